Source: an optimization exercise on an open RTL-to-GDS flow (aim: small area). Production flows keep margins and buffers that such runs may drop. Where RTL was checked, it was by simulation tests only, not by an equivalence proof against the original. Order is by start time. A run may have started before the one above it ended, and the first run may already hold edits. Not every run is shown, and edits may drop behaviour that the tests do not exercise. Only the layout flow was run in runs 2, 3, 13 and 16; the RTL was not checked for function there. No activity file was given, so power comes from the tool's default toggle rates.

[design/flow/run.sh]
#!/bin/bash
# synth_recipe.tcl (not shown) runs the flow's synth.tcl, then flattens the netlist and writes it again
# the make line also repeats each setting of config.mk as NAME=value (left out here)
make -C /OpenROAD-flow-scripts/flow DESIGN_CONFIG=/design/flow/config.mk WORK_HOME=/design/flow/orfs CLKGATE_MAP_FILE= SYNTH_SCRIPT=/design/flow/synth_recipe.tcl finish
[design/flow/config.mk]
export PLATFORM = sky130hd
export DESIGN_NAME = float_multiply
export DESIGN_NICKNAME = float_multiply
export VERILOG_FILES = /design/flow/design.v
export SDC_FILE = /design/flow/constraint.sdc
export NUM_CORES = 4
export LEC_CHECK = 0
export ABC_AREA = 1
export CAP_MARGIN = 20
export CORE_MARGIN = 2
export CORE_UTILIZATION = 50
export SLEW_MARGIN = 20
[design/flow/constraint.sdc]
create_clock -name core_clock -period 10.0 [get_ports {clk}]
set_input_delay 2.0000 -clock core_clock [delete_from_list [all_inputs] [get_ports {clk}]]
set_output_delay 2.0000 -clock core_clock [all_outputs]
set_load 0.01 [all_outputs]
[design/flow/design.v]
module float_multiply (clk, reset, IN1, IN2, OUT);
input clk, reset;
input [31:0] IN1, IN2;
output [31:0] OUT;
reg [31:0] X1;
reg [31:0] X2;
reg [2:0]  stage;
reg [25:0] acc;      
wire changed = (IN1 != X1) || (IN2 != X2);
wire st0 = (stage == 3'd0);
wire st7 = (stage == 3'd7);
reg [3:0] digit;
always @(*) begin
    case (stage)
        3'd1: digit = X2[3:0];
        3'd2: digit = X2[7:4];
        3'd3: digit = X2[11:8];
        3'd4: digit = X2[15:12];
        3'd5: digit = X2[19:16];
        default: digit = {1'b1, X2[22:20]};
    endcase
end
wire [23:0] ma = {1'b1, X1[22:0]};
wire [27:0] sum = acc[25:2] + ma * digit;
always @(posedge clk) begin
    if (reset || (st7 && changed))
        stage <= 3'd0;
    else if (!st7)
        stage <= stage + 3'd1;
    if (st0) begin
        X1 <= IN1;
        X2 <= IN2;
    end
    if (st0)
        acc <= 26'd0;
    else if (!st7)
        acc <= sum[27:2];
end
wire p47 = acc[25];
wire [22:0] v = p47 ? acc[24:2] : acc[23:1];
wire rb = p47 ? acc[1] : acc[0];
wire [22:0] frac = v + rb;
wire [7:0] expo = X1[30:23] + X2[30:23] + 8'd129 + p47;
wire zero = (X1[30:0] == 31'd0) || (X2[30:0] == 31'd0);
assign OUT = (st7 && !zero) ? {X1[31] ^ X2[31], expo, frac} : 32'd0;
endmodule
==> results.yml, run 1 <==
route:
  drcViolationCount: 0
  post_drt_wl_per_cell_um: 14.98
  drt-pass1-iter-count: 5
  vias: 7966
  via_per_inst: 5.067
  routed_wl_um: 23550
  first_iter_violations: 523
  antenna_left: 0
cells_and_area:
  areaGrowthSynthToFinish_pct: 16.00
  nets: 1524
  insertedDiodeCount: 0
  fillers: 1794
  layout-drive-gt1-share_pct: 5.232
synthesis:
  synth_top_area_share_pct: 20.15
  synth_cells: 1243
  ys_top_cells_by_area: "edfxtp_1 20%, fa_1 14%, inv_1 9.9%"
  synth_edf_count: 64
  synth_flop_cell: "edfxtp_1"
  yosysTopAreaCell: "edfxtp_1"
  yosysSeqAreaShare_pct: 26.23
  async_flop_share_pct: 0
  yosysUniqueCellTypes: 49
  synth_area_um2: 9539
  avgSynthCellArea_um2: 7.674
  syn_nets: 1433
  synth-seq-cells: 93
  ys_warn_count: 1
cts:
  h-tree-depth: 3
  cts_hold_buf: 0
  cts_buffers: 9
  cts.clk_slew.worst_paths_ns: 0.07
  post-cts-setup-buffers: 0
  post_cts_resized: 0
  clock_path_buffers: 2
  clockRootBuffer: "clkbuf_16"
  cts_tree: "built"
  clock-sinks: 93
  insertion_delay_ns: 0.36
worst_setup_path:
  path_cells: "inv_1 -> ha_1 -> inv_1 -> ha_1 -> fa_1 -> nand2_1 -> nand2_1 -> a21oi_1 -> inv_1 -> nand2_1 -> inv_1 -> nor2_1 -> nor2_1 -> nor2_1 -> nor2_1 -> nor3_1 -> clkdlybuf4s50_1"
  start_kind: "flip-flop"
  r2r_cells: 26
  end_kind: "output pin"
  cpMaxStageDelayCell: "dfxtp_2"
  worstPathRequired_ns: 8.00
  critical_path_class: "flip-flop to output pin"
  crit_arrival_ns: 3.98
  max_stage_delay_ns: 0.90
  critPathMaxFanout: 47
global_route:
  grt_pass1_vias: 7755
  grt_pass1_wl_um: 38840
  overflow: 0
  antenna_found_initial: 0
  track_usage_pct: 24.44
  grt_max_degree: 48
placement:
  place_congestion: 0.9001
  hpwl_um: 19590
  placement.io_buffers: 97
floorplanning:
  rows: 50
  die_area_um2: 20200
  die_w_um: 142.1
  core_area_um2: 18710
  start_util_pct: 51.00
  pin_count: 98
  chipHeight_um: 142.1
worst_hold_path:
  min_path_cells: 2
  min_path_type: "flip-flop to flip-flop"
timing:
  worst_pin_slew_ns: 0.9246
  rsz0062_at_grt: "no"
  clock_skew_ns: 0.01309
  finalCritPeriodShare_pct: 59.85
  tns_ns: 0
  period_minus_slack_ns: 5.985
  finalHoldViolCount: 0
  relSlewSlack_pct: 38.36
  fmax_mhz: 167.1
  setup_viol: 0
  slew_viol_final: 0
flow_run:
  drv_cap: 0
status:
  status: "timing/DRC/antenna clean"
==> synthesized netlist by cell type (15+ instances only) <==
cell	count
nor2_1	191
nand2_1	179
nor4_1	15
a21oi_1	40
clkbuf_1	15
fa_1	68
xor2_1	35
xnor2_1	47
nand3_1	49
nor3_1	27
inv_1	251
o21ai_0	43
dfxtp_1	29
nand4_1	26
ha_1	56
edfxtp_1	64
==> cells by family after synthesis <==
family / after synthesis / synth area share [%]
simple gates: 518 / 23.94
buf+inv: 286 / 11.73
compound gates: 140 / 8.959
fa+ha+maj: 124 / 21.62
flops: 93 / 26.23
xor+xnor: 82 / 7.529
==> flip-flops by register name (all words and copies together) (netlist names) <==
name,cells
X1,32
X2,32
acc,26
stage,3
==> layout make-up <==
type                    instances  area (um^2)  share of cell area (%)
inverters                     262        983.4                   8.887
clock inverters                 6        96.34                  0.8706
repair buffers                104         1041                   9.408
flip-flops and latches         93         2504                   22.63
clock buffers                   9        225.2                   2.035
well taps                     234        292.8                   2.646
multi-input cells             864         5923                   53.53
==> metrics by stage <==
step	util [%]	setup WS [ns]	hold WS (ns)	instances	cell area, um^2
final	59.16	4.015	0.4894	1572	11070
after global routing	59.16	3.686	0.5186	1572	11070
after CTS	59.02	4.009	0.4910	1571	11040
after detailed placement	57.30	4.412	0.4770	1556	10720
after global placement	57.30	4.476	0.4713	1556	10720
after floorplan	-	5.008	0.4454	1243	9539
==> critical path, delay by kind of cell, from the launching register on <==
family	cells	cell delay (ns)
AO/OA/AOI/OAI	1	0.13
adder cells (fa/ha/maj)	3	0.94
buffers and inverters	5	1.00
flip-flops	1	0.90
AND/OR/NAND/NOR	8	0.66
==> worst paths after layout <==
path                                from      end  slack [ns]
worst max-delay path             acc[25]  OUT[29]        4.02
worst min-delay path              acc[0]   acc[0]        0.49
worst max register to register  stage[2]  acc[23]        4.44
worst min register to register    acc[0]   acc[0]        0.49
==> routing by layer <==
layer | GRT usage, % | up-vias | share of wire, %
met5 | 0 | - | 0
met4 | 7.526 | 0 | 2.0
met3 | 2.153 | 21 | 3.7
met2 | 37.86 | 179 | 43
met1 | 36.40 | 3646 | 51
li1 | - | 4120 | -
==> placed cells by master (no fill, tap or decap), drive strengths merged, types with 32 or more instances in the layout <==
master	n
inv	263
nor2	199
nand2	183
clkdlybuf4s50	97
fa	68
edfxtp	64
o21ai	60
ha	56
nand3	50
xnor2	47
a21oi	40
xor2	35
nor3	32
Power of run 1 is not shown: the default activity estimate is doubtful for this run.
==> run 2, diff against run 1 <==
==> design/flow/design.v (replaced) <==
module fa (a, b, c, s, co);
input a, b, c;
output s, co;
assign s = a ^ b ^ c;
assign co = (a & b) | (a & c) | (b & c);
endmodule
module ha (a, b, s, co);
input a, b;
output s, co;
assign s = a ^ b;
assign co = a & b;
endmodule
module float_multiply (clk, reset, IN1, IN2, OUT);
input clk, reset;
input [31:0] IN1, IN2;
output [31:0] OUT;
reg [31:0] X1;
reg [31:0] X2;
reg [2:0]  stage;
reg [25:0] acc;    
reg        cf;     
wire changed = (IN1 != X1) || (IN2 != X2);
wire st0 = (stage == 3'd0);
wire st7 = (stage == 3'd7);
reg [3:0] digit;
always @(*) begin
    case (stage)
        3'd1: digit = X2[3:0];
        3'd2: digit = X2[7:4];
        3'd3: digit = X2[11:8];
        3'd4: digit = X2[15:12];
        3'd5: digit = X2[19:16];
        default: digit = {1'b1, X2[22:20]};
    endcase
end
wire [23:0] ma = {1'b1, X1[22:0]};
wire [23:0] pp0 = ma & {24{digit[0]}};
wire [23:0] pp1 = ma & {24{digit[1]}};
wire [23:0] pp2 = ma & {24{digit[2]}};
wire [23:0] pp3 = ma & {24{digit[3]}};
wire fs0;
wire fc0;
wire fs1;
wire fc1;
wire fs2;
wire fc2;
wire hs0;
wire hc0;
wire fs3;
wire fc3;
wire hs1;
wire hc1;
wire fs4;
wire fc4;
wire hs2;
wire hc2;
wire fs5;
wire fc5;
wire hs3;
wire hc3;
wire fs6;
wire fc6;
wire hs4;
wire hc4;
wire fs7;
wire fc7;
wire hs5;
wire hc5;
wire fs8;
wire fc8;
wire hs6;
wire hc6;
wire fs9;
wire fc9;
wire fs10;
wire fc10;
wire fs11;
wire fc11;
wire hs7;
wire hc7;
wire fs12;
wire fc12;
wire hs8;
wire hc8;
wire fs13;
wire fc13;
wire hs9;
wire hc9;
wire fs14;
wire fc14;
wire hs10;
wire hc10;
wire fs15;
wire fc15;
wire hs11;
wire hc11;
wire fs16;
wire fc16;
wire hs12;
wire hc12;
wire fs17;
wire fc17;
wire hs13;
wire hc13;
wire fs18;
wire fc18;
wire hs14;
wire hc14;
wire fs19;
wire fc19;
wire hs15;
wire hc15;
wire fs20;
wire fc20;
wire hs16;
wire hc16;
wire fs21;
wire fc21;
wire hs17;
wire hc17;
wire fs22;
wire fc22;
wire hs18;
wire hc18;
wire fs23;
wire fc23;
wire hs19;
wire hc19;
wire fs24;
wire fc24;
wire fs25;
wire fc25;
wire fs26;
wire fc26;
wire fs27;
wire fc27;
wire fs28;
wire fc28;
wire fs29;
wire fc29;
wire fs30;
wire fc30;
wire fs31;
wire fc31;
wire fs32;
wire fc32;
wire fs33;
wire fc33;
wire fs34;
wire fc34;
wire fs35;
wire fc35;
wire fs36;
wire fc36;
wire fs37;
wire fc37;
wire fs38;
wire fc38;
wire fs39;
wire fc39;
wire fs40;
wire fc40;
wire fs41;
wire fc41;
wire fs42;
wire fc42;
wire fs43;
wire fc43;
wire fs44;
wire fc44;
wire fs45;
wire fc45;
wire fs46;
wire fc46;
wire fs47;
wire fc47;
wire fs48;
wire fc48;
wire fs49;
wire fc49;
wire fs50;
wire fc50;
wire fs51;
wire fc51;
wire fs52;
wire fc52;
wire fs53;
wire fc53;
wire fs54;
wire fc54;
wire fs55;
wire fc55;
wire fs56;
wire fc56;
wire fs57;
wire fc57;
wire fs58;
wire fc58;
wire fs59;
wire fc59;
wire fs60;
wire fc60;
wire fs61;
wire fc61;
wire fs62;
wire fc62;
wire fs63;
wire fc63;
wire fs64;
wire fc64;
wire fs65;
wire fc65;
wire fs66;
wire fc66;
wire fs67;
wire fc67;
wire fs68;
wire fc68;
wire fs69;
wire fc69;
wire fs70;
wire fc70;
wire fs71;
wire fc71;
wire hs20;
wire hc20;
wire hs21;
wire hc21;
wire hs22;
wire hc22;
wire fs72;
wire fc72;
wire hs23;
wire hc23;
wire fs73;
wire fc73;
wire fs74;
wire fc74;
wire fs75;
wire fc75;
wire fs76;
wire fc76;
wire fs77;
wire fc77;
wire fs78;
wire fc78;
wire fs79;
wire fc79;
wire fs80;
wire fc80;
wire fs81;
wire fc81;
wire hs24;
wire hc24;
wire fs82;
wire fc82;
wire fs83;
wire fc83;
wire fs84;
wire fc84;
wire fs85;
wire fc85;
wire fs86;
wire fc86;
wire fs87;
wire fc87;
wire fs88;
wire fc88;
wire fs89;
wire fc89;
wire fs90;
wire fc90;
wire hs25;
wire hc25;
wire hs26;
wire hc26;
wire hs27;
wire hc27;
wire hs28;
wire hc28;
fa u_fa0 (.a(acc[3]), .b(pp0[1]), .c(pp1[0]), .s(fs0), .co(fc0));
fa u_fa1 (.a(acc[4]), .b(pp0[2]), .c(pp1[1]), .s(fs1), .co(fc1));
fa u_fa2 (.a(acc[5]), .b(pp0[3]), .c(pp1[2]), .s(fs2), .co(fc2));
ha u_ha0 (.a(pp2[1]), .b(pp3[0]), .s(hs0), .co(hc0));
fa u_fa3 (.a(acc[6]), .b(pp0[4]), .c(pp1[3]), .s(fs3), .co(fc3));
ha u_ha1 (.a(pp2[2]), .b(pp3[1]), .s(hs1), .co(hc1));
fa u_fa4 (.a(acc[7]), .b(pp0[5]), .c(pp1[4]), .s(fs4), .co(fc4));
ha u_ha2 (.a(pp2[3]), .b(pp3[2]), .s(hs2), .co(hc2));
fa u_fa5 (.a(acc[8]), .b(pp0[6]), .c(pp1[5]), .s(fs5), .co(fc5));
ha u_ha3 (.a(pp2[4]), .b(pp3[3]), .s(hs3), .co(hc3));
fa u_fa6 (.a(acc[9]), .b(pp0[7]), .c(pp1[6]), .s(fs6), .co(fc6));
ha u_ha4 (.a(pp2[5]), .b(pp3[4]), .s(hs4), .co(hc4));
fa u_fa7 (.a(acc[10]), .b(pp0[8]), .c(pp1[7]), .s(fs7), .co(fc7));
ha u_ha5 (.a(pp2[6]), .b(pp3[5]), .s(hs5), .co(hc5));
fa u_fa8 (.a(acc[11]), .b(pp0[9]), .c(pp1[8]), .s(fs8), .co(fc8));
ha u_ha6 (.a(pp2[7]), .b(pp3[6]), .s(hs6), .co(hc6));
fa u_fa9 (.a(acc[12]), .b(pp0[10]), .c(pp1[9]), .s(fs9), .co(fc9));
fa u_fa10 (.a(pp2[8]), .b(pp3[7]), .c(cf), .s(fs10), .co(fc10));
fa u_fa11 (.a(acc[13]), .b(pp0[11]), .c(pp1[10]), .s(fs11), .co(fc11));
ha u_ha7 (.a(pp2[9]), .b(pp3[8]), .s(hs7), .co(hc7));
fa u_fa12 (.a(acc[14]), .b(pp0[12]), .c(pp1[11]), .s(fs12), .co(fc12));
ha u_ha8 (.a(pp2[10]), .b(pp3[9]), .s(hs8), .co(hc8));
fa u_fa13 (.a(acc[15]), .b(pp0[13]), .c(pp1[12]), .s(fs13), .co(fc13));
ha u_ha9 (.a(pp2[11]), .b(pp3[10]), .s(hs9), .co(hc9));
fa u_fa14 (.a(acc[16]), .b(pp0[14]), .c(pp1[13]), .s(fs14), .co(fc14));
ha u_ha10 (.a(pp2[12]), .b(pp3[11]), .s(hs10), .co(hc10));
fa u_fa15 (.a(acc[17]), .b(pp0[15]), .c(pp1[14]), .s(fs15), .co(fc15));
ha u_ha11 (.a(pp2[13]), .b(pp3[12]), .s(hs11), .co(hc11));
fa u_fa16 (.a(acc[18]), .b(pp0[16]), .c(pp1[15]), .s(fs16), .co(fc16));
ha u_ha12 (.a(pp2[14]), .b(pp3[13]), .s(hs12), .co(hc12));
fa u_fa17 (.a(acc[19]), .b(pp0[17]), .c(pp1[16]), .s(fs17), .co(fc17));
ha u_ha13 (.a(pp2[15]), .b(pp3[14]), .s(hs13), .co(hc13));
fa u_fa18 (.a(acc[20]), .b(pp0[18]), .c(pp1[17]), .s(fs18), .co(fc18));
ha u_ha14 (.a(pp2[16]), .b(pp3[15]), .s(hs14), .co(hc14));
fa u_fa19 (.a(acc[21]), .b(pp0[19]), .c(pp1[18]), .s(fs19), .co(fc19));
ha u_ha15 (.a(pp2[17]), .b(pp3[16]), .s(hs15), .co(hc15));
fa u_fa20 (.a(acc[22]), .b(pp0[20]), .c(pp1[19]), .s(fs20), .co(fc20));
ha u_ha16 (.a(pp2[18]), .b(pp3[17]), .s(hs16), .co(hc16));
fa u_fa21 (.a(acc[23]), .b(pp0[21]), .c(pp1[20]), .s(fs21), .co(fc21));
ha u_ha17 (.a(pp2[19]), .b(pp3[18]), .s(hs17), .co(hc17));
fa u_fa22 (.a(acc[24]), .b(pp0[22]), .c(pp1[21]), .s(fs22), .co(fc22));
ha u_ha18 (.a(pp2[20]), .b(pp3[19]), .s(hs18), .co(hc18));
fa u_fa23 (.a(acc[25]), .b(pp0[23]), .c(pp1[22]), .s(fs23), .co(fc23));
ha u_ha19 (.a(pp2[21]), .b(pp3[20]), .s(hs19), .co(hc19));
fa u_fa24 (.a(pp1[23]), .b(pp2[22]), .c(pp3[21]), .s(fs24), .co(fc24));
fa u_fa25 (.a(fc0), .b(fs1), .c(pp2[0]), .s(fs25), .co(fc25));
fa u_fa26 (.a(fc1), .b(fs2), .c(hs0), .s(fs26), .co(fc26));
fa u_fa27 (.a(fc2), .b(hc0), .c(fs3), .s(fs27), .co(fc27));
fa u_fa28 (.a(fc3), .b(hc1), .c(fs4), .s(fs28), .co(fc28));
fa u_fa29 (.a(fc4), .b(hc2), .c(fs5), .s(fs29), .co(fc29));
fa u_fa30 (.a(fc5), .b(hc3), .c(fs6), .s(fs30), .co(fc30));
fa u_fa31 (.a(fc6), .b(hc4), .c(fs7), .s(fs31), .co(fc31));
fa u_fa32 (.a(fc7), .b(hc5), .c(fs8), .s(fs32), .co(fc32));
fa u_fa33 (.a(fc8), .b(hc6), .c(fs9), .s(fs33), .co(fc33));
fa u_fa34 (.a(fc9), .b(fc10), .c(fs11), .s(fs34), .co(fc34));
fa u_fa35 (.a(fc11), .b(hc7), .c(fs12), .s(fs35), .co(fc35));
fa u_fa36 (.a(fc12), .b(hc8), .c(fs13), .s(fs36), .co(fc36));
fa u_fa37 (.a(fc13), .b(hc9), .c(fs14), .s(fs37), .co(fc37));
fa u_fa38 (.a(fc14), .b(hc10), .c(fs15), .s(fs38), .co(fc38));
fa u_fa39 (.a(fc15), .b(hc11), .c(fs16), .s(fs39), .co(fc39));
fa u_fa40 (.a(fc16), .b(hc12), .c(fs17), .s(fs40), .co(fc40));
fa u_fa41 (.a(fc17), .b(hc13), .c(fs18), .s(fs41), .co(fc41));
fa u_fa42 (.a(fc18), .b(hc14), .c(fs19), .s(fs42), .co(fc42));
fa u_fa43 (.a(fc19), .b(hc15), .c(fs20), .s(fs43), .co(fc43));
fa u_fa44 (.a(fc20), .b(hc16), .c(fs21), .s(fs44), .co(fc44));
fa u_fa45 (.a(fc21), .b(hc17), .c(fs22), .s(fs45), .co(fc45));
fa u_fa46 (.a(fc22), .b(hc18), .c(fs23), .s(fs46), .co(fc46));
fa u_fa47 (.a(fc23), .b(hc19), .c(fs24), .s(fs47), .co(fc47));
fa u_fa48 (.a(fc24), .b(pp2[23]), .c(pp3[22]), .s(fs48), .co(fc48));
fa u_fa49 (.a(fc26), .b(fs27), .c(hs1), .s(fs49), .co(fc49));
fa u_fa50 (.a(fc27), .b(fs28), .c(hs2), .s(fs50), .co(fc50));
fa u_fa51 (.a(fc28), .b(fs29), .c(hs3), .s(fs51), .co(fc51));
fa u_fa52 (.a(fc29), .b(fs30), .c(hs4), .s(fs52), .co(fc52));
fa u_fa53 (.a(fc30), .b(fs31), .c(hs5), .s(fs53), .co(fc53));
fa u_fa54 (.a(fc31), .b(fs32), .c(hs6), .s(fs54), .co(fc54));
fa u_fa55 (.a(fc32), .b(fs33), .c(fs10), .s(fs55), .co(fc55));
fa u_fa56 (.a(fc33), .b(fs34), .c(hs7), .s(fs56), .co(fc56));
fa u_fa57 (.a(fc34), .b(fs35), .c(hs8), .s(fs57), .co(fc57));
fa u_fa58 (.a(fc35), .b(fs36), .c(hs9), .s(fs58), .co(fc58));
fa u_fa59 (.a(fc36), .b(fs37), .c(hs10), .s(fs59), .co(fc59));
fa u_fa60 (.a(fc37), .b(fs38), .c(hs11), .s(fs60), .co(fc60));
fa u_fa61 (.a(fc38), .b(fs39), .c(hs12), .s(fs61), .co(fc61));
fa u_fa62 (.a(fc39), .b(fs40), .c(hs13), .s(fs62), .co(fc62));
fa u_fa63 (.a(fc40), .b(fs41), .c(hs14), .s(fs63), .co(fc63));
fa u_fa64 (.a(fc41), .b(fs42), .c(hs15), .s(fs64), .co(fc64));
fa u_fa65 (.a(fc42), .b(fs43), .c(hs16), .s(fs65), .co(fc65));
fa u_fa66 (.a(fc43), .b(fs44), .c(hs17), .s(fs66), .co(fc66));
fa u_fa67 (.a(fc44), .b(fs45), .c(hs18), .s(fs67), .co(fc67));
fa u_fa68 (.a(fc45), .b(fs46), .c(hs19), .s(fs68), .co(fc68));
fa u_fa69 (.a(fc68), .b(fc46), .c(fs47), .s(fs69), .co(fc69));
fa u_fa70 (.a(fc69), .b(fc47), .c(fs48), .s(fs70), .co(fc70));
fa u_fa71 (.a(fc70), .b(fc48), .c(pp3[23]), .s(fs71), .co(fc71));
ha u_ha20 (.a(acc[2]), .b(pp0[0]), .s(hs20), .co(hc20));
ha u_ha21 (.a(fs0), .b(hc20), .s(hs21), .co(hc21));
ha u_ha22 (.a(fs25), .b(hc21), .s(hs22), .co(hc22));
fa u_fa72 (.a(fc25), .b(fs26), .c(hc22), .s(fs72), .co(fc72));
ha u_ha23 (.a(fs49), .b(fc72), .s(hs23), .co(hc23));
fa u_fa73 (.a(fc49), .b(fs50), .c(hc23), .s(fs73), .co(fc73));
fa u_fa74 (.a(fc50), .b(fs51), .c(fc73), .s(fs74), .co(fc74));
fa u_fa75 (.a(fc51), .b(fs52), .c(fc74), .s(fs75), .co(fc75));
fa u_fa76 (.a(fc52), .b(fs53), .c(fc75), .s(fs76), .co(fc76));
fa u_fa77 (.a(fc53), .b(fs54), .c(fc76), .s(fs77), .co(fc77));
fa u_fa78 (.a(fc54), .b(fs55), .c(fc77), .s(fs78), .co(fc78));
fa u_fa79 (.a(fc55), .b(fs56), .c(fc78), .s(fs79), .co(fc79));
fa u_fa80 (.a(fc56), .b(fs57), .c(fc79), .s(fs80), .co(fc80));
fa u_fa81 (.a(fc57), .b(fs58), .c(fc80), .s(fs81), .co(fc81));
ha u_ha24 (.a(fc58), .b(fs59), .s(hs24), .co(hc24));
fa u_fa82 (.a(fc59), .b(fs60), .c(hc24), .s(fs82), .co(fc82));
fa u_fa83 (.a(fc60), .b(fs61), .c(fc82), .s(fs83), .co(fc83));
fa u_fa84 (.a(fc61), .b(fs62), .c(fc83), .s(fs84), .co(fc84));
fa u_fa85 (.a(fc62), .b(fs63), .c(fc84), .s(fs85), .co(fc85));
fa u_fa86 (.a(fc63), .b(fs64), .c(fc85), .s(fs86), .co(fc86));
fa u_fa87 (.a(fc64), .b(fs65), .c(fc86), .s(fs87), .co(fc87));
fa u_fa88 (.a(fc65), .b(fs66), .c(fc87), .s(fs88), .co(fc88));
fa u_fa89 (.a(fc66), .b(fs67), .c(fc88), .s(fs89), .co(fc89));
fa u_fa90 (.a(fc67), .b(fs68), .c(fc89), .s(fs90), .co(fc90));
ha u_ha25 (.a(fs69), .b(fc90), .s(hs25), .co(hc25));
ha u_ha26 (.a(fs70), .b(hc25), .s(hs26), .co(hc26));
ha u_ha27 (.a(fs71), .b(hc26), .s(hs27), .co(hc27));
ha u_ha28 (.a(fc71), .b(hc27), .s(hs28), .co(hc28));
wire [27:0] sum = {hs28, hs27, hs26, hs25, fs90, fs89, fs88, fs87, fs86, fs85, fs84, fs83, fs82, hs24, fs81, fs80, fs79, fs78, fs77, fs76, fs75, fs74, fs73, hs23, fs72, hs22, hs21, hs20};
wire cf_n = fc81;
always @(posedge clk) begin
    if (reset || (st7 && changed))
        stage <= 3'd0;
    else if (!st7)
        stage <= stage + 3'd1;
    if (st0) begin
        X1 <= IN1;
        X2 <= IN2;
    end
    if (st0) begin
        acc <= 26'd0;
        cf <= 1'b0;
    end else if (!st7) begin
        acc <= sum[27:2];
        cf <= cf_n;
    end
end
wire [25:0] t = acc + {cf, 12'd0};
wire p47 = t[25];
wire [22:0] v = p47 ? t[24:2] : t[23:1];
wire rb = p47 ? t[1] : t[0];
wire [22:0] frac = v + rb;
wire [7:0] expo = X1[30:23] + X2[30:23] + 8'd129 + p47;
wire zero = (X1[30:0] == 31'd0) || (X2[30:0] == 31'd0);
assign OUT = (st7 && !zero) ? {X1[31] ^ X2[31], expo, frac} : 32'd0;
endmodule
--- a/design/flow/config.mk
+++ b/design/flow/config.mk
@@ -5,8 +5,9 @@
 export SDC_FILE = /design/flow/constraint.sdc
 export NUM_CORES = 4
 export LEC_CHECK = 0
-export ABC_AREA = 1
 export CAP_MARGIN = 20
 export CORE_MARGIN = 2
 export CORE_UTILIZATION = 50
+export CTS_BUF_LIST = sky130_fd_sc_hd__clkbuf_8
 export SLEW_MARGIN = 20
+export SYNTH_HIERARCHICAL = 1
==> run 2 against run 1 <==
  * Critical endpoint is now acc[25]
  * Count of clock-buffer cells in the layout did not move
  * Via count decreased by 14%
  * Non-clock buffer count increased by 1
  * Maximum frequency fell by 33%
  * Final cell count down 26%
  * Sequential share of layout area rose by 2.0 points
  * Core utilization about the same
  * Highest routed layer unchanged
==> results.yml, run 2 <==
worst_setup_path:
  critical_path_class: "flip-flop to flip-flop"
  end_kind: "flip-flop"
  crit_arrival_ns: 9.19
  max_stage_delay_ns: 0.69
  worstReg2RegStart: "stage[2]"
  worstPathRequired_ns: 10.25
  critPathMaxFanout: 24
  cp_common_cell: "fa_1"
  start_kind: "flip-flop"
  cp-startpoint: "stage[2]"
  r2r_setup_slack_ns: 1.07
  cpMaxStageDelayCell: "dfxtp_1"
cts:
  cts_buffers: 9
  clock-sinks: 94
  cts_tree: "built"
  clockRootBuffer: "clkbuf_8"
  h-tree-depth: 3
  cts.clk_slew.worst_paths_ns: 0.11
  clock_path_buffers: 2
  insertion_delay_ns: 0.40
  post-cts-setup-buffers: 0
  post_cts_resized: 0
  cts_hold_buf: 0
synthesis:
  yosysTopAreaCell: "edfxtp_1"
  ys_top_cells_by_count: "92 x fa_1, 75 x nor2_1, 71 x and2_1, 64 x edfxtp_1, 52 x ha_1"
  synth_top_area_share_pct: 21.52
  synth_cells: 856
  ys_warn_count: 7
  synth_edf_count: 64
  yosysSeqAreaShare_pct: 28.24
  avgSynthCellArea_um2: 10.43
  syn_nets: 1066
  synth_area_um2: 8932
  yosysUniqueCellTypes: 69
  yosysMostFrequentCell: "fa_1"
  synth-seq-cells: 94
  synth_flop_cell: "edfxtp_1"
  ys_top_cells_by_area: "edfxtp_1 22%, fa_1 21%, ha_1 7.3%"
  async_flop_share_pct: 0
cells_and_area:
  areaGrowthSynthToFinish_pct: 14.86
  layout-drive-gt1-share_pct: 4.497
  nets: 1139
  final_common_cell: "clkdlybuf4s50_1"
  layout_common_cells: "97 x clkdlybuf4s50_1, 92 x fa_1, 75 x nor2_1, 71 x and2_1, 64 x edfxtp_1"
  insertedDiodeCount: 0
  reg.largest.list: "X1 x32, X2 x32, acc x26"
  final_area_um2: 10260
  fin_util_pct: 59.11
route:
  via_per_inst: 5.911
  drt-pass1-iter-count: 5
  first_iter_violations: 454
  post_drt_wl_per_cell_um: 20.14
  antenna_left: 0
  drcViolationCount: 0
  routed_wl_um: 23350
  vias: 6851
timing:
  finalCritPeriodShare_pct: 89.34
  clock_skew_ns: 0.01524
  period_minus_slack_ns: 8.934
  slew_viol_final: 0
  fmax_mhz: 111.9
  setup_ws_ns: 1.066
  worst_pin_slew_ns: 0.9480
  whs_ns: 0.5193
  tns_ns: 0
  setup_viol: 0
  finalHoldViolCount: 0
  rsz0062_at_grt: "no"
  relSlewSlack_pct: 36.80
floorplanning:
  die_w_um: 137.7
  core_area_um2: 17360
  die_area_um2: 18950
  pin_count: 98
  chipHeight_um: 137.7
  start_util_pct: 51.46
  rows: 48
worst_hold_path:
  min_from: "acc[0]"
  min_path_type: "flip-flop to flip-flop"
global_route:
  grt_max_degree: 78
  overflow: 0
  track_usage_pct: 26.06
  grt_pass1_vias: 6916
  antenna_found_initial: 0
  grt_pass1_wl_um: 37130
pwr:
  p_leak_nw: 3.833
  powerDensity_nw_per_um2: 257.1
  vdd_drop_max_mv: 0.1607
status:
  status: "timing/DRC/antenna clean"
placement:
  placement.io_buffers: 97
  place_congestion: 0.8931
  pre_cts_ws_ns: 1.156
  placed_area_um2: 10080
  hpwl_um: 18250
flow_run:
  drv_cap: 0
[run 2: layout make-up]
class / instances / area, um^2
Fill cell: 1493 / 7097
Inverter: 16 / 60.06
Tap cell: 225 / 281.5
Clock buffer: 9 / 123.9
Sequential cell: 94 / 2522
Multi-Input combinational cell: 703 / 6183
Clock inverter: 7 / 57.56
Timing Repair Buffer: 105 / 1031
[run 2: path summary, 6_finish.rpt]
| path | to | cells after the start |
|---|---|---|
| max reg2reg | acc[25] | 26 |
| min reg2reg | acc[0] | 2 |
| min | acc[0] | 2 |
| max | acc[25] | 26 |
[run 2: cells by family (layout without fill, tap and decap cells)]
family	count (synthesis)	count (layout)	share of synthesized area, %
multiplexers	31	31	3.474
adder cells (fa/ha/maj)	144	144	27.90
AND/OR/NAND/NOR	333	333	20.37
XOR/XNOR	89	89	8.895
buffers and inverters	59	137	2.731
AO/OA/AOI/OAI	106	106	8.391
flip-flops	94	94	28.24
[run 2: through the flow]
step / total power, mW / instances
after floorplan: 2.011 / 856
after global placement: 2.354 / 1143
after detailed placement: 2.424 / 1143
after CTS: 2.677 / 1159
after global routing: 2.977 / 1159
final: 2.638 / 1159
[run 2: modules after synthesis, one instance, submodules excluded]
module,cells inside,flip-flops and latches
float_multiply,736,94
ha,1,0
fa,1,0
[run 2: metal layers]
metal | vias to the layer above | GRT usage [%] | wire [um]
met5 | - | 0 | 0
met4 | 0 | 6.987 | 384
met3 | 26 | 3.422 | 1101
met2 | 244 | 42.92 | 11260
met1 | 3403 | 36.39 | 10600
li1 | 3178 | - | -
[run 2: power breakdown]
group | internal, mW | switching (mW)
combinational | 0.824 | 0.880
sequential | 0.518 | 0.165
clock | 0.0935 | 0.158
[run 2: worst max-delay path: cells and delay by family, from the launching register on]
kind | cells | cell delay (ns)
adders and majority gates | 18 | 6.18
AOI/OAI and AO/OA | 4 | 1.34
DFF | 1 | 0.69
and+or+nand+nor | 2 | 0.31
buffers and inverters | 1 | 0.13
muxes | 1 | 0.12
==> run 3, diff against run 2 <==
==> design/flow/flow/run.sh (new file) <==
#!/bin/bash
# Standard layout, with the port buffers made from the smallest buffer cell.
set -euo pipefail
bash standard.sh BUFFER_PORTS_ARGS="-buffer_cell sky130_fd_sc_hd__buf_1" finish > flow.log 2>&1
==> design/flow/standard.sh (new file) <==
#!/bin/bash
# synth_recipe.tcl (not shown) runs the flow's synth.tcl, then flattens the netlist and writes it again
# the make line also repeats each setting of config.mk as NAME=value (left out here)
make -C /OpenROAD-flow-scripts/flow DESIGN_CONFIG=/design/flow/config.mk WORK_HOME=/design/flow/orfs CLKGATE_MAP_FILE= SYNTH_SCRIPT=/design/flow/synth_recipe.tcl "${@:-finish}"
removed: design/flow/run.sh
==> run 3 against run 2 <==
  * Flip-flop and latch count unchanged
  * Non-clock buffer count unchanged
  * Global-route usage is 0.31 points lower
  * Still clean on timing, DRC and antenna
  * Register-to-register slack about the same
  * Power up 1.8%
  * Wire length increased by 0.29%
  * Worst hold slack better by 0.0066 ns
  * Critical path depth is the same
  * Area after synthesis is the same
  * Sequential share of layout area is 1.4 points higher
  * Clock power rose by about 20%
==> results.yml, run 3 <==
route:
  post_drt_wl_per_cell_um: 20.20
  wl_met2_um: 11200
  wl_met3_um: 1296
  first_iter_violations: 441
  drcViolationCount: 0
  wl_met1_um: 10510
  via_per_inst: 5.807
  routed_wl_um: 23410
  vias: 6730
  antenna_left: 0
  drt-pass1-iter-count: 5
  top_layer_used: "met4"
cts:
  cts_buffers: 9
  post_cts_resized: 0
  clock_path_buffers: 2
  clockRootBuffer: "clkbuf_8"
  cts.clk_slew.worst_paths_ns: 0.11
  insertion_delay_ns: 0.39
  post-cts-setup-buffers: 0
  cts_tree: "built"
  clock-sinks: 94
  cts_hold_buf: 0
  h-tree-depth: 3
worst_hold_path:
  min_path_type: "flip-flop to flip-flop"
placement:
  dp_cells: 1143
  hpwl_um: 18230
  placement.io_buffers: 97
  place_congestion: 0.8571
global_route:
  overflow: 0
  track_usage_pct: 25.76
  grt_max_degree: 47
  antenna_found_initial: 0
  grt_pass1_wl_um: 36570
  grt_pass1_vias: 6707
cells_and_area:
  reg.largest.list: "X1 x32, X2 x32, acc x26"
  regArea_um2: 2522
  layoutNonFillerInstCount: 1159
  layout_common_cells: "97 x buf_1, 92 x fa_1, 75 x nor2_1, 71 x and2_1, 64 x edfxtp_1"
  fillers: 1548
  nets: 1139
  final_common_cell: "buf_1"
  layout-drive-gt1-share_pct: 4.604
  areaGrowthSynthToFinish_pct: 8.587
  fin_util_pct: 55.88
  multi_input_area_um2: 6183
  insertedDiodeCount: 0
timing:
  period_minus_slack_ns: 8.941
  setup_viol: 0
  worst_pin_slew_ns: 1.017
  slew_viol_final: 0
  finalHoldViolCount: 0
  tns_ns: 0
  rsz0062_at_grt: "no"
  relSlewSlack_pct: 31.97
  fmax_mhz: 111.8
  clock_skew_ns: 0.01466
  finalCritPeriodShare_pct: 89.41
synthesis:
  avgSynthCellArea_um2: 10.43
  synth_flop_cell: "edfxtp_1"
  synth_cells: 856
  synth_area_um2: 8932
  async_flop_share_pct: 0
  ys_top_cells_by_area: "edfxtp_1 22%, fa_1 21%, ha_1 7.3%"
  yosysUniqueCellTypes: 69
  yosysSeqAreaShare_pct: 28.24
  ys_top_cells_by_count: "92 x fa_1, 75 x nor2_1, 71 x and2_1, 64 x edfxtp_1, 52 x ha_1"
  yosysTopAreaCell: "edfxtp_1"
  synth_edf_count: 64
  yosysMostFrequentCell: "fa_1"
  synth_top_area_share_pct: 21.52
  ys_warn_count: 7
  syn_nets: 1066
  synth-seq-cells: 94
worst_setup_path:
  end_kind: "flip-flop"
  crit_arrival_ns: 9.20
  critical_path_class: "flip-flop to flip-flop"
  start_kind: "flip-flop"
  worstPathRequired_ns: 10.26
  critPathMaxFanout: 24
floorplanning:
  die_area_um2: 18950
  pin_count: 98
  start_util_pct: 51.46
  chipHeight_um: 137.7
  core_area_um2: 17360
  rows: 48
  die_w_um: 137.7
pwr:
  p_leak_nw: 3.610
  powerDensity_nw_per_um2: 276.8
  vdd_drop_max_mv: 0.2112
  p_total_mw: 2.685
status:
  status: "timing/DRC/antenna clean"
flow_run:
  drv_cap: 0
[run 3: path summary, 6_finish.rpt]
path	to	depth (start not counted)	slack, ns	start
max	acc[25]	26	1.06	stage[2]
min	acc[0]	2	0.53	acc[0]
max reg2reg	acc[25]	26	1.06	stage[2]
min reg2reg	acc[0]	2	0.53	acc[0]
[run 3: layout make-up]
class                   count  area share [%]
multi-input cells         703           63.75
flip-flops and latches     94           26.01
clock inverters             7           1.071
clock buffers               9           1.277
inverters                  16          0.6192
repair buffers            105           4.373
well taps                 225           2.902
[run 3: critical path: stages (launching register included)]
cell and delay (ns):
dfxtp_1 0.70, inv_1 0.12, ha_1 0.29, a211oi_1 0.22
o21ai_0 0.25, o2111ai_1 0.16, o21a_1 0.73, and2_1 0.25
fa_1 0.44, fa_1 0.52, fa_1 0.42, ha_1 0.21
fa_1 0.38, fa_1 0.39, fa_1 0.39, fa_1 0.39
fa_1 0.39, fa_1 0.38, fa_1 0.39, fa_1 0.38
fa_1 0.37, ha_1 0.20, ha_1 0.18, ha_1 0.18
ha_1 0.27, mux2i_1 0.13, nor2_1 0.05
[run 3: Yosys stat by module, one instance, submodules excluded]
module	cell area (um^2)	cells inside
float_multiply	6748	736
ha	12.51	1
fa	20.02	1
[run 3: kinds of logic (layout without fill, tap and decap cells)]
family | count (synthesis) | after routing | share of synthesized area, %
DFF | 94 | 94 | 28.24
muxes | 31 | 31 | 3.474
xor gates and xnor gates | 89 | 89 | 8.895
AOI/OAI and AO/OA | 106 | 106 | 8.391
adders and majority gates | 144 | 144 | 27.90
buffers and inverters | 59 | 137 | 2.731
and+or+nand+nor | 333 | 333 | 20.37
[run 3: metal layers]
metal | global-route usage, % | vias up
met5 | 0 | -
met4 | 6.701 | 0
met3 | 3.385 | 27
met2 | 42.34 | 221
met1 | 36.10 | 3303
li1 | - | 3179
[run 3: metrics by stage]
step | hold slack, ns | area (um^2) | setup WS (ns)
finish | 0.5258 | 9699 | 1.059
global route | 0.5813 | 9699 | 0.6596
CTS | 0.5304 | 9697 | 1.078
detailed placement | 0.5047 | 9469 | 1.140
global placement | 0.4803 | 9469 | 1.358
floorplan | 0.4632 | 8932 | 2.097
[run 3: power breakdown]
part           switching [mW]  internal (mW)
combinational           0.889          0.810
clock                   0.158          0.144
sequential              0.167          0.517
==> run 4, diff against run 3 <==
--- a/design/flow/design.v
+++ b/design/flow/design.v
@@ -417,12 +417,62 @@
         cf <= cf_n;
     end
 end
-wire [25:0] t = acc + {cf, 12'd0};
-wire p47 = t[25];
-wire [22:0] v = p47 ? t[24:2] : t[23:1];
-wire rb = p47 ? t[1] : t[0];
-wire [22:0] frac = v + rb;
-wire [7:0] expo = X1[30:23] + X2[30:23] + 8'd129 + p47;
+wire p47 = acc[25] ^ (cf & (&acc[24:12]));
+wire [25:0] u;
+wire [26:0] uc;
+wire np47 = ~p47;
+ha u_t0 (.a(acc[0]), .b(np47), .s(u[0]), .co(uc[1]));
+fa u_t1 (.a(acc[1]), .b(p47), .c(uc[1]), .s(u[1]), .co(uc[2]));
+ha u_t2 (.a(acc[2]), .b(uc[2]), .s(u[2]), .co(uc[3]));
+ha u_t3 (.a(acc[3]), .b(uc[3]), .s(u[3]), .co(uc[4]));
+ha u_t4 (.a(acc[4]), .b(uc[4]), .s(u[4]), .co(uc[5]));
+ha u_t5 (.a(acc[5]), .b(uc[5]), .s(u[5]), .co(uc[6]));
+ha u_t6 (.a(acc[6]), .b(uc[6]), .s(u[6]), .co(uc[7]));
+ha u_t7 (.a(acc[7]), .b(uc[7]), .s(u[7]), .co(uc[8]));
+ha u_t8 (.a(acc[8]), .b(uc[8]), .s(u[8]), .co(uc[9]));
+ha u_t9 (.a(acc[9]), .b(uc[9]), .s(u[9]), .co(uc[10]));
+ha u_t10 (.a(acc[10]), .b(uc[10]), .s(u[10]), .co(uc[11]));
+ha u_t11 (.a(acc[11]), .b(uc[11]), .s(u[11]), .co(uc[12]));
+fa u_t12 (.a(acc[12]), .b(cf), .c(uc[12]), .s(u[12]), .co(uc[13]));
+ha u_t13 (.a(acc[13]), .b(uc[13]), .s(u[13]), .co(uc[14]));
+ha u_t14 (.a(acc[14]), .b(uc[14]), .s(u[14]), .co(uc[15]));
+ha u_t15 (.a(acc[15]), .b(uc[15]), .s(u[15]), .co(uc[16]));
+ha u_t16 (.a(acc[16]), .b(uc[16]), .s(u[16]), .co(uc[17]));
+ha u_t17 (.a(acc[17]), .b(uc[17]), .s(u[17]), .co(uc[18]));
+ha u_t18 (.a(acc[18]), .b(uc[18]), .s(u[18]), .co(uc[19]));
+ha u_t19 (.a(acc[19]), .b(uc[19]), .s(u[19]), .co(uc[20]));
+ha u_t20 (.a(acc[20]), .b(uc[20]), .s(u[20]), .co(uc[21]));
+ha u_t21 (.a(acc[21]), .b(uc[21]), .s(u[21]), .co(uc[22]));
+ha u_t22 (.a(acc[22]), .b(uc[22]), .s(u[22]), .co(uc[23]));
+ha u_t23 (.a(acc[23]), .b(uc[23]), .s(u[23]), .co(uc[24]));
+ha u_t24 (.a(acc[24]), .b(uc[24]), .s(u[24]), .co(uc[25]));
+ha u_t25 (.a(acc[25]), .b(uc[25]), .s(u[25]), .co(uc[26]));
+wire [22:0] frac = p47 ? u[24:2] : u[23:1];
+wire [7:0] ex = X1[30:23];
+wire [7:0] ey = X2[30:23];
+wire [7:0] es;
+wire [8:0] ec;
+assign ec[0] = p47;
+fa u_e0 (.a(ex[0]), .b(ey[0]), .c(ec[0]), .s(es[0]), .co(ec[1]));
+fa u_e1 (.a(ex[1]), .b(ey[1]), .c(ec[1]), .s(es[1]), .co(ec[2]));
+fa u_e2 (.a(ex[2]), .b(ey[2]), .c(ec[2]), .s(es[2]), .co(ec[3]));
+fa u_e3 (.a(ex[3]), .b(ey[3]), .c(ec[3]), .s(es[3]), .co(ec[4]));
+fa u_e4 (.a(ex[4]), .b(ey[4]), .c(ec[4]), .s(es[4]), .co(ec[5]));
+fa u_e5 (.a(ex[5]), .b(ey[5]), .c(ec[5]), .s(es[5]), .co(ec[6]));
+fa u_e6 (.a(ex[6]), .b(ey[6]), .c(ec[6]), .s(es[6]), .co(ec[7]));
+fa u_e7 (.a(ex[7]), .b(ey[7]), .c(ec[7]), .s(es[7]), .co(ec[8]));
+wire [7:0] ei;
+wire [8:0] eic;
+assign eic[0] = 1'b1;
+ha u_ei0 (.a(es[0]), .b(eic[0]), .s(ei[0]), .co(eic[1]));
+ha u_ei1 (.a(es[1]), .b(eic[1]), .s(ei[1]), .co(eic[2]));
+ha u_ei2 (.a(es[2]), .b(eic[2]), .s(ei[2]), .co(eic[3]));
+ha u_ei3 (.a(es[3]), .b(eic[3]), .s(ei[3]), .co(eic[4]));
+ha u_ei4 (.a(es[4]), .b(eic[4]), .s(ei[4]), .co(eic[5]));
+ha u_ei5 (.a(es[5]), .b(eic[5]), .s(ei[5]), .co(eic[6]));
+ha u_ei6 (.a(es[6]), .b(eic[6]), .s(ei[6]), .co(eic[7]));
+ha u_ei7 (.a(es[7]), .b(eic[7]), .s(ei[7]), .co(eic[8]));
+wire [7:0] expo = {~ei[7], ei[6:0]};
 wire zero = (X1[30:0] == 31'd0) || (X2[30:0] == 31'd0);
 assign OUT = (st7 && !zero) ? {X1[31] ^ X2[31], expo, frac} : 32'd0;
 endmodule
==> run 4 against run 3 <==
  * Via count is 22% lower
  * Setup slack worse by 0.28 ns
  * Flip-flop and latch count stayed put
  * Power is 4.5% lower
  * Die area is 9.6% lower
  * Largest cell class unchanged
==> results.yml, run 4 <==
cts:
  cts.clk_slew.worst_paths_ns: 0.11
  insertion_delay_ns: 0.40
  clock-sinks: 94
  clock_path_buffers: 2
  post-cts-setup-buffers: 0
  cts_tree: "built"
  cts_hold_buf: 0
  post_cts_resized: 0
  h-tree-depth: 3
  cts_buffers: 9
  clockRootBuffer: "clkbuf_8"
pwr:
  vdd_drop_max_mv: 0.1282
  switchingPower_mw: 1.097
  p_comb_share_pct: 63.8
  seqPwrFrac_pct: 24.6
  netSwitchingFraction_pct: 42.81
  p_int_mw: 1.466
  p_leak_nw: 3.542
  powerDensity_nw_per_um2: 289.8
  p_clk_share_pct: 11.6
  p_total_mw: 2.563
route:
  first_iter_violations: 339
  routed_wl_um: 19390
  antenna_left: 0
  vias: 5256
  post_drt_wl_per_cell_um: 20.06
  via_per_inst: 5.435
  drcViolationCount: 0
  drt-pass1-iter-count: 4
synthesis:
  synth-seq-cells: 94
  avgSynthCellArea_um2: 12.32
  ys_warn_count: 7
  async_flop_share_pct: 0
  ys_top_cells_by_area: "fa_1 25%, edfxtp_1 24%, ha_1 10%"
  synth_edf_count: 64
  synth_cells: 653
  yosysSeqAreaShare_pct: 31.35
  yosysUniqueCellTypes: 45
  synth_top_area_share_pct: 25.13
  ys_top_cells_by_count: "101 x fa_1, 69 x and2_1, 66 x ha_1, 65 x xnor2_1, 64 x edfxtp_1"
  syn_nets: 886
  synth_area_um2: 8045
  yosysMostFrequentCell: "fa_1"
  yosysTopAreaCell: "fa_1"
  synth_flop_cell: "edfxtp_1"
global_route:
  antenna_found_initial: 0
  grt_pass1_vias: 5590
  grt_pass1_wl_um: 30710
  overflow: 0
  grt_max_degree: 55
  track_usage_pct: 24.38
worst_setup_path:
  end_kind: "output pin"
  cp_common_cell: "ha_1"
  cpMaxStageDelayCell: "nor4_2"
  crit_family: "adder cells"
  cp_num_buf_inv: 2
  critPathMaxFanout: 4
  critical_path_class: "flip-flop to output pin"
  worstPathRequired_ns: 8.00
  start_kind: "flip-flop"
  max_stage_delay_ns: 0.52
  crit_arrival_ns: 7.22
cells_and_area:
  reg.largest.list: "X1 x32, X2 x32, acc x26"
  fin_util_pct: 55.87
  layout-drive-gt1-share_pct: 4.527
  insertedDiodeCount: 0
  nets: 979
  areaGrowthSynthToFinish_pct: 9.907
  final_common_cell: "fa_1"
  layout_common_cells: "101 x fa_1, 97 x buf_1, 69 x and2_1, 65 x xnor2_1, 65 x ha_1"
floorplanning:
  die_w_um: 130.9
  die_area_um2: 17120
  chipHeight_um: 130.9
  rows: 46
  start_util_pct: 50.83
  pin_count: 98
  core_area_um2: 15830
timing:
  setup_viol: 0
  slew_viol_final: 0
  setup_ws_ns: 0.7795
  rsz0062_at_grt: "no"
  clock_skew_ns: 0.01930
  finalHoldViolCount: 0
  tns_ns: 0
  finalCritPeriodShare_pct: 92.21
  worst_pin_slew_ns: 1.033
  relSlewSlack_pct: 31.01
  fmax_mhz: 108.5
  period_minus_slack_ns: 9.221
placement:
  place_congestion: 0.9238
  placement.io_buffers: 97
  hpwl_um: 15540
  pre_cts_ws_ns: 1.187
flow_run:
  drv_cap: 0
worst_hold_path:
  min_path_type: "flip-flop to flip-flop"
status:
  status: "timing/DRC/antenna clean"
## run 4: Yosys stat by module, one instance, submodules excluded
module / area [um^2] / times used / cells / flip-flops and latches
float_multiply: 5273 / 1 / 492 / 94
fa: 20.02 / 101 / 1 / 0
ha: 12.51 / 60 / 1 / 0
## run 4: area by class of cell
class / count / area [um^2]
repair buffers: 105 / 424.2
flip-flops and latches: 94 / 2522
multi-input cells: 523 / 5351
fillers: 1401 / 6985
inverters: 13 / 48.80
clock inverters: 7 / 101.3
well taps: 216 / 270.3
clock buffers: 9 / 123.9
## run 4: kinds of logic (layout without fill, tap and decap cells)
group	count (synthesis)	count (layout)	synth area share [%]
fa+ha+maj	167	167	35.40
xor+xnor	66	66	7.278
compound gates	25	25	2.644
flops	94	94	31.35
other cells	1	1	0.04661
buf+inv	36	134	2.442
mux	50	50	6.221
simple gates	214	214	14.62
## run 4: stage by stage
stage	hold WS (ns)	cells	area [um^2]
after global placement	0.4905	951	8617
final	0.5334	967	8842
after floorplan	0.4702	653	8045
after CTS	0.5344	967	8842
after global routing	0.5653	967	8842
after detailed placement	0.5055	951	8617
## run 4: power groups by stage
| stage | logic [mW] | registers, mW | clock network (mW) |
|---|---|---|---|
| after floorplan | 1.30 | 0.599 | 0 |
| after global placement | 1.63 | 0.641 | 0 |
| after detailed placement | 1.67 | 0.642 | 0 |
| after CTS | 1.68 | 0.633 | 0.305 |
| after global routing | 1.92 | 0.647 | 0.320 |
| final | 1.63 | 0.631 | 0.297 |
## run 4: worst register-to-register path: cells and delay by family, from the launching register on
| kind | cells | cell delay (ns) |
|---|---|---|
| buf+inv | 1 | 0.18 |
| flops | 1 | 0.51 |
| fa+ha+maj | 18 | 6.27 |
| simple gates | 2 | 0.38 |
| compound gates | 4 | 1.05 |
| mux | 1 | 0.12 |
## run 4: worst paths after layout
check	from	endpoint	slack, ns	depth (start not counted)
setup / recovery	acc[24]	OUT[22]	0.78	31
hold / removal	acc[0]	acc[0]	0.53	2
setup reg to reg	stage[1]	acc[25]	1.35	26
hold reg to reg	acc[0]	acc[0]	0.53	2
## run 4: per-layer routing
metal	share of wire (%)	GRT usage, %
met1	46	34.26
met2	47	38.51
met3	3.9	3.176
met4	3.4	10.26
met5	0	0
==> run 5, diff against run 4 <==
==> design/flow/design.v (replaced) <==
module fa (a, b, c, s, co);
input a, b, c;
output s, co;
assign s = a ^ b ^ c;
assign co = (a & b) | (a & c) | (b & c);
endmodule
module ha (a, b, s, co);
input a, b;
output s, co;
assign s = a ^ b;
assign co = a & b;
endmodule
module float_multiply (clk, reset, IN1, IN2, OUT);
input clk, reset;
input [31:0] IN1, IN2;
output [31:0] OUT;
reg [31:0] X1;
reg [31:0] X2;
reg [2:0]  stage;
reg [25:0] acc;    
reg        cf;     
wire changed = (IN1 != X1) || (IN2 != X2);
wire st0 = (stage == 3'd0);
wire st7 = (stage == 3'd7);
reg [3:0] digit;
always @(*) begin
    case (stage)
        3'd1: digit = X2[3:0];
        3'd2: digit = X2[7:4];
        3'd3: digit = X2[11:8];
        3'd4: digit = X2[15:12];
        3'd5: digit = X2[19:16];
        default: digit = {1'b1, X2[22:20]};
    endcase
end
wire [23:0] ma = {1'b1, X1[22:0]};
wire [23:0] pp0 = ma & {24{digit[0]}};
wire [23:0] pp1 = ma & {24{digit[1]}};
wire [23:0] pp2 = ma & {24{digit[2]}};
wire [23:0] pp3 = ma & {24{digit[3]}};
wire hs0;
wire hc0;
wire fs0;
wire fc0;
wire fs1;
wire fc1;
wire fs2;
wire fc2;
wire fs3;
wire fc3;
wire fs4;
wire fc4;
wire fs5;
wire fc5;
wire fs6;
wire fc6;
wire hs1;
wire hc1;
wire fs7;
wire fc7;
wire hs2;
wire hc2;
wire fs8;
wire fc8;
wire hs3;
wire hc3;
wire fs9;
wire fc9;
wire hs4;
wire hc4;
wire fs10;
wire fc10;
wire hs5;
wire hc5;
wire fs11;
wire fc11;
wire hs6;
wire hc6;
wire fs12;
wire fc12;
wire hs7;
wire hc7;
wire fs13;
wire fc13;
wire hs8;
wire hc8;
wire fs14;
wire fc14;
wire hs9;
wire hc9;
wire fs15;
wire fc15;
wire hs10;
wire hc10;
wire fs16;
wire fc16;
wire hs11;
wire hc11;
wire fs17;
wire fc17;
wire hs12;
wire hc12;
wire fs18;
wire fc18;
wire hs13;
wire hc13;
wire fs19;
wire fc19;
wire hs14;
wire hc14;
wire hs15;
wire hc15;
wire hs16;
wire hc16;
wire fs20;
wire fc20;
wire fs21;
wire fc21;
wire fs22;
wire fc22;
wire fs23;
wire fc23;
wire fs24;
wire fc24;
wire fs25;
wire fc25;
wire fs26;
wire fc26;
wire fs27;
wire fc27;
wire fs28;
wire fc28;
wire fs29;
wire fc29;
wire fs30;
wire fc30;
wire fs31;
wire fc31;
wire fs32;
wire fc32;
wire fs33;
wire fc33;
wire fs34;
wire fc34;
wire fs35;
wire fc35;
wire fs36;
wire fc36;
wire fs37;
wire fc37;
wire fs38;
wire fc38;
wire fs39;
wire fc39;
wire fs40;
wire fc40;
wire fs41;
wire fc41;
wire hs17;
wire hc17;
wire hs18;
wire hc18;
wire fs42;
wire fc42;
wire fs43;
wire fc43;
wire fs44;
wire fc44;
wire fs45;
wire fc45;
wire fs46;
wire fc46;
wire fs47;
wire fc47;
wire fs48;
wire fc48;
wire fs49;
wire fc49;
wire fs50;
wire fc50;
wire fs51;
wire fc51;
wire fs52;
wire fc52;
wire fs53;
wire fc53;
wire fs54;
wire fc54;
wire fs55;
wire fc55;
wire fs56;
wire fc56;
wire fs57;
wire fc57;
wire fs58;
wire fc58;
wire fs59;
wire fc59;
wire fs60;
wire fc60;
wire fs61;
wire fc61;
wire fs62;
wire fc62;
wire fs63;
wire fc63;
wire fs64;
wire fc64;
wire fs65;
wire fc65;
wire hs19;
wire hc19;
wire hs20;
wire hc20;
wire fs66;
wire fc66;
wire fs67;
wire fc67;
wire fs68;
wire fc68;
wire fs69;
wire fc69;
wire fs70;
wire fc70;
wire fs71;
wire fc71;
wire fs72;
wire fc72;
wire fs73;
wire fc73;
wire fs74;
wire fc74;
wire fs75;
wire fc75;
wire fs76;
wire fc76;
wire fs77;
wire fc77;
wire fs78;
wire fc78;
wire hs21;
wire hc21;
wire fs79;
wire fc79;
wire fs80;
wire fc80;
wire fs81;
wire fc81;
wire fs82;
wire fc82;
wire fs83;
wire fc83;
wire fs84;
wire fc84;
wire fs85;
wire fc85;
wire fs86;
wire fc86;
wire fs87;
wire fc87;
wire fs88;
wire fc88;
wire fs89;
wire fc89;
wire fs90;
wire fc90;
wire hs22;
wire hc22;
ha u_ha0 (.a(acc[5]), .b(pp0[3]), .s(hs0), .co(hc0));
fa u_fa0 (.a(acc[6]), .b(pp0[4]), .c(pp1[3]), .s(fs0), .co(fc0));
fa u_fa1 (.a(acc[7]), .b(pp0[5]), .c(pp1[4]), .s(fs1), .co(fc1));
fa u_fa2 (.a(acc[8]), .b(pp0[6]), .c(pp1[5]), .s(fs2), .co(fc2));
fa u_fa3 (.a(acc[9]), .b(pp0[7]), .c(pp1[6]), .s(fs3), .co(fc3));
fa u_fa4 (.a(acc[10]), .b(pp0[8]), .c(pp1[7]), .s(fs4), .co(fc4));
fa u_fa5 (.a(acc[11]), .b(pp0[9]), .c(pp1[8]), .s(fs5), .co(fc5));
fa u_fa6 (.a(acc[12]), .b(pp0[10]), .c(pp1[9]), .s(fs6), .co(fc6));
ha u_ha1 (.a(pp2[8]), .b(pp3[7]), .s(hs1), .co(hc1));
fa u_fa7 (.a(acc[13]), .b(pp0[11]), .c(pp1[10]), .s(fs7), .co(fc7));
ha u_ha2 (.a(pp2[9]), .b(pp3[8]), .s(hs2), .co(hc2));
fa u_fa8 (.a(acc[14]), .b(pp0[12]), .c(pp1[11]), .s(fs8), .co(fc8));
ha u_ha3 (.a(pp2[10]), .b(pp3[9]), .s(hs3), .co(hc3));
fa u_fa9 (.a(acc[15]), .b(pp0[13]), .c(pp1[12]), .s(fs9), .co(fc9));
ha u_ha4 (.a(pp2[11]), .b(pp3[10]), .s(hs4), .co(hc4));
fa u_fa10 (.a(acc[16]), .b(pp0[14]), .c(pp1[13]), .s(fs10), .co(fc10));
ha u_ha5 (.a(pp2[12]), .b(pp3[11]), .s(hs5), .co(hc5));
fa u_fa11 (.a(acc[17]), .b(pp0[15]), .c(pp1[14]), .s(fs11), .co(fc11));
ha u_ha6 (.a(pp2[13]), .b(pp3[12]), .s(hs6), .co(hc6));
fa u_fa12 (.a(acc[18]), .b(pp0[16]), .c(pp1[15]), .s(fs12), .co(fc12));
ha u_ha7 (.a(pp2[14]), .b(pp3[13]), .s(hs7), .co(hc7));
fa u_fa13 (.a(acc[19]), .b(pp0[17]), .c(pp1[16]), .s(fs13), .co(fc13));
ha u_ha8 (.a(pp2[15]), .b(pp3[14]), .s(hs8), .co(hc8));
fa u_fa14 (.a(acc[20]), .b(pp0[18]), .c(pp1[17]), .s(fs14), .co(fc14));
ha u_ha9 (.a(pp2[16]), .b(pp3[15]), .s(hs9), .co(hc9));
fa u_fa15 (.a(acc[21]), .b(pp0[19]), .c(pp1[18]), .s(fs15), .co(fc15));
ha u_ha10 (.a(pp2[17]), .b(pp3[16]), .s(hs10), .co(hc10));
fa u_fa16 (.a(acc[22]), .b(pp0[20]), .c(pp1[19]), .s(fs16), .co(fc16));
ha u_ha11 (.a(pp2[18]), .b(pp3[17]), .s(hs11), .co(hc11));
fa u_fa17 (.a(acc[23]), .b(pp0[21]), .c(pp1[20]), .s(fs17), .co(fc17));
ha u_ha12 (.a(pp2[19]), .b(pp3[18]), .s(hs12), .co(hc12));
fa u_fa18 (.a(acc[24]), .b(pp0[22]), .c(pp1[21]), .s(fs18), .co(fc18));
ha u_ha13 (.a(pp2[20]), .b(pp3[19]), .s(hs13), .co(hc13));
fa u_fa19 (.a(acc[25]), .b(pp0[23]), .c(pp1[22]), .s(fs19), .co(fc19));
ha u_ha14 (.a(pp2[21]), .b(pp3[20]), .s(hs14), .co(hc14));
ha u_ha15 (.a(pp1[23]), .b(pp2[22]), .s(hs15), .co(hc15));
ha u_ha16 (.a(acc[4]), .b(pp0[2]), .s(hs16), .co(hc16));
fa u_fa20 (.a(pp1[2]), .b(pp2[1]), .c(pp3[0]), .s(fs20), .co(fc20));
fa u_fa21 (.a(pp2[2]), .b(pp3[1]), .c(fs0), .s(fs21), .co(fc21));
fa u_fa22 (.a(pp2[3]), .b(pp3[2]), .c(fs1), .s(fs22), .co(fc22));
fa u_fa23 (.a(pp2[4]), .b(pp3[3]), .c(fs2), .s(fs23), .co(fc23));
fa u_fa24 (.a(pp2[5]), .b(pp3[4]), .c(fs3), .s(fs24), .co(fc24));
fa u_fa25 (.a(pp2[6]), .b(pp3[5]), .c(fs4), .s(fs25), .co(fc25));
fa u_fa26 (.a(pp2[7]), .b(pp3[6]), .c(fs5), .s(fs26), .co(fc26));
fa u_fa27 (.a(cf), .b(fs6), .c(hs1), .s(fs27), .co(fc27));
fa u_fa28 (.a(fs7), .b(hs2), .c(fc6), .s(fs28), .co(fc28));
fa u_fa29 (.a(fs8), .b(hs3), .c(fc7), .s(fs29), .co(fc29));
fa u_fa30 (.a(fs9), .b(hs4), .c(fc8), .s(fs30), .co(fc30));
fa u_fa31 (.a(fs10), .b(hs5), .c(fc9), .s(fs31), .co(fc31));
fa u_fa32 (.a(fs11), .b(hs6), .c(fc10), .s(fs32), .co(fc32));
fa u_fa33 (.a(fs12), .b(hs7), .c(fc11), .s(fs33), .co(fc33));
fa u_fa34 (.a(fs13), .b(hs8), .c(fc12), .s(fs34), .co(fc34));
fa u_fa35 (.a(fs14), .b(hs9), .c(fc13), .s(fs35), .co(fc35));
fa u_fa36 (.a(fs15), .b(hs10), .c(fc14), .s(fs36), .co(fc36));
fa u_fa37 (.a(fs16), .b(hs11), .c(fc15), .s(fs37), .co(fc37));
fa u_fa38 (.a(fs17), .b(hs12), .c(fc16), .s(fs38), .co(fc38));
fa u_fa39 (.a(fs18), .b(hs13), .c(fc17), .s(fs39), .co(fc39));
fa u_fa40 (.a(fs19), .b(hs14), .c(fc18), .s(fs40), .co(fc40));
fa u_fa41 (.a(pp3[21]), .b(hs15), .c(fc19), .s(fs41), .co(fc41));
ha u_ha17 (.a(pp2[23]), .b(pp3[22]), .s(hs17), .co(hc17));
ha u_ha18 (.a(acc[3]), .b(pp0[1]), .s(hs18), .co(hc18));
fa u_fa42 (.a(pp1[1]), .b(pp2[0]), .c(hs16), .s(fs42), .co(fc42));
fa u_fa43 (.a(hs0), .b(fs20), .c(hc16), .s(fs43), .co(fc43));
fa u_fa44 (.a(hc0), .b(fs21), .c(fc20), .s(fs44), .co(fc44));
fa u_fa45 (.a(fc0), .b(fs22), .c(fc21), .s(fs45), .co(fc45));
fa u_fa46 (.a(fc1), .b(fs23), .c(fc22), .s(fs46), .co(fc46));
fa u_fa47 (.a(fc2), .b(fs24), .c(fc23), .s(fs47), .co(fc47));
fa u_fa48 (.a(fc3), .b(fs25), .c(fc24), .s(fs48), .co(fc48));
fa u_fa49 (.a(fc4), .b(fs26), .c(fc25), .s(fs49), .co(fc49));
fa u_fa50 (.a(fc5), .b(fs27), .c(fc26), .s(fs50), .co(fc50));
fa u_fa51 (.a(hc1), .b(fs28), .c(fc27), .s(fs51), .co(fc51));
fa u_fa52 (.a(hc2), .b(fs29), .c(fc28), .s(fs52), .co(fc52));
fa u_fa53 (.a(hc3), .b(fs30), .c(fc29), .s(fs53), .co(fc53));
fa u_fa54 (.a(hc4), .b(fs31), .c(fc30), .s(fs54), .co(fc54));
fa u_fa55 (.a(hc5), .b(fs32), .c(fc31), .s(fs55), .co(fc55));
fa u_fa56 (.a(hc6), .b(fs33), .c(fc32), .s(fs56), .co(fc56));
fa u_fa57 (.a(hc7), .b(fs34), .c(fc33), .s(fs57), .co(fc57));
fa u_fa58 (.a(hc8), .b(fs35), .c(fc34), .s(fs58), .co(fc58));
fa u_fa59 (.a(hc9), .b(fs36), .c(fc35), .s(fs59), .co(fc59));
fa u_fa60 (.a(hc10), .b(fs37), .c(fc36), .s(fs60), .co(fc60));
fa u_fa61 (.a(hc11), .b(fs38), .c(fc37), .s(fs61), .co(fc61));
fa u_fa62 (.a(hc12), .b(fs39), .c(fc38), .s(fs62), .co(fc62));
fa u_fa63 (.a(hc13), .b(fs40), .c(fc39), .s(fs63), .co(fc63));
fa u_fa64 (.a(hc14), .b(fs41), .c(fc40), .s(fs64), .co(fc64));
fa u_fa65 (.a(hc15), .b(hs17), .c(fc41), .s(fs65), .co(fc65));
ha u_ha19 (.a(pp3[23]), .b(hc17), .s(hs19), .co(hc19));
ha u_ha20 (.a(acc[2]), .b(pp0[0]), .s(hs20), .co(hc20));
fa u_fa66 (.a(pp1[0]), .b(hs18), .c(hc20), .s(fs66), .co(fc66));
fa u_fa67 (.a(fs42), .b(hc18), .c(fc66), .s(fs67), .co(fc67));
fa u_fa68 (.a(fs43), .b(fc42), .c(fc67), .s(fs68), .co(fc68));
fa u_fa69 (.a(fs44), .b(fc43), .c(fc68), .s(fs69), .co(fc69));
fa u_fa70 (.a(fs45), .b(fc44), .c(fc69), .s(fs70), .co(fc70));
fa u_fa71 (.a(fs46), .b(fc45), .c(fc70), .s(fs71), .co(fc71));
fa u_fa72 (.a(fs47), .b(fc46), .c(fc71), .s(fs72), .co(fc72));
fa u_fa73 (.a(fs48), .b(fc47), .c(fc72), .s(fs73), .co(fc73));
fa u_fa74 (.a(fs49), .b(fc48), .c(fc73), .s(fs74), .co(fc74));
fa u_fa75 (.a(fs50), .b(fc49), .c(fc74), .s(fs75), .co(fc75));
fa u_fa76 (.a(fs51), .b(fc50), .c(fc75), .s(fs76), .co(fc76));
fa u_fa77 (.a(fs52), .b(fc51), .c(fc76), .s(fs77), .co(fc77));
fa u_fa78 (.a(fs53), .b(fc52), .c(fc77), .s(fs78), .co(fc78));
ha u_ha21 (.a(fs54), .b(fc53), .s(hs21), .co(hc21));
fa u_fa79 (.a(fs55), .b(fc54), .c(hc21), .s(fs79), .co(fc79));
fa u_fa80 (.a(fs56), .b(fc55), .c(fc79), .s(fs80), .co(fc80));
fa u_fa81 (.a(fs57), .b(fc56), .c(fc80), .s(fs81), .co(fc81));
fa u_fa82 (.a(fs58), .b(fc57), .c(fc81), .s(fs82), .co(fc82));
fa u_fa83 (.a(fs59), .b(fc58), .c(fc82), .s(fs83), .co(fc83));
fa u_fa84 (.a(fs60), .b(fc59), .c(fc83), .s(fs84), .co(fc84));
fa u_fa85 (.a(fs61), .b(fc60), .c(fc84), .s(fs85), .co(fc85));
fa u_fa86 (.a(fs62), .b(fc61), .c(fc85), .s(fs86), .co(fc86));
fa u_fa87 (.a(fs63), .b(fc62), .c(fc86), .s(fs87), .co(fc87));
fa u_fa88 (.a(fs64), .b(fc63), .c(fc87), .s(fs88), .co(fc88));
fa u_fa89 (.a(fs65), .b(fc64), .c(fc88), .s(fs89), .co(fc89));
fa u_fa90 (.a(hs19), .b(fc65), .c(fc89), .s(fs90), .co(fc90));
ha u_ha22 (.a(hc19), .b(fc90), .s(hs22), .co(hc22));
wire [27:0] sum = {hs22, fs90, fs89, fs88, fs87, fs86, fs85, fs84, fs83, fs82, fs81, fs80, fs79, hs21, fs78, fs77, fs76, fs75, fs74, fs73, fs72, fs71, fs70, fs69, fs68, fs67, fs66, hs20};
wire cf_n = fc78;
always @(posedge clk) begin
    if (reset || (st7 && changed))
        stage <= 3'd0;
    else if (!st7)
        stage <= stage + 3'd1;
    if (st0) begin
        X1 <= IN1;
        X2 <= IN2;
    end
    if (st0) begin
        acc <= 26'd0;
        cf <= 1'b0;
    end else if (!st7) begin
        acc <= sum[27:2];
        cf <= cf_n;
    end
end
wire p47 = acc[25] ^ (cf & (&acc[24:12]));
wire [25:0] u;
wire [26:0] uc;
wire np47 = ~p47;
ha u_t0 (.a(acc[0]), .b(np47), .s(u[0]), .co(uc[1]));
fa u_t1 (.a(acc[1]), .b(p47), .c(uc[1]), .s(u[1]), .co(uc[2]));
ha u_t2 (.a(acc[2]), .b(uc[2]), .s(u[2]), .co(uc[3]));
ha u_t3 (.a(acc[3]), .b(uc[3]), .s(u[3]), .co(uc[4]));
ha u_t4 (.a(acc[4]), .b(uc[4]), .s(u[4]), .co(uc[5]));
ha u_t5 (.a(acc[5]), .b(uc[5]), .s(u[5]), .co(uc[6]));
ha u_t6 (.a(acc[6]), .b(uc[6]), .s(u[6]), .co(uc[7]));
ha u_t7 (.a(acc[7]), .b(uc[7]), .s(u[7]), .co(uc[8]));
ha u_t8 (.a(acc[8]), .b(uc[8]), .s(u[8]), .co(uc[9]));
ha u_t9 (.a(acc[9]), .b(uc[9]), .s(u[9]), .co(uc[10]));
ha u_t10 (.a(acc[10]), .b(uc[10]), .s(u[10]), .co(uc[11]));
ha u_t11 (.a(acc[11]), .b(uc[11]), .s(u[11]), .co(uc[12]));
fa u_t12 (.a(acc[12]), .b(cf), .c(uc[12]), .s(u[12]), .co(uc[13]));
ha u_t13 (.a(acc[13]), .b(uc[13]), .s(u[13]), .co(uc[14]));
ha u_t14 (.a(acc[14]), .b(uc[14]), .s(u[14]), .co(uc[15]));
ha u_t15 (.a(acc[15]), .b(uc[15]), .s(u[15]), .co(uc[16]));
ha u_t16 (.a(acc[16]), .b(uc[16]), .s(u[16]), .co(uc[17]));
ha u_t17 (.a(acc[17]), .b(uc[17]), .s(u[17]), .co(uc[18]));
ha u_t18 (.a(acc[18]), .b(uc[18]), .s(u[18]), .co(uc[19]));
ha u_t19 (.a(acc[19]), .b(uc[19]), .s(u[19]), .co(uc[20]));
ha u_t20 (.a(acc[20]), .b(uc[20]), .s(u[20]), .co(uc[21]));
ha u_t21 (.a(acc[21]), .b(uc[21]), .s(u[21]), .co(uc[22]));
ha u_t22 (.a(acc[22]), .b(uc[22]), .s(u[22]), .co(uc[23]));
ha u_t23 (.a(acc[23]), .b(uc[23]), .s(u[23]), .co(uc[24]));
ha u_t24 (.a(acc[24]), .b(uc[24]), .s(u[24]), .co(uc[25]));
ha u_t25 (.a(acc[25]), .b(uc[25]), .s(u[25]), .co(uc[26]));
wire [22:0] frac = p47 ? u[24:2] : u[23:1];
wire [7:0] ex = X1[30:23];
wire [7:0] ey = X2[30:23];
wire [7:0] es;
wire [8:0] ec;
assign ec[0] = p47;
fa u_e0 (.a(ex[0]), .b(ey[0]), .c(ec[0]), .s(es[0]), .co(ec[1]));
fa u_e1 (.a(ex[1]), .b(ey[1]), .c(ec[1]), .s(es[1]), .co(ec[2]));
fa u_e2 (.a(ex[2]), .b(ey[2]), .c(ec[2]), .s(es[2]), .co(ec[3]));
fa u_e3 (.a(ex[3]), .b(ey[3]), .c(ec[3]), .s(es[3]), .co(ec[4]));
fa u_e4 (.a(ex[4]), .b(ey[4]), .c(ec[4]), .s(es[4]), .co(ec[5]));
fa u_e5 (.a(ex[5]), .b(ey[5]), .c(ec[5]), .s(es[5]), .co(ec[6]));
fa u_e6 (.a(ex[6]), .b(ey[6]), .c(ec[6]), .s(es[6]), .co(ec[7]));
fa u_e7 (.a(ex[7]), .b(ey[7]), .c(ec[7]), .s(es[7]), .co(ec[8]));
wire [7:0] ei;
wire [8:0] eic;
assign eic[0] = 1'b1;
ha u_ei0 (.a(es[0]), .b(eic[0]), .s(ei[0]), .co(eic[1]));
ha u_ei1 (.a(es[1]), .b(eic[1]), .s(ei[1]), .co(eic[2]));
ha u_ei2 (.a(es[2]), .b(eic[2]), .s(ei[2]), .co(eic[3]));
ha u_ei3 (.a(es[3]), .b(eic[3]), .s(ei[3]), .co(eic[4]));
ha u_ei4 (.a(es[4]), .b(eic[4]), .s(ei[4]), .co(eic[5]));
ha u_ei5 (.a(es[5]), .b(eic[5]), .s(ei[5]), .co(eic[6]));
ha u_ei6 (.a(es[6]), .b(eic[6]), .s(ei[6]), .co(eic[7]));
ha u_ei7 (.a(es[7]), .b(eic[7]), .s(ei[7]), .co(eic[8]));
wire [7:0] expo = {~ei[7], ei[6:0]};
wire zero = (X1[30:0] == 31'd0) || (X2[30:0] == 31'd0);
assign OUT = (st7 && !zero) ? {X1[31] ^ X2[31], expo, frac} : 32'd0;
endmodule
==> run 5 against run 4 <==
  * Global-route usage fell by 1.1 points
  * Flip-flop and latch count did not move
  * Cell area fell by 1.5%
  * Non-clock buffer count fell by 2
  * Die area fell by 0.91%
  * Combinational power barely moved
  * Wire length fell by 4.1%
  * Clock power fell by 15%
  * First-iteration DRC count fell by 2.7%
  * Sequential power barely moved
  * Largest cell class unchanged
==> results.yml, run 5 <==
pwr:
  switchingPower_mw: 1.097
  p_leak_nw: 3.463
  p_comb_share_pct: 65.0
  powerDensity_nw_per_um2: 289.4
  seqPwrFrac_pct: 25.0
  p_clk_share_pct: 10.0
  vdd_drop_max_mv: 0.1560
  p_int_mw: 1.423
  netSwitchingFraction_pct: 43.54
synthesis:
  synth-seq-cells: 94
  synth_area_um2: 7970
  async_flop_share_pct: 0
  avgSynthCellArea_um2: 12.32
  synth_flop_cell: "edfxtp_1"
  ys_top_cells_by_area: "fa_1 25%, edfxtp_1 24%, ha_1 9.4%"
  yosysTopAreaCell: "fa_1"
  syn_nets: 874
  yosysUniqueCellTypes: 45
  synth_cells: 647
  synth_top_area_share_pct: 25.37
  yosysMostFrequentCell: "fa_1"
  yosysSeqAreaShare_pct: 31.65
  synth_edf_count: 64
  ys_warn_count: 7
  ys_top_cells_by_count: "101 x fa_1, 69 x and2_1, 65 x xnor2_1, 64 x edfxtp_1"
cells_and_area:
  areaGrowthSynthToFinish_pct: 9.262
  insertedDiodeCount: 0
  fillers: 1385
  reg.largest.list: "X1 x32, X2 x32, acc x26"
  nets: 965
  layout-drive-gt1-share_pct: 4.172
  final_common_cell: "fa_1"
  layout_common_cells: "101 x fa_1, 97 x buf_1, 69 x and2_1, 65 x xnor2_1, 64 x edfxtp_1"
global_route:
  antenna_found_initial: 0
  grt_max_degree: 59
  grt_pass1_wl_um: 29510
  grt_pass1_vias: 5439
  track_usage_pct: 23.32
  overflow: 0
worst_setup_path:
  rr_endpoint: "acc[25]"
  crit_arrival_ns: 9.77
  start_kind: "flip-flop"
  crit_family: "adder cells"
  cp_common_cell: "fa_1"
  max_stage_delay_ns: 0.69
  r2r_setup_slack_ns: 0.48
  cp_num_buf_inv: 1
  critPathMaxFanout: 24
  worstPathRequired_ns: 10.25
  end_kind: "flip-flop"
  r2r_cells: 26
  critical_path_class: "flip-flop to flip-flop"
  cpMaxStageDelayCell: "a21oi_2"
  worstReg2RegStart: "stage[1]"
cts:
  cts_tree: "built"
  cts_buffers: 9
  cts.clk_slew.worst_paths_ns: 0.11
  cts_hold_buf: 0
  clock-sinks: 94
  insertion_delay_ns: 0.39
  clockRootBuffer: "clkbuf_8"
  post_cts_resized: 0
  post-cts-setup-buffers: 0
  clock_path_buffers: 2
  h-tree-depth: 3
timing:
  setup_viol: 0
  fmax_mhz: 105.1
  relSlewSlack_pct: 37.75
  whs_ns: 0.5304
  setup_ws_ns: 0.4825
  rsz0062_at_grt: "no"
  finalCritPeriodShare_pct: 95.18
  tns_ns: 0
  worst_pin_slew_ns: 0.9337
  clock_skew_ns: 0.01621
  slew_viol_final: 0
  finalHoldViolCount: 0
  period_minus_slack_ns: 9.518
route:
  via_per_inst: 5.377
  first_iter_violations: 330
  vias: 5157
  drt-pass1-iter-count: 5
  drcViolationCount: 0
  post_drt_wl_per_cell_um: 19.40
  routed_wl_um: 18600
  antenna_left: 0
placement:
  hpwl_um: 14790
  place_congestion: 0.8812
  pre_cts_ws_ns: 0.4217
  placement.io_buffers: 97
floorplanning:
  rows: 46
  start_util_pct: 50.72
  pin_count: 98
  chipHeight_um: 130.3
  die_area_um2: 16970
  die_w_um: 130.3
  core_area_um2: 15710
worst_hold_path:
  min_path_cells: 2
  holdPathEnd: "acc[0]"
  min_from: "acc[0]"
  min_path_type: "flip-flop to flip-flop"
status:
  status: "timing/DRC/antenna clean"
flow_run:
  drv_cap: 0
-- run 5: modules after synthesis, one instance, submodules excluded --
module | flip-flops and latches | times used | cells inside | cell area, um^2
fa | 0 | 101 | 1 | 20.02
ha | 0 | 54 | 1 | 12.51
float_multiply | 94 | 1 | 492 | 5273
-- run 5: worst register-to-register path, stage by stage, from the launching register on --
cell and delay (ns):
dfxtp_1 0.51, inv_1 0.19, ha_1 0.34, or2_1 0.30, o21ai_1 0.23, a211oi_1 0.10
a21oi_2 0.69, and2_1 0.26, fa_1 0.45, fa_1 0.59, fa_1 0.43, ha_1 0.22
fa_1 0.38, fa_1 0.38, fa_1 0.38, fa_1 0.38, fa_1 0.38, fa_1 0.39
fa_1 0.39, fa_1 0.40, fa_1 0.40, fa_1 0.38, fa_1 0.38, fa_1 0.37
ha_1 0.28, mux2i_1 0.13, nor2_1 0.05
-- run 5: worst max-delay path by stage --
stage | endpoint | start | slack (ns) | cells past startpoint
floorplan | acc[25] | stage[1] | 1.33 | 28
global placement | acc[25] | stage[1] | 0.75 | 26
detailed placement | acc[25] | stage[1] | 0.42 | 26
CTS | acc[25] | stage[1] | 0.41 | 26
global route | acc[25] | stage[1] | 0.03 | 26
finish | acc[25] | stage[1] | 0.48 | 26
-- run 5: cells by family after synthesis --
group           share of synthesized area (%)
compound gates                          2.669
xor+xnor                                7.347
fa+ha+maj                               34.79
buf+inv                                 2.465
flops                                   31.65
mux                                     6.279
other cells                           0.04705
simple gates                            14.76
-- run 5: power groups by stage --
stage	logic (mW)	registers, mW	clock network, mW
6_report	1.64	0.630	0.251
5_1_grt	1.92	0.647	0.266
4_1_cts	1.68	0.631	0.254
3_5_place_dp	1.68	0.640	0
3_3_place_gp	1.62	0.640	0
2_1_floorplan	1.33	0.597	0
-- run 5: cell type report --
class	instances	area [um^2]	share of cell area [%]
sequential	94	2522	28.97
timing repair buffer	103	409.1	4.698
inverter	13	48.80	0.5603
clock buffer	10	137.6	1.580
multi-input combinational	517	5276	60.59
clock inverter	6	43.79	0.5029
tap	216	270.3	3.103
-- run 5: through the flow --
step,cells,utilization [%],cell area [um^2],power [mW]
2_1_floorplan,647,-,7970,1.930
3_3_place_gp,943,54.27,8527,2.257
3_5_place_dp,943,54.27,8527,2.316
4_1_cts,959,55.42,8708,2.567
5_1_grt,959,55.42,8708,2.828
6_report,959,55.42,8708,2.520
-- run 5: per-layer routing --
layer,global-route usage (%),wire length (um),share of wire (%)
met2,38.59,8954,48
met1,32.37,8463,45
met5,0,0,0
met3,3.813,905,4.9
met4,5.882,282,1.5
==> run 6, diff against run 5 <==
==> design/flow/design.v (replaced) <==
module fa (a, b, c, s, co);
input a, b, c;
output s, co;
assign s = a ^ b ^ c;
assign co = (a & b) | (a & c) | (b & c);
endmodule
module ha (a, b, s, co);
input a, b;
output s, co;
assign s = a ^ b;
assign co = a & b;
endmodule
module float_multiply (clk, reset, IN1, IN2, OUT);
input clk, reset;
input [31:0] IN1, IN2;
output [31:0] OUT;
reg [31:0] X1;
reg [31:0] X2;
reg [2:0]  stage;
reg [28:0] acc;     
reg [1:0]  cf;      
wire changed = (IN1 != X1) || (IN2 != X2);
wire st0 = (stage == 3'd0);
wire st7 = (stage == 3'd7);
wire [22:0] fa_m = (IN1[22:0] & {23{st0}}) | (X1[22:0] & {23{~st0}});
reg [4:0] win;
always @(*) begin
    case (stage)
        3'd0: win = {IN2[1:0], 3'b000};
        3'd1: win = X2[5:1];
        3'd2: win = X2[9:5];
        3'd3: win = X2[13:9];
        3'd4: win = X2[17:13];
        3'd5: win = X2[21:17];
        default: win = {3'b001, X2[22:21]};
    endcase
end
wire one0 = win[0] ^ win[1];
wire two0 = (win[2] & ~win[1] & ~win[0]) | (~win[2] & win[1] & win[0]);
wire neg0 = win[2] & ~(win[1] & win[0]);
wire one1 = win[2] ^ win[3];
wire two1 = (win[4] & ~win[3] & ~win[2]) | (~win[4] & win[3] & win[2]);
wire neg1 = win[4] & ~(win[3] & win[2]);
wire [23:0] m0 = {1'b1, X1[22:0]};
wire [23:0] m1 = {1'b1, fa_m};
wire [25:0] e0 = {neg0, {m0 ^ {24{neg0}}}, neg0};    
wire [25:0] e1 = {neg1, {m1 ^ {24{neg1}}}, neg1};
wire [24:0] pp0 = ({25{one0}} & e0[25:1]) | ({25{two0}} & e0[24:0]);
wire [24:0] pp1 = ({25{one1}} & e1[25:1]) | ({25{two1}} & e1[24:0]);
wire [24:0] A = acc[28:4] & {25{~st0}};
wire [1:0] cfg = cf & {2{~st0}};
wire nA24 = ~A[24];
wire nneg0 = ~neg0;
wire nneg1 = ~neg1;
wire npp1_24 = ~pp1[24];
wire fs0;
wire fc0;
wire fs1;
wire fc1;
wire fs2;
wire fc2;
wire fs3;
wire fc3;
wire fs4;
wire fc4;
wire fs5;
wire fc5;
wire fs6;
wire fc6;
wire fs7;
wire fc7;
wire fs8;
wire fc8;
wire fs9;
wire fc9;
wire fs10;
wire fc10;
wire fs11;
wire fc11;
wire fs12;
wire fc12;
wire fs13;
wire fc13;
wire fs14;
wire fc14;
wire fs15;
wire fc15;
wire hs0;
wire hc0;
wire fs16;
wire fc16;
wire fs17;
wire fc17;
wire hs1;
wire hc1;
wire fs18;
wire fc18;
wire fs19;
wire fc19;
wire hs2;
wire hc2;
wire fs20;
wire fc20;
wire fs21;
wire fc21;
wire hs3;
wire hc3;
wire fs22;
wire fc22;
wire fs23;
wire fc23;
wire fs24;
wire fc24;
wire fs25;
wire fc25;
wire fs26;
wire fc26;
wire fs27;
wire fc27;
wire fs28;
wire fc28;
wire fs29;
wire fc29;
wire fs30;
wire fc30;
wire fs31;
wire fc31;
wire fs32;
wire fc32;
wire fs33;
wire fc33;
wire hs4;
wire hc4;
wire fs34;
wire fc34;
wire fs35;
wire fc35;
wire hs5;
wire hc5;
wire fs36;
wire fc36;
wire fs37;
wire fc37;
wire hs6;
wire hc6;
wire fs38;
wire fc38;
wire fs39;
wire fc39;
wire hs7;
wire hc7;
wire fs40;
wire fc40;
wire fs41;
wire fc41;
wire fs42;
wire fc42;
wire fs43;
wire fc43;
wire fs44;
wire fc44;
wire fs45;
wire fc45;
wire fs46;
wire fc46;
wire fs47;
wire fc47;
wire fs48;
wire fc48;
wire fs49;
wire fc49;
wire fs50;
wire fc50;
wire fs51;
wire fc51;
fa u_fa0 (.a(A[0]), .b(neg0), .c(pp0[0]), .s(fs0), .co(fc0));
fa u_fa1 (.a(A[1]), .b(pp0[1]), .c(fc0), .s(fs1), .co(fc1));
fa u_fa2 (.a(A[2]), .b(neg1), .c(pp0[2]), .s(fs2), .co(fc2));
fa u_fa3 (.a(pp1[0]), .b(fs2), .c(fc1), .s(fs3), .co(fc3));
fa u_fa4 (.a(A[3]), .b(pp0[3]), .c(pp1[1]), .s(fs4), .co(fc4));
fa u_fa5 (.a(fc2), .b(fs4), .c(fc3), .s(fs5), .co(fc5));
fa u_fa6 (.a(A[4]), .b(pp0[4]), .c(pp1[2]), .s(fs6), .co(fc6));
fa u_fa7 (.a(fc4), .b(fs6), .c(fc5), .s(fs7), .co(fc7));
fa u_fa8 (.a(A[5]), .b(pp0[5]), .c(pp1[3]), .s(fs8), .co(fc8));
fa u_fa9 (.a(fc6), .b(fs8), .c(fc7), .s(fs9), .co(fc9));
fa u_fa10 (.a(A[6]), .b(pp0[6]), .c(pp1[4]), .s(fs10), .co(fc10));
fa u_fa11 (.a(fc8), .b(fs10), .c(fc9), .s(fs11), .co(fc11));
fa u_fa12 (.a(A[7]), .b(pp0[7]), .c(pp1[5]), .s(fs12), .co(fc12));
fa u_fa13 (.a(fc10), .b(fs12), .c(fc11), .s(fs13), .co(fc13));
fa u_fa14 (.a(A[8]), .b(cfg[0]), .c(pp0[8]), .s(fs14), .co(fc14));
fa u_fa15 (.a(pp1[6]), .b(fc12), .c(fs14), .s(fs15), .co(fc15));
ha u_ha0 (.a(fs15), .b(fc13), .s(hs0), .co(hc0));
fa u_fa16 (.a(A[9]), .b(pp0[9]), .c(pp1[7]), .s(fs16), .co(fc16));
fa u_fa17 (.a(fc14), .b(fs16), .c(fc15), .s(fs17), .co(fc17));
ha u_ha1 (.a(fs17), .b(hc0), .s(hs1), .co(hc1));
fa u_fa18 (.a(A[10]), .b(pp0[10]), .c(pp1[8]), .s(fs18), .co(fc18));
fa u_fa19 (.a(fc16), .b(fs18), .c(fc17), .s(fs19), .co(fc19));
ha u_ha2 (.a(fs19), .b(hc1), .s(hs2), .co(hc2));
fa u_fa20 (.a(A[11]), .b(pp0[11]), .c(pp1[9]), .s(fs20), .co(fc20));
fa u_fa21 (.a(fc18), .b(fs20), .c(fc19), .s(fs21), .co(fc21));
ha u_ha3 (.a(fs21), .b(hc2), .s(hs3), .co(hc3));
fa u_fa22 (.a(A[12]), .b(pp0[12]), .c(pp1[10]), .s(fs22), .co(fc22));
fa u_fa23 (.a(fc20), .b(fs22), .c(fc21), .s(fs23), .co(fc23));
fa u_fa24 (.a(A[13]), .b(pp0[13]), .c(pp1[11]), .s(fs24), .co(fc24));
fa u_fa25 (.a(fc22), .b(fs24), .c(fc23), .s(fs25), .co(fc25));
fa u_fa26 (.a(A[14]), .b(pp0[14]), .c(pp1[12]), .s(fs26), .co(fc26));
fa u_fa27 (.a(fc24), .b(fs26), .c(fc25), .s(fs27), .co(fc27));
fa u_fa28 (.a(A[15]), .b(pp0[15]), .c(pp1[13]), .s(fs28), .co(fc28));
fa u_fa29 (.a(fc26), .b(fs28), .c(fc27), .s(fs29), .co(fc29));
fa u_fa30 (.a(A[16]), .b(pp0[16]), .c(pp1[14]), .s(fs30), .co(fc30));
fa u_fa31 (.a(fc28), .b(fs30), .c(fc29), .s(fs31), .co(fc31));
fa u_fa32 (.a(A[17]), .b(cfg[1]), .c(pp0[17]), .s(fs32), .co(fc32));
fa u_fa33 (.a(pp1[15]), .b(fc30), .c(fs32), .s(fs33), .co(fc33));
ha u_ha4 (.a(fs33), .b(fc31), .s(hs4), .co(hc4));
fa u_fa34 (.a(A[18]), .b(pp0[18]), .c(pp1[16]), .s(fs34), .co(fc34));
fa u_fa35 (.a(fc32), .b(fs34), .c(fc33), .s(fs35), .co(fc35));
ha u_ha5 (.a(fs35), .b(hc4), .s(hs5), .co(hc5));
fa u_fa36 (.a(A[19]), .b(pp0[19]), .c(pp1[17]), .s(fs36), .co(fc36));
fa u_fa37 (.a(fc34), .b(fs36), .c(fc35), .s(fs37), .co(fc37));
ha u_ha6 (.a(fs37), .b(hc5), .s(hs6), .co(hc6));
fa u_fa38 (.a(A[20]), .b(pp0[20]), .c(pp1[18]), .s(fs38), .co(fc38));
fa u_fa39 (.a(fc36), .b(fs38), .c(fc37), .s(fs39), .co(fc39));
ha u_ha7 (.a(fs39), .b(hc6), .s(hs7), .co(hc7));
fa u_fa40 (.a(A[21]), .b(pp0[21]), .c(pp1[19]), .s(fs40), .co(fc40));
fa u_fa41 (.a(fc38), .b(fs40), .c(fc39), .s(fs41), .co(fc41));
fa u_fa42 (.a(A[22]), .b(pp0[22]), .c(pp1[20]), .s(fs42), .co(fc42));
fa u_fa43 (.a(fc40), .b(fs42), .c(fc41), .s(fs43), .co(fc43));
fa u_fa44 (.a(A[23]), .b(pp0[23]), .c(pp1[21]), .s(fs44), .co(fc44));
fa u_fa45 (.a(fc42), .b(fs44), .c(fc43), .s(fs45), .co(fc45));
fa u_fa46 (.a(A[24]), .b(pp0[24]), .c(pp1[22]), .s(fs46), .co(fc46));
fa u_fa47 (.a(fc44), .b(fs46), .c(fc45), .s(fs47), .co(fc47));
fa u_fa48 (.a(nA24), .b(nneg0), .c(pp1[23]), .s(fs48), .co(fc48));
fa u_fa49 (.a(fc46), .b(fs48), .c(fc47), .s(fs49), .co(fc49));
fa u_fa50 (.a(npp1_24), .b(fc48), .c(fc49), .s(fs50), .co(fc50));
fa u_fa51 (.a(nneg1), .b(pp1[24]), .c(fc50), .s(fs51), .co(fc51));
wire [28:0] sum = {
    ~(fc51),
    fs51,
    fs50,
    fs49,
    fs47,
    fs45,
    fs43,
    fs41,
    hs7,
    hs6,
    hs5,
    hs4,
    fs31,
    fs29,
    fs27,
    fs25,
    fs23,
    hs3,
    hs2,
    hs1,
    hs0,
    fs13,
    fs11,
    fs9,
    fs7,
    fs5,
    fs3,
    fs1,
    fs0};
wire [1:0] cf_n = {hc7, hc3};
always @(posedge clk) begin
    if (reset || (st7 && changed))
        stage <= 3'd0;
    else if (!st7)
        stage <= stage + 3'd1;
    X1 <= {X1[31:23], fa_m};
    if (st0) begin
        X1[31:23] <= IN1[31:23];
        X2 <= IN2;
    end
    if (!st7) begin
        acc <= sum;
        cf <= cf_n;
    end
end
wire tc_in12 = 1'b0;
wire tc_out12 = (acc[12] & cf[0]) | ((acc[12] | cf[0]) & tc_in12);
wire tc_in21 = tc_out12 & (&acc[20:13]);
wire tc_out21 = (acc[21] & cf[1]) | ((acc[21] | cf[1]) & tc_in21);
wire p47 = acc[25] ^ (tc_out21 & (&acc[24:22]));
wire np47 = ~p47;
wire [25:0] u;
wire [26:0] uc;
ha u_t0 (.a(acc[0]), .b(np47), .s(u[0]), .co(uc[1]));
fa u_t1 (.a(acc[1]), .b(p47), .c(uc[1]), .s(u[1]), .co(uc[2]));
ha u_t2 (.a(acc[2]), .b(uc[2]), .s(u[2]), .co(uc[3]));
ha u_t3 (.a(acc[3]), .b(uc[3]), .s(u[3]), .co(uc[4]));
ha u_t4 (.a(acc[4]), .b(uc[4]), .s(u[4]), .co(uc[5]));
ha u_t5 (.a(acc[5]), .b(uc[5]), .s(u[5]), .co(uc[6]));
ha u_t6 (.a(acc[6]), .b(uc[6]), .s(u[6]), .co(uc[7]));
ha u_t7 (.a(acc[7]), .b(uc[7]), .s(u[7]), .co(uc[8]));
ha u_t8 (.a(acc[8]), .b(uc[8]), .s(u[8]), .co(uc[9]));
ha u_t9 (.a(acc[9]), .b(uc[9]), .s(u[9]), .co(uc[10]));
ha u_t10 (.a(acc[10]), .b(uc[10]), .s(u[10]), .co(uc[11]));
ha u_t11 (.a(acc[11]), .b(uc[11]), .s(u[11]), .co(uc[12]));
fa u_t12 (.a(acc[12]), .b(cf[0]), .c(uc[12]), .s(u[12]), .co(uc[13]));
ha u_t13 (.a(acc[13]), .b(uc[13]), .s(u[13]), .co(uc[14]));
ha u_t14 (.a(acc[14]), .b(uc[14]), .s(u[14]), .co(uc[15]));
ha u_t15 (.a(acc[15]), .b(uc[15]), .s(u[15]), .co(uc[16]));
ha u_t16 (.a(acc[16]), .b(uc[16]), .s(u[16]), .co(uc[17]));
ha u_t17 (.a(acc[17]), .b(uc[17]), .s(u[17]), .co(uc[18]));
ha u_t18 (.a(acc[18]), .b(uc[18]), .s(u[18]), .co(uc[19]));
ha u_t19 (.a(acc[19]), .b(uc[19]), .s(u[19]), .co(uc[20]));
ha u_t20 (.a(acc[20]), .b(uc[20]), .s(u[20]), .co(uc[21]));
fa u_t21 (.a(acc[21]), .b(cf[1]), .c(uc[21]), .s(u[21]), .co(uc[22]));
ha u_t22 (.a(acc[22]), .b(uc[22]), .s(u[22]), .co(uc[23]));
ha u_t23 (.a(acc[23]), .b(uc[23]), .s(u[23]), .co(uc[24]));
ha u_t24 (.a(acc[24]), .b(uc[24]), .s(u[24]), .co(uc[25]));
ha u_t25 (.a(acc[25]), .b(uc[25]), .s(u[25]), .co(uc[26]));
wire [22:0] frac = p47 ? u[24:2] : u[23:1];
wire [7:0] ex = X1[30:23];
wire [7:0] ey = X2[30:23];
wire [7:0] es;
wire [8:0] ec;
assign ec[0] = p47;
fa u_e0 (.a(ex[0]), .b(ey[0]), .c(ec[0]), .s(es[0]), .co(ec[1]));
fa u_e1 (.a(ex[1]), .b(ey[1]), .c(ec[1]), .s(es[1]), .co(ec[2]));
fa u_e2 (.a(ex[2]), .b(ey[2]), .c(ec[2]), .s(es[2]), .co(ec[3]));
fa u_e3 (.a(ex[3]), .b(ey[3]), .c(ec[3]), .s(es[3]), .co(ec[4]));
fa u_e4 (.a(ex[4]), .b(ey[4]), .c(ec[4]), .s(es[4]), .co(ec[5]));
fa u_e5 (.a(ex[5]), .b(ey[5]), .c(ec[5]), .s(es[5]), .co(ec[6]));
fa u_e6 (.a(ex[6]), .b(ey[6]), .c(ec[6]), .s(es[6]), .co(ec[7]));
fa u_e7 (.a(ex[7]), .b(ey[7]), .c(ec[7]), .s(es[7]), .co(ec[8]));
wire [7:0] ei;
wire [8:0] eic;
assign eic[0] = 1'b1;
ha u_ei0 (.a(es[0]), .b(eic[0]), .s(ei[0]), .co(eic[1]));
ha u_ei1 (.a(es[1]), .b(eic[1]), .s(ei[1]), .co(eic[2]));
ha u_ei2 (.a(es[2]), .b(eic[2]), .s(ei[2]), .co(eic[3]));
ha u_ei3 (.a(es[3]), .b(eic[3]), .s(ei[3]), .co(eic[4]));
ha u_ei4 (.a(es[4]), .b(eic[4]), .s(ei[4]), .co(eic[5]));
ha u_ei5 (.a(es[5]), .b(eic[5]), .s(ei[5]), .co(eic[6]));
ha u_ei6 (.a(es[6]), .b(eic[6]), .s(ei[6]), .co(eic[7]));
ha u_ei7 (.a(es[7]), .b(eic[7]), .s(ei[7]), .co(eic[8]));
wire [7:0] expo = {~ei[7], ei[6:0]};
wire zero = (X1[30:0] == 31'd0) || (X2[30:0] == 31'd0);
assign OUT = (st7 && !zero) ? {X1[31] ^ X2[31], expo, frac} : 32'd0;
endmodule
==> run 6 against run 5 <==
  * Combinational power down 9%
  * Sequential power up 25%
  * Die area down 3.8%
  * Critical path depth up 6
  * Clock power up 14%
  * Maximum frequency up 2.5%
  * Wire length up 1.5%
  * Area after synthesis down 4.0%
  * Critical endpoint is now OUT[22]
  * Power up 2.3%
  * Count of clock-buffer cells in the layout down 1
  * Synthesized cell count down 3.2%
  * Cell area down 4.2%
==> results.yml, run 6 <==
pwr:
  vdd_drop_max_mv: 0.1049
  p_total_mw: 2.579
  p_leak_nw: 3.337
  powerDensity_nw_per_um2: 309.0
route:
  drcViolationCount: 0
  post_drt_wl_per_cell_um: 20.85
  routed_wl_um: 18890
  via_per_inst: 5.732
  vias: 5193
  first_iter_violations: 266
  antenna_left: 0
  drt-pass1-iter-count: 4
global_route:
  track_usage_pct: 24.31
  grt_pass1_wl_um: 29840
  grt_max_degree: 60
  overflow: 0
  antenna_found_initial: 0
  grt_pass1_vias: 5378
worst_setup_path:
  cp_common_cell: "ha_1"
  worstPathRequired_ns: 8.00
  end_kind: "output pin"
  critical_path_class: "flip-flop to output pin"
  critPathMaxFanout: 3
  max_stage_delay_ns: 0.47
  start_kind: "flip-flop"
  cpMaxStageDelayCell: "edfxtp_1"
  crit_arrival_ns: 7.28
floorplanning:
  pin_count: 98
  die_w_um: 127.7
  die_area_um2: 16320
  chipHeight_um: 127.7
  core_area_um2: 15090
  start_util_pct: 50.73
  rows: 45
synthesis:
  ys_warn_count: 7
  synth_cells: 626
  synth_top_area_share_pct: 28.24
  syn_nets: 801
  ys_top_cells_by_count: "86 x xor2_1, 72 x edfxtp_1, 63 x fa_1, 46 x ha_1, 36 x nor2_1"
  ys_top_cells_by_area: "edfxtp_1 28%, fa_1 16%, xor2_1 9.8%"
  synth-seq-cells: 98
  yosysSeqAreaShare_pct: 35.04
  yosysUniqueCellTypes: 52
  synth_flop_cell: "edfxtp_1"
  synth_edf_count: 72
  yosysTopAreaCell: "edfxtp_1"
  async_flop_share_pct: 0
  yosysMostFrequentCell: "xor2_1"
  synth_area_um2: 7655
  avgSynthCellArea_um2: 12.23
cts:
  cts_tree: "built"
  clock_path_buffers: 2
  insertion_delay_ns: 0.40
  clockRootBuffer: "clkbuf_8"
  cts_buffers: 9
  h-tree-depth: 3
  cts_hold_buf: 0
  post-cts-setup-buffers: 0
  cts.clk_slew.worst_paths_ns: 0.09
  post_cts_resized: 0
  clock-sinks: 98
cells_and_area:
  final_area_um2: 8346
  insertedDiodeCount: 0
  layout_common_cells: "97 x buf_1, 85 x xor2_1, 72 x edfxtp_1, 63 x fa_1, 46 x ha_1"
  reg.largest.list: "X1 x32, X2 x32, acc x29"
  nets: 888
  layout-drive-gt1-share_pct: 10.45
  final_common_cell: "buf_1"
  areaGrowthSynthToFinish_pct: 9.022
  fin_util_pct: 55.31
timing:
  fmax_mhz: 107.7
  setup_viol: 0
  rsz0062_at_grt: "no"
  period_minus_slack_ns: 9.284
  relSlewSlack_pct: 35.09
  clock_skew_ns: 0.01540
  slew_viol_final: 0
  finalHoldViolCount: 0
  tns_ns: 0
  worst_pin_slew_ns: 0.9713
  finalCritPeriodShare_pct: 92.84
status:
  status: "timing/DRC/antenna clean"
worst_hold_path:
  min_path_type: "flip-flop to flip-flop"
flow_run:
  drv_cap: 0
placement:
  place_congestion: 0.9031
  placed_area_um2: 8135
  hpwl_um: 15350
  placement.io_buffers: 97
## run 6: cell count changes after synthesis, sizes merged, moves of 23 or more
cell | previous run | this run
and2 | 69 | 0
xnor2 | 66 | 26
mux2i | 50 | 27
fa | 101 | 63
mux2 | 0 | 26
xor2 | 0 | 86
## run 6: cell type report
| type | count | area (um^2) |
|---|---|---|
| Clock buffer | 9 | 123.9 |
| Multi-Input combinational cell | 486 | 4751 |
| Tap cell | 188 | 235.2 |
| Timing Repair Buffer | 103 | 409.1 |
| Fill cell | 1364 | 6744 |
| Inverter | 15 | 57.56 |
| Sequential cell | 98 | 2683 |
| Clock inverter | 7 | 86.33 |
## run 6: final timing paths
kind	slack (ns)	start	cells after the start	endpoint
min reg2reg	0.54	stage[1]	2	stage[1]
max	0.72	acc[18]	32	OUT[22]
max reg2reg	1.34	stage[2]	24	acc[20]
min	0.54	stage[1]	2	stage[1]
## run 6: logic make-up after synthesis
kind of cell / after synthesis / synth area share [%]
AND/OR/NAND/NOR: 141 / 10.22
XOR/XNOR: 112 / 12.81
adder cells (fa/ha/maj): 109 / 23.99
flip-flops: 98 / 35.04
AO/OA/AOI/OAI: 70 / 7.454
multiplexers: 53 / 7.404
buffers and inverters: 42 / 3.024
other: 1 / 0.04899
## run 6: worst max-delay path: cells and delay by family, from the launching register on
family / cells / cell delay, ns
multiplexers: 1 / 0.13
buffers and inverters: 2 / 0.34
flip-flops: 1 / 0.47
adder cells (fa/ha/maj): 24 / 5.13
XOR/XNOR: 1 / 0.21
AND/OR/NAND/NOR: 4 / 0.60
## run 6: power by group
group | internal (mW) | switching, mW | total [mW]
registers | 0.680 | 0.109 | 0.789
logic | 0.694 | 0.809 | 1.50
clock network | 0.138 | 0.149 | 0.287
total | 1.51 | 1.07 | 2.58
## run 6: modules after synthesis, one instance, submodules excluded
module | area, um^2 | cells inside | flops+latches
float_multiply | 5918 | 525 | 98
fa | 20.02 | 1 | 0
ha | 12.51 | 1 | 0
## run 6: through the flow
| stage | setup slack, ns | hold WS (ns) | instances |
|---|---|---|---|
| floorplan | 1.251 | 0.4901 | 626 |
| global placement | 0.8499 | 0.5125 | 890 |
| detailed placement | 0.6872 | 0.5250 | 890 |
| CTS | 0.6530 | 0.5368 | 906 |
| global route | 0.2744 | 0.5811 | 906 |
| finish | 0.7158 | 0.5384 | 906 |
## run 6: layer usage
layer / up-vias / track usage [%] / wire [um]
li1: 2456 / - / -
met1: 2590 / 31.58 / 8231
met4: 0 / 7.111 / 406
met5: - / 0 / 0
met2: 126 / 42.50 / 9542
met3: 21 / 3.548 / 710
==> run 7, diff against run 6 <==
--- a/design/flow/config.mk
+++ b/design/flow/config.mk
@@ -8,6 +8,7 @@
 export CAP_MARGIN = 20
 export CORE_MARGIN = 2
 export CORE_UTILIZATION = 50
-export CTS_BUF_LIST = sky130_fd_sc_hd__clkbuf_8
+export CTS_BUF_LIST = sky130_fd_sc_hd__clkbuf_16
+export CTS_CLUSTER_SIZE = 50
 export SLEW_MARGIN = 20
 export SYNTH_HIERARCHICAL = 1
==> run 7 against run 6 <==
  * Critical endpoint unchanged
  * Sequential share of layout area decreased by 0.39 points
  * Still clean
  * Count of clock-buffer cells in the layout unchanged
  * Die area unchanged
  * Flip-flop and latch count unchanged
  * Sequential power about the same
  * Clock power increased by 31%
==> results.yml, run 7 <==
status:
  status: "timing/DRC/antenna clean"
timing:
  relSlewSlack_pct: 35.08
  rsz0062_at_grt: "no"
  slew_viol_final: 0
  worst_pin_slew_ns: 0.9714
  clock_skew_ns: 0.01020
  finalCritPeriodShare_pct: 92.39
  tns_ns: 0
  fmax_mhz: 108.2
  period_minus_slack_ns: 9.239
  whs_ns: 0.5352
  finalHoldViolCount: 0
  setup_viol: 0
cells_and_area:
  regArea_um2: 2683
  layout-drive-gt1-share_pct: 10.45
  nets: 888
  insertedDiodeCount: 0
  final_common_cell: "buf_1"
  multi_input_area_um2: 4751
  fillers: 1349
  layout_common_cells: "97 x buf_1, 85 x xor2_1, 72 x edfxtp_1, 63 x fa_1, 46 x ha_1"
  reg.largest.list: "X1 x32, X2 x32, acc x29"
  areaGrowthSynthToFinish_pct: 10.35
cts:
  cts_hold_buf: 0
  cts_buffers: 9
  post_cts_resized: 0
  clock_path_buffers: 2
  h-tree-depth: 3
  insertion_delay_ns: 0.36
  cts_tree: "built"
  clock-sinks: 98
  clockRootBuffer: "clkbuf_16"
  post-cts-setup-buffers: 0
  cts.clk_slew.worst_paths_ns: 0.07
floorplanning:
  core_area_um2: 15090
  die_w_um: 127.7
  rows: 45
  chipHeight_um: 127.7
  start_util_pct: 50.73
  die_area_um2: 16320
  pin_count: 98
synthesis:
  ys_top_cells_by_area: "edfxtp_1 28%, fa_1 16%, xor2_1 9.8%"
  ys_warn_count: 7
  synth-xor-area-share_pct: 12.81
  yosysUniqueCellTypes: 52
  avgSynthCellArea_um2: 12.23
  yosysSeqAreaShare_pct: 35.04
  synth_flop_cell: "edfxtp_1"
  synth_edf_count: 72
  synth-compound-area-share_pct: 7.453
  synth_area_um2: 7655
  synth_cells: 626
  yosysMostFrequentCell: "xor2_1"
  synth-seq-cells: 98
  muxShareOfSynthArea_pct: 7.404
  ys_top_cells_by_count: "86 x xor2_1, 72 x edfxtp_1, 63 x fa_1, 46 x ha_1, 36 x nor2_1"
  async_flop_share_pct: 0
  synth_top_family_by_area: "adder cells"
  syn_nets: 801
  synth_top_area_share_pct: 28.24
  yosysTopAreaCell: "edfxtp_1"
  yosys.area_share.simple_pct: 10.22
  synthAdderAreaFrac_pct: 23.99
route:
  post_drt_wl_per_cell_um: 20.90
  first_iter_violations: 269
  wl_met2_um: 9467
  top_layer_used: "met4"
  routed_wl_um: 18930
  wl_met1_um: 8365
  vias: 5209
  drcViolationCount: 0
  wl_met3_um: 610
  via_per_inst: 5.749
  antenna_left: 0
  drt-pass1-iter-count: 4
worst_setup_path:
  start_kind: "flip-flop"
  cp_num_buf_inv: 2
  end_kind: "output pin"
  crit_family: "adder cells"
  worstPathRequired_ns: 8.00
  max_stage_delay_ns: 0.45
  critPathMaxFanout: 3
  cpMaxStageDelayCell: "edfxtp_1"
  cp_common_cell: "ha_1"
  crit_arrival_ns: 7.24
  critical_path_class: "flip-flop to output pin"
worst_hold_path:
  min_path_type: "flip-flop to flip-flop"
global_route:
  track_usage_pct: 24.29
  grt_pass1_wl_um: 29810
  grt_pass1_vias: 5414
  antenna_found_initial: 0
  grt_max_degree: 60
  overflow: 0
placement:
  hpwl_um: 15350
  placement.io_buffers: 97
  place_congestion: 0.9031
pwr:
  netSwitchingFraction_pct: 40.42
  p_total_mw: 2.673
  switchingPower_mw: 1.080
  p_leak_nw: 3.383
  powerDensity_nw_per_um2: 316.4
  seqPwrFrac_pct: 29.5
  p_int_mw: 1.592
  vdd_drop_max_mv: 0.1060
  p_clk_share_pct: 14.1
  p_comb_share_pct: 56.4
flow_run:
  drv_cap: 0
## run 7: cell count changes in the layout (fill, tap and decap cells not counted)
| cell | previous run | this run |
|---|---|---|
| clkbuf_8 | 9 | 0 |
| clkbuf_16 | 0 | 9 |
## run 7: worst paths after layout
kind | from | endpoint | slack (ns) | cells past startpoint
worst max-delay path | acc[18] | OUT[22] | 0.76 | 32
worst min-delay path | stage[1] | stage[1] | 0.54 | 2
worst max register to register | stage[2] | acc[20] | 1.34 | 24
worst min register to register | stage[1] | stage[1] | 0.54 | 2
## run 7: logic make-up (layout without fill, tap and decap cells)
group           count (synthesis)  after routing
flops                          98             98
compound gates                 70             70
fa+ha+maj                     109            109
buf+inv                        42            134
other cells                     1              1
xor+xnor                      112            112
simple gates                  141            141
mux                            53             53
## run 7: area by class of cell
type / count / area share [%]
clock buffers: 9 / 2.666
clock inverters: 7 / 1.022
inverters: 15 / 0.6814
multi-input cells: 486 / 56.24
flip-flops and latches: 98 / 31.76
well taps: 188 / 2.785
repair buffers: 103 / 4.844
## run 7: power groups by stage
stage	combinational, mW	clock, mW	sequential [mW]
after global routing	1.73	0.394	0.807
after floorplan	1.14	0	0.757
after CTS	1.53	0.380	0.791
after global placement	1.48	0	0.797
after detailed placement	1.52	0	0.798
final	1.51	0.377	0.790
## run 7: Yosys stat by module (local to each module, per instance)
| module | times used | cells |
|---|---|---|
| fa | 63 | 1 |
| float_multiply | 1 | 525 |
| ha | 38 | 1 |
## run 7: worst register-to-register path: cells and delay by family (launching register included)
kind	cells	cell delay, ns
flip-flops	1	0.70
XOR/XNOR	1	0.42
AND/OR/NAND/NOR	4	1.13
adder cells (fa/ha/maj)	16	5.40
AO/OA/AOI/OAI	1	0.19
buffers and inverters	2	0.58
## run 7: layer usage
metal / vias to the layer above / track usage [%]
met3: 25 / 2.671
met1: 2598 / 31.53
met5: - / 0
li1: 2454 / -
met4: 0 / 8.985
met2: 132 / 42.25
## run 7: stage by stage
step                      std cells  instance area [um^2]  utilization, %  worst slack (ns)
after CTS                       906                  8447           55.98            0.7020
after global placement          890                  8135           53.91            0.8499
after global routing            906                  8447           55.98            0.3315
after floorplan                 626                  7655               -             1.251
after detailed placement        890                  8135           53.91            0.6872
final                           906                  8447           55.98            0.7615
==> run 8, diff against run 7 <==
--- a/design/flow/config.mk
+++ b/design/flow/config.mk
@@ -8,7 +8,7 @@
 export CAP_MARGIN = 20
 export CORE_MARGIN = 2
 export CORE_UTILIZATION = 50
-export CTS_BUF_LIST = sky130_fd_sc_hd__clkbuf_16
-export CTS_CLUSTER_SIZE = 50
+export CTS_BUF_LIST = sky130_fd_sc_hd__clkbuf_8
+export CTS_CLUSTER_SIZE = 30
 export SLEW_MARGIN = 20
 export SYNTH_HIERARCHICAL = 1
==> run 8 against run 7 <==
  * Core utilization decreased by 0.67 points
  * Die area unchanged
  * Maximum frequency decreased by 0.49%
  * Synthesized cell count unchanged
  * Critical path type unchanged
  * Combinational power about the same
  * Wire length decreased by 0.22%
  * Cell area decreased by 1.2%
  * Area after synthesis unchanged
  * Non-clock buffer count unchanged
==> results.yml, run 8 <==
timing:
  fmax_mhz: 107.7
  clock_skew_ns: 0.01540
  finalCritPeriodShare_pct: 92.84
  tns_ns: 0
  setup_viol: 0
  period_minus_slack_ns: 9.284
  finalHoldViolCount: 0
  slew_viol_final: 0
  relSlewSlack_pct: 35.09
  rsz0062_at_grt: "no"
  worst_pin_slew_ns: 0.9713
cts:
  post_cts_resized: 0
  clock_path_buffers: 2
  clock-sinks: 98
  cts.clk_slew.worst_paths_ns: 0.09
  cts_tree: "built"
  post-cts-setup-buffers: 0
  h-tree-depth: 3
  cts_hold_buf: 0
  insertion_delay_ns: 0.40
  cts_buffers: 9
  clockRootBuffer: "clkbuf_8"
floorplanning:
  core_area_um2: 15090
  rows: 45
  chipHeight_um: 127.7
  die_w_um: 127.7
  die_area_um2: 16320
  pin_count: 98
  start_util_pct: 50.73
worst_setup_path:
  crit_arrival_ns: 7.28
  r2r_setup_slack_ns: 1.34
  worstPathRequired_ns: 8.00
  cp_num_buf_inv: 2
  max_stage_delay_ns: 0.47
  r2r_cells: 24
  crit_cells: 32
  worstReg2RegStart: "stage[2]"
  rr_endpoint: "acc[20]"
  cp_common_cell: "ha_1"
  end_kind: "output pin"
  start_kind: "flip-flop"
  critPathMaxFanout: 3
  critical_path_class: "flip-flop to output pin"
  cpMaxStageDelayCell: "edfxtp_1"
  crit_family: "adder cells"
flow_run:
  drv_cap: 0
cells_and_area:
  reg.largest.list: "X1 x32, X2 x32, acc x29"
  nets: 888
  final_common_cell: "buf_1"
  layoutNonFillerInstCount: 906
  layout_common_cells: "97 x buf_1, 85 x xor2_1, 72 x edfxtp_1, 63 x fa_1, 46 x ha_1"
  layout-drive-gt1-share_pct: 10.45
  insertedDiodeCount: 0
  areaGrowthSynthToFinish_pct: 9.022
global_route:
  antenna_found_initial: 0
  grt_max_degree: 60
  grt_pass1_wl_um: 29840
  grt_pass1_vias: 5378
  overflow: 0
  track_usage_pct: 24.31
synthesis:
  synth_flop_cell: "edfxtp_1"
  synth-seq-cells: 98
  synthAdderAreaFrac_pct: 23.99
  muxShareOfSynthArea_pct: 7.404
  synth_edf_count: 72
  synth_top_family_by_area: "adder cells"
  synth_top_area_share_pct: 28.24
  yosysSeqAreaShare_pct: 35.04
  yosysUniqueCellTypes: 52
  synth-compound-area-share_pct: 7.453
  yosysTopAreaCell: "edfxtp_1"
  syn_nets: 801
  yosysMostFrequentCell: "xor2_1"
  synth_area_um2: 7655
  synth-xor-area-share_pct: 12.81
  ys_warn_count: 7
  synth_cells: 626
  ys_top_cells_by_count: "86 x xor2_1, 72 x edfxtp_1, 63 x fa_1, 46 x ha_1, 36 x nor2_1"
  avgSynthCellArea_um2: 12.23
  async_flop_share_pct: 0
  yosys.area_share.simple_pct: 10.22
  ys_top_cells_by_area: "edfxtp_1 28%, fa_1 16%, xor2_1 9.8%"
status:
  status: "timing/DRC/antenna clean"
route:
  via_per_inst: 5.732
  drcViolationCount: 0
  routed_wl_um: 18890
  antenna_left: 0
  post_drt_wl_per_cell_um: 20.85
  drt-pass1-iter-count: 4
  first_iter_violations: 266
  vias: 5193
placement:
  placement.io_buffers: 97
  place_congestion: 0.9031
  dp_cells: 890
  hpwl_um: 15350
pwr:
  p_leak_nw: 3.337
  vdd_drop_max_mv: 0.1049
  powerDensity_nw_per_um2: 309.0
worst_hold_path:
  holdPathEnd: "stage[1]"
  min_path_type: "flip-flop to flip-flop"
  min_from: "stage[1]"
  min_path_cells: 2
run 8: worst max path at each step:
stage	start	endpoint	slack (ns)
after floorplan	cf[0]	OUT[22]	1.25
after global placement	IN2[0]	acc[27]	0.85
after detailed placement	IN2[0]	acc[20]	0.69
after CTS	acc[18]	OUT[22]	0.65
after global routing	acc[18]	OUT[22]	0.27
final	acc[18]	OUT[22]	0.72
run 8: cell families (layout without fill, tap and decap cells):
group	Yosys count	count (layout)
muxes	53	53
adders and majority gates	109	109
xor gates and xnor gates	112	112
other	1	1
buffers and inverters	42	134
DFF	98	98
AOI/OAI and AO/OA	70	70
and+or+nand+nor	141	141
run 8: routing by layer:
metal  wire length [um]  up-vias  GRT usage [%]  part of all wire [%]
li1                   -     2456              -                     -
met3                710       21          3.548                   3.8
met1               8231     2590          31.58                    44
met4                406        0          7.111                   2.1
met5                  0        -              0                     0
met2               9542      126          42.50                    51
run 8: power by group:
group	switching [mW]	total [mW]	leakage (nW)	internal, mW
Clock	0.149	0.287	0.102	0.138
Sequential	0.109	0.789	0.953	0.680
Combinational	0.809	1.50	2.28	0.694
Total	1.07	2.58	3.34	1.51
run 8: stage by stage:
step	utilization [%]	hold WS, ns	setup WS [ns]	total power, mW	instance area [um^2]
2_1_floorplan	-	0.4901	1.251	1.895	7655
3_3_place_gp	53.91	0.5125	0.8499	2.279	8135
3_5_place_dp	53.91	0.5250	0.6872	2.319	8135
4_1_cts	55.31	0.5368	0.6530	2.613	8346
5_1_grt	55.31	0.5811	0.2744	2.845	8346
6_report	55.31	0.5384	0.7158	2.579	8346
run 8: per-module statistics from Yosys (local to each module, per instance):
module          flops+latches  times used  cells inside
float_multiply             98           1           525
ha                          0          38             1
fa                          0          63             1
run 8: worst register-to-register path, stage by stage (launching register included):
cell,delay (ns)
dfxtp_1,0.70
inv_1,0.14
ha_1,0.32
or4_4,0.61
and3b_1,0.23
nor2_1,0.12
ha_1,0.19
nand2b_4,0.18
clkinv_2,0.44
xnor2_1,0.42
o22ai_1,0.19
fa_1,0.50
fa_1,0.40
fa_1,0.39
fa_1,0.39
fa_1,0.40
fa_1,0.40
fa_1,0.38
fa_1,0.40
fa_1,0.40
fa_1,0.40
ha_1,0.20
ha_1,0.18
ha_1,0.18
ha_1,0.27
run 8: final cells by class:
class | instances | area (um^2)
inverter | 15 | 57.56
clock inverter | 7 | 86.33
multi-input combinational | 486 | 4751
sequential | 98 | 2683
timing repair buffer | 103 | 409.1
tap | 188 | 235.2
clock buffer | 9 | 123.9
fill | 1364 | 6744
==> run 9, diff against run 8 <==
==> design/flow/flow/run.sh (replaced) <==
#!/bin/bash
# Standard layout, with the port buffers made from the smallest buffer cell
# and no dummy loads added to the clock tree.
set -euo pipefail
bash standard.sh \
  BUFFER_PORTS_ARGS="-buffer_cell sky130_fd_sc_hd__buf_1" \
  CTS_ARGS="-sink_clustering_enable -repair_clock_nets -buf_list sky130_fd_sc_hd__clkbuf_8 -dont_use_dummy_load" \
  finish > flow.log 2>&1
--- a/design/flow/config.mk
+++ b/design/flow/config.mk
@@ -9,6 +9,5 @@
 export CORE_MARGIN = 2
 export CORE_UTILIZATION = 50
 export CTS_BUF_LIST = sky130_fd_sc_hd__clkbuf_8
-export CTS_CLUSTER_SIZE = 30
 export SLEW_MARGIN = 20
 export SYNTH_HIERARCHICAL = 1
==> run 9 against run 8 <==
  * Still clean on timing, DRC and antenna
  * Cell area shrank 1.0%
  * Setup slack better by 0.017 ns
  * Critical path depth is the same
  * Sequential share of layout area increased by 0.34 points
  * Flip-flop and latch count stayed put
  * Clock power is 25% lower
  * Maximum frequency is 0.18% higher
  * Sequential power hardly changed
  * Critical endpoint unchanged
==> results.yml, run 9 <==
cells_and_area:
  layout_common_cells: "97 x buf_1, 85 x xor2_1, 72 x edfxtp_1, 63 x fa_1, 46 x ha_1"
  layoutNonFillerInstCount: 899
  reg.largest.list: "X1 x32, X2 x32, acc x29"
  layout-drive-gt1-share_pct: 9.986
  nets: 888
  final_common_cell: "buf_1"
  areaGrowthSynthToFinish_pct: 7.895
  insertedDiodeCount: 0
worst_setup_path:
  cpMaxStageDelayCell: "edfxtp_1"
  cp-startpoint: "acc[18]"
  r2r_setup_slack_ns: 1.35
  worstPathRequired_ns: 8.00
  end_kind: "output pin"
  start_kind: "flip-flop"
  max_stage_delay_ns: 0.46
  worstReg2RegStart: "stage[2]"
  critPathMaxFanout: 3
  critical_path_class: "flip-flop to output pin"
  r2r_cells: 24
  rr_endpoint: "acc[20]"
  cp_common_cell: "ha_1"
  crit_arrival_ns: 7.27
synthesis:
  yosys.area_share.simple_pct: 10.22
  synthAdderAreaFrac_pct: 23.99
  muxShareOfSynthArea_pct: 7.404
  async_flop_share_pct: 0
  synth-xor-area-share_pct: 12.81
  ys_top_cells_by_area: "edfxtp_1 28%, fa_1 16%, xor2_1 9.8%"
  syn_nets: 801
  yosysTopAreaCell: "edfxtp_1"
  synth_top_area_share_pct: 28.24
  avgSynthCellArea_um2: 12.23
  ys_top_cells_by_count: "86 x xor2_1, 72 x edfxtp_1, 63 x fa_1, 46 x ha_1, 36 x nor2_1"
  synth_flop_cell: "edfxtp_1"
  synth-compound-area-share_pct: 7.453
  synth_edf_count: 72
  synth_area_um2: 7655
  yosysSeqAreaShare_pct: 35.04
  synth_top_family_by_area: "adder cells"
  synth-seq-cells: 98
  synth_cells: 626
  yosysMostFrequentCell: "xor2_1"
  yosysUniqueCellTypes: 52
  ys_warn_count: 7
route:
  drcViolationCount: 0
  routed_wl_um: 18890
  vias: 5191
  antenna_left: 0
  first_iter_violations: 287
  post_drt_wl_per_cell_um: 21.01
  drt-pass1-iter-count: 4
  via_per_inst: 5.774
floorplanning:
  pin_count: 98
  start_util_pct: 50.73
  core_area_um2: 15090
  chipHeight_um: 127.7
  die_area_um2: 16320
  die_w_um: 127.7
  rows: 45
cts:
  insertion_delay_ns: 0.38
  clock_path_buffers: 2
  clock-sinks: 98
  post-cts-setup-buffers: 0
  clockRootBuffer: "clkbuf_8"
  cts_buffers: 9
  post_cts_resized: 0
  h-tree-depth: 3
  cts.clk_slew.worst_paths_ns: 0.10
  cts_hold_buf: 0
  cts_tree: "built"
global_route:
  grt_pass1_vias: 5384
  track_usage_pct: 24.27
  grt_pass1_wl_um: 29760
  antenna_found_initial: 0
  busiest_layer: "met2"
  gr-usage-met3_pct: 3.673
  use_met2_pct: 42.09
  overflow: 0
  grt_max_degree: 60
  grtUsageMet1_pct: 31.61
timing:
  fmax_mhz: 107.9
  period_minus_slack_ns: 9.268
  worst_pin_slew_ns: 0.9696
  tns_ns: 0
  clock_skew_ns: 0.01791
  slew_viol_final: 0
  finalCritPeriodShare_pct: 92.68
  relSlewSlack_pct: 35.20
  finalHoldViolCount: 0
  setup_viol: 0
  whs_ns: 0.5347
  rsz0062_at_grt: "no"
  setup_ws_ns: 0.7324
worst_hold_path:
  min_path_type: "flip-flop to flip-flop"
  holdPathEnd: "stage[1]"
  min_path_cells: 2
  min_from: "stage[1]"
pwr:
  p_leak_nw: 3.300
  p_total_mw: 2.507
  vdd_drop_max_mv: 0.1059
  powerDensity_nw_per_um2: 303.5
flow_run:
  drv_cap: 0
placement:
  placement.io_buffers: 97
  pre_cts_ws_ns: 0.6872
  dp_cells: 890
  hpwl_um: 15350
  place_congestion: 0.9031
status:
  status: "timing/DRC/antenna clean"
==> run 9: final cells by class <==
cell class / instances / area [um^2]
repair buffers: 103 / 409.1
clock buffers: 9 / 123.9
multi-input cells: 486 / 4751
well taps: 188 / 235.2
fillers: 1372 / 6830
flip-flops and latches: 98 / 2683
inverters: 15 / 57.56
==> run 9: critical path, delay by kind of cell, from the launching register on <==
kind                     cells  cell delay, ns
XOR/XNOR                     1            0.22
flip-flops                   1            0.46
buffers and inverters        2            0.33
multiplexers                 1            0.13
AND/OR/NAND/NOR              4            0.60
adder cells (fa/ha/maj)     24            5.14
==> run 9: stage by stage <==
step	cell area [um^2]	util [%]
2_1_floorplan	7655	-
3_3_place_gp	8135	53.91
3_5_place_dp	8135	53.91
4_1_cts	8259	54.73
5_1_grt	8259	54.73
6_report	8259	54.73
==> run 9: how the worst max path moves through the flow <==
stage	endpoint	slack, ns	depth (start not counted)
after floorplan	OUT[22]	1.25	32
after global placement	acc[27]	0.85	20
after detailed placement	acc[20]	0.69	22
after CTS	OUT[22]	0.66	32
after global routing	OUT[22]	0.27	32
final	OUT[22]	0.73	32
==> run 9: kinds of logic (layout without fill, tap and decap cells) <==
| logic type | after synthesis | after routing |
|---|---|---|
| adders and majority gates | 109 | 109 |
| DFF | 98 | 98 |
| AOI/OAI and AO/OA | 70 | 70 |
| other | 1 | 1 |
| muxes | 53 | 53 |
| buffers and inverters | 42 | 127 |
| xor gates and xnor gates | 112 | 112 |
| and+or+nand+nor | 141 | 141 |
==> run 9: where the power goes <==
group,internal [mW],switching [mW]
Clock,0.0812,0.134
Sequential,0.680,0.109
Combinational,0.694,0.809
Total,1.46,1.05
==> run 9: per-module statistics from Yosys (local to each module, per instance) <==
| module | flops+latches | times used | cells |
|---|---|---|---|
| float_multiply | 98 | 1 | 525 |
| fa | 0 | 63 | 1 |
| ha | 0 | 38 | 1 |
==> run 9: routing by layer <==
metal | vias up | part of all wire, % | wire length [um]
met2 | 140 | 50 | 9473
met3 | 20 | 3.8 | 716
met1 | 2581 | 44 | 8287
met5 | - | 0 | 0
li1 | 2450 | - | -
met4 | 0 | 2.2 | 408
==> run 10, diff against run 9 <==
--- a/design/flow/design.v
+++ b/design/flow/design.v
@@ -18,7 +18,7 @@
 reg [31:0] X2;
 reg [2:0]  stage;
 reg [28:0] acc;     
-reg [1:0]  cf;      
+reg [0:0]  cf;      
 wire changed = (IN1 != X1) || (IN2 != X2);
 wire st0 = (stage == 3'd0);
 wire st7 = (stage == 3'd7);
@@ -48,7 +48,7 @@
 wire [24:0] pp0 = ({25{one0}} & e0[25:1]) | ({25{two0}} & e0[24:0]);
 wire [24:0] pp1 = ({25{one1}} & e1[25:1]) | ({25{two1}} & e1[24:0]);
 wire [24:0] A = acc[28:4] & {25{~st0}};
-wire [1:0] cfg = cf & {2{~st0}};
+wire [0:0] cfg = cf & {1{~st0}};
 wire nA24 = ~A[24];
 wire nneg0 = ~neg0;
 wire nneg1 = ~neg1;
@@ -85,26 +85,18 @@
 wire fc14;
 wire fs15;
 wire fc15;
-wire hs0;
-wire hc0;
 wire fs16;
 wire fc16;
 wire fs17;
 wire fc17;
-wire hs1;
-wire hc1;
 wire fs18;
 wire fc18;
 wire fs19;
 wire fc19;
-wire hs2;
-wire hc2;
 wire fs20;
 wire fc20;
 wire fs21;
 wire fc21;
-wire hs3;
-wire hc3;
 wire fs22;
 wire fc22;
 wire fs23;
@@ -117,38 +109,38 @@
 wire fc26;
 wire fs27;
 wire fc27;
+wire hs0;
+wire hc0;
 wire fs28;
 wire fc28;
 wire fs29;
 wire fc29;
+wire hs1;
+wire hc1;
 wire fs30;
 wire fc30;
 wire fs31;
 wire fc31;
+wire hs2;
+wire hc2;
 wire fs32;
 wire fc32;
 wire fs33;
 wire fc33;
-wire hs4;
-wire hc4;
+wire hs3;
+wire hc3;
 wire fs34;
 wire fc34;
 wire fs35;
 wire fc35;
-wire hs5;
-wire hc5;
 wire fs36;
 wire fc36;
 wire fs37;
 wire fc37;
-wire hs6;
-wire hc6;
 wire fs38;
 wire fc38;
 wire fs39;
 wire fc39;
-wire hs7;
-wire hc7;
 wire fs40;
 wire fc40;
 wire fs41;
@@ -187,40 +179,36 @@
 fa u_fa11 (.a(fc8), .b(fs10), .c(fc9), .s(fs11), .co(fc11));
 fa u_fa12 (.a(A[7]), .b(pp0[7]), .c(pp1[5]), .s(fs12), .co(fc12));
 fa u_fa13 (.a(fc10), .b(fs12), .c(fc11), .s(fs13), .co(fc13));
-fa u_fa14 (.a(A[8]), .b(cfg[0]), .c(pp0[8]), .s(fs14), .co(fc14));
-fa u_fa15 (.a(pp1[6]), .b(fc12), .c(fs14), .s(fs15), .co(fc15));
-ha u_ha0 (.a(fs15), .b(fc13), .s(hs0), .co(hc0));
+fa u_fa14 (.a(A[8]), .b(pp0[8]), .c(pp1[6]), .s(fs14), .co(fc14));
+fa u_fa15 (.a(fc12), .b(fs14), .c(fc13), .s(fs15), .co(fc15));
 fa u_fa16 (.a(A[9]), .b(pp0[9]), .c(pp1[7]), .s(fs16), .co(fc16));
 fa u_fa17 (.a(fc14), .b(fs16), .c(fc15), .s(fs17), .co(fc17));
-ha u_ha1 (.a(fs17), .b(hc0), .s(hs1), .co(hc1));
 fa u_fa18 (.a(A[10]), .b(pp0[10]), .c(pp1[8]), .s(fs18), .co(fc18));
 fa u_fa19 (.a(fc16), .b(fs18), .c(fc17), .s(fs19), .co(fc19));
-ha u_ha2 (.a(fs19), .b(hc1), .s(hs2), .co(hc2));
 fa u_fa20 (.a(A[11]), .b(pp0[11]), .c(pp1[9]), .s(fs20), .co(fc20));
 fa u_fa21 (.a(fc18), .b(fs20), .c(fc19), .s(fs21), .co(fc21));
-ha u_ha3 (.a(fs21), .b(hc2), .s(hs3), .co(hc3));
 fa u_fa22 (.a(A[12]), .b(pp0[12]), .c(pp1[10]), .s(fs22), .co(fc22));
 fa u_fa23 (.a(fc20), .b(fs22), .c(fc21), .s(fs23), .co(fc23));
 fa u_fa24 (.a(A[13]), .b(pp0[13]), .c(pp1[11]), .s(fs24), .co(fc24));
 fa u_fa25 (.a(fc22), .b(fs24), .c(fc23), .s(fs25), .co(fc25));
-fa u_fa26 (.a(A[14]), .b(pp0[14]), .c(pp1[12]), .s(fs26), .co(fc26));
-fa u_fa27 (.a(fc24), .b(fs26), .c(fc25), .s(fs27), .co(fc27));
+fa u_fa26 (.a(A[14]), .b(cfg[0]), .c(pp0[14]), .s(fs26), .co(fc26));
+fa u_fa27 (.a(pp1[12]), .b(fc24), .c(fs26), .s(fs27), .co(fc27));
+ha u_ha0 (.a(fs27), .b(fc25), .s(hs0), .co(hc0));
 fa u_fa28 (.a(A[15]), .b(pp0[15]), .c(pp1[13]), .s(fs28), .co(fc28));
 fa u_fa29 (.a(fc26), .b(fs28), .c(fc27), .s(fs29), .co(fc29));
+ha u_ha1 (.a(fs29), .b(hc0), .s(hs1), .co(hc1));
 fa u_fa30 (.a(A[16]), .b(pp0[16]), .c(pp1[14]), .s(fs30), .co(fc30));
 fa u_fa31 (.a(fc28), .b(fs30), .c(fc29), .s(fs31), .co(fc31));
-fa u_fa32 (.a(A[17]), .b(cfg[1]), .c(pp0[17]), .s(fs32), .co(fc32));
-fa u_fa33 (.a(pp1[15]), .b(fc30), .c(fs32), .s(fs33), .co(fc33));
-ha u_ha4 (.a(fs33), .b(fc31), .s(hs4), .co(hc4));
+ha u_ha2 (.a(fs31), .b(hc1), .s(hs2), .co(hc2));
+fa u_fa32 (.a(A[17]), .b(pp0[17]), .c(pp1[15]), .s(fs32), .co(fc32));
+fa u_fa33 (.a(fc30), .b(fs32), .c(fc31), .s(fs33), .co(fc33));
+ha u_ha3 (.a(fs33), .b(hc2), .s(hs3), .co(hc3));
 fa u_fa34 (.a(A[18]), .b(pp0[18]), .c(pp1[16]), .s(fs34), .co(fc34));
 fa u_fa35 (.a(fc32), .b(fs34), .c(fc33), .s(fs35), .co(fc35));
-ha u_ha5 (.a(fs35), .b(hc4), .s(hs5), .co(hc5));
 fa u_fa36 (.a(A[19]), .b(pp0[19]), .c(pp1[17]), .s(fs36), .co(fc36));
 fa u_fa37 (.a(fc34), .b(fs36), .c(fc35), .s(fs37), .co(fc37));
-ha u_ha6 (.a(fs37), .b(hc5), .s(hs6), .co(hc6));
 fa u_fa38 (.a(A[20]), .b(pp0[20]), .c(pp1[18]), .s(fs38), .co(fc38));
 fa u_fa39 (.a(fc36), .b(fs38), .c(fc37), .s(fs39), .co(fc39));
-ha u_ha7 (.a(fs39), .b(hc6), .s(hs7), .co(hc7));
 fa u_fa40 (.a(A[21]), .b(pp0[21]), .c(pp1[19]), .s(fs40), .co(fc40));
 fa u_fa41 (.a(fc38), .b(fs40), .c(fc39), .s(fs41), .co(fc41));
 fa u_fa42 (.a(A[22]), .b(pp0[22]), .c(pp1[20]), .s(fs42), .co(fc42));
@@ -242,19 +230,19 @@
     fs45,
     fs43,
     fs41,
-    hs7,
-    hs6,
-    hs5,
-    hs4,
-    fs31,
-    fs29,
-    fs27,
-    fs25,
-    fs23,
+    fs39,
+    fs37,
+    fs35,
     hs3,
     hs2,
     hs1,
     hs0,
+    fs25,
+    fs23,
+    fs21,
+    fs19,
+    fs17,
+    fs15,
     fs13,
     fs11,
     fs9,
@@ -263,7 +251,7 @@
     fs3,
     fs1,
     fs0};
-wire [1:0] cf_n = {hc7, hc3};
+wire [0:0] cf_n = {hc3};
 always @(posedge clk) begin
     if (reset || (st7 && changed))
         stage <= 3'd0;
@@ -279,11 +267,9 @@
         cf <= cf_n;
     end
 end
-wire tc_in12 = 1'b0;
-wire tc_out12 = (acc[12] & cf[0]) | ((acc[12] | cf[0]) & tc_in12);
-wire tc_in21 = tc_out12 & (&acc[20:13]);
-wire tc_out21 = (acc[21] & cf[1]) | ((acc[21] | cf[1]) & tc_in21);
-wire p47 = acc[25] ^ (tc_out21 & (&acc[24:22]));
+wire tc_in18 = 1'b0;
+wire tc_out18 = (acc[18] & cf[0]) | ((acc[18] | cf[0]) & tc_in18);
+wire p47 = acc[25] ^ (tc_out18 & (&acc[24:19]));
 wire np47 = ~p47;
 wire [25:0] u;
 wire [26:0] uc;
@@ -299,16 +285,16 @@
 ha u_t9 (.a(acc[9]), .b(uc[9]), .s(u[9]), .co(uc[10]));
 ha u_t10 (.a(acc[10]), .b(uc[10]), .s(u[10]), .co(uc[11]));
 ha u_t11 (.a(acc[11]), .b(uc[11]), .s(u[11]), .co(uc[12]));
-fa u_t12 (.a(acc[12]), .b(cf[0]), .c(uc[12]), .s(u[12]), .co(uc[13]));
+ha u_t12 (.a(acc[12]), .b(uc[12]), .s(u[12]), .co(uc[13]));
 ha u_t13 (.a(acc[13]), .b(uc[13]), .s(u[13]), .co(uc[14]));
 ha u_t14 (.a(acc[14]), .b(uc[14]), .s(u[14]), .co(uc[15]));
 ha u_t15 (.a(acc[15]), .b(uc[15]), .s(u[15]), .co(uc[16]));
 ha u_t16 (.a(acc[16]), .b(uc[16]), .s(u[16]), .co(uc[17]));
 ha u_t17 (.a(acc[17]), .b(uc[17]), .s(u[17]), .co(uc[18]));
-ha u_t18 (.a(acc[18]), .b(uc[18]), .s(u[18]), .co(uc[19]));
+fa u_t18 (.a(acc[18]), .b(cf[0]), .c(uc[18]), .s(u[18]), .co(uc[19]));
 ha u_t19 (.a(acc[19]), .b(uc[19]), .s(u[19]), .co(uc[20]));
 ha u_t20 (.a(acc[20]), .b(uc[20]), .s(u[20]), .co(uc[21]));
-fa u_t21 (.a(acc[21]), .b(cf[1]), .c(uc[21]), .s(u[21]), .co(uc[22]));
+ha u_t21 (.a(acc[21]), .b(uc[21]), .s(u[21]), .co(uc[22]));
 ha u_t22 (.a(acc[22]), .b(uc[22]), .s(u[22]), .co(uc[23]));
 ha u_t23 (.a(acc[23]), .b(uc[23]), .s(u[23]), .co(uc[24]));
 ha u_t24 (.a(acc[24]), .b(uc[24]), .s(u[24]), .co(uc[25]));
==> run 10 against run 9 <==
  * Highest routed layer unchanged
  * Worst hold slack gained 0.018 ns
  * Critical endpoint is now acc[17]
  * Sequential power fell by 2%
  * Global-route usage increased by 0.24 points
  * Clock power about the same
  * Largest cell class unchanged
  * Sequential share of layout area up 0.060 points
  * First-iteration DRC count is 23% higher
  * Core utilization grew 1.1 points
  * Wire length shrank 0.39%
  * Maximum frequency down 1.7%
  * Register-to-register slack worse by 0.78 ns
  * Non-clock buffer count up 5
  * Power is 1.2% lower
==> results.yml, run 10 <==
status:
  status: "timing/DRC/antenna clean"
worst_setup_path:
  cp_common_cell: "fa_1"
  critical_path_class: "flip-flop to flip-flop"
  crit_arrival_ns: 9.57
  start_kind: "flip-flop"
  critPathMaxFanout: 25
  end_kind: "flip-flop"
  cpMaxStageDelayCell: "ha_1"
  max_stage_delay_ns: 0.48
  worstPathRequired_ns: 10.14
synthesis:
  synth_cells: 611
  ys_top_cells_by_count: "86 x xor2_1, 71 x edfxtp_1, 62 x fa_1, 43 x ha_1, 33 x nor2_1"
  syn_nets: 782
  yosysTopAreaCell: "edfxtp_1"
  yosysUniqueCellTypes: 53
  ys_top_cells_by_area: "edfxtp_1 28%, fa_1 17%, xor2_1 10%"
  avgSynthCellArea_um2: 12.29
  async_flop_share_pct: 0
  synth-seq-cells: 97
  synth_flop_cell: "edfxtp_1"
  yosysMostFrequentCell: "xor2_1"
  ys_warn_count: 7
  synth_top_area_share_pct: 28.40
  synth_area_um2: 7507
  yosysSeqAreaShare_pct: 35.33
  synth_edf_count: 71
cells_and_area:
  fillers: 1275
  multi_input_area_um2: 4647
  insertedDiodeCount: 0
  reg.largest.list: "X1 x32, X2 x32, acc x29"
  regArea_um2: 2653
  nets: 872
  areaGrowthSynthToFinish_pct: 8.583
  final_common_cell: "buf_1"
  layout-drive-gt1-share_pct: 8.298
  layout_common_cells: "97 x buf_1, 86 x xor2_1, 71 x edfxtp_1, 62 x fa_1, 43 x ha_1"
floorplanning:
  core_area_um2: 14590
  pin_count: 98
  die_area_um2: 16010
  start_util_pct: 51.46
  rows: 44
  chipHeight_um: 126.5
  die_w_um: 126.5
route:
  drt-pass1-iter-count: 5
  antenna_left: 0
  via_per_inst: 5.836
  routed_wl_um: 18810
  drcViolationCount: 0
  first_iter_violations: 354
  post_drt_wl_per_cell_um: 21.30
  vias: 5153
timing:
  slew_viol_final: 0
  tns_ns: 0
  finalCritPeriodShare_pct: 94.31
  worst_pin_slew_ns: 1.017
  setup_viol: 0
  rsz0062_at_grt: "no"
  finalHoldViolCount: 0
  period_minus_slack_ns: 9.431
  fmax_mhz: 106.0
  relSlewSlack_pct: 32.06
  clock_skew_ns: 0.02944
cts:
  insertion_delay_ns: 0.39
  cts_tree: "built"
  post-cts-setup-buffers: 0
  cts_buffers: 9
  clockRootBuffer: "clkbuf_8"
  post_cts_resized: 0
  h-tree-depth: 3
  cts_hold_buf: 0
  cts.clk_slew.worst_paths_ns: 0.09
  clock_path_buffers: 2
  clock-sinks: 97
global_route:
  antenna_found_initial: 0
  grt_max_degree: 38
  grt_pass1_vias: 5289
  track_usage_pct: 24.51
  grt_pass1_wl_um: 29530
  overflow: 0
pwr:
  vdd_drop_max_mv: 0.2193
  p_leak_nw: 3.251
  powerDensity_nw_per_um2: 303.8
  p_total_mw: 2.476
placement:
  hpwl_um: 14970
  place_congestion: 0.9026
  placement.io_buffers: 97
worst_hold_path:
  min_path_type: "flip-flop to flip-flop"
flow_run:
  drv_cap: 0
[run 10: cell types whose count changed after synthesis, sizes merged, moves of 3 or more]
cell   change
nor2       -4
ha         -3
nand4      -3
o21ai      -4
[run 10: worst paths after layout]
path | depth (start not counted) | from | end | slack [ns]
setup / recovery | 28 | stage[0] | acc[17] | 0.57
hold / removal | 2 | stage[1] | stage[1] | 0.55
setup reg to reg | 28 | stage[0] | acc[17] | 0.57
hold reg to reg | 2 | stage[1] | stage[1] | 0.55
[run 10: final cells by class]
type | instances | area share, %
Timing Repair Buffer | 108 | 5.480
Clock buffer | 9 | 1.520
Tap cell | 184 | 2.824
Sequential cell | 97 | 32.54
Inverter | 13 | 0.6293
Multi-Input combinational cell | 472 | 57.01
[run 10: critical path, delay by kind of cell (launching register included)]
kind                     cells  cell delay (ns)
buffers and inverters        2             0.30
AND/OR/NAND/NOR              1             0.22
XOR/XNOR                     1             0.29
adder cells (fa/ha/maj)     20             7.05
AO/OA/AOI/OAI                4             0.94
flip-flops                   1             0.35
[run 10: logic make-up (layout without fill, tap and decap cells)]
family,after synthesis,in the layout,synth area share (%)
compound gates,72,72,7.433
xor+xnor,113,113,13.18
fa+ha+maj,105,105,23.70
buf+inv,42,130,2.883
flops,97,97,35.33
mux,53,53,7.733
other cells,1,1,0.04995
simple gates,128,128,9.684
[run 10: layer usage]
| metal | vias to the layer above | global-route usage, % | wire (um) |
|---|---|---|---|
| met4 | 0 | 6.076 | 261 |
| met2 | 155 | 37.53 | 8547 |
| met1 | 2592 | 35.73 | 8771 |
| li1 | 2390 | - | - |
| met5 | - | 0 | 0 |
| met3 | 16 | 5.356 | 1232 |
[run 10: report_power, final]
group	switching, mW	internal, mW
Clock	0.135	0.0812
Sequential	0.0980	0.672
Combinational	0.804	0.686
Total	1.04	1.44
[run 10: per-module statistics from Yosys, one instance, submodules excluded]
module          flip-flops and latches  cells inside
float_multiply                      97           514
fa                                   0             1
ha                                   0             1
[run 10: metrics by stage]
step	cell area (um^2)	setup WS (ns)	cells	hold WS [ns]	utilization [%]
floorplan	7507	0.5978	611	0.4901	-
global placement	8028	0.4296	874	0.5151	55.03
detailed placement	8028	0.3484	874	0.5474	55.03
CTS	8152	0.5511	883	0.5611	55.87
global route	8152	0.1646	883	0.5834	55.87
finish	8152	0.5693	883	0.5523	55.87
==> run 11, diff against run 10 <==
==> design/flow/flow/run.sh (replaced) <==
#!/bin/bash
set -euo pipefail
bash standard.sh \
  BUFFER_PORTS_ARGS="-buffer_cell sky130_fd_sc_hd__buf_1" \
  CTS_ARGS="-sink_clustering_enable -repair_clock_nets -buf_list {sky130_fd_sc_hd__clkbuf_4 sky130_fd_sc_hd__clkbuf_8} -dont_use_dummy_load" \
  finish > flow.log 2>&1
==> run 11 against run 10 <==
  * Power did not move
  * Clock power barely moved
  * Largest power group unchanged
  * Largest cell class unchanged
  * Count of clock-buffer cells in the layout did not move
  * Die area did not move
  * Clock skew did not move
  * Critical path type unchanged
  * Still clean
==> results.yml, run 11 <==
floorplanning:
  chipHeight_um: 126.5
  rows: 44
  die_w_um: 126.5
  core_area_um2: 14590
  pin_count: 98
  start_util_pct: 51.46
  die_area_um2: 16010
flow_run:
  drv_cap: 0
cells_and_area:
  fillers: 1275
  regArea_um2: 2653
  layout_common_cells: "97 x buf_1, 86 x xor2_1, 71 x edfxtp_1, 62 x fa_1, 43 x ha_1"
  multi_input_area_um2: 4647
  final_common_cell: "buf_1"
  insertedDiodeCount: 0
  reg.largest.list: "X1 x32, X2 x32, acc x29"
  layout-drive-gt1-share_pct: 8.298
  nets: 872
  areaGrowthSynthToFinish_pct: 8.583
cts:
  clock-sinks: 97
  post-cts-setup-buffers: 0
  cts_buffers: 9
  h-tree-depth: 3
  insertion_delay_ns: 0.39
  cts_hold_buf: 0
  cts.clk_slew.worst_paths_ns: 0.09
  post_cts_resized: 0
  cts_tree: "built"
  clock_path_buffers: 2
  clockRootBuffer: "clkbuf_8"
worst_setup_path:
  crit_family: "adder cells"
  end_kind: "flip-flop"
  max_stage_delay_ns: 0.48
  worstReg2RegStart: "stage[0]"
  critPathMaxFanout: 25
  critical_path_class: "flip-flop to flip-flop"
  start_kind: "flip-flop"
  rr_endpoint: "acc[17]"
  worstPathRequired_ns: 10.14
  cp_common_cell: "fa_1"
  crit_arrival_ns: 9.57
  cp_num_buf_inv: 2
  r2r_cells: 28
  r2r_setup_slack_ns: 0.57
  cpMaxStageDelayCell: "ha_1"
route:
  routed_wl_um: 18810
  wl_met1_um: 8771
  top_layer_used: "met4"
  via_per_inst: 5.836
  drt-pass1-iter-count: 5
  first_iter_violations: 354
  post_drt_wl_per_cell_um: 21.30
  drcViolationCount: 0
  wl_met2_um: 8547
  antenna_left: 0
  wl_met3_um: 1232
  vias: 5153
synthesis:
  synth_area_um2: 7507
  avgSynthCellArea_um2: 12.29
  synth_cells: 611
  synth-seq-cells: 97
  yosysSeqAreaShare_pct: 35.33
  async_flop_share_pct: 0
  ys_top_cells_by_area: "edfxtp_1 28%, fa_1 17%, xor2_1 10%"
  yosysMostFrequentCell: "xor2_1"
  synth_flop_cell: "edfxtp_1"
  syn_nets: 782
  ys_warn_count: 7
  yosysUniqueCellTypes: 53
  yosysTopAreaCell: "edfxtp_1"
  synth_edf_count: 71
  synth_top_area_share_pct: 28.40
  ys_top_cells_by_count: "86 x xor2_1, 71 x edfxtp_1, 62 x fa_1, 43 x ha_1, 33 x nor2_1"
timing:
  period_minus_slack_ns: 9.431
  slew_viol_final: 0
  finalHoldViolCount: 0
  setup_viol: 0
  fmax_mhz: 106.0
  rsz0062_at_grt: "no"
  relSlewSlack_pct: 32.06
  finalCritPeriodShare_pct: 94.31
  setup_ws_ns: 0.5693
  tns_ns: 0
  worst_pin_slew_ns: 1.017
  clock_skew_ns: 0.02944
global_route:
  grt_pass1_vias: 5289
  track_usage_pct: 24.51
  grt_pass1_wl_um: 29530
  antenna_found_initial: 0
  grt_max_degree: 38
  overflow: 0
placement:
  placement.io_buffers: 97
  pre_cts_ws_ns: 0.3484
  place_congestion: 0.9026
  hpwl_um: 14970
status:
  status: "timing/DRC/antenna clean"
worst_hold_path:
  min_path_type: "flip-flop to flip-flop"
  min_path_cells: 2
  min_from: "stage[1]"
  holdPathEnd: "stage[1]"
pwr:
  vdd_drop_max_mv: 0.2193
  powerDensity_nw_per_um2: 303.8
  p_leak_nw: 3.251
[run 11: worst register-to-register path, delay by kind of cell, from the launching register on]
family / cells / cell delay [ns]
AOI/OAI and AO/OA: 4 / 0.95
adders and majority gates: 20 / 7.06
DFF: 1 / 0.35
xor gates and xnor gates: 1 / 0.30
and+or+nand+nor: 1 / 0.22
buffers and inverters: 2 / 0.30
[run 11: layout make-up]
cell class | instances | area share (%)
flip-flops and latches | 97 | 32.54
clock buffers | 9 | 1.520
multi-input cells | 472 | 57.01
well taps | 184 | 2.824
repair buffers | 108 | 5.480
inverters | 13 | 0.6293
[run 11: cells by family (layout without fill, tap and decap cells)]
group / Yosys count / in the layout / share of synthesized area [%]
AOI/OAI and AO/OA: 72 / 72 / 7.433
xor gates and xnor gates: 113 / 113 / 13.18
adders and majority gates: 105 / 105 / 23.70
buffers and inverters: 42 / 130 / 2.883
DFF: 97 / 97 / 35.33
muxes: 53 / 53 / 7.733
other: 1 / 1 / 0.04995
and+or+nand+nor: 128 / 128 / 9.684
[run 11: routing by layer]
layer	vias up	GRT usage, %
met5	-	0
met4	0	6.076
met3	16	5.356
met2	155	37.53
met1	2592	35.73
li1	2390	-
[run 11: per-module statistics from Yosys (local to each module, per instance)]
| module | area, um^2 | cells inside | flops+latches |
|---|---|---|---|
| fa | 20.02 | 1 | 0 |
| float_multiply | 5828 | 514 | 97 |
| ha | 12.51 | 1 | 0 |
[run 11: worst max-delay path by stage]
stage / from / endpoint / cells past startpoint
2_1_floorplan: IN2[0] / acc[27] / 23
3_3_place_gp: IN2[0] / acc[27] / 23
3_5_place_dp: IN2[0] / acc[27] / 23
4_1_cts: stage[0] / acc[17] / 27
5_1_grt: stage[1] / acc[17] / 28
6_report: stage[0] / acc[17] / 28
[run 11: through the flow]
| stage | hold slack [ns] | utilization, % | power (mW) | instance area [um^2] | std cells |
|---|---|---|---|---|---|
| floorplan | 0.4901 | - | 1.842 | 7507 | 611 |
| global placement | 0.5151 | 55.03 | 2.251 | 8028 | 874 |
| detailed placement | 0.5474 | 55.03 | 2.278 | 8028 | 874 |
| CTS | 0.5611 | 55.87 | 2.503 | 8152 | 883 |
| global route | 0.5834 | 55.87 | 2.720 | 8152 | 883 |
| finish | 0.5523 | 55.87 | 2.476 | 8152 | 883 |
[run 11: power breakdown]
part / internal (mW) / leakage (nW) / switching (mW)
logic: 0.686 / 2.25 / 0.804
registers: 0.672 / 0.941 / 0.0980
clock network: 0.0812 / 0.0647 / 0.135
total: 1.44 / 3.25 / 1.04
==> run 12, diff against run 11 <==
==> design/flow/flow/run.sh (replaced) <==
#!/bin/bash
set -euo pipefail
bash standard.sh \
  BUFFER_PORTS_ARGS="-buffer_cell sky130_fd_sc_hd__buf_1" \
  CTS_ARGS="-sink_clustering_enable -repair_clock_nets -root_buf sky130_fd_sc_hd__clkbuf_8 -buf_list sky130_fd_sc_hd__clkbuf_4 -sink_clustering_size 10 -dont_use_dummy_load" \
  finish > flow.log 2>&1
==> run 12 against run 11 <==
  * Still clean on timing, DRC and antenna
  * Sequential power barely moved
  * Power unchanged
  * Area after synthesis unchanged
  * Count of clock-buffer cells in the layout unchanged
  * Die area unchanged
  * Largest power group unchanged
==> results.yml, run 12 <==
cts:
  cts_buffers: 9
  clockRootBuffer: "clkbuf_8"
  clock_path_buffers: 2
  cts_hold_buf: 0
  h-tree-depth: 3
  post-cts-setup-buffers: 0
  insertion_delay_ns: 0.39
  cts.clk_slew.worst_paths_ns: 0.09
  post_cts_resized: 0
  cts_tree: "built"
  clock-sinks: 97
worst_setup_path:
  critical_path_class: "flip-flop to flip-flop"
  cp_common_cell: "fa_1"
  end_kind: "flip-flop"
  r2r_cells: 28
  crit_arrival_ns: 9.57
  max_stage_delay_ns: 0.48
  worstReg2RegStart: "stage[0]"
  worstPathRequired_ns: 10.14
  start_kind: "flip-flop"
  r2r_setup_slack_ns: 0.57
  critPathMaxFanout: 25
  cpMaxStageDelayCell: "ha_1"
  rr_endpoint: "acc[17]"
synthesis:
  synth_edf_count: 71
  avgSynthCellArea_um2: 12.29
  ys_top_cells_by_area: "edfxtp_1 28%, fa_1 17%, xor2_1 10%"
  yosysUniqueCellTypes: 53
  synth_top_area_share_pct: 28.40
  synth-seq-cells: 97
  syn_nets: 782
  synth_area_um2: 7507
  yosysTopAreaCell: "edfxtp_1"
  synth_flop_cell: "edfxtp_1"
  yosysSeqAreaShare_pct: 35.33
  ys_warn_count: 7
  synth_cells: 611
  yosysMostFrequentCell: "xor2_1"
  async_flop_share_pct: 0
  ys_top_cells_by_count: "86 x xor2_1, 71 x edfxtp_1, 62 x fa_1, 43 x ha_1, 33 x nor2_1"
placement:
  placement.io_buffers: 97
  place_congestion: 0.9026
  hpwl_um: 14970
  placed_area_um2: 8028
  dp_cells: 874
timing:
  period_minus_slack_ns: 9.431
  slew_viol_final: 0
  whs_ns: 0.5523
  clock_skew_ns: 0.02944
  finalHoldViolCount: 0
  finalCritPeriodShare_pct: 94.31
  relSlewSlack_pct: 32.06
  worst_pin_slew_ns: 1.017
  fmax_mhz: 106.0
  rsz0062_at_grt: "no"
  setup_viol: 0
  tns_ns: 0
global_route:
  antenna_found_initial: 0
  grt_pass1_vias: 5289
  grt_max_degree: 38
  track_usage_pct: 24.51
  grt_pass1_wl_um: 29530
  overflow: 0
route:
  vias: 5153
  via_per_inst: 5.836
  drcViolationCount: 0
  routed_wl_um: 18810
  post_drt_wl_per_cell_um: 21.30
  drt-pass1-iter-count: 5
  first_iter_violations: 354
  antenna_left: 0
cells_and_area:
  final_area_um2: 8152
  reg.largest.list: "X1 x32, X2 x32, acc x29"
  fin_util_pct: 55.87
  layout_common_cells: "97 x buf_1, 86 x xor2_1, 71 x edfxtp_1, 62 x fa_1, 43 x ha_1"
  regArea_um2: 2653
  layoutNonFillerInstCount: 883
  fillers: 1275
  nets: 872
  areaGrowthSynthToFinish_pct: 8.583
  final_common_cell: "buf_1"
  multi_input_area_um2: 4647
  layout-drive-gt1-share_pct: 8.298
  insertedDiodeCount: 0
floorplanning:
  die_area_um2: 16010
  rows: 44
  die_w_um: 126.5
  pin_count: 98
  core_area_um2: 14590
  chipHeight_um: 126.5
  start_util_pct: 51.46
pwr:
  vdd_drop_max_mv: 0.2193
  powerDensity_nw_per_um2: 303.8
  p_leak_nw: 3.251
worst_hold_path:
  holdPathEnd: "stage[1]"
  min_path_type: "flip-flop to flip-flop"
  min_path_cells: 2
  min_from: "stage[1]"
status:
  status: "timing/DRC/antenna clean"
flow_run:
  drv_cap: 0
==> run 12: cell counts in the layout (fill, tap and decap cells not counted) <==
Identical to the previous run, type by type.
==> run 12: layout make-up <==
cell class,instances,area share [%]
Timing Repair Buffer,108,5.480
Tap cell,184,2.824
Inverter,13,0.6293
Sequential cell,97,32.54
Multi-Input combinational cell,472,57.01
Clock buffer,9,1.520
==> run 12: cell families after synthesis <==
family	Yosys count	share of synthesized area, %
AND/OR/NAND/NOR	128	9.684
adder cells (fa/ha/maj)	105	23.70
other	1	0.04995
XOR/XNOR	113	13.18
flip-flops	97	35.33
AO/OA/AOI/OAI	72	7.433
multiplexers	53	7.733
buffers and inverters	42	2.883
==> run 12: worst max-delay path: cells and delay by family, from the launching register on <==
family	cells	cell delay (ns)
and+or+nand+nor	1	0.22
adders and majority gates	20	7.05
xor gates and xnor gates	1	0.29
AOI/OAI and AO/OA	4	0.94
DFF	1	0.35
buffers and inverters	2	0.30
==> run 12: where the power goes <==
| group | internal [mW] | switching, mW | total [mW] |
|---|---|---|---|
| sequential | 0.672 | 0.0980 | 0.770 |
| clock | 0.0812 | 0.135 | 0.216 |
| combinational | 0.686 | 0.804 | 1.49 |
==> run 12: worst max-delay path by stage <==
stage,end,cells after the start,from
floorplan,acc[27],23,IN2[0]
global placement,acc[27],23,IN2[0]
detailed placement,acc[27],23,IN2[0]
CTS,acc[17],27,stage[0]
global route,acc[17],28,stage[1]
finish,acc[17],28,stage[0]
==> run 12: stage by stage <==
stage          power, mW  setup WS (ns)
6_report           2.476         0.5693
3_5_place_dp       2.278         0.3484
3_3_place_gp       2.251         0.4296
4_1_cts            2.503         0.5511
5_1_grt            2.720         0.1646
2_1_floorplan      1.842         0.5978
==> run 12: routing by layer <==
layer	vias up	routed length, um	GRT usage, %
met5	-	0	0
met4	0	261	6.076
met3	16	1232	5.356
met2	155	8547	37.53
met1	2592	8771	35.73
li1	2390	-	-
==> run 12: per-module statistics from Yosys, one instance, submodules excluded <==
module          cell area [um^2]  cells
fa                         20.02      1
float_multiply              5828    514
ha                         12.51      1
==> run 13, diff against run 12 <==
--- a/design/flow/design.v
+++ b/design/flow/design.v
@@ -10,6 +10,23 @@
 assign s = a ^ b;
 assign co = a & b;
 endmodule
+module neq64 (a, b, y);
+input [63:0] a, b;
+output y;
+assign y = (a != b);
+endmodule
+module isz31 (a, y);
+input [30:0] a;
+output y;
+assign y = (a == 31'd0);
+endmodule
+module brow (one, two, neg, m, pp);
+input one, two, neg;
+input [22:0] m;
+output [24:0] pp;
+wire [25:0] e = {neg, {{1'b1, m} ^ {24{neg}}}, neg};
+assign pp = ({25{one}} & e[25:1]) | ({25{two}} & e[24:0]);
+endmodule
 module float_multiply (clk, reset, IN1, IN2, OUT);
 input clk, reset;
 input [31:0] IN1, IN2;
@@ -19,7 +36,8 @@
 reg [2:0]  stage;
 reg [28:0] acc;     
 reg [0:0]  cf;      
-wire changed = (IN1 != X1) || (IN2 != X2);
+wire changed;
+neq64 u_cmp (.a({IN2, IN1}), .b({X2, X1}), .y(changed));
 wire st0 = (stage == 3'd0);
 wire st7 = (stage == 3'd7);
 wire [22:0] fa_m = (IN1[22:0] & {23{st0}}) | (X1[22:0] & {23{~st0}});
@@ -43,10 +61,9 @@
 wire neg1 = win[4] & ~(win[3] & win[2]);
 wire [23:0] m0 = {1'b1, X1[22:0]};
 wire [23:0] m1 = {1'b1, fa_m};
-wire [25:0] e0 = {neg0, {m0 ^ {24{neg0}}}, neg0};    
-wire [25:0] e1 = {neg1, {m1 ^ {24{neg1}}}, neg1};
-wire [24:0] pp0 = ({25{one0}} & e0[25:1]) | ({25{two0}} & e0[24:0]);
-wire [24:0] pp1 = ({25{one1}} & e1[25:1]) | ({25{two1}} & e1[24:0]);
+wire [24:0] pp0, pp1;
+brow u_row0 (.one(one0), .two(two0), .neg(neg0), .m(X1[22:0]), .pp(pp0));
+brow u_row1 (.one(one1), .two(two1), .neg(neg1), .m(fa_m), .pp(pp1));
 wire [24:0] A = acc[28:4] & {25{~st0}};
 wire [0:0] cfg = cf & {1{~st0}};
 wire nA24 = ~A[24];
@@ -273,8 +290,11 @@
 wire np47 = ~p47;
 wire [25:0] u;
 wire [26:0] uc;
-ha u_t0 (.a(acc[0]), .b(np47), .s(u[0]), .co(uc[1]));
+assign u[0] = 1'b0;   
+assign uc[1] = acc[0] & np47;
 fa u_t1 (.a(acc[1]), .b(p47), .c(uc[1]), .s(u[1]), .co(uc[2]));
+assign u[25] = 1'b0;   
+assign uc[26:25] = 2'b00;
 ha u_t2 (.a(acc[2]), .b(uc[2]), .s(u[2]), .co(uc[3]));
 ha u_t3 (.a(acc[3]), .b(uc[3]), .s(u[3]), .co(uc[4]));
 ha u_t4 (.a(acc[4]), .b(uc[4]), .s(u[4]), .co(uc[5]));
@@ -297,8 +317,7 @@
 ha u_t21 (.a(acc[21]), .b(uc[21]), .s(u[21]), .co(uc[22]));
 ha u_t22 (.a(acc[22]), .b(uc[22]), .s(u[22]), .co(uc[23]));
 ha u_t23 (.a(acc[23]), .b(uc[23]), .s(u[23]), .co(uc[24]));
-ha u_t24 (.a(acc[24]), .b(uc[24]), .s(u[24]), .co(uc[25]));
-ha u_t25 (.a(acc[25]), .b(uc[25]), .s(u[25]), .co(uc[26]));
+assign u[24] = acc[24] ^ uc[24];
 wire [22:0] frac = p47 ? u[24:2] : u[23:1];
 wire [7:0] ex = X1[30:23];
 wire [7:0] ey = X2[30:23];
@@ -315,16 +334,21 @@
 fa u_e7 (.a(ex[7]), .b(ey[7]), .c(ec[7]), .s(es[7]), .co(ec[8]));
 wire [7:0] ei;
 wire [8:0] eic;
+assign ei[0] = ~es[0];
+assign eic[1] = es[0];
 assign eic[0] = 1'b1;
-ha u_ei0 (.a(es[0]), .b(eic[0]), .s(ei[0]), .co(eic[1]));
+assign eic[8] = 1'b0;
 ha u_ei1 (.a(es[1]), .b(eic[1]), .s(ei[1]), .co(eic[2]));
 ha u_ei2 (.a(es[2]), .b(eic[2]), .s(ei[2]), .co(eic[3]));
 ha u_ei3 (.a(es[3]), .b(eic[3]), .s(ei[3]), .co(eic[4]));
 ha u_ei4 (.a(es[4]), .b(eic[4]), .s(ei[4]), .co(eic[5]));
 ha u_ei5 (.a(es[5]), .b(eic[5]), .s(ei[5]), .co(eic[6]));
 ha u_ei6 (.a(es[6]), .b(eic[6]), .s(ei[6]), .co(eic[7]));
-ha u_ei7 (.a(es[7]), .b(eic[7]), .s(ei[7]), .co(eic[8]));
+assign ei[7] = es[7] ^ eic[7];
 wire [7:0] expo = {~ei[7], ei[6:0]};
-wire zero = (X1[30:0] == 31'd0) || (X2[30:0] == 31'd0);
+wire za, zb;
+isz31 u_za (.a(X1[30:0]), .y(za));
+isz31 u_zb (.a(X2[30:0]), .y(zb));
+wire zero = za | zb;
 assign OUT = (st7 && !zero) ? {X1[31] ^ X2[31], expo, frac} : 32'd0;
 endmodule
==> design/flow/flow/run.sh (replaced) <==
#!/bin/bash
# Standard layout, with the port buffers made from the smallest buffer cell
# and no dummy loads added to the clock tree.
set -euo pipefail
bash standard.sh \
  BUFFER_PORTS_ARGS="-buffer_cell sky130_fd_sc_hd__buf_1" \
  CTS_ARGS="-sink_clustering_enable -repair_clock_nets -buf_list sky130_fd_sc_hd__clkbuf_8 -dont_use_dummy_load" \
  finish > flow.log 2>&1
==> run 13 against run 12 <==
  * Core utilization down 0.12 points
  * First-iteration DRC count is 21% lower
  * Area after synthesis fell by 0.60%
  * Sequential share of layout area rose by 0.20 points
  * Wire length shrank 5.5%
  * Via count down 3.2%
  * Synthesized cell count is 1.5% lower
  * Power up 0.37%
  * Non-clock buffer count is 4 higher
==> results.yml, run 13 <==
worst_hold_path:
  min_path_type: "flip-flop to flip-flop"
  min_from: "X1[10]"
  min_path_cells: 1
  holdPathEnd: "X1[10]"
timing:
  fmax_mhz: 106.8
  relSlewSlack_pct: 34.06
  finalCritPeriodShare_pct: 93.63
  finalHoldViolCount: 0
  slew_viol_final: 0
  clock_skew_ns: 0.01569
  tns_ns: 0
  setup_viol: 0
  worst_pin_slew_ns: 0.9891
  rsz0062_at_grt: "no"
  period_minus_slack_ns: 9.363
floorplanning:
  core_area_um2: 14530
  die_w_um: 126.2
  pin_count: 98
  chipHeight_um: 126.2
  die_area_um2: 15920
  start_util_pct: 51.34
  rows: 44
pwr:
  vdd_drop_max_mv: 0.1053
  powerDensity_nw_per_um2: 306.7
  p_leak_nw: 3.150
  p_total_mw: 2.485
cts:
  post_cts_resized: 0
  post-cts-setup-buffers: 0
  clock-sinks: 97
  cts_tree: "built"
  cts_buffers: 9
  cts_hold_buf: 0
  insertion_delay_ns: 0.38
  cts.clk_slew.worst_paths_ns: 0.09
  clockRootBuffer: "clkbuf_8"
  h-tree-depth: 3
  clock_path_buffers: 2
synthesis:
  synth_top_area_share_pct: 28.57
  yosysMostFrequentCell: "edfxtp_1"
  ys_top_cells_by_area: "edfxtp_1 29%, fa_1 17%, xnor2_1 7.6%"
  yosysUniqueCellTypes: 45
  yosysSeqAreaShare_pct: 35.55
  async_flop_share_pct: 0
  synth_cells: 602
  ys_warn_count: 7
  syn_nets: 768
  synth_edf_count: 71
  yosysTopAreaCell: "edfxtp_1"
  synth_area_um2: 7462
  synth_flop_cell: "edfxtp_1"
  ys_top_cells_by_count: "71 x edfxtp_1, 65 x xnor2_1, 62 x fa_1, 49 x xor2_1, 46 x a22o_1"
  avgSynthCellArea_um2: 12.40
  synth-seq-cells: 97
global_route:
  grt_pass1_vias: 5216
  overflow: 0
  grt_max_degree: 42
  grt_pass1_wl_um: 28750
  track_usage_pct: 23.46
  antenna_found_initial: 0
cells_and_area:
  nets: 860
  layout-drive-gt1-share_pct: 6.069
  final_common_cell: "buf_1"
  reg.largest.list: "X1 x32, X2 x32, acc x29"
  insertedDiodeCount: 0
  areaGrowthSynthToFinish_pct: 8.585
  layout_common_cells: "97 x buf_1, 71 x edfxtp_1, 65 x xnor2_1, 62 x fa_1, 49 x xor2_1"
worst_setup_path:
  r2r_cells: 27
  cp-startpoint: "IN2[1]"
  crit_arrival_ns: 9.49
  path_cells: "buf_1 -> a222oi_1 -> o21ai_1 -> o21ai_1 -> inv_1 -> xor2_1 -> a22o_1 -> fa_1 -> fa_1 -> fa_1 -> fa_1 -> fa_1 -> fa_1 -> fa_1 -> fa_1 -> fa_1 -> fa_1 -> fa_1 -> fa_1 -> fa_1 -> fa_1 -> fa_1"
  worstReg2RegStart: "stage[2]"
  crit_family: "adder cells"
  r2r_setup_slack_ns: 0.68
  max_stage_delay_ns: 0.43
  critPathMaxFanout: 4
  worstPathRequired_ns: 10.13
  end_kind: "flip-flop"
  cp_num_buf_inv: 2
  critical_path_class: "input port to flip-flop"
  cp_common_cell: "fa_1"
  cpMaxStageDelayCell: "fa_1"
  rr_endpoint: "acc[17]"
  start_kind: "input port"
route:
  post_drt_wl_per_cell_um: 20.28
  drt-pass1-iter-count: 4
  via_per_inst: 5.695
  first_iter_violations: 279
  wl_met2_um: 8699
  routed_wl_um: 17770
  top_layer_used: "met4"
  antenna_left: 0
  drcViolationCount: 0
  wl_met1_um: 7724
  wl_met3_um: 976
  vias: 4989
placement:
  hpwl_um: 14460
  placement.io_buffers: 97
  place_congestion: 0.8979
status:
  status: "timing/DRC/antenna clean"
flow_run:
  drv_cap: 0
-- run 13: cell count changes in the layout (fill, tap and decap cells not counted), sizes merged, moves of 4 or more --
| cell | change |
|---|---|
| xnor2 | +39 |
| nand4 | +13 |
| nor4 | -14 |
| o22ai | -21 |
| nor2b | -25 |
| buf | +4 |
| and2 | +32 |
| xor2 | -37 |
| and3 | -7 |
| a22o | +24 |
| ha | -5 |
-- run 13: worst max path at each step --
| stage | cells after the start | slack (ns) | end |
|---|---|---|---|
| after floorplan | 23 | 0.61 | acc[27] |
| after global placement | 22 | 0.35 | acc[27] |
| after detailed placement | 22 | 0.26 | acc[27] |
| after CTS | 22 | 0.66 | acc[27] |
| after global routing | 27 | 0.33 | acc[17] |
| final | 22 | 0.64 | acc[27] |
-- run 13: where the power goes --
group / switching (mW) / total (mW) / internal, mW
Clock: 0.134 / 0.215 / 0.0811
Combinational: 0.793 / 1.50 / 0.705
Sequential: 0.101 / 0.773 / 0.672
-- run 13: stage by stage --
step | hold slack, ns | area, um^2 | util, % | setup WS (ns) | cells
after floorplan | 0.5671 | 7462 | - | 0.6070 | 602
after global placement | 0.5916 | 7979 | 54.90 | 0.3547 | 867
after detailed placement | 0.6083 | 7979 | 54.90 | 0.2584 | 867
after CTS | 0.6288 | 8103 | 55.75 | 0.6623 | 876
after global routing | 0.6482 | 8103 | 55.75 | 0.3315 | 876
final | 0.6271 | 8103 | 55.75 | 0.6371 | 876
-- run 13: cell type report --
| type | count | area [um^2] |
|---|---|---|
| clock buffers | 9 | 123.9 |
| multi-input cells | 463 | 4578 |
| well taps | 184 | 230.2 |
| fillers | 1303 | 6431 |
| inverters | 11 | 41.29 |
| repair buffers | 112 | 476.7 |
| flip-flops and latches | 97 | 2653 |
-- run 13: metal layers --
| layer | track usage (%) | vias to the layer above |
|---|---|---|
| met4 | 7.951 | 0 |
| met5 | 0 | - |
| li1 | - | 2358 |
| met3 | 4.333 | 23 |
| met2 | 38.71 | 152 |
| met1 | 31.40 | 2456 |
-- run 13: worst reg2reg max path: stages, from the launching register on --
cell	delay [ns]
dfxtp_1	0.64
inv_2	0.13
ha_1	0.31
a2111o_1	0.38
mux2_4	0.33
ha_1	0.19
or2_1	0.29
inv_1	0.12
xor2_1	0.10
a22o_1	0.22
fa_1	0.39
fa_1	0.39
fa_1	0.39
fa_1	0.42
fa_1	0.39
fa_1	0.40
fa_1	0.40
fa_1	0.41
fa_1	0.40
fa_1	0.40
fa_1	0.40
fa_1	0.39
fa_1	0.39
fa_1	0.38
ha_1	0.19
ha_1	0.18
ha_1	0.18
ha_1	0.27
-- run 13: logic make-up (layout without fill, tap and decap cells) --
family                   Yosys count  in the layout  synth area share [%]
AO/OA/AOI/OAI                     72             72                 8.032
XOR/XNOR                         115            115                 13.60
adder cells (fa/ha/maj)          100            100                 23.00
buffers and inverters             42            132                 3.320
flip-flops                        97             97                 35.55
multiplexers                      50             50                 7.260
AND/OR/NAND/NOR                  126            126                 9.239
-- run 13: modules after synthesis, one instance, submodules excluded --
| module | cells inside | flops+latches | cell area (um^2) | copies in the design |
|---|---|---|---|---|
| float_multiply | 284 | 97 | 3985 | 1 |
| neq64 | 85 | 0 | 691.9 | 1 |
| brow | 59 | 0 | 506.7 | 2 |
| isz31 | 11 | 0 | 71.32 | 2 |
| fa | 1 | 0 | 20.02 | 62 |
| ha | 1 | 0 | 12.51 | 31 |
==> run 14, diff against run 13 <==
--- a/design/flow/design.v
+++ b/design/flow/design.v
@@ -27,6 +27,12 @@
 wire [25:0] e = {neg, {{1'b1, m} ^ {24{neg}}}, neg};
 assign pp = ({25{one}} & e[25:1]) | ({25{two}} & e[24:0]);
 endmodule
+module ao22x23 (a, sa, b, sb, y);
+input [22:0] a, b;
+input sa, sb;
+output [22:0] y;
+assign y = (a & {23{sa}}) | (b & {23{sb}});
+endmodule
 module float_multiply (clk, reset, IN1, IN2, OUT);
 input clk, reset;
 input [31:0] IN1, IN2;
@@ -40,7 +46,8 @@
 neq64 u_cmp (.a({IN2, IN1}), .b({X2, X1}), .y(changed));
 wire st0 = (stage == 3'd0);
 wire st7 = (stage == 3'd7);
-wire [22:0] fa_m = (IN1[22:0] & {23{st0}}) | (X1[22:0] & {23{~st0}});
+wire [22:0] fa_m;
+ao22x23 u_fam (.a(IN1[22:0]), .sa(st0), .b(X1[22:0]), .sb(~st0), .y(fa_m));
 reg [4:0] win;
 always @(*) begin
     case (stage)
@@ -318,7 +325,9 @@
 ha u_t22 (.a(acc[22]), .b(uc[22]), .s(u[22]), .co(uc[23]));
 ha u_t23 (.a(acc[23]), .b(uc[23]), .s(u[23]), .co(uc[24]));
 assign u[24] = acc[24] ^ uc[24];
-wire [22:0] frac = p47 ? u[24:2] : u[23:1];
+wire g = st7 & ~zero;
+wire [22:0] frac_g;
+ao22x23 u_frac (.a(u[24:2]), .sa(g & p47), .b(u[23:1]), .sb(g & ~p47), .y(frac_g));
 wire [7:0] ex = X1[30:23];
 wire [7:0] ey = X2[30:23];
 wire [7:0] es;
@@ -350,5 +359,5 @@
 isz31 u_za (.a(X1[30:0]), .y(za));
 isz31 u_zb (.a(X2[30:0]), .y(zb));
 wire zero = za | zb;
-assign OUT = (st7 && !zero) ? {X1[31] ^ X2[31], expo, frac} : 32'd0;
+assign OUT = {g & (X1[31] ^ X2[31]), expo & {8{g}}, frac_g};
 endmodule
--- a/design/flow/config.mk
+++ b/design/flow/config.mk
@@ -7,7 +7,7 @@
 export LEC_CHECK = 0
 export CAP_MARGIN = 20
 export CORE_MARGIN = 2
-export CORE_UTILIZATION = 50
+export CORE_UTILIZATION = 65
 export CTS_BUF_LIST = sky130_fd_sc_hd__clkbuf_8
 export SLEW_MARGIN = 20
 export SYNTH_HIERARCHICAL = 1
==> run 14 against run 13 <==
  * Still clean on timing, DRC and antenna
  * Worst hold slack got worse by 0.0045 ns
  * Clock power down 5%
  * Critical path depth increased by 5
  * Flip-flop and latch count is the same
  * First-iteration DRC count increased by 30%
  * Wire length down 7.1%
  * Count of clock-buffer cells in the layout unchanged
  * Sequential power down 0.5%
  * Critical endpoint unchanged
  * Largest cell class unchanged
  * Largest power group unchanged
==> results.yml, run 14 <==
status:
  status: "timing/DRC/antenna clean"
worst_setup_path:
  cp-startpoint: "stage[2]"
  critical_path_class: "flip-flop to flip-flop"
  worstReg2RegStart: "stage[2]"
  r2r_cells: 27
  r2r_setup_slack_ns: 0.40
  crit_end: "acc[27]"
  end_kind: "flip-flop"
  critPathMaxFanout: 17
  worstPathRequired_ns: 10.12
  crit_arrival_ns: 9.72
  rr_endpoint: "acc[27]"
  start_kind: "flip-flop"
worst_hold_path:
  min_path_type: "flip-flop to flip-flop"
timing:
  setup_viol: 0
  rsz0062_at_grt: "no"
  finalCritPeriodShare_pct: 96.04
  relSlewSlack_pct: 39.70
  worst_pin_slew_ns: 0.9015
  slew_viol_final: 0
  fmax_mhz: 104.1
  period_minus_slack_ns: 9.604
  clock_skew_ns: 0.01327
  finalHoldViolCount: 0
  tns_ns: 0
synthesis:
  synth_top_area_share_pct: 28.92
  async_flop_share_pct: 0
  synth-seq-cells: 97
  synth_edf_count: 71
  synth_top_family_by_area: "adder cells"
  ys_top_cells_by_count: "89 x a22o_1, 71 x edfxtp_1, 66 x xnor2_1, 62 x fa_1, 49 x xor2_1"
  ys_warn_count: 7
  yosys.area_share.simple_pct: 8.841
  yosysSeqAreaShare_pct: 35.97
  synth-xor-area-share_pct: 13.66
  yosysTopAreaCell: "edfxtp_1"
  synth-compound-area-share_pct: 13.42
  synth_flop_cell: "edfxtp_1"
  yosysUniqueCellTypes: 41
  synth_cells: 583
  yosysMostFrequentCell: "a22o_1"
  muxShareOfSynthArea_pct: 0.7466
  avgSynthCellArea_um2: 12.65
  syn_nets: 749
  synthAdderAreaFrac_pct: 23.28
  synth_area_um2: 7373
  ys_top_cells_by_area: "edfxtp_1 29%, fa_1 17%, a22o_1 11%"
cts:
  insertion_delay_ns: 0.37
  post_cts_resized: 0
  h-tree-depth: 3
  cts_buffers: 9
  cts.clk_slew.worst_paths_ns: 0.09
  post-cts-setup-buffers: 0
  clockRootBuffer: "clkbuf_8"
  cts_hold_buf: 0
  clock_path_buffers: 2
  cts_tree: "built"
  clock-sinks: 97
floorplanning:
  chipHeight_um: 110.5
  die_area_um2: 12210
  start_util_pct: 67.43
  die_w_um: 110.5
  rows: 38
  pin_count: 98
  core_area_um2: 10940
route:
  via_per_inst: 6.129
  antenna_left: 0
  post_drt_wl_per_cell_um: 20.36
  vias: 4971
  drt-pass1-iter-count: 6
  first_iter_violations: 363
  routed_wl_um: 16510
  drcViolationCount: 0
cells_and_area:
  layout-drive-gt1-share_pct: 5.961
  areaGrowthSynthToFinish_pct: 6.703
  reg.largest.list: "X1 x32, X2 x32, acc x29"
  nets: 839
  layout_common_cells: "97 x buf_1, 89 x a22o_1, 71 x edfxtp_1, 66 x xnor2_1, 62 x fa_1"
  final_common_cell: "buf_1"
  layoutNonFillerInstCount: 811
  insertedDiodeCount: 0
pwr:
  p_int_mw: 1.371
  powerDensity_nw_per_um2: 292.0
  seqPwrFrac_pct: 33.5
  p_comb_share_pct: 57.6
  switchingPower_mw: 0.9268
  netSwitchingFraction_pct: 40.34
  p_leak_nw: 3.059
  p_clk_share_pct: 8.9
  vdd_drop_max_mv: 0.1400
flow_run:
  drv_cap: 0
placement:
  dp_cells: 802
  place_congestion: 0.9438
  hpwl_um: 13380
  placement.io_buffers: 97
global_route:
  grt_pass1_vias: 5201
  overflow: 0
  antenna_found_initial: 0
  grt_pass1_wl_um: 26940
  grt_max_degree: 51
  track_usage_pct: 28.12
run 14: cell types whose count changed after synthesis, moves of 3 or more:
cell / before / now
buf_6: 2 / 10
nand2_1: 8 / 11
mux2i_1: 23 / 1
mux2_2: 10 / 4
a22o_2: 0 / 6
mux2_1: 15 / 0
nand3_1: 5 / 1
nor2_1: 32 / 11
clkbuf_1: 15 / 8
a22o_1: 46 / 89
run 14: critical path, stage by stage (launching register included):
cell and delay (ns):
dfxtp_1 0.61, inv_1 0.16, ha_1 0.31, or3_1 0.43
or2_4 0.27, nor2_1 0.10, a31oi_1 0.09, ha_1 0.24
or2_1 0.29, inv_1 0.15, buf_4 0.28, xor2_1 0.23
a22o_1 0.19, fa_1 0.44, fa_1 0.40, fa_1 0.40
fa_1 0.39, fa_1 0.40, fa_1 0.39, fa_1 0.42
fa_1 0.41, fa_1 0.39, fa_1 0.39, fa_1 0.40
fa_1 0.39, fa_1 0.38, fa_1 0.39, fa_1 0.43
run 14: worst min-delay path by stage:
stage	from	end	slack, ns	cells past startpoint
6_report	X1[1]	X1[1]	0.62	1
5_1_grt	X1[16]	X1[16]	0.65	1
4_1_cts	X1[1]	X1[1]	0.63	1
3_5_place_dp	X1[1]	X1[1]	0.61	1
3_3_place_gp	stage[0]	stage[0]	0.59	3
2_1_floorplan	X1[1]	X1[1]	0.56	1
run 14: cell families after synthesis:
logic type | count (synthesis)
XOR/XNOR | 115
multiplexers | 5
buffers and inverters | 40
flip-flops | 97
AND/OR/NAND/NOR | 111
AO/OA/AOI/OAI | 115
adder cells (fa/ha/maj) | 100
run 14: metrics by stage:
stage | worst slack, ns | util [%] | power, mW | hold slack (ns) | area (um^2)
2_1_floorplan | 0.6440 | - | 1.786 | 0.5585 | 7373
3_3_place_gp | 0.4125 | 70.81 | 2.044 | 0.5887 | 7744
3_5_place_dp | 0.2664 | 70.81 | 2.114 | 0.6052 | 7744
4_1_cts | 0.4544 | 71.95 | 2.318 | 0.6278 | 7868
5_1_grt | 0.03260 | 71.95 | 2.534 | 0.6507 | 7868
6_report | 0.3960 | 71.95 | 2.297 | 0.6226 | 7868
run 14: layout make-up:
class,count,area (um^2)
clock buffer,9,123.9
fill,823,3068
inverter,10,37.54
multi-input combinational,446,4424
sequential,97,2653
tap,140,175.2
timing repair buffer,109,454.2
run 14: power groups by stage:
stage          Clock [mW]  Sequential (mW)  Combinational [mW]
6_report            0.205            0.769                1.32
5_1_grt             0.221            0.785                1.53
4_1_cts             0.209            0.769                1.34
3_5_place_dp            0            0.776                1.34
3_3_place_gp            0            0.772                1.27
2_1_floorplan           0            0.743                1.04
run 14: Yosys stat by module, one instance, submodules excluded:
module / area [um^2] / cells inside / flops+latches
ao22x23: 250.2 / 27 / 0
neq64: 691.9 / 85 / 0
float_multiply: 3396 / 211 / 97
isz31: 71.32 / 11 / 0
brow: 506.7 / 59 / 0
fa: 20.02 / 1 / 0
ha: 12.51 / 1 / 0
run 14: metal layers:
| metal | vias up | track usage, % | part of all wire [%] | wire [um] |
|---|---|---|---|---|
| li1 | 2330 | - | - | - |
| met2 | 200 | 47.08 | 48 | 7968 |
| met1 | 2399 | 36.58 | 42 | 6939 |
| met3 | 42 | 3.183 | 5.4 | 893 |
| met5 | - | 0 | 0 | 0 |
| met4 | 0 | 13.92 | 4.3 | 712 |
==> run 15, diff against run 14 <==
--- a/design/flow/config.mk
+++ b/design/flow/config.mk
@@ -7,7 +7,7 @@
 export LEC_CHECK = 0
 export CAP_MARGIN = 20
 export CORE_MARGIN = 2
-export CORE_UTILIZATION = 65
+export CORE_UTILIZATION = 50
 export CTS_BUF_LIST = sky130_fd_sc_hd__clkbuf_8
 export SLEW_MARGIN = 20
 export SYNTH_HIERARCHICAL = 1
==> run 15 against run 14 <==
  * Clock skew rose by 0.012 ns
  * Sequential power about the same
  * Area after synthesis unchanged
  * Setup slack improved by 0.16 ns
  * Final cell count increased by 5.7%
  * Critical path type unchanged
  * Synthesized cell count unchanged
==> results.yml, run 15 <==
status:
  status: "timing/DRC/antenna clean"
worst_setup_path:
  crit_arrival_ns: 9.59
  worstPathRequired_ns: 10.14
  critical_path_class: "flip-flop to flip-flop"
  start_kind: "flip-flop"
  critPathMaxFanout: 7
  end_kind: "flip-flop"
  max_stage_delay_ns: 0.42
  cpMaxStageDelayCell: "or3_1"
  cp_common_cell: "fa_1"
timing:
  finalCritPeriodShare_pct: 94.42
  setup_ws_ns: 0.5577
  rsz0062_at_grt: "no"
  finalHoldViolCount: 0
  fmax_mhz: 105.9
  relSlewSlack_pct: 58.39
  slew_viol_final: 0
  period_minus_slack_ns: 9.442
  setup_viol: 0
  tns_ns: 0
  clock_skew_ns: 0.02574
  worst_pin_slew_ns: 0.6221
placement:
  pre_cts_ws_ns: 0.2976
  hpwl_um: 14230
  placed_area_um2: 7814
  place_congestion: 0.9296
  placement.io_buffers: 97
cells_and_area:
  regArea_um2: 2653
  multi_input_area_um2: 4424
  layout_common_cells: "97 x buf_1, 89 x a22o_1, 71 x edfxtp_1, 66 x xnor2_1, 62 x fa_1"
  fillers: 1306
  insertedDiodeCount: 0
  reg.largest.list: "X1 x32, X2 x32, acc x29"
  final_common_cell: "buf_1"
  areaGrowthSynthToFinish_pct: 7.653
  layout-drive-gt1-share_pct: 6.241
  final_area_um2: 7938
  nets: 841
synthesis:
  synth_top_area_share_pct: 28.92
  synth-seq-cells: 97
  syn_nets: 749
  synth_flop_cell: "edfxtp_1"
  avgSynthCellArea_um2: 12.65
  ys_top_cells_by_area: "edfxtp_1 29%, fa_1 17%, a22o_1 11%"
  async_flop_share_pct: 0
  ys_warn_count: 7
  synth_cells: 583
  yosysTopAreaCell: "edfxtp_1"
  synth_edf_count: 71
  synth_area_um2: 7373
  yosysUniqueCellTypes: 41
  yosysMostFrequentCell: "a22o_1"
  yosysSeqAreaShare_pct: 35.97
  ys_top_cells_by_count: "89 x a22o_1, 71 x edfxtp_1, 66 x xnor2_1, 62 x fa_1, 49 x xor2_1"
pwr:
  powerDensity_nw_per_um2: 289.3
  vdd_drop_max_mv: 0.1067
  p_leak_nw: 3.069
global_route:
  grt_max_degree: 50
  overflow: 0
  antenna_found_initial: 0
  grt_pass1_wl_um: 27860
  grt_pass1_vias: 5166
  track_usage_pct: 22.90
floorplanning:
  die_area_um2: 15730
  rows: 44
  core_area_um2: 14480
  chipHeight_um: 125.4
  start_util_pct: 50.92
  die_w_um: 125.4
  pin_count: 98
cts:
  clock_path_buffers: 2
  post-cts-setup-buffers: 0
  cts_buffers: 9
  clockRootBuffer: "clkbuf_8"
  cts_tree: "built"
  clock-sinks: 97
  cts_hold_buf: 0
  post_cts_resized: 0
  cts.clk_slew.worst_paths_ns: 0.10
  h-tree-depth: 3
  insertion_delay_ns: 0.38
flow_run:
  drv_cap: 0
route:
  drcViolationCount: 0
  antenna_left: 0
  first_iter_violations: 246
  via_per_inst: 5.764
  post_drt_wl_per_cell_um: 20.10
  routed_wl_um: 17230
  drt-pass1-iter-count: 6
  vias: 4940
worst_hold_path:
  min_path_type: "flip-flop to flip-flop"
==> run 15: cell types whose count changed in the layout (fill, tap and decap cells not counted) <==
cell	delta
buf_4	+2
==> run 15: final timing paths <==
| path | depth (start not counted) | slack, ns | endpoint | start |
|---|---|---|---|---|
| max reg2reg | 28 | 0.56 | acc[17] | stage[0] |
| min | 1 | 0.63 | X1[15] | X1[15] |
| max | 28 | 0.56 | acc[17] | stage[0] |
| min reg2reg | 1 | 0.63 | X1[15] | X1[15] |
==> run 15: cell type report <==
cell class                      count  share of cell area (%)
Multi-Input combinational cell    446                   55.74
Sequential cell                    97                   33.42
Timing Repair Buffer              111                   5.911
Tap cell                          184                   2.900
Clock buffer                        9                   1.561
Inverter                           10                  0.4729
==> run 15: logic make-up after synthesis <==
logic type / Yosys count / share of synthesized area (%)
flops: 97 / 35.97
mux: 5 / 0.7466
xor+xnor: 115 / 13.66
buf+inv: 40 / 4.073
fa+ha+maj: 100 / 23.28
simple gates: 111 / 8.841
compound gates: 115 / 13.42
==> run 15: power breakdown <==
part | internal, mW | switching [mW]
Clock | 0.0810 | 0.128
Combinational | 0.617 | 0.700
Sequential | 0.672 | 0.0981
Total | 1.37 | 0.927
==> run 15: layer usage <==
layer	global-route usage, %	up-vias	wire [um]
li1	-	2338	-
met1	29.63	2412	7437
met2	38.06	159	8286
met3	3.295	31	867
met4	10.85	0	636
met5	0	-	0
==> run 15: per-module statistics from Yosys (local to each module, per instance) <==
| module | copies in the design | area, um^2 |
|---|---|---|
| ao22x23 | 2 | 250.2 |
| brow | 2 | 506.7 |
| fa | 62 | 20.02 |
| float_multiply | 1 | 3396 |
| ha | 31 | 12.51 |
| isz31 | 2 | 71.32 |
| neq64 | 1 | 691.9 |
==> run 15: critical path, delay by kind of cell (launching register included) <==
kind | cells | cell delay, ns
simple gates | 3 | 0.87
compound gates | 2 | 0.56
buf+inv | 1 | 0.21
xor+xnor | 1 | 0.23
fa+ha+maj | 21 | 6.99
flops | 1 | 0.33
==> run 15: metrics by stage <==
stage	hold WS (ns)	util, %	power, mW	std cells
2_1_floorplan	0.5585	-	1.786	583
3_3_place_gp	0.5911	53.97	2.091	848
3_5_place_dp	0.6132	53.97	2.127	848
4_1_cts	0.6278	54.82	2.339	857
5_1_grt	0.6511	54.82	2.568	857
6_report	0.6267	54.82	2.297	857
==> run 16, diff against run 15 <==
--- a/design/flow/design.v
+++ b/design/flow/design.v
@@ -33,6 +33,11 @@
 output [22:0] y;
 assign y = (a & {23{sa}}) | (b & {23{sb}});
 endmodule
+module ao22s (a, sa, b, sb, y);
+input a, sa, b, sb;
+output y;
+assign y = (a & sa) | (b & sb);
+endmodule
 module float_multiply (clk, reset, IN1, IN2, OUT);
 input clk, reset;
 input [31:0] IN1, IN2;
@@ -276,20 +281,32 @@
     fs1,
     fs0};
 wire [0:0] cf_n = {hc3};
+wire [40:0] xin = {IN2, IN1[31:23]};
+wire [40:0] xold = {X2, X1[31:23]};
+wire [29:0] anew = {cf_n, sum};
+wire [29:0] aold = {cf, acc};
+wire nst0 = ~st0;
+wire nst7 = ~st7;
+wire [40:0] xd;
+wire [29:0] ad;
+genvar gi;
+generate
+    for (gi = 0; gi < 41; gi = gi + 1) begin : g_xd
+        ao22s u_xd (.a(xin[gi]), .sa(st0), .b(xold[gi]), .sb(nst0), .y(xd[gi]));
+    end
+    for (gi = 0; gi < 30; gi = gi + 1) begin : g_ad
+        ao22s u_ad (.a(anew[gi]), .sa(nst7), .b(aold[gi]), .sb(st7), .y(ad[gi]));
+    end
+endgenerate
 always @(posedge clk) begin
     if (reset || (st7 && changed))
         stage <= 3'd0;
     else if (!st7)
         stage <= stage + 3'd1;
-    X1 <= {X1[31:23], fa_m};
-    if (st0) begin
-        X1[31:23] <= IN1[31:23];
-        X2 <= IN2;
-    end
-    if (!st7) begin
-        acc <= sum;
-        cf <= cf_n;
-    end
+    X1 <= {xd[8:0], fa_m};
+    X2 <= xd[40:9];
+    acc <= ad[28:0];
+    cf <= ad[29:29];
 end
 wire tc_in18 = 1'b0;
 wire tc_out18 = (acc[18] & cf[0]) | ((acc[18] | cf[0]) & tc_in18);
==> run 16 against run 15 <==
  * Flip-flop and latch count is the same
  * Cell area shrank 0.54%
  * Register-to-register slack is essentially flat
  * Via count grew 10%
  * Global-route usage grew 1.8 points
  * Non-clock buffer count grew 5
==> results.yml, run 16 <==
status:
  status: "timing/DRC/antenna clean"
synthesis:
  synth_area_um2: 7281
  ys_top_cells_by_count: "159 x a22o_1, 97 x dfxtp_1, 66 x xnor2_1, 62 x fa_1, 49 x xor2_1"
  synth-seq-cells: 97
  ys_warn_count: 7
  synth_cells: 654
  yosysMostFrequentCell: "a22o_1"
  synth_flop_cell: "dfxtp_1"
  yosysUniqueCellTypes: 39
  synth_top_area_share_pct: 26.67
  yosys.area_share.simple_pct: 8.885
  avgSynthCellArea_um2: 11.13
  async_flop_share_pct: 0
  syn_nets: 820
  synth-xor-area-share_pct: 13.83
  yosysTopAreaCell: "dfxtp_1"
  synth_top_family_by_area: "adder cells"
  muxShareOfSynthArea_pct: 0.9108
  synthAdderAreaFrac_pct: 23.58
  synth_edf_count: 0
  ys_top_cells_by_area: "dfxtp_1 27%, a22o_1 19%, fa_1 17%"
  synth-compound-area-share_pct: 22.01
  yosysSeqAreaShare_pct: 26.67
timing:
  clock_skew_ns: 0.02486
  finalHoldViolCount: 0
  slew_viol_final: 0
  worst_pin_slew_ns: 0.6544
  fmax_mhz: 105.8
  period_minus_slack_ns: 9.451
  whs_ns: 0.4810
  finalCritPeriodShare_pct: 94.51
  rsz0062_at_grt: "no"
  relSlewSlack_pct: 56.32
  tns_ns: 0
  setup_viol: 0
global_route:
  grt_pass1_vias: 5560
  overflow: 0
  antenna_found_initial: 0
  grt_pass1_wl_um: 30510
  track_usage_pct: 24.67
  grt_max_degree: 49
floorplanning:
  start_util_pct: 50.67
  pin_count: 98
  chipHeight_um: 124.7
  die_w_um: 124.7
  core_area_um2: 14370
  die_area_um2: 15540
  rows: 44
cts:
  clockRootBuffer: "clkbuf_8"
  h-tree-depth: 3
  clock_path_buffers: 2
  insertion_delay_ns: 0.38
  cts_hold_buf: 0
  cts_tree: "built"
  post-cts-setup-buffers: 0
  cts_buffers: 9
  post_cts_resized: 0
  clock-sinks: 97
  cts.clk_slew.worst_paths_ns: 0.10
cells_and_area:
  insertedDiodeCount: 0
  fin_util_pct: 54.95
  final_common_cell: "a22o_1"
  reg.largest.list: "X1 x32, X2 x32, acc x29"
  layout-drive-gt1-share_pct: 6.400
  areaGrowthSynthToFinish_pct: 8.438
  layout_common_cells: "159 x a22o_1, 97 x dfxtp_1, 97 x buf_1, 66 x xnor2_1, 62 x fa_1"
  fillers: 1331
  nets: 918
worst_setup_path:
  worstPathRequired_ns: 10.28
  critical_path_class: "flip-flop to flip-flop"
  start_kind: "flip-flop"
  critPathMaxFanout: 6
  max_stage_delay_ns: 0.41
  crit_arrival_ns: 9.73
  cpMaxStageDelayCell: "fa_1"
  cp_common_cell: "fa_1"
  end_kind: "flip-flop"
route:
  routed_wl_um: 18650
  via_per_inst: 5.839
  vias: 5454
  antenna_left: 0
  wl_met1_um: 8145
  drt-pass1-iter-count: 5
  top_layer_used: "met4"
  first_iter_violations: 309
  wl_met3_um: 985
  drcViolationCount: 0
  post_drt_wl_per_cell_um: 19.96
  wl_met2_um: 9246
worst_hold_path:
  min_path_type: "flip-flop to flip-flop"
pwr:
  powerDensity_nw_per_um2: 361.0
  p_leak_nw: 3.248
  p_total_mw: 2.850
  vdd_drop_max_mv: 0.1266
placement:
  hpwl_um: 15120
  place_congestion: 0.9113
  placement.io_buffers: 97
flow_run:
  drv_cap: 0
run 16: cell types whose count changed in the layout (fill, tap and decap cells not counted), sizes merged, moves of 5 or more:
cell | previous run | this run
dfxtp | 26 | 97
edfxtp | 71 | 0
a22o | 95 | 165
buf | 111 | 116
run 16: layout make-up:
| type | instances | area (um^2) | share of cell area [%] |
|---|---|---|---|
| Sequential cell | 97 | 1942 | 24.60 |
| Clock buffer | 9 | 123.9 | 1.569 |
| Multi-Input combinational cell | 517 | 5051 | 63.98 |
| Timing Repair Buffer | 116 | 506.7 | 6.418 |
| Tap cell | 184 | 230.2 | 2.916 |
| Inverter | 11 | 41.29 | 0.5230 |
run 16: modules after synthesis, one instance, submodules excluded:
module          cells  flops+latches  copies in the design
ao22s               1              0                    71
ao22x23            27              0                     2
brow               59              0                     2
fa                  1              0                    62
float_multiply    211             97                     1
ha                  1              0                    31
isz31              11              0                     2
neq64              85              0                     1
run 16: power breakdown:
| group | internal (mW) | switching [mW] | leakage, nW |
|---|---|---|---|
| Combinational | 1.05 | 0.888 | 2.37 |
| Sequential | 0.547 | 0.151 | 0.816 |
| Clock | 0.0811 | 0.130 | 0.0647 |
run 16: metal layers:
layer | vias up | track usage (%)
met5 | - | 0
met4 | 0 | 6.675
met3 | 19 | 3.522
met2 | 133 | 42.21
met1 | 2662 | 32.81
li1 | 2640 | -
run 16: critical path: cells and delay by family, from the launching register on:
| family | cells | cell delay (ns) |
|---|---|---|
| XOR/XNOR | 1 | 0.20 |
| adder cells (fa/ha/maj) | 21 | 7.06 |
| buffers and inverters | 1 | 0.17 |
| AND/OR/NAND/NOR | 3 | 0.81 |
| AO/OA/AOI/OAI | 3 | 0.78 |
| flip-flops | 1 | 0.34 |
run 16: final timing paths:
check,slack (ns),cells past startpoint,startpoint,endpoint
worst max-delay path,0.55,29,stage[0],acc[17]
worst min-delay path,0.48,1,acc[27],acc[27]
worst max register to register,0.55,29,stage[0],acc[17]
worst min register to register,0.48,1,acc[27],acc[27]
run 16: through the flow:
stage | area [um^2] | cells | setup WS, ns
3_3_place_gp | 7771 | 925 | 0.2595
5_1_grt | 7895 | 934 | 0.1862
6_report | 7895 | 934 | 0.5488
3_5_place_dp | 7771 | 925 | 0.2227
2_1_floorplan | 7281 | 654 | 0.02666
4_1_cts | 7895 | 934 | 0.5398
run 16: cells by family (layout without fill, tap and decap cells):
kind of cell | count (synthesis) | count (layout)
flops | 97 | 97
xor+xnor | 115 | 115
compound gates | 185 | 185
mux | 6 | 6
fa+ha+maj | 100 | 100
buf+inv | 40 | 136
simple gates | 111 | 111
==> run 17, diff against run 16 <==
--- a/design/flow/design.v
+++ b/design/flow/design.v
@@ -283,20 +283,13 @@
 wire [0:0] cf_n = {hc3};
 wire [40:0] xin = {IN2, IN1[31:23]};
 wire [40:0] xold = {X2, X1[31:23]};
-wire [29:0] anew = {cf_n, sum};
-wire [29:0] aold = {cf, acc};
 wire nst0 = ~st0;
-wire nst7 = ~st7;
 wire [40:0] xd;
-wire [29:0] ad;
 genvar gi;
 generate
     for (gi = 0; gi < 41; gi = gi + 1) begin : g_xd
         ao22s u_xd (.a(xin[gi]), .sa(st0), .b(xold[gi]), .sb(nst0), .y(xd[gi]));
     end
-    for (gi = 0; gi < 30; gi = gi + 1) begin : g_ad
-        ao22s u_ad (.a(anew[gi]), .sa(nst7), .b(aold[gi]), .sb(st7), .y(ad[gi]));
-    end
 endgenerate
 always @(posedge clk) begin
     if (reset || (st7 && changed))
@@ -305,8 +298,10 @@
         stage <= stage + 3'd1;
     X1 <= {xd[8:0], fa_m};
     X2 <= xd[40:9];
-    acc <= ad[28:0];
-    cf <= ad[29:29];
+    if (!st7) begin
+        acc <= sum;
+        cf <= cf_n;
+    end
 end
 wire tc_in18 = 1'b0;
 wire tc_out18 = (acc[18] & cf[0]) | ((acc[18] | cf[0]) & tc_in18);
==> run 17 against run 16 <==
  * Still clean
  * Register-to-register slack lost 0.15 ns
  * Flip-flop and latch count unchanged
  * First-iteration DRC count is 2.9% lower
  * Via count shrank 4.1%
  * Sequential share of layout area up 3.9 points
  * Final cell count shrank 4.0%
  * Clock skew decreased by 0.0062 ns
  * Core utilization fell by 0.31 points
  * Critical path depth down 1
  * Critical endpoint is now acc[17]
  * Largest cell class unchanged
==> results.yml, run 17 <==
synthesis:
  yosysUniqueCellTypes: 41
  ys_warn_count: 7
  synth_edf_count: 30
  yosysSeqAreaShare_pct: 30.62
  synth_area_um2: 7322
  ys_top_cells_by_count: "130 x a22o_1, 67 x dfxtp_1, 66 x xnor2_1, 62 x fa_1, 49 x xor2_1"
  async_flop_share_pct: 0
  synth_cells: 624
  synth-seq-cells: 97
  ys_top_cells_by_area: "dfxtp_1 18%, fa_1 17%, a22o_1 16%"
  syn_nets: 790
  synth_top_area_share_pct: 18.32
  synth_flop_cell: "dfxtp_1"
  avgSynthCellArea_um2: 11.73
  yosysMostFrequentCell: "a22o_1"
  yosysTopAreaCell: "dfxtp_1"
worst_setup_path:
  cp-startpoint: "stage[2]"
  start_kind: "flip-flop"
  max_stage_delay_ns: 0.57
  cp_common_cell: "fa_1"
  end_kind: "flip-flop"
  cpMaxStageDelayCell: "dfxtp_1"
  worstPathRequired_ns: 10.14
  critical_path_class: "flip-flop to flip-flop"
  worstReg2RegStart: "stage[2]"
  critPathMaxFanout: 12
  crit_arrival_ns: 9.75
cells_and_area:
  layout-drive-gt1-share_pct: 5.891
  final_area_um2: 7881
  insertedDiodeCount: 0
  nets: 881
  layout_common_cells: "130 x a22o_1, 97 x buf_1, 67 x dfxtp_1, 66 x xnor2_1, 62 x fa_1"
  fillers: 1356
  areaGrowthSynthToFinish_pct: 7.638
  final_common_cell: "a22o_1"
  reg.largest.list: "X1 x32, X2 x32, acc x29"
worst_hold_path:
  min_path_type: "flip-flop to flip-flop"
  min_from: "X2[0]"
timing:
  tns_ns: 0
  finalHoldViolCount: 0
  fmax_mhz: 104.1
  rsz0062_at_grt: "no"
  clock_skew_ns: 0.01869
  period_minus_slack_ns: 9.605
  relSlewSlack_pct: 48.15
  slew_viol_final: 0
  worst_pin_slew_ns: 0.7751
  setup_viol: 0
  finalCritPeriodShare_pct: 96.05
pwr:
  vdd_drop_max_mv: 0.09213
  p_leak_nw: 3.178
  powerDensity_nw_per_um2: 312.8
route:
  first_iter_violations: 300
  vias: 5230
  post_drt_wl_per_cell_um: 19.99
  antenna_left: 0
  via_per_inst: 5.831
  routed_wl_um: 17930
  drt-pass1-iter-count: 6
  drcViolationCount: 0
cts:
  post-cts-setup-buffers: 0
  cts.clk_slew.worst_paths_ns: 0.09
  cts_tree: "built"
  clockRootBuffer: "clkbuf_8"
  cts_hold_buf: 0
  clock-sinks: 97
  insertion_delay_ns: 0.38
  cts_buffers: 9
  h-tree-depth: 3
  clock_path_buffers: 2
  post_cts_resized: 0
global_route:
  grt_pass1_wl_um: 28860
  track_usage_pct: 23.71
  grt_pass1_vias: 5322
  grt_max_degree: 41
  antenna_found_initial: 0
  overflow: 0
floorplanning:
  die_w_um: 125.0
  die_area_um2: 15630
  core_area_um2: 14420
  chipHeight_um: 125.0
  rows: 44
  start_util_pct: 50.76
  pin_count: 98
status:
  status: "timing/DRC/antenna clean"
flow_run:
  drv_cap: 0
placement:
  placed_area_um2: 7757
  hpwl_um: 14610
  place_congestion: 0.8889
  placement.io_buffers: 97
run 17: cell count changes in the layout (fill, tap and decap cells not counted), moves of 6 or more:
| cell | previous run | this run |
|---|---|---|
| a22o_1 | 159 | 130 |
| buf_4 | 19 | 13 |
| dfxtp_1 | 97 | 67 |
| edfxtp_1 | 0 | 30 |
run 17: area by class of cell:
| type | instances | area, um^2 | share of cell area [%] |
|---|---|---|---|
| timing repair buffer | 110 | 461.7 | 5.858 |
| multi-input combinational | 487 | 4786 | 60.72 |
| sequential | 97 | 2242 | 28.45 |
| tap | 184 | 230.2 | 2.921 |
| inverter | 10 | 37.54 | 0.4763 |
| clock buffer | 9 | 123.9 | 1.572 |
run 17: worst max-delay path: cells and delay by family (launching register included):
family                     cells  cell delay (ns)
AOI/OAI and AO/OA              2             0.54
adders and majority gates     20             6.88
DFF                            1             0.57
buffers and inverters          3             0.46
and+or+nand+nor                3             0.90
run 17: metrics by stage:
| stage | utilization, % | hold slack [ns] | total power, mW | std cells | setup slack, ns |
|---|---|---|---|---|---|
| 6_report | 54.64 | 0.5523 | 2.465 | 897 | 0.3951 |
| 5_1_grt | 54.64 | 0.5730 | 2.733 | 897 | 0.04501 |
| 4_1_cts | 54.64 | 0.5499 | 2.493 | 897 | 0.4410 |
| 3_5_place_dp | 53.78 | 0.5245 | 2.274 | 888 | 0.3134 |
| 3_3_place_gp | 53.78 | 0.5143 | 2.238 | 888 | 0.3963 |
| 2_1_floorplan | - | 0.4857 | 1.900 | 624 | 0.07734 |
run 17: worst paths after layout:
path	cells after the start	slack [ns]	end
max	28	0.40	acc[17]
min	1	0.55	X2[0]
max reg2reg	28	0.40	acc[17]
min reg2reg	1	0.55	X2[0]
run 17: routing by layer:
metal	track usage (%)	share of wire, %	vias up
li1	-	-	2494
met1	30.91	44	2575
met2	39.90	49	133
met3	3.466	4.3	28
met4	9.608	3.0	0
met5	0	0	-
run 17: kinds of logic (layout without fill, tap and decap cells):
kind of cell,count (synthesis),count (layout),share of synthesized area (%)
AOI/OAI and AO/OA,156,156,18.42
xor gates and xnor gates,115,115,13.76
and+or+nand+nor,111,111,8.903
adders and majority gates,100,100,23.45
DFF,97,97,30.62
buffers and inverters,40,129,4.101
muxes,5,5,0.7518
run 17: Yosys stat by module, one instance, submodules excluded:
module | copies in the design | flops+latches | cell area [um^2] | cells inside
fa | 62 | 0 | 20.02 | 1
ao22x23 | 2 | 0 | 250.2 | 27
isz31 | 2 | 0 | 71.32 | 11
neq64 | 1 | 0 | 691.9 | 85
ha | 31 | 0 | 12.51 | 1
float_multiply | 1 | 97 | 2985 | 211
brow | 2 | 0 | 506.7 | 59
ao22s | 41 | 0 | 8.758 | 1
run 17: report_power, final:
part           total (mW)  internal (mW)  switching, mW
Combinational        1.46          0.690          0.773
Clock               0.210         0.0810          0.129
Sequential          0.792          0.660          0.132
==> run 18, diff against run 17 <==
--- a/design/flow/design.v
+++ b/design/flow/design.v
@@ -76,8 +76,8 @@
 wire [24:0] pp0, pp1;
 brow u_row0 (.one(one0), .two(two0), .neg(neg0), .m(X1[22:0]), .pp(pp0));
 brow u_row1 (.one(one1), .two(two1), .neg(neg1), .m(fa_m), .pp(pp1));
-wire [24:0] A = acc[28:4] & {25{~st0}};
-wire [0:0] cfg = cf & {1{~st0}};
+wire [24:0] A = acc[28:4];
+wire [0:0] cfg = cf;
 wire nA24 = ~A[24];
 wire nneg0 = ~neg0;
 wire nneg1 = ~neg1;
@@ -283,25 +283,32 @@
 wire [0:0] cf_n = {hc3};
 wire [40:0] xin = {IN2, IN1[31:23]};
 wire [40:0] xold = {X2, X1[31:23]};
+wire [29:0] anew = {cf_n, sum};
+wire [29:0] aold = {cf, acc};
 wire nst0 = ~st0;
+wire restart = reset || (st7 && changed);
+wire a_new = ~st7 & ~reset;       
+wire a_keep = st7 & ~restart;     
 wire [40:0] xd;
+wire [29:0] ad;
 genvar gi;
 generate
     for (gi = 0; gi < 41; gi = gi + 1) begin : g_xd
         ao22s u_xd (.a(xin[gi]), .sa(st0), .b(xold[gi]), .sb(nst0), .y(xd[gi]));
     end
+    for (gi = 0; gi < 30; gi = gi + 1) begin : g_ad
+        ao22s u_ad (.a(anew[gi]), .sa(a_new), .b(aold[gi]), .sb(a_keep), .y(ad[gi]));
+    end
 endgenerate
 always @(posedge clk) begin
-    if (reset || (st7 && changed))
+    if (restart)
         stage <= 3'd0;
     else if (!st7)
         stage <= stage + 3'd1;
     X1 <= {xd[8:0], fa_m};
     X2 <= xd[40:9];
-    if (!st7) begin
-        acc <= sum;
-        cf <= cf_n;
-    end
+    acc <= ad[28:0];
+    cf <= ad[29:29];
 end
 wire tc_in18 = 1'b0;
 wire tc_out18 = (acc[18] & cf[0]) | ((acc[18] | cf[0]) & tc_in18);
==> run 18 against run 17 <==
  * Wire length up 2.1%
  * Largest power group unchanged
  * First-iteration DRC count down 0.67%
  * Setup slack better by 0.046 ns
  * Power up 0.16%
  * Final cell count up 0.45%
  * Worst hold slack worse by 0.069 ns
  * Via count up 3.5%
  * Synthesized cell count up 0.96%
  * Global-route usage up 2.1 points
  * Count of clock-buffer cells in the layout unchanged
  * Cell area down 2.0%
  * Sequential share of layout area down 3.3 points
  * Still clean
==> results.yml, run 18 <==
status:
  status: "timing/DRC/antenna clean"
timing:
  period_minus_slack_ns: 9.559
  rsz0062_at_grt: "no"
  setup_viol: 0
  relSlewSlack_pct: 49.09
  tns_ns: 0
  clock_skew_ns: 0.01351
  slew_viol_final: 0
  whs_ns: 0.4835
  worst_pin_slew_ns: 0.7608
  fmax_mhz: 104.6
  finalCritPeriodShare_pct: 95.59
  finalHoldViolCount: 0
  setup_ws_ns: 0.4414
synthesis:
  yosysTopAreaCell: "dfxtp_1"
  avgSynthCellArea_um2: 11.33
  synth_flop_cell: "dfxtp_1"
  synth_top_area_share_pct: 27.21
  yosysMostFrequentCell: "a22o_1"
  syn_nets: 796
  yosysUniqueCellTypes: 46
  yosysSeqAreaShare_pct: 27.21
  ys_warn_count: 7
  synth_cells: 630
  synth-seq-cells: 97
  async_flop_share_pct: 0
  synth_area_um2: 7136
  synth_edf_count: 0
  ys_top_cells_by_area: "dfxtp_1 27%, a22o_1 19%, fa_1 17%"
  ys_top_cells_by_count: "157 x a22o_1, 97 x dfxtp_1, 66 x xnor2_1, 62 x fa_1, 49 x xor2_1"
pwr:
  powerDensity_nw_per_um2: 319.6
  vdd_drop_max_mv: 0.1305
  p_leak_nw: 3.200
cts:
  clock_path_buffers: 2
  cts_hold_buf: 0
  h-tree-depth: 3
  cts_tree: "built"
  post-cts-setup-buffers: 0
  clockRootBuffer: "clkbuf_8"
  cts.clk_slew.worst_paths_ns: 0.10
  insertion_delay_ns: 0.37
  cts_buffers: 9
  clock-sinks: 97
  post_cts_resized: 0
cells_and_area:
  fin_util_pct: 55.44
  nets: 889
  final_common_cell: "a22o_1"
  reg.largest.list: "X1 x32, X2 x32, acc x29"
  layoutNonFillerInstCount: 901
  fillers: 1274
  layout_common_cells: "157 x a22o_1, 97 x dfxtp_1, 97 x buf_1, 66 x xnor2_1, 62 x fa_1"
  insertedDiodeCount: 0
  layout-drive-gt1-share_pct: 6.241
  areaGrowthSynthToFinish_pct: 8.259
floorplanning:
  core_area_um2: 13930
  chipHeight_um: 123.5
  start_util_pct: 51.21
  die_w_um: 123.5
  rows: 43
  die_area_um2: 15240
  pin_count: 98
route:
  wl_met1_um: 8081
  via_per_inst: 6.006
  routed_wl_um: 18310
  drt-pass1-iter-count: 4
  post_drt_wl_per_cell_um: 20.32
  antenna_left: 0
  first_iter_violations: 298
  wl_met2_um: 8961
  top_layer_used: "met4"
  drcViolationCount: 0
  wl_met3_um: 838
  vias: 5411
global_route:
  overflow: 0
  antenna_found_initial: 0
  grt_max_degree: 65
  grt_pass1_wl_um: 29660
  grt_pass1_vias: 5383
  track_usage_pct: 25.80
worst_setup_path:
  cpMaxStageDelayCell: "dfxtp_1"
  crit_arrival_ns: 9.82
  end_kind: "flip-flop"
  max_stage_delay_ns: 0.73
  cp_num_buf_inv: 3
  start_kind: "flip-flop"
  r2r_setup_slack_ns: 0.44
  crit_family: "adder cells"
  critPathMaxFanout: 19
  critical_path_class: "flip-flop to flip-flop"
  cp_common_cell: "fa_1"
  worstPathRequired_ns: 10.26
placement:
  hpwl_um: 14760
  placement.io_buffers: 97
  dp_cells: 892
  place_congestion: 0.8363
  pre_cts_ws_ns: 0.3143
flow_run:
  drv_cap: 0
worst_hold_path:
  min_path_type: "flip-flop to flip-flop"
run 18: area by class of cell:
class	instances	area (um^2)	share of cell area, %
timing repair buffer	113	488.0	6.317
clock buffer	9	123.9	1.604
sequential	97	1942	25.14
tap	180	225.2	2.915
multi-input combinational	492	4908	63.54
inverter	10	37.54	0.4859
run 18: through the flow:
stage               power [mW]  area [um^2]
floorplan                1.898         7138
global placement         2.240         7590
detailed placement       2.271         7601
CTS                      2.486         7725
global route             2.733         7725
finish                   2.469         7725
run 18: per-layer routing:
layer  up-vias  track usage (%)
met5         -                0
met4         0            8.594
met1      2660            34.22
met3        25            3.690
met2       155            43.27
li1       2571                -
run 18: Yosys stat by module (local to each module, per instance):
module          copies in the design  cells inside  cell area [um^2]
float_multiply                     1           187              2536
neq64                              1            85             691.9
brow                               2            59             506.7
ao22x23                            2            27             250.2
isz31                              2            11             71.32
fa                                62             1             20.02
ha                                31             1             12.51
ao22s                             71             1             8.758
run 18: worst paths after layout:
path,startpoint,endpoint,cells after the start
worst max register to register,stage[2],acc[17],28
worst min-delay path,acc[0],acc[0],1
worst max-delay path,stage[2],acc[17],28
worst min register to register,acc[0],acc[0],1
run 18: power by group:
group	internal (mW)	total (mW)	leakage [nW]	switching (mW)
Combinational	0.822	1.60	2.32	0.773
Clock	0.0812	0.212	0.0647	0.131
Sequential	0.508	0.662	0.813	0.154
Total	1.41	2.47	3.20	1.06
run 18: kinds of logic (layout without fill, tap and decap cells):
kind of cell,count (synthesis),count (layout),share of synthesized area (%)
AOI/OAI and AO/OA,188,188,22.72
xor gates and xnor gates,115,115,14.12
adders and majority gates,100,100,24.06
DFF,97,97,27.21
and+or+nand+nor,84,84,6.769
buffers and inverters,41,132,4.296
muxes,5,5,0.8240
==> run 19, diff against run 18 <==
==> design/flow/flow/run.sh (replaced) <==
#!/bin/bash
set -euo pipefail
bash standard.sh \
  BUFFER_PORTS_ARGS="-buffer_cell sky130_fd_sc_hd__buf_1" \
  CTS_ARGS="-sink_clustering_enable -repair_clock_nets -buf_list sky130_fd_sc_hd__clkbuf_16 -sink_clustering_size 35 -sink_buffer_max_cap_derate 1.0 -dont_use_dummy_load" \
  finish > flow.log 2>&1
==> run 19 against run 18 <==
  * Clock power rose by 42%
  * Setup slack got worse by 0.031 ns
  * Sequential power barely moved
  * Synthesized cell count is the same
  * Core utilization increased by 0.73 points
  * Sequential share of layout area is 0.33 points lower
  * Largest cell class unchanged
  * Area after synthesis unchanged
  * Critical path type unchanged
==> results.yml, run 19 <==
global_route:
  grt_pass1_wl_um: 29730
  track_usage_pct: 25.94
  antenna_found_initial: 0
  grt_pass1_vias: 5405
  grt_max_degree: 65
  overflow: 0
route:
  first_iter_violations: 304
  antenna_left: 0
  via_per_inst: 6.026
  post_drt_wl_per_cell_um: 20.39
  routed_wl_um: 18370
  drcViolationCount: 0
  vias: 5429
  drt-pass1-iter-count: 4
pwr:
  vdd_drop_max_mv: 0.1305
  p_total_mw: 2.561
  powerDensity_nw_per_um2: 327.2
  p_leak_nw: 3.246
worst_setup_path:
  cp-startpoint: "stage[2]"
  cp_common_cell: "fa_1"
  rr_endpoint: "acc[17]"
  cpMaxStageDelayCell: "dfxtp_1"
  crit_family: "adder cells"
  crit_arrival_ns: 9.83
  critPathMaxFanout: 19
  start_kind: "flip-flop"
  critical_path_class: "flip-flop to flip-flop"
  end_kind: "flip-flop"
  r2r_setup_slack_ns: 0.41
  cp_num_buf_inv: 3
  max_stage_delay_ns: 0.73
  worstPathRequired_ns: 10.24
  r2r_cells: 28
  worstReg2RegStart: "stage[2]"
synthesis:
  yosysSeqAreaShare_pct: 27.21
  async_flop_share_pct: 0
  yosys.area_share.simple_pct: 6.768
  ys_top_cells_by_area: "dfxtp_1 27%, a22o_1 19%, fa_1 17%"
  syn_nets: 796
  synth_top_family_by_area: "adder cells"
  ys_top_cells_by_count: "157 x a22o_1, 97 x dfxtp_1, 66 x xnor2_1, 62 x fa_1, 49 x xor2_1"
  avgSynthCellArea_um2: 11.33
  yosysTopAreaCell: "dfxtp_1"
  synth-xor-area-share_pct: 14.12
  ys_warn_count: 7
  synth_area_um2: 7136
  yosysMostFrequentCell: "a22o_1"
  muxShareOfSynthArea_pct: 0.8241
  synth_flop_cell: "dfxtp_1"
  synth-compound-area-share_pct: 22.72
  yosysUniqueCellTypes: 46
  synth_edf_count: 0
  synthAdderAreaFrac_pct: 24.06
  synth_top_area_share_pct: 27.21
  synth-seq-cells: 97
  synth_cells: 630
floorplanning:
  die_w_um: 123.5
  rows: 43
  chipHeight_um: 123.5
  pin_count: 98
  core_area_um2: 13930
  start_util_pct: 51.21
  die_area_um2: 15240
timing:
  rsz0062_at_grt: "no"
  setup_ws_ns: 0.4108
  setup_viol: 0
  clock_skew_ns: 0.009489
  worst_pin_slew_ns: 0.7606
  fmax_mhz: 104.3
  whs_ns: 0.4772
  finalHoldViolCount: 0
  tns_ns: 0
  slew_viol_final: 0
  period_minus_slack_ns: 9.589
  relSlewSlack_pct: 49.11
  finalCritPeriodShare_pct: 95.89
flow_run:
  drv_cap: 0
cells_and_area:
  fillers: 1255
  final_area_um2: 7826
  layout-drive-gt1-share_pct: 6.241
  regArea_um2: 1942
  layoutNonFillerInstCount: 901
  fin_util_pct: 56.16
  insertedDiodeCount: 0
  areaGrowthSynthToFinish_pct: 9.679
  multi_input_area_um2: 4908
  final_common_cell: "a22o_1"
  layout_common_cells: "157 x a22o_1, 97 x dfxtp_1, 97 x buf_1, 66 x xnor2_1, 62 x fa_1"
  reg.largest.list: "X1 x32, X2 x32, acc x29"
  nets: 889
placement:
  place_congestion: 0.8363
  hpwl_um: 14760
  placement.io_buffers: 97
  pre_cts_ws_ns: 0.3143
  placed_area_um2: 7601
  dp_cells: 892
cts:
  clock_path_buffers: 2
  post_cts_resized: 0
  clockRootBuffer: "clkbuf_16"
  cts_tree: "built"
  cts_hold_buf: 0
  cts.clk_slew.worst_paths_ns: 0.07
  post-cts-setup-buffers: 0
  cts_buffers: 9
  clock-sinks: 97
  insertion_delay_ns: 0.35
  h-tree-depth: 3
worst_hold_path:
  min_path_cells: 1
  min_from: "acc[0]"
  holdPathEnd: "acc[0]"
  min_path_type: "flip-flop to flip-flop"
status:
  status: "timing/DRC/antenna clean"
[run 19: power breakdown]
group | internal (mW) | switching [mW] | total (mW)
logic | 0.824 | 0.775 | 1.60
registers | 0.509 | 0.154 | 0.662
clock network | 0.159 | 0.141 | 0.300
[run 19: kinds of logic (layout without fill, tap and decap cells)]
kind of cell               after synthesis  count (layout)
AOI/OAI and AO/OA                      188             188
xor gates and xnor gates               115             115
adders and majority gates              100             100
buffers and inverters                   41             132
DFF                                     97              97
muxes                                    5               5
and+or+nand+nor                         84              84
[run 19: worst max-delay path by stage]
stage / to / cells past startpoint
finish: acc[17] / 28
global route: acc[17] / 28
CTS: acc[17] / 28
floorplan: acc[27] / 25
detailed placement: acc[27] / 23
global placement: acc[27] / 24
[run 19: per-module statistics from Yosys, one instance, submodules excluded]
module / cells inside / times used / cell area (um^2) / flops+latches
ha: 1 / 31 / 12.51 / 0
float_multiply: 187 / 1 / 2536 / 97
neq64: 85 / 1 / 691.9 / 0
isz31: 11 / 2 / 71.32 / 0
brow: 59 / 2 / 506.7 / 0
fa: 1 / 62 / 20.02 / 0
ao22x23: 27 / 2 / 250.2 / 0
ao22s: 1 / 71 / 8.758 / 0
[run 19: worst reg2reg max path: cells and delay by family (launching register included)]
family | cells | cell delay, ns
flops | 1 | 0.73
xor+xnor | 1 | 0.24
compound gates | 3 | 0.78
simple gates | 1 | 0.34
mux | 1 | 0.33
fa+ha+maj | 19 | 6.56
buf+inv | 3 | 0.50
[run 19: layer usage]
layer	share of wire, %	track usage [%]	vias to the layer above
met3	4.8	4.013	28
li1	-	-	2571
met1	43	34.03	2659
met4	2.6	9.659	0
met2	49	43.23	171
met5	0	0	-
[run 19: final cells by class]
type                            instances  area share, %
Multi-Input combinational cell        492          62.72
Sequential cell                        97          24.81
Timing Repair Buffer                  113          6.235
Clock buffer                            9          2.878
Tap cell                              180          2.878
Inverter                               10         0.4796
==> run 20, diff against run 19 <==
==> design/flow/flow/run.sh (replaced) <==
#!/bin/bash
# Standard layout, with the port buffers made from the smallest buffer cell
# and no dummy loads added to the clock tree.
set -euo pipefail
bash standard.sh \
  BUFFER_PORTS_ARGS="-buffer_cell sky130_fd_sc_hd__buf_1" \
  CTS_ARGS="-sink_clustering_enable -repair_clock_nets -buf_list sky130_fd_sc_hd__clkbuf_8 -dont_use_dummy_load" \
  finish > flow.log 2>&1
--- a/design/flow/config.mk
+++ b/design/flow/config.mk
@@ -7,7 +7,7 @@
 export LEC_CHECK = 0
 export CAP_MARGIN = 20
 export CORE_MARGIN = 2
-export CORE_UTILIZATION = 50
+export CORE_UTILIZATION = 60
 export CTS_BUF_LIST = sky130_fd_sc_hd__clkbuf_8
 export SLEW_MARGIN = 20
 export SYNTH_HIERARCHICAL = 1
==> run 20 against run 19 <==
  * Sequential share of layout area grew 0.51 points
  * Non-clock buffer count down 2
  * Die area fell by 16%
  * Wire length is 3.4% lower
  * Setup slack improved by 0.015 ns
  * Clock power down 31%
  * Largest power group unchanged
==> results.yml, run 20 <==
cells_and_area:
  fillers: 975
  insertedDiodeCount: 0
  multi_input_area_um2: 4916
  layout-drive-gt1-share_pct: 6.120
  nets: 887
  reg.largest.list: "X1 x32, X2 x32, acc x29"
  final_common_cell: "a22o_1"
  fin_util_pct: 66.58
  regArea_um2: 1942
  final_area_um2: 7667
  layout_common_cells: "157 x a22o_1, 97 x dfxtp_1, 97 x buf_1, 66 x xnor2_1, 62 x fa_1"
  areaGrowthSynthToFinish_pct: 7.452
  layoutNonFillerInstCount: 862
worst_setup_path:
  start_kind: "input port"
  crit_arrival_ns: 9.84
  critPathMaxFanout: 15
  worstPathRequired_ns: 10.26
  critical_path_class: "input port to flip-flop"
  end_kind: "flip-flop"
synthesis:
  syn_nets: 796
  ys_top_cells_by_area: "dfxtp_1 27%, a22o_1 19%, fa_1 17%"
  synth-xor-area-share_pct: 14.12
  ys_warn_count: 7
  async_flop_share_pct: 0
  yosysSeqAreaShare_pct: 27.21
  yosysUniqueCellTypes: 46
  synth_flop_cell: "dfxtp_1"
  yosysTopAreaCell: "dfxtp_1"
  muxShareOfSynthArea_pct: 0.8241
  avgSynthCellArea_um2: 11.33
  yosysMostFrequentCell: "a22o_1"
  synth_edf_count: 0
  synth-compound-area-share_pct: 22.72
  ys_top_cells_by_count: "157 x a22o_1, 97 x dfxtp_1, 66 x xnor2_1, 62 x fa_1, 49 x xor2_1"
  synth_top_family_by_area: "adder cells"
  synthAdderAreaFrac_pct: 24.06
  synth_top_area_share_pct: 27.21
  yosys.area_share.simple_pct: 6.768
  synth_area_um2: 7136
  synth-seq-cells: 97
  synth_cells: 630
pwr:
  powerDensity_nw_per_um2: 321.7
  p_leak_nw: 3.192
  p_total_mw: 2.467
  vdd_drop_max_mv: 0.1126
global_route:
  grt_pass1_wl_um: 28660
  grt_pass1_vias: 5496
  overflow: 0
  grt_max_degree: 43
  antenna_found_initial: 0
  track_usage_pct: 28.86
floorplanning:
  core_area_um2: 11520
  die_area_um2: 12780
  start_util_pct: 61.96
  pin_count: 98
  rows: 39
  die_w_um: 113.1
  chipHeight_um: 113.1
cts:
  h-tree-depth: 3
  post_cts_resized: 0
  cts_buffers: 9
  cts_hold_buf: 0
  cts.clk_slew.worst_paths_ns: 0.08
  clockRootBuffer: "clkbuf_8"
  clock_path_buffers: 2
  insertion_delay_ns: 0.37
  cts_tree: "built"
  clock-sinks: 97
  post-cts-setup-buffers: 0
route:
  drcViolationCount: 0
  post_drt_wl_per_cell_um: 20.58
  via_per_inst: 6.345
  antenna_left: 0
  vias: 5469
  routed_wl_um: 17740
  first_iter_violations: 297
  drt-pass1-iter-count: 23
timing:
  worst_pin_slew_ns: 1.045
  setup_ws_ns: 0.4258
  tns_ns: 0
  setup_viol: 0
  whs_ns: 0.4934
  finalHoldViolCount: 0
  period_minus_slack_ns: 9.574
  slew_viol_final: 0
  relSlewSlack_pct: 30.11
  finalCritPeriodShare_pct: 95.74
  fmax_mhz: 104.4
  clock_skew_ns: 0.02067
  rsz0062_at_grt: "no"
placement:
  placement.io_buffers: 97
  hpwl_um: 14490
  dp_cells: 853
  place_congestion: 0.8652
  pre_cts_ws_ns: 0.05567
  placed_area_um2: 7538
flow_run:
  drv_cap: 0
status:
  status: "timing/DRC/antenna clean"
worst_hold_path:
  min_path_type: "flip-flop to flip-flop"
## run 20: cell counts after synthesis
No cell type changed its count.
## run 20: modules after synthesis, one instance, submodules excluded
module          cell area [um^2]  cells inside
isz31                      71.32            11
ha                         12.51             1
float_multiply              2536           187
fa                         20.02             1
neq64                      691.9            85
ao22x23                    250.2            27
ao22s                      8.758             1
brow                       506.7            59
## run 20: cell families (layout without fill, tap and decap cells)
family                     after synthesis  count (layout)
xor gates and xnor gates               115             115
muxes                                    5               5
buffers and inverters                   41             130
and+or+nand+nor                         84              84
AOI/OAI and AO/OA                      188             188
DFF                                     97              97
adders and majority gates              100             100
## run 20: path summary, 6_finish.rpt
| kind | startpoint | end | slack [ns] | cells past startpoint |
|---|---|---|---|---|
| worst max-delay path | IN2[0] | acc[17] | 0.43 | 23 |
| worst min-delay path | acc[0] | acc[0] | 0.49 | 1 |
| worst max register to register | stage[2] | acc[17] | 0.46 | 28 |
| worst min register to register | acc[0] | acc[0] | 0.49 | 1 |
## run 20: worst max-delay path: stages
cell	delay, ns
buf_1	0.11
a222oi_1	0.22
o21ai_0	0.12
nor2_1	0.32
xor2_1	0.86
a22o_1	0.30
fa_1	0.45
fa_1	0.43
fa_1	0.40
fa_1	0.39
fa_1	0.41
fa_1	0.40
fa_1	0.42
fa_1	0.40
fa_1	0.40
fa_1	0.39
fa_1	0.40
fa_1	0.38
ha_1	0.20
ha_1	0.18
ha_1	0.17
ha_1	0.27
a22o_1	0.22
## run 20: layout make-up
cell class	instances	area share (%)
Sequential cell	97	25.33
Multi-Input combinational cell	492	64.12
Tap cell	143	2.334
Clock buffer	9	1.616
Inverter	10	0.4896
Timing Repair Buffer	111	6.119
## run 20: power by group
| group | internal, mW | switching [mW] | leakage (nW) | total (mW) |
|---|---|---|---|---|
| combinational | 0.823 | 0.775 | 2.31 | 1.60 |
| clock | 0.0811 | 0.126 | 0.0647 | 0.207 |
| sequential | 0.508 | 0.153 | 0.813 | 0.661 |
| total | 1.41 | 1.05 | 3.19 | 2.47 |
## run 20: per-layer routing
metal  part of all wire, %  track usage (%)
met2                    50            49.70
met4                   2.3            10.16
met5                     0                0
met1                    43            37.27
met3                   4.7            4.178
==> run 21, diff against run 20 <==
--- a/design/flow/config.mk
+++ b/design/flow/config.mk
@@ -7,7 +7,7 @@
 export LEC_CHECK = 0
 export CAP_MARGIN = 20
 export CORE_MARGIN = 2
-export CORE_UTILIZATION = 60
+export CORE_UTILIZATION = 70
 export CTS_BUF_LIST = sky130_fd_sc_hd__clkbuf_8
 export SLEW_MARGIN = 20
 export SYNTH_HIERARCHICAL = 1
==> run 21 against run 20 <==
  * Clock skew is 0.0042 ns lower
  * Area after synthesis stayed put
  * First-iteration DRC count is 40% higher
  * Die area is 14% lower
  * Combinational power hardly changed
  * Cell area is 0.16% lower
  * Count of clock-buffer cells in the layout stayed put
  * Final cell count is 1.2% lower
  * Synthesized cell count stayed put
  * Non-clock buffer count stayed put
  * Flip-flop and latch count stayed put
  * Critical endpoint is now acc[27]
  * Largest cell class unchanged
==> results.yml, run 21 <==
synthesis:
  synth_flop_cell: "dfxtp_1"
  ys_top_cells_by_count: "157 x a22o_1, 97 x dfxtp_1, 66 x xnor2_1, 62 x fa_1, 49 x xor2_1"
  avgSynthCellArea_um2: 11.33
  synth_top_area_share_pct: 27.21
  ys_top_cells_by_area: "dfxtp_1 27%, a22o_1 19%, fa_1 17%"
  syn_nets: 796
  yosysSeqAreaShare_pct: 27.21
  yosysTopAreaCell: "dfxtp_1"
  ys_warn_count: 7
  yosysUniqueCellTypes: 46
  synth_area_um2: 7136
  yosysMostFrequentCell: "a22o_1"
  synth_edf_count: 0
  synth-seq-cells: 97
  synth_cells: 630
  async_flop_share_pct: 0
worst_setup_path:
  end_kind: "flip-flop"
  crit_arrival_ns: 10.01
  cp-startpoint: "IN2[0]"
  rr_endpoint: "acc[27]"
  max_stage_delay_ns: 0.45
  start_kind: "input port"
  cpMaxStageDelayCell: "fa_1"
  path_cells: "buf_1 -> a222oi_1 -> o21ai_0 -> nor2_1 -> o21ai_0 -> inv_1 -> xor2_1 -> a22o_1 -> fa_1 -> fa_1 -> fa_1 -> fa_1 -> fa_1 -> fa_1 -> fa_1 -> fa_1 -> fa_1 -> fa_1 -> fa_1 -> fa_1 -> fa_1 -> fa_1 -> fa_1 -> a22o_1"
  cp_common_cell: "fa_1"
  r2r_cells: 26
  r2r_setup_slack_ns: 0.35
  critical_path_class: "input port to flip-flop"
  worstReg2RegStart: "stage[2]"
  worstPathRequired_ns: 10.27
  critPathMaxFanout: 4
  crit_end: "acc[27]"
timing:
  relSlewSlack_pct: 42.54
  tns_ns: 0
  setup_ws_ns: 0.2651
  worst_pin_slew_ns: 0.8452
  clock_skew_ns: 0.01652
  setup_viol: 0
  fmax_mhz: 102.7
  period_minus_slack_ns: 9.735
  rsz0062_at_grt: "no"
  finalHoldViolCount: 0
  finalCritPeriodShare_pct: 97.35
  slew_viol_final: 0
  whs_ns: 0.4845
global_route:
  track_usage_pct: 32.93
  antenna_found_initial: 0
  overflow: 0
  grt_max_degree: 51
  grt_pass1_wl_um: 28320
  grt_pass1_vias: 5547
floorplanning:
  start_util_pct: 72.67
  rows: 36
  core_area_um2: 9819
  die_area_um2: 11020
  die_w_um: 105.0
  pin_count: 98
  chipHeight_um: 105.0
worst_hold_path:
  min_path_cells: 1
  min_path_type: "flip-flop to flip-flop"
cells_and_area:
  insertedDiodeCount: 0
  areaGrowthSynthToFinish_pct: 7.277
  nets: 887
  final_common_cell: "a22o_1"
  layout-drive-gt1-share_pct: 6.120
  layoutNonFillerInstCount: 852
  layout_common_cells: "157 x a22o_1, 97 x dfxtp_1, 97 x buf_1, 66 x xnor2_1, 62 x fa_1"
  reg.largest.list: "X1 x32, X2 x32, acc x29"
  fillers: 710
placement:
  hpwl_um: 14200
  placement.io_buffers: 97
  place_congestion: 0.8953
  pre_cts_ws_ns: 0.02772
  dp_cells: 843
pwr:
  p_total_mw: 2.490
  powerDensity_nw_per_um2: 325.3
  p_leak_nw: 3.191
  vdd_drop_max_mv: 0.1390
cts:
  cts.clk_slew.worst_paths_ns: 0.09
  h-tree-depth: 3
  post_cts_resized: 0
  clock_path_buffers: 2
  insertion_delay_ns: 0.37
  clockRootBuffer: "clkbuf_8"
  post-cts-setup-buffers: 0
  clock-sinks: 97
  cts_buffers: 9
  cts_tree: "built"
  cts_hold_buf: 0
route:
  routed_wl_um: 17640
  drt-pass1-iter-count: 5
  post_drt_wl_per_cell_um: 20.70
  antenna_left: 0
  via_per_inst: 6.506
  first_iter_violations: 416
  vias: 5543
  drcViolationCount: 0
flow_run:
  drv_cap: 0
status:
  status: "timing/DRC/antenna clean"
-- run 21: changes by cell type in the layout (fill, tap and decap cells not counted) --
| cell | before | now |
|---|---|---|
| xor2_1 | 49 | 48 |
| nor2_1 | 15 | 16 |
| xor2_2 | 0 | 1 |
| nor2_4 | 1 | 0 |
-- run 21: final cells by class --
cell class	count	area [um^2]	area share (%)
multi-input combinational	492	4916	64.22
inverter	10	37.54	0.4904
timing repair buffer	111	469.2	6.129
clock buffer	9	123.9	1.618
sequential	97	1942	25.37
tap	133	166.4	2.174
-- run 21: critical path, delay by kind of cell --
| family | cells | cell delay (ns) |
|---|---|---|
| fa+ha+maj | 15 | 6.02 |
| compound gates | 5 | 1.09 |
| simple gates | 1 | 0.41 |
| buf+inv | 2 | 0.34 |
| xor+xnor | 1 | 0.13 |
-- run 21: how the worst min path moves through the flow --
stage | start | end | slack (ns)
floorplan | acc[0] | acc[0] | 0.43
global placement | acc[0] | acc[0] | 0.46
detailed placement | acc[0] | acc[0] | 0.47
CTS | acc[0] | acc[0] | 0.49
global route | acc[0] | acc[0] | 0.52
finish | acc[0] | acc[0] | 0.48
-- run 21: through the flow --
step	util [%]	instance area [um^2]
floorplan	-	7138
global placement	76.62	7523
detailed placement	76.62	7523
CTS	77.88	7647
global route	77.96	7655
finish	77.96	7655
-- run 21: report_power, final --
group | internal [mW] | leakage, nW | total (mW) | switching (mW)
registers | 0.508 | 0.813 | 0.661 | 0.154
clock network | 0.0810 | 0.0647 | 0.206 | 0.125
logic | 0.831 | 2.31 | 1.62 | 0.791
total | 1.42 | 3.19 | 2.49 | 1.07
-- run 21: cell families after synthesis --
kind of cell | Yosys count | synth area share [%]
simple gates | 84 | 6.769
xor+xnor | 115 | 14.12
fa+ha+maj | 100 | 24.06
mux | 5 | 0.8240
flops | 97 | 27.21
buf+inv | 41 | 4.296
compound gates | 188 | 22.72
-- run 21: modules after synthesis (local to each module, per instance) --
module | copies in the design | cells inside | flops+latches
float_multiply | 1 | 187 | 97
neq64 | 1 | 85 | 0
brow | 2 | 59 | 0
ao22x23 | 2 | 27 | 0
isz31 | 2 | 11 | 0
fa | 62 | 1 | 0
ha | 31 | 1 | 0
ao22s | 71 | 1 | 0
-- run 21: metal layers --
metal / part of all wire, % / global-route usage [%]
met5: 0 / 0
met4: 4.9 / 18.76
met3: 5.8 / 5.427
met2: 49 / 54.96
met1: 41 / 40.36
==> run 22, diff against run 21 <==
==> design/flow/config.mk (replaced) <==
export PLATFORM = sky130hd
export DESIGN_NAME = float_multiply
export DESIGN_NICKNAME = float_multiply
export VERILOG_FILES = /design/flow/design.v
export SDC_FILE = /design/flow/constraint.sdc
export NUM_CORES = 4
export LEC_CHECK = 0
export CAP_MARGIN = 5
export CORE_MARGIN = 2
export CORE_UTILIZATION = 50
export CTS_BUF_LIST = sky130_fd_sc_hd__clkbuf_8
export SLEW_MARGIN = 5
export SYNTH_HIERARCHICAL = 1
==> run 22 against run 21 <==
  * Still clean
  * First-iteration DRC count shrank 27%
  * Clock skew rose by 0.0055 ns
  * Sequential power about the same
  * Register-to-register slack improved by 0.13 ns
  * Die area grew 38%
  * Largest power group unchanged
==> results.yml, run 22 <==
status:
  status: "timing/DRC/antenna clean"
timing:
  setup_viol: 0
  worst_pin_slew_ns: 0.8297
  slew_viol_final: 0
  fmax_mhz: 105.0
  clock_skew_ns: 0.02201
  period_minus_slack_ns: 9.523
  setup_ws_ns: 0.4765
  relSlewSlack_pct: 44.63
  tns_ns: 0
  rsz0062_at_grt: "no"
  finalHoldViolCount: 0
  finalCritPeriodShare_pct: 95.23
placement:
  place_congestion: 0.8363
  dp_cells: 891
  hpwl_um: 14800
  pre_cts_ws_ns: 0.2789
  placement.io_buffers: 97
cts:
  clock_path_buffers: 2
  cts_tree: "built"
  cts_hold_buf: 0
  cts_buffers: 9
  clockRootBuffer: "clkbuf_8"
  insertion_delay_ns: 0.39
  cts.clk_slew.worst_paths_ns: 0.10
  post_cts_resized: 0
  post-cts-setup-buffers: 0
  clock-sinks: 97
  h-tree-depth: 3
floorplanning:
  chipHeight_um: 123.5
  rows: 43
  start_util_pct: 51.21
  die_area_um2: 15240
  die_w_um: 123.5
  pin_count: 98
  core_area_um2: 13930
synthesis:
  ys_top_cells_by_area: "dfxtp_1 27%, a22o_1 19%, fa_1 17%"
  synthAdderAreaFrac_pct: 24.06
  yosysSeqAreaShare_pct: 27.21
  synth_cells: 630
  muxShareOfSynthArea_pct: 0.8241
  yosys.area_share.simple_pct: 6.768
  synth-compound-area-share_pct: 22.72
  ys_warn_count: 7
  avgSynthCellArea_um2: 11.33
  synth_top_family_by_area: "adder cells"
  synth_flop_cell: "dfxtp_1"
  synth_edf_count: 0
  yosysUniqueCellTypes: 46
  yosysTopAreaCell: "dfxtp_1"
  synth_area_um2: 7136
  yosysMostFrequentCell: "a22o_1"
  synth-seq-cells: 97
  synth-xor-area-share_pct: 14.12
  synth_top_area_share_pct: 27.21
  async_flop_share_pct: 0
  syn_nets: 796
  ys_top_cells_by_count: "157 x a22o_1, 97 x dfxtp_1, 66 x xnor2_1, 62 x fa_1, 49 x xor2_1"
global_route:
  overflow: 0
  grt_max_degree: 65
  grt_pass1_vias: 5351
  track_usage_pct: 25.47
  antenna_found_initial: 0
  grt_pass1_wl_um: 29330
worst_setup_path:
  max_stage_delay_ns: 0.74
  crit_family: "adder cells"
  start_kind: "flip-flop"
  cp_common_cell: "fa_1"
  cp_num_buf_inv: 3
  worstPathRequired_ns: 10.27
  cpMaxStageDelayCell: "dfxtp_1"
  critical_path_class: "flip-flop to flip-flop"
  crit_arrival_ns: 9.79
  critPathMaxFanout: 19
  end_kind: "flip-flop"
route:
  via_per_inst: 6.014
  vias: 5413
  drt-pass1-iter-count: 4
  post_drt_wl_per_cell_um: 20.37
  first_iter_violations: 305
  drcViolationCount: 0
  routed_wl_um: 18340
  antenna_left: 0
cells_and_area:
  final_common_cell: "a22o_1"
  fin_util_pct: 55.37
  reg.largest.list: "X1 x32, X2 x32, acc x29"
  layout-drive-gt1-share_pct: 6.250
  areaGrowthSynthToFinish_pct: 8.136
  layout_common_cells: "157 x a22o_1, 97 x dfxtp_1, 97 x buf_1, 66 x xnor2_1, 62 x fa_1"
  fillers: 1260
  insertedDiodeCount: 0
  nets: 888
  layoutNonFillerInstCount: 900
worst_hold_path:
  min_path_type: "flip-flop to flip-flop"
pwr:
  p_total_mw: 2.466
  vdd_drop_max_mv: 0.1153
  p_leak_nw: 3.193
  powerDensity_nw_per_um2: 319.6
flow_run:
  drv_cap: 0
run 22: cell counts after synthesis:
Identical to the previous run, type by type.
run 22: power breakdown:
| group | switching [mW] | internal (mW) | leakage [nW] |
|---|---|---|---|
| Sequential | 0.153 | 0.508 | 0.813 |
| Clock | 0.133 | 0.0811 | 0.0647 |
| Combinational | 0.770 | 0.821 | 2.32 |
run 22: layout make-up:
class	count	area [um^2]	share of cell area [%]
repair buffers	112	476.7	6.178
clock buffers	9	123.9	1.605
multi-input cells	492	4911	63.65
flip-flops and latches	97	1942	25.17
inverters	10	37.54	0.4865
well taps	180	225.2	2.919
run 22: metrics by stage:
stage	area (um^2)	hold WS [ns]
3_5_place_dp	7590	0.4618
4_1_cts	7714	0.4822
2_1_floorplan	7138	0.4339
3_3_place_gp	7590	0.4535
5_1_grt	7716	0.5216
6_report	7716	0.4848
run 22: per-layer routing:
metal  routed length [um]  vias up  track usage, %
met5                    0        -               0
met4                  480        0           9.517
met3                  749       25           3.137
met2                 8916      141           42.96
met1                 8191     2670           33.46
li1                     -     2577               -
run 22: final timing paths:
| kind | to | from | slack (ns) | cells past startpoint |
|---|---|---|---|---|
| setup / recovery | acc[17] | stage[2] | 0.48 | 28 |
| hold reg to reg | acc[0] | acc[0] | 0.48 | 1 |
| hold / removal | acc[0] | acc[0] | 0.48 | 1 |
| setup reg to reg | acc[17] | stage[2] | 0.48 | 28 |
run 22: kinds of logic (layout without fill, tap and decap cells):
family,count (synthesis),after routing
muxes,5,5
DFF,97,97
AOI/OAI and AO/OA,188,188
adders and majority gates,100,100
buffers and inverters,41,131
and+or+nand+nor,84,84
xor gates and xnor gates,115,115
run 22: per-module statistics from Yosys, one instance, submodules excluded:
module / flops+latches / cells
float_multiply: 97 / 187
fa: 0 / 1
ao22x23: 0 / 27
ao22s: 0 / 1
ha: 0 / 1
neq64: 0 / 85
brow: 0 / 59
isz31: 0 / 11
==> run 23, diff against run 22 <==
--- a/design/flow/config.mk
+++ b/design/flow/config.mk
@@ -7,7 +7,7 @@
 export LEC_CHECK = 0
 export CAP_MARGIN = 5
 export CORE_MARGIN = 2
-export CORE_UTILIZATION = 50
+export CORE_UTILIZATION = 60
 export CTS_BUF_LIST = sky130_fd_sc_hd__clkbuf_8
 export SLEW_MARGIN = 5
 export SYNTH_HIERARCHICAL = 1
==> run 23 against run 22 <==
  * Register-to-register slack got worse by 0.02 ns
  * Sequential power about the same
  * Synthesized cell count unchanged
  * Area after synthesis unchanged
  * Worst hold slack improved by 0.0084 ns
  * Global-route usage increased by 3.4 points
  * Combinational power about the same
  * Critical path depth decreased by 5
  * Critical endpoint unchanged
==> results.yml, run 23 <==
status:
  status: "timing/DRC/antenna clean"
synthesis:
  yosys.area_share.simple_pct: 6.768
  synth_cells: 630
  synth_top_area_share_pct: 27.21
  syn_nets: 796
  yosysSeqAreaShare_pct: 27.21
  muxShareOfSynthArea_pct: 0.8241
  ys_top_cells_by_count: "157 x a22o_1, 97 x dfxtp_1, 66 x xnor2_1, 62 x fa_1, 49 x xor2_1"
  synth_flop_cell: "dfxtp_1"
  synth-xor-area-share_pct: 14.12
  synth_top_family_by_area: "adder cells"
  synth_edf_count: 0
  synthAdderAreaFrac_pct: 24.06
  synth-compound-area-share_pct: 22.72
  yosysUniqueCellTypes: 46
  synth_area_um2: 7136
  yosysMostFrequentCell: "a22o_1"
  async_flop_share_pct: 0
  ys_warn_count: 7
  avgSynthCellArea_um2: 11.33
  synth-seq-cells: 97
  yosysTopAreaCell: "dfxtp_1"
  ys_top_cells_by_area: "dfxtp_1 27%, a22o_1 19%, fa_1 17%"
worst_hold_path:
  min_path_cells: 1
  min_path_type: "flip-flop to flip-flop"
  min_from: "acc[0]"
  holdPathEnd: "acc[0]"
timing:
  tns_ns: 0
  rsz0062_at_grt: "no"
  fmax_mhz: 104.4
  worst_pin_slew_ns: 1.166
  period_minus_slack_ns: 9.579
  slew_viol_final: 0
  clock_skew_ns: 0.01840
  finalHoldViolCount: 0
  setup_ws_ns: 0.4206
  relSlewSlack_pct: 22.18
  whs_ns: 0.4932
  finalCritPeriodShare_pct: 95.79
  setup_viol: 0
worst_setup_path:
  r2r_setup_slack_ns: 0.46
  start_kind: "input port"
  worstReg2RegStart: "stage[2]"
  critical_path_class: "input port to flip-flop"
  rr_endpoint: "acc[17]"
  crit_arrival_ns: 9.84
  worstPathRequired_ns: 10.26
  cp-startpoint: "IN2[0]"
  end_kind: "flip-flop"
  critPathMaxFanout: 15
  r2r_cells: 28
cts:
  clock-sinks: 97
  clock_path_buffers: 2
  post-cts-setup-buffers: 0
  cts_buffers: 9
  cts.clk_slew.worst_paths_ns: 0.08
  insertion_delay_ns: 0.37
  h-tree-depth: 3
  clockRootBuffer: "clkbuf_8"
  post_cts_resized: 0
  cts_hold_buf: 0
  cts_tree: "built"
cells_and_area:
  final_area_um2: 7662
  layoutNonFillerInstCount: 862
  final_common_cell: "a22o_1"
  fin_util_pct: 66.54
  reg.largest.list: "X1 x32, X2 x32, acc x29"
  nets: 887
  areaGrowthSynthToFinish_pct: 7.382
  layout-drive-gt1-share_pct: 6.120
  insertedDiodeCount: 0
  layout_common_cells: "157 x a22o_1, 97 x dfxtp_1, 97 x buf_1, 66 x xnor2_1, 62 x fa_1"
route:
  first_iter_violations: 297
  via_per_inst: 6.342
  post_drt_wl_per_cell_um: 20.53
  antenna_left: 0
  drt-pass1-iter-count: 16
  vias: 5467
  drcViolationCount: 0
  routed_wl_um: 17700
floorplanning:
  chipHeight_um: 113.1
  pin_count: 98
  core_area_um2: 11520
  start_util_pct: 61.96
  die_w_um: 113.1
  die_area_um2: 12780
  rows: 39
placement:
  place_congestion: 0.8652
  hpwl_um: 14490
  placement.io_buffers: 97
  pre_cts_ws_ns: 0.05567
  dp_cells: 853
  placed_area_um2: 7538
global_route:
  grt_pass1_vias: 5496
  grt_pass1_wl_um: 28660
  antenna_found_initial: 0
  track_usage_pct: 28.86
  overflow: 0
  grt_max_degree: 43
pwr:
  vdd_drop_max_mv: 0.1124
  p_total_mw: 2.465
  powerDensity_nw_per_um2: 321.7
  p_leak_nw: 3.190
flow_run:
  drv_cap: 0
[run 23: where the power goes]
part / switching, mW / internal (mW)
logic: 0.775 / 0.823
clock network: 0.126 / 0.0810
registers: 0.152 / 0.508
[run 23: layout make-up]
type,instances,area (um^2)
Multi-Input combinational cell,492,4911
Fill cell,975,3854
Sequential cell,97,1942
Timing Repair Buffer,111,469.2
Tap cell,143,178.9
Clock buffer,9,123.9
Inverter,10,37.54
[run 23: how the worst max path moves through the flow]
stage / slack (ns) / to
final: 0.42 / acc[17]
after global routing: 0.07 / acc[27]
after CTS: 0.46 / acc[17]
after detailed placement: 0.06 / acc[27]
after global placement: 0.18 / acc[27]
after floorplan: 0.45 / acc[27]
[run 23: layer usage]
metal	part of all wire, %	GRT usage (%)
met1	43	37.27
met2	50	49.70
met3	4.8	4.178
met4	2.3	10.16
met5	0	0
[run 23: critical path: stages]
cell,delay [ns]
buf_1,0.11
a222oi_1,0.22
o21ai_0,0.12
nor2_1,0.32
xor2_1,0.86
a22o_1,0.30
fa_1,0.45
fa_1,0.43
fa_1,0.40
fa_1,0.39
fa_1,0.41
fa_1,0.40
fa_1,0.42
fa_1,0.40
fa_1,0.40
fa_1,0.39
fa_1,0.40
fa_1,0.38
ha_1,0.20
ha_1,0.18
ha_1,0.17
ha_1,0.27
a22o_1,0.22
[run 23: cell families after synthesis]
logic type / Yosys count
fa+ha+maj: 100
compound gates: 188
flops: 97
simple gates: 84
buf+inv: 41
xor+xnor: 115
mux: 5
[run 23: Yosys stat by module (local to each module, per instance)]
module	cell area [um^2]	cells
ha	12.51	1
isz31	71.32	11
ao22x23	250.2	27
brow	506.7	59
neq64	691.9	85
float_multiply	2536	187
ao22s	8.758	1
fa	20.02	1
==> run 24, diff against run 23 <==
--- a/design/flow/design.v
+++ b/design/flow/design.v
@@ -20,12 +20,12 @@
 output y;
 assign y = (a == 31'd0);
 endmodule
-module brow (one, two, neg, m, pp);
-input one, two, neg;
+module brow (one_n, two_n, neg, m, pp);
+input one_n, two_n, neg;     
 input [22:0] m;
 output [24:0] pp;
-wire [25:0] e = {neg, {{1'b1, m} ^ {24{neg}}}, neg};
-assign pp = ({25{one}} & e[25:1]) | ({25{two}} & e[24:0]);
+wire [25:0] en = {~neg, ~({1'b1, m} ^ {24{neg}}), ~neg};
+assign pp = ~(({25{one_n}} | en[25:1]) & ({25{two_n}} | en[24:0]));
 endmodule
 module ao22x23 (a, sa, b, sb, y);
 input [22:0] a, b;
@@ -74,8 +74,8 @@
 wire [23:0] m0 = {1'b1, X1[22:0]};
 wire [23:0] m1 = {1'b1, fa_m};
 wire [24:0] pp0, pp1;
-brow u_row0 (.one(one0), .two(two0), .neg(neg0), .m(X1[22:0]), .pp(pp0));
-brow u_row1 (.one(one1), .two(two1), .neg(neg1), .m(fa_m), .pp(pp1));
+brow u_row0 (.one_n(~one0), .two_n(~two0), .neg(neg0), .m(X1[22:0]), .pp(pp0));
+brow u_row1 (.one_n(~one1), .two_n(~two1), .neg(neg1), .m(fa_m), .pp(pp1));
 wire [24:0] A = acc[28:4];
 wire [0:0] cfg = cf;
 wire nA24 = ~A[24];
==> run 24 against run 23 <==
  * Still clean on timing, DRC and antenna
  * Area after synthesis decreased by 1.6%
  * First-iteration DRC count decreased by 1.0%
  * Non-clock buffer count increased by 3
  * Critical path type unchanged
  * Largest power group unchanged
  * Highest routed layer unchanged
==> results.yml, run 24 <==
global_route:
  antenna_found_initial: 0
  overflow: 0
  grt_pass1_wl_um: 29010
  grtUsageMet1_pct: 39.05
  gr-usage-met3_pct: 4.050
  grt_pass1_vias: 5537
  use_met2_pct: 48.27
  grt_max_degree: 55
  track_usage_pct: 29.17
  busiest_layer: "met2"
placement:
  pre_cts_ws_ns: 0.06673
  place_congestion: 0.8801
  dp_cells: 859
  hpwl_um: 14050
  placement.io_buffers: 97
worst_setup_path:
  end_kind: "flip-flop"
  critPathMaxFanout: 4
  r2r_setup_slack_ns: 0.52
  r2r_cells: 27
  start_kind: "input port"
  worstPathRequired_ns: 10.27
  worstReg2RegStart: "stage[0]"
  rr_endpoint: "acc[27]"
  critical_path_class: "input port to flip-flop"
  crit_arrival_ns: 9.87
synthesis:
  synth_area_um2: 7020
  synth-seq-cells: 97
  synth_top_area_share_pct: 27.66
  syn_nets: 800
  async_flop_share_pct: 0
  ys_warn_count: 7
  ys_top_cells_by_count: "112 x a22o_1, 112 x xnor2_1, 97 x dfxtp_1, 62 x fa_1, 48 x o22ai_1"
  yosysTopAreaCell: "dfxtp_1"
  yosysUniqueCellTypes: 41
  yosysSeqAreaShare_pct: 27.66
  avgSynthCellArea_um2: 11.09
  synth_cells: 633
  ys_top_cells_by_area: "dfxtp_1 28%, fa_1 18%, a22o_1 14%"
  synth_edf_count: 0
  synth_flop_cell: "dfxtp_1"
cts:
  clock_path_buffers: 2
  h-tree-depth: 3
  cts_hold_buf: 0
  post_cts_resized: 0
  clock-sinks: 97
  cts.clk_slew.worst_paths_ns: 0.08
  cts_buffers: 9
  post-cts-setup-buffers: 0
  clockRootBuffer: "clkbuf_8"
  cts_tree: "built"
  insertion_delay_ns: 0.38
flow_run:
  drv_cap: 0
route:
  post_drt_wl_per_cell_um: 20.00
  via_per_inst: 6.285
  antenna_left: 0
  drt-pass1-iter-count: 7
  drcViolationCount: 0
  first_iter_violations: 294
  routed_wl_um: 17360
  vias: 5455
timing:
  relSlewSlack_pct: 61.60
  tns_ns: 0
  period_minus_slack_ns: 9.598
  setup_ws_ns: 0.4025
  setup_viol: 0
  rsz0062_at_grt: "no"
  fmax_mhz: 104.2
  slew_viol_final: 0
  clock_skew_ns: 0.01017
  finalHoldViolCount: 0
  finalCritPeriodShare_pct: 95.98
  worst_pin_slew_ns: 0.5760
floorplanning:
  pin_count: 98
  rows: 39
  start_util_pct: 61.48
  chipHeight_um: 112.2
  die_w_um: 112.2
  die_area_um2: 12580
  core_area_um2: 11420
cells_and_area:
  layout-drive-gt1-share_pct: 5.793
  areaGrowthSynthToFinish_pct: 7.771
  layout_common_cells: "112 x xnor2_1, 112 x a22o_1, 97 x dfxtp_1, 97 x buf_1, 62 x fa_1"
  layoutNonFillerInstCount: 868
  nets: 894
  reg.largest.list: "X1 x32, X2 x32, acc x29"
  insertedDiodeCount: 0
worst_hold_path:
  min_path_type: "flip-flop to flip-flop"
  holdPathEnd: "acc[0]"
  min_from: "acc[0]"
  min_path_cells: 1
pwr:
  p_leak_nw: 2.971
  powerDensity_nw_per_um2: 322.7
  vdd_drop_max_mv: 0.1618
status:
  status: "timing/DRC/antenna clean"
run 24: cell types whose count changed after synthesis, sizes merged, moves of 3 or more:
| cell | previous run | this run |
|---|---|---|
| xor2 | 49 | 2 |
| o22ai | 2 | 48 |
| xnor2 | 66 | 112 |
| a22o | 163 | 118 |
| buf | 19 | 26 |
| clkbuf | 12 | 5 |
| inv | 10 | 16 |
| mux2 | 4 | 1 |
| mux2i | 1 | 4 |
run 24: per-stage QoR:
stage                     utilization (%)  hold slack [ns]  cell area, um^2  total power, mW
after global routing                66.26           0.5214             7566            2.697
after floorplan                         -           0.4339             7023            1.876
after detailed placement            65.18           0.4645             7442            2.251
after CTS                           66.26           0.4905             7566            2.463
final                               66.26           0.4794             7566            2.442
after global placement              65.18           0.4677             7442            2.185
run 24: cell families (layout without fill, tap and decap cells):
kind of cell    after synthesis  count (layout)  share of synthesized area, %
xor+xnor                    114             114                         14.22
simple gates                 87              87                         7.218
compound gates              182             182                         20.87
buf+inv                      47             139                         4.669
flops                        97              97                         27.66
mux                           5               5                        0.7307
fa+ha+maj                   101             101                         24.63
run 24: layout make-up:
type                    count  area [um^2]
inverters                  16        60.06
repair buffers            114        491.7
fillers                   962         3852
well taps                 143        178.9
clock buffers               9        123.9
multi-input cells         489         4770
flip-flops and latches     97         1942
run 24: modules after synthesis, one instance, submodules excluded, a selection:
module | flops+latches | cells | copies in the design
float_multiply | 97 | 192 | 1
fa | 0 | 1 | 62
ao22x23 | 0 | 27 | 2
ha | 0 | 1 | 31
isz31 | 0 | 11 | 2
brow | 0 | 58 | 2
ao22s | 0 | 1 | 71
run 24: power by group:
part / leakage (nW) / switching [mW] / internal, mW / total, mW
sequential: 0.813 / 0.146 / 0.508 / 0.654
clock: 0.0647 / 0.127 / 0.0810 / 0.208
combinational: 2.09 / 0.777 / 0.803 / 1.58
run 24: critical path: stages:
cell and delay, ns:
buf_1 0.11, a222oi_1 0.30, o21ai_0 0.19, ha_1 0.23, or2_2 0.34, inv_1 0.15, xnor2_1 0.17, o22ai_1 0.15
fa_1 0.41, fa_1 0.43, fa_1 0.41, fa_1 0.40, fa_1 0.39, fa_1 0.40, fa_1 0.40, fa_1 0.39
fa_1 0.39, fa_1 0.39, fa_1 0.39, fa_1 0.39, fa_1 0.38, fa_1 0.39, fa_1 0.44, a22o_1 0.23
run 24: routing by layer:
metal	wire length [um]	part of all wire, %	vias up
met5	0	0	-
met4	496	2.9	0
met3	908	5.2	29
met2	8412	48	194
met1	7546	43	2669
li1	-	-	2563
run 24: worst max path at each step:
stage / endpoint / depth (start not counted) / slack (ns) / startpoint
after floorplan: acc[27] / 25 / 0.32 / IN2[0]
after global routing: acc[27] / 24 / 0.05 / IN2[0]
after global placement: acc[27] / 24 / 0.21 / IN2[0]
after CTS: acc[27] / 24 / 0.46 / IN2[0]
after detailed placement: acc[27] / 24 / 0.07 / IN2[0]
final: acc[27] / 24 / 0.40 / IN2[0]
==> run 25, diff against run 24 <==
--- a/design/flow/config.mk
+++ b/design/flow/config.mk
@@ -5,9 +5,9 @@
 export SDC_FILE = /design/flow/constraint.sdc
 export NUM_CORES = 4
 export LEC_CHECK = 0
-export CAP_MARGIN = 5
+export CAP_MARGIN = 0
 export CORE_MARGIN = 2
 export CORE_UTILIZATION = 60
 export CTS_BUF_LIST = sky130_fd_sc_hd__clkbuf_8
-export SLEW_MARGIN = 5
+export SLEW_MARGIN = 0
 export SYNTH_HIERARCHICAL = 1
==> run 25 against run 24 <==
  * Maximum frequency stayed put
  * Critical path depth stayed put
  * Area after synthesis stayed put
  * Synthesized cell count stayed put
  * Still clean
  * Cell area stayed put
  * Via count stayed put
  * Sequential share of layout area stayed put
  * Die area stayed put
  * Sequential power hardly changed
  * Clock skew stayed put
  * Wire length stayed put
==> results.yml, run 25 <==
synthesis:
  yosysTopAreaCell: "dfxtp_1"
  synth_top_area_share_pct: 27.66
  ys_top_cells_by_area: "dfxtp_1 28%, fa_1 18%, a22o_1 14%"
  ys_warn_count: 7
  ys_top_cells_by_count: "112 x a22o_1, 112 x xnor2_1, 97 x dfxtp_1, 62 x fa_1, 48 x o22ai_1"
  synth_cells: 633
  synth_area_um2: 7020
  async_flop_share_pct: 0
  synth_flop_cell: "dfxtp_1"
  avgSynthCellArea_um2: 11.09
  synth-seq-cells: 97
  syn_nets: 800
  yosysSeqAreaShare_pct: 27.66
  yosysUniqueCellTypes: 41
  synth_edf_count: 0
cts:
  cts.clk_slew.worst_paths_ns: 0.08
  post_cts_resized: 0
  clock-sinks: 97
  cts_buffers: 9
  post-cts-setup-buffers: 0
  h-tree-depth: 3
  cts_tree: "built"
  cts_hold_buf: 0
  clockRootBuffer: "clkbuf_8"
  clock_path_buffers: 2
  insertion_delay_ns: 0.38
timing:
  period_minus_slack_ns: 9.598
  clock_skew_ns: 0.01017
  relSlewSlack_pct: 61.60
  rsz0062_at_grt: "no"
  slew_viol_final: 0
  tns_ns: 0
  finalCritPeriodShare_pct: 95.98
  fmax_mhz: 104.2
  finalHoldViolCount: 0
  worst_pin_slew_ns: 0.5760
  setup_viol: 0
floorplanning:
  chipHeight_um: 112.2
  die_area_um2: 12580
  rows: 39
  core_area_um2: 11420
  pin_count: 98
  start_util_pct: 61.48
  die_w_um: 112.2
placement:
  hpwl_um: 14050
  place_congestion: 0.8801
  placed_area_um2: 7442
  dp_cells: 859
  placement.io_buffers: 97
global_route:
  grt_pass1_vias: 5537
  grt_max_degree: 55
  grt_pass1_wl_um: 29010
  antenna_found_initial: 0
  track_usage_pct: 29.17
  overflow: 0
worst_setup_path:
  worstReg2RegStart: "stage[0]"
  r2r_setup_slack_ns: 0.52
  rr_endpoint: "acc[27]"
  end_kind: "flip-flop"
  critical_path_class: "input port to flip-flop"
  r2r_cells: 27
  start_kind: "input port"
  critPathMaxFanout: 4
  worstPathRequired_ns: 10.27
  crit_arrival_ns: 9.87
route:
  first_iter_violations: 294
  routed_wl_um: 17360
  drcViolationCount: 0
  via_per_inst: 6.285
  vias: 5455
  post_drt_wl_per_cell_um: 20.00
  antenna_left: 0
  drt-pass1-iter-count: 7
worst_hold_path:
  min_path_type: "flip-flop to flip-flop"
  holdPathEnd: "acc[0]"
  min_path_cells: 1
  min_from: "acc[0]"
flow_run:
  drv_cap: 0
cells_and_area:
  nets: 894
  layout_common_cells: "112 x xnor2_1, 112 x a22o_1, 97 x dfxtp_1, 97 x buf_1, 62 x fa_1"
  reg.largest.list: "X1 x32, X2 x32, acc x29"
  layoutNonFillerInstCount: 868
  areaGrowthSynthToFinish_pct: 7.771
  final_area_um2: 7566
  insertedDiodeCount: 0
  layout-drive-gt1-share_pct: 5.793
status:
  status: "timing/DRC/antenna clean"
pwr:
  p_leak_nw: 2.971
  powerDensity_nw_per_um2: 322.7
  vdd_drop_max_mv: 0.1618
  p_total_mw: 2.442
[run 25: cell counts after synthesis]
No cell type changed its count.
[run 25: layer usage]
metal	global-route usage (%)	up-vias	part of all wire (%)
met4	11.54	0	2.9
met5	0	-	0
li1	-	2563	-
met2	48.27	194	48
met1	39.05	2669	43
met3	4.050	29	5.2
[run 25: cells by family (layout without fill, tap and decap cells)]
| group | Yosys count | count (layout) | share of synthesized area, % |
|---|---|---|---|
| compound gates | 182 | 182 | 20.87 |
| xor+xnor | 114 | 114 | 14.22 |
| fa+ha+maj | 101 | 101 | 24.63 |
| flops | 97 | 97 | 27.66 |
| simple gates | 87 | 87 | 7.218 |
| buf+inv | 47 | 139 | 4.669 |
| mux | 5 | 5 | 0.7307 |
[run 25: modules after synthesis (local to each module, per instance)]
module,cells,flip-flops and latches
fa,1,0
neq64,85,0
ao22x23,27,0
isz31,11,0
ao22s,1,0
float_multiply,192,97
ha,1,0
brow,58,0
[run 25: final cells by class]
cell class                      count  area [um^2]
Multi-Input combinational cell    489         4770
Fill cell                         962         3852
Sequential cell                    97         1942
Timing Repair Buffer              114        491.7
Tap cell                          143        178.9
Clock buffer                        9        123.9
Inverter                           16        60.06
[run 25: worst max-delay path by stage]
stage               startpoint       to  slack, ns  depth (start not counted)
floorplan               IN2[0]  acc[27]       0.32                         25
global placement        IN2[0]  acc[27]       0.21                         24
detailed placement      IN2[0]  acc[27]       0.07                         24
CTS                     IN2[0]  acc[27]       0.46                         24
global route            IN2[0]  acc[27]       0.05                         24
finish                  IN2[0]  acc[27]       0.40                         24
[run 25: per-stage QoR]
| stage | setup slack [ns] | utilization (%) | hold WS (ns) |
|---|---|---|---|
| 4_1_cts | 0.4592 | 66.26 | 0.4905 |
| 3_5_place_dp | 0.06673 | 65.18 | 0.4645 |
| 5_1_grt | 0.05079 | 66.26 | 0.5214 |
| 2_1_floorplan | 0.3177 | - | 0.4339 |
| 6_report | 0.4025 | 66.26 | 0.4794 |
| 3_3_place_gp | 0.2079 | 65.18 | 0.4677 |
[run 25: critical path: stages]
cell and delay (ns):
buf_1 0.11, a222oi_1 0.30, o21ai_0 0.19, ha_1 0.23
or2_2 0.34, inv_1 0.15, xnor2_1 0.17, o22ai_1 0.15
fa_1 0.41, fa_1 0.43, fa_1 0.41, fa_1 0.40
fa_1 0.39, fa_1 0.40, fa_1 0.40, fa_1 0.39
fa_1 0.39, fa_1 0.39, fa_1 0.39, fa_1 0.39
fa_1 0.38, fa_1 0.39, fa_1 0.44, a22o_1 0.23
[run 25: where the power goes]
group | switching, mW | internal, mW
clock | 0.127 | 0.0810
sequential | 0.146 | 0.508
combinational | 0.777 | 0.803
==> run 26, diff against run 25 <==
--- a/design/flow/config.mk
+++ b/design/flow/config.mk
@@ -5,9 +5,10 @@
 export SDC_FILE = /design/flow/constraint.sdc
 export NUM_CORES = 4
 export LEC_CHECK = 0
-export CAP_MARGIN = 0
+export CAP_MARGIN = 5
 export CORE_MARGIN = 2
 export CORE_UTILIZATION = 60
 export CTS_BUF_LIST = sky130_fd_sc_hd__clkbuf_8
-export SLEW_MARGIN = 0
+export GPL_TIMING_DRIVEN = 0
+export SLEW_MARGIN = 5
 export SYNTH_HIERARCHICAL = 1
==> run 26 against run 25 <==
  * Combinational power barely moved
  * Non-clock buffer count grew 18
  * Power rose by 0.66%
  * Final cell count is 2.1% higher
  * Global-route usage rose by 0.12 points
  * Critical path type unchanged
  * Largest cell class unchanged
  * Highest routed layer unchanged
  * Largest power group unchanged
  * Die area unchanged
  * Sequential share of layout area is 0.81 points lower
  * Still clean on timing, DRC and antenna
==> results.yml, run 26 <==
synthesis:
  synth_flop_cell: "dfxtp_1"
  synth-seq-cells: 97
  ys_warn_count: 7
  yosysTopAreaCell: "dfxtp_1"
  synth_cells: 633
  synth_top_area_share_pct: 27.66
  async_flop_share_pct: 0
  yosysUniqueCellTypes: 41
  yosysSeqAreaShare_pct: 27.66
  ys_top_cells_by_area: "dfxtp_1 28%, fa_1 18%, a22o_1 14%"
  syn_nets: 800
  avgSynthCellArea_um2: 11.09
  synth_area_um2: 7020
  ys_top_cells_by_count: "112 x a22o_1, 112 x xnor2_1, 97 x dfxtp_1, 62 x fa_1, 48 x o22ai_1"
  synth_edf_count: 0
route:
  antenna_left: 0
  post_drt_wl_per_cell_um: 19.97
  first_iter_violations: 323
  via_per_inst: 6.217
  vias: 5508
  routed_wl_um: 17690
  drt-pass1-iter-count: 7
  drcViolationCount: 0
cts:
  clockRootBuffer: "clkbuf_8"
  h-tree-depth: 3
  clock-sinks: 97
  cts_hold_buf: 0
  cts.clk_slew.worst_paths_ns: 0.09
  clock_path_buffers: 2
  insertion_delay_ns: 0.37
  cts_buffers: 9
  cts_tree: "built"
timing:
  relSlewSlack_pct: 42.02
  clock_skew_ns: 0.01524
  fmax_mhz: 102.7
  rsz0062_at_grt: "no"
  period_minus_slack_ns: 9.739
  worst_pin_slew_ns: 0.8659
  finalHoldViolCount: 0
  slew_viol_final: 0
  setup_viol: 0
  whs_ns: 0.4910
  finalCritPeriodShare_pct: 97.39
  tns_ns: 0
cells_and_area:
  regArea_um2: 1942
  nets: 912
  multi_input_area_um2: 4810
  reg.largest.list: "X1 x32, X2 x32, acc x29"
  final_area_um2: 7812
  fin_util_pct: 68.42
  fillers: 953
  layout-drive-gt1-share_pct: 8.614
  areaGrowthSynthToFinish_pct: 11.28
  insertedDiodeCount: 0
  layout_common_cells: "112 x xnor2_1, 112 x a22o_1, 97 x dfxtp_1, 97 x buf_1, 60 x fa_1"
global_route:
  track_usage_pct: 29.29
  grt_pass1_wl_um: 28990
  antenna_found_initial: 0
  overflow: 0
  grt_pass1_vias: 5598
  grt_max_degree: 47
worst_setup_path:
  crit_family: "adder cells"
  start_kind: "input port"
  cp_common_cell: "fa_1"
  worstPathRequired_ns: 10.27
  cp_num_buf_inv: 4
  crit_arrival_ns: 10.01
  critPathMaxFanout: 10
  end_kind: "flip-flop"
  cpMaxStageDelayCell: "fa_1"
  critical_path_class: "input port to flip-flop"
  max_stage_delay_ns: 0.44
pwr:
  vdd_drop_max_mv: 0.1440
  p_leak_nw: 3.056
  powerDensity_nw_per_um2: 314.6
floorplanning:
  die_area_um2: 12580
  core_area_um2: 11420
  pin_count: 98
  die_w_um: 112.2
  rows: 39
  chipHeight_um: 112.2
  start_util_pct: 61.48
worst_hold_path:
  min_path_type: "flip-flop to flip-flop"
placement:
  placed_area_um2: 7629
  place_congestion: 0.9056
  hpwl_um: 14570
  placement.io_buffers: 97
status:
  status: "timing/DRC/antenna clean"
flow_run:
  drv_cap: 0
run 26: area by class of cell:
type | count | area share (%)
clock buffer | 9 | 1.586
timing repair buffer | 101 | 5.397
buffer | 31 | 3.539
multi-input combinational | 489 | 61.56
tap | 143 | 2.290
inverter | 16 | 0.7687
sequential | 97 | 24.86
run 26: final timing paths:
path,cells past startpoint,from,end,slack [ns]
setup / recovery,26,IN2[0],acc[27],0.26
hold / removal,1,acc[0],acc[0],0.49
setup reg to reg,33,stage[2],acc[17],0.42
hold reg to reg,1,acc[0],acc[0],0.49
run 26: routing by layer:
metal | part of all wire [%] | vias to the layer above | global-route usage (%) | wire [um]
li1 | - | 2603 | - | -
met1 | 42 | 2678 | 37.53 | 7346
met2 | 49 | 182 | 50.28 | 8739
met3 | 4.4 | 45 | 3.078 | 782
met4 | 4.7 | 0 | 13.25 | 823
met5 | 0 | - | 0 | 0
run 26: through the flow:
step	instances	total power, mW	setup WS (ns)
2_1_floorplan	633	1.876	0.3177
3_3_place_gp	873	2.186	-0.7533
3_5_place_dp	876	2.247	-0.3208
4_1_cts	885	2.454	0.06302
5_1_grt	886	2.736	0.01319
6_report	886	2.458	0.2615
run 26: what timing repair did:
| action | in CTS | in global routing |
|---|---|---|
| resized for setup | 0 | 17 |
| buffers inserted | 0 | 1 |
| endpoints found under the setup margin | 0 | 6 |
| endpoints found under the hold margin | 0 | 0 |
run 26: cell families after synthesis:
group / Yosys count / synth area share [%]
AOI/OAI and AO/OA: 182 / 20.87
buffers and inverters: 47 / 4.669
DFF: 97 / 27.66
adders and majority gates: 101 / 24.63
xor gates and xnor gates: 114 / 14.22
and+or+nand+nor: 87 / 7.218
muxes: 5 / 0.7307
run 26: Yosys stat by module (local to each module, per instance):
module,times used,cells
ao22s,71,1
ao22x23,2,27
brow,2,58
fa,62,1
float_multiply,1,192
ha,31,1
isz31,2,11
neq64,1,85
run 26: where the power goes:
group / internal (mW) / leakage [nW] / switching [mW] / total, mW
combinational: 0.821 / 2.18 / 0.769 / 1.59
sequential: 0.508 / 0.813 / 0.152 / 0.659
clock: 0.0811 / 0.0647 / 0.127 / 0.208
total: 1.41 / 3.06 / 1.05 / 2.46
==> run 27, diff against run 26 <==
--- a/design/flow/design.v
+++ b/design/flow/design.v
@@ -297,7 +297,10 @@
         ao22s u_xd (.a(xin[gi]), .sa(st0), .b(xold[gi]), .sb(nst0), .y(xd[gi]));
     end
     for (gi = 0; gi < 30; gi = gi + 1) begin : g_ad
-        ao22s u_ad (.a(anew[gi]), .sa(a_new), .b(aold[gi]), .sb(a_keep), .y(ad[gi]));
+        if (gi >= 26 && gi < 29)
+            assign ad[gi] = anew[gi] & a_new;
+        else
+            ao22s u_ad (.a(anew[gi]), .sa(a_new), .b(aold[gi]), .sb(a_keep), .y(ad[gi]));
     end
 endgenerate
 always @(posedge clk) begin
--- a/design/flow/config.mk
+++ b/design/flow/config.mk
@@ -9,6 +9,5 @@
 export CORE_MARGIN = 2
 export CORE_UTILIZATION = 60
 export CTS_BUF_LIST = sky130_fd_sc_hd__clkbuf_8
-export GPL_TIMING_DRIVEN = 0
 export SLEW_MARGIN = 5
 export SYNTH_HIERARCHICAL = 1
==> run 27 against run 26 <==
  * Die area grew 0.28%
  * Synthesized cell count stayed put
  * Global-route usage is 0.80 points lower
  * Power decreased by 1.2%
  * Critical endpoint unchanged
  * Largest cell class unchanged
==> results.yml, run 27 <==
global_route:
  antenna_found_initial: 0
  overflow: 0
  grt_max_degree: 65
  track_usage_pct: 28.49
  grt_pass1_vias: 5472
  grt_pass1_wl_um: 27970
route:
  routed_wl_um: 17230
  drt-pass1-iter-count: 5
  antenna_left: 0
  via_per_inst: 6.285
  drcViolationCount: 0
  vias: 5443
  post_drt_wl_per_cell_um: 19.90
  first_iter_violations: 272
pwr:
  vdd_drop_max_mv: 0.1624
  p_total_mw: 2.428
  seqPwrFrac_pct: 27.0
  netSwitchingFraction_pct: 42.93
  p_clk_share_pct: 8.6
  powerDensity_nw_per_um2: 321.4
  p_int_mw: 1.386
  p_comb_share_pct: 64.4
  switchingPower_mw: 1.043
  p_leak_nw: 2.957
cts:
  h-tree-depth: 3
  cts.clk_slew.worst_paths_ns: 0.09
  post-cts-setup-buffers: 0
  cts_hold_buf: 0
  clock-sinks: 97
  cts_tree: "built"
  clock_path_buffers: 2
  insertion_delay_ns: 0.38
  clockRootBuffer: "clkbuf_8"
  cts_buffers: 9
  post_cts_resized: 0
worst_setup_path:
  max_stage_delay_ns: 0.60
  start_kind: "flip-flop"
  critical_path_class: "flip-flop to flip-flop"
  end_kind: "flip-flop"
  crit_arrival_ns: 9.71
  worstPathRequired_ns: 10.27
  r2r_setup_slack_ns: 0.56
  critPathMaxFanout: 26
  cp_common_cell: "fa_1"
  cpMaxStageDelayCell: "or4_4"
worst_hold_path:
  min_path_type: "flip-flop to flip-flop"
cells_and_area:
  regArea_um2: 1942
  reg.largest.list: "X1 x32, X2 x32, acc x29"
  nets: 892
  layout_common_cells: "112 x xnor2_1, 109 x a22o_1, 97 x dfxtp_1, 97 x buf_1, 62 x fa_1"
  layoutNonFillerInstCount: 866
  fillers: 980
  multi_input_area_um2: 4781
  layout-drive-gt1-share_pct: 6.086
  insertedDiodeCount: 0
  areaGrowthSynthToFinish_pct: 7.322
  final_common_cell: "xnor2_1"
placement:
  place_congestion: 0.8502
  dp_cells: 857
  placement.io_buffers: 97
  hpwl_um: 13920
synthesis:
  yosysSeqAreaShare_pct: 27.58
  yosysMostFrequentCell: "xnor2_1"
  synth_edf_count: 0
  yosysTopAreaCell: "dfxtp_1"
  synth_cells: 633
  avgSynthCellArea_um2: 11.12
  synth_flop_cell: "dfxtp_1"
  synth_top_area_share_pct: 27.58
  synth-seq-cells: 97
  async_flop_share_pct: 0
  ys_top_cells_by_area: "dfxtp_1 28%, fa_1 18%, xnor2_1 14%"
  ys_top_cells_by_count: "112 x xnor2_1, 109 x a22o_1, 97 x dfxtp_1, 62 x fa_1, 48 x o22ai_1"
  synth_area_um2: 7041
  yosysUniqueCellTypes: 44
  ys_warn_count: 7
  syn_nets: 800
floorplanning:
  chipHeight_um: 112.3
  start_util_pct: 61.66
  rows: 39
  die_w_um: 112.3
  pin_count: 98
  die_area_um2: 12620
  core_area_um2: 11420
timing:
  finalHoldViolCount: 0
  fmax_mhz: 106.0
  slew_viol_final: 0
  clock_skew_ns: 0.01654
  worst_pin_slew_ns: 0.6938
  setup_viol: 0
  tns_ns: 0
  rsz0062_at_grt: "no"
  relSlewSlack_pct: 53.75
  period_minus_slack_ns: 9.437
  finalCritPeriodShare_pct: 94.37
flow_run:
  drv_cap: 0
status:
  status: "timing/DRC/antenna clean"
## run 27: Yosys stat by module, one instance, submodules excluded
module          flops+latches  copies in the design  cells
ao22s                       0                    68      1
ao22x23                     0                     2     27
brow                        0                     2     58
fa                          0                    62      1
float_multiply             97                     1    195
ha                          0                    31      1
isz31                       0                     2     11
neq64                       0                     1     85
## run 27: routing by layer
layer,vias up,GRT usage [%],share of wire [%]
li1,2566,-,-
met5,-,0,0
met4,0,12.68,3.5
met2,186,48.59,49
met3,41,4.104,4.6
met1,2650,36.16,43
## run 27: power groups by stage
stage	clock [mW]	combinational (mW)	sequential (mW)
finish	0.208	1.56	0.656
detailed placement	0	1.57	0.666
floorplan	0	1.25	0.619
global route	0.227	1.77	0.678
global placement	0	1.51	0.663
CTS	0.211	1.57	0.658
## run 27: metrics by stage
stage / hold slack, ns / utilization [%] / instance area [um^2] / setup slack, ns
3_3_place_gp: 0.4561 / 65.09 / 7432 / 0.4239
5_1_grt: 0.5360 / 66.17 / 7556 / 0.1765
2_1_floorplan: 0.4339 / - / 7043 / 0.6254
6_report: 0.4881 / 66.17 / 7556 / 0.5631
3_5_place_dp: 0.4698 / 65.09 / 7432 / 0.1924
4_1_cts: 0.4917 / 66.17 / 7556 / 0.5390
## run 27: worst paths after layout
| path | start | to | depth (start not counted) |
|---|---|---|---|
| worst max-delay path | stage[0] | acc[27] | 27 |
| worst min-delay path | acc[3] | acc[3] | 1 |
| worst max register to register | stage[0] | acc[27] | 27 |
| worst min register to register | acc[3] | acc[3] | 1 |
## run 27: area by class of cell
| type | instances | share of cell area [%] |
|---|---|---|
| Clock buffer | 9 | 1.639 |
| Inverter | 16 | 0.8114 |
| Multi-Input combinational cell | 490 | 63.27 |
| Sequential cell | 97 | 25.70 |
| Tap cell | 143 | 2.368 |
| Timing Repair Buffer | 111 | 6.210 |
## run 27: worst max-delay path: cells and delay by family (launching register included)
family,cells,cell delay [ns]
buf+inv,3,0.57
fa+ha+maj,18,6.82
xor+xnor,1,0.15
compound gates,1,0.26
simple gates,3,0.95
flops,1,0.35
mux,1,0.23
## run 27: cells by family (layout without fill, tap and decap cells)
group | count (synthesis) | in the layout | share of synthesized area, %
compound gates | 178 | 178 | 20.40
xor+xnor | 114 | 114 | 14.18
fa+ha+maj | 101 | 101 | 24.56
buf+inv | 46 | 136 | 4.692
simple gates | 91 | 91 | 7.588
mux | 6 | 6 | 0.9952
flops | 97 | 97 | 27.58

==> separate check: timing with driven ports <==
How much do the figures lean on ideal ports? The routed layouts below were timed once more, with nothing changed but the port constraints.
Step 1 sets driving cells, clkbuf_16 on the clock port and buf_2 on the other inputs (assumed; they add their load-dependent delay and slew).
Step 2 moves the port delays by t, midway between the first and last clock arrival at a register: inputs arrive t later, outputs are due t later. That takes back most of the time a late clock gives input paths.
a / b / c = no drivers / after step 1 / after step 2; a / b = the first two.
run	t (ns)	setup WS [ns]	hold slack, ns	slew at the worst register clock pin (ns)	pins driven straight from the clock port
run 1	0.403	4.015 / 3.969 / 4.372	0.489 / 0.489 / 0.489	0.07 / 0.07	1
run 2	0.429	1.066 / 1.066 / 1.066	0.519 / 0.519 / 0.519	0.11 / 0.11	1
run 3	0.427	1.059 / 1.059 / 1.059	0.526 / 0.526 / 0.526	0.11 / 0.11	1
run 4	0.428	0.779 / 0.740 / 1.168	0.533 / 0.533 / 0.533	0.11 / 0.11	1
run 5	0.418	0.482 / 0.482 / 0.482	0.530 / 0.530 / 0.530	0.11 / 0.11	1
run 6	0.426	0.716 / 0.681 / 0.698	0.538 / 0.538 / 0.538	0.11 / 0.11	1
run 7	0.391	0.761 / 0.723 / 0.685	0.535 / 0.535 / 0.535	0.07 / 0.07	1
run 8	0.426	0.716 / 0.681 / 0.698	0.538 / 0.538 / 0.538	0.11 / 0.11	1
run 9	0.408	0.732 / 0.698 / 0.703	0.535 / 0.535 / 0.535	0.10 / 0.10	1
run 10	0.413	0.569 / 0.569 / 0.296	0.552 / 0.552 / 0.552	0.10 / 0.10	1
run 11	0.413	0.569 / 0.569 / 0.296	0.552 / 0.552 / 0.552	0.10 / 0.10	1
run 12	0.413	0.569 / 0.569 / 0.296	0.552 / 0.552 / 0.552	0.10 / 0.10	1
run 13	0.412	0.637 / 0.653 / 0.241	0.627 / 0.627 / 0.627	0.09 / 0.09	1
run 14	0.397	0.396 / 0.396 / 0.245	0.623 / 0.623 / 0.623	0.09 / 0.09	1
run 15	0.402	0.558 / 0.558 / 0.325	0.627 / 0.627 / 0.627	0.10 / 0.10	1
run 16	0.404	0.549 / 0.549 / 0.226	0.481 / 0.481 / 0.481	0.10 / 0.10	1
run 17	0.408	0.395 / 0.395 / 0.317	0.552 / 0.552 / 0.552	0.09 / 0.09	1
run 18	0.406	0.441 / 0.441 / 0.253	0.483 / 0.483 / 0.483	0.10 / 0.10	1
run 19	0.389	0.411 / 0.411 / 0.210	0.477 / 0.477 / 0.477	0.07 / 0.07	1
run 20	0.396	0.426 / 0.443 / 0.048	0.493 / 0.493 / 0.493	0.09 / 0.09	1
run 21	0.397	0.265 / 0.281 / -0.115	0.484 / 0.484 / 0.484	0.09 / 0.09	1
run 22	0.416	0.477 / 0.477 / 0.214	0.485 / 0.485 / 0.485	0.10 / 0.10	1
run 23	0.394	0.421 / 0.438 / 0.044	0.493 / 0.493 / 0.493	0.09 / 0.09	1
run 24	0.409	0.402 / 0.421 / 0.011	0.479 / 0.479 / 0.479	0.09 / 0.09	1
run 25	0.409	0.402 / 0.421 / 0.011	0.479 / 0.479 / 0.479	0.09 / 0.09	1
run 26	0.396	0.261 / 0.275 / -0.120	0.491 / 0.491 / 0.491	0.09 / 0.09	1
run 27	0.410	0.563 / 0.563 / 0.187	0.488 / 0.488 / 0.488	0.10 / 0.10	1
With both steps, setup timing fails in run 21 and run 26, where it was met with ideal ports. The setup slack of run 13, which loses most, moves by +0.016 ns with the drivers and by -0.396 ns with both steps.
